This is an optimization exercise on Yosys and OpenROAD, whose aim is small area, a short achievable clock period and few clock cycles, not a production implementation. Only simulation tests tie the RTL to the original design; equivalence was not proved. Runs are listed by start time; runs that overlapped did not see each other's results, and the first one shown may already differ from the original design. Some runs may be left out. An edit can pass the tests and still lose a function that they never use.

$ cat flow/config.mk
export PLATFORM = sky130hd
export DESIGN_NAME = CHIP
export DESIGN_NICKNAME = CHIP
export VERILOG_FILES = /design/flow/design.v
export SDC_FILE = /design/flow/constraint.sdc
export NUM_CORES = 4
export LEC_CHECK = 0
export CAP_MARGIN = 20
export CORE_MARGIN = 2
export CORE_UTILIZATION = 40
export SLEW_MARGIN = 20
$ cat flow/constraint.sdc
create_clock -name core_clock -period 20.0 [get_ports {clk}]
set_input_delay 4.0000 -clock core_clock [delete_from_list [all_inputs] [get_ports {clk}]]
set_output_delay 4.0000 -clock core_clock [all_outputs]
set_load 0.01 [all_outputs]
$ cat flow/design.v
module ALU (
    input      signed [31:0] data1_i  ,
    input      signed [31:0] data2_i  ,
    input             [ 3:0] ALUCtrl_i,
    output reg signed [31:0] data_o   ,
    output                   Zero_o
);
    wire signed [31:0] Adder_o     ;
    wire        [32:0] data1_extend;
    wire        [32:0] data2_extend;
    wire               overflow    ;
    wire               neg         ;
    assign neg = ALUCtrl_i[3] || ALUCtrl_i[2];
    assign data1_extend = {data1_i[31], data1_i};
    assign data2_extend = {data2_i[31], data2_i} ^ {33{neg}};
    assign {overflow, Adder_o} = data1_extend + data2_extend + neg;
    assign Zero_o = (data_o == 0);
    always @(*) begin
        case(ALUCtrl_i)
            4'b0000 : data_o = data1_i & data2_i;
            4'b0001  : data_o = data1_i | data2_i;
            4'b0011 : data_o = data1_i ^ data2_i;
            4'b1000 : data_o = overflow;
            4'b1001 : data_o = data1_i << data2_i[4:0];
            4'b1010 : data_o = data1_i >> data2_i[4:0];
            4'b1011 : data_o = data1_i >>> data2_i[4:0];
            default : data_o = Adder_o;
        endcase
    end
endmodule
module ALU_Control (
    input      [2:0] funct3_i ,
    input            funct7_i ,
    input      [1:0] ALUOp_i  ,
    output reg [3:0] ALUCtrl_o
);
    always @(*)
        begin
            if ({funct7_i, funct3_i, ALUOp_i} == 6'b000001)
                ALUCtrl_o = 4'b0010;  
            else if ({funct7_i, funct3_i, ALUOp_i} == 6'b100001)
                ALUCtrl_o = 4'b0110;  
            else if ({funct3_i, ALUOp_i} == 5'b00010)
                ALUCtrl_o = 4'b0010;  
            else if ({funct7_i, funct3_i, ALUOp_i} == 6'b011101)
                ALUCtrl_o = 4'b0000;  
            else if ({funct3_i, ALUOp_i} == 5'b11110)
                ALUCtrl_o = 4'b0000;  
            else if ({funct7_i, funct3_i, ALUOp_i} == 6'b011001)
                ALUCtrl_o = 4'b0001;  
            else if ({funct3_i, ALUOp_i} == 5'b11010)
                ALUCtrl_o = 4'b0001;  
            else if ({funct7_i, funct3_i, ALUOp_i} == 6'b010001)
                ALUCtrl_o = 4'b0011;  
            else if ({funct3_i, ALUOp_i} == 5'b10010)
                ALUCtrl_o = 4'b0011;  
            else if ({funct7_i, funct3_i, ALUOp_i} == 6'b000110)
                ALUCtrl_o = 4'b1001;  
            else if ({funct7_i, funct3_i, ALUOp_i} == 6'b110110)
                ALUCtrl_o = 4'b1011;  
            else if ({funct7_i, funct3_i, ALUOp_i} == 6'b010110)
                ALUCtrl_o = 4'b1010;  
            else if ({funct7_i, funct3_i, ALUOp_i} == 6'b001001)
                ALUCtrl_o = 4'b1000;  
            else if ({funct3_i, ALUOp_i} == 5'b01010)
                ALUCtrl_o = 4'b1000;  
            else if ({funct3_i, ALUOp_i} == 5'b00000)
                ALUCtrl_o = 4'b0110;  
            else
                ALUCtrl_o = 4'b0010;  
        end
endmodule
module Adder (
    input  [31:0] data1_in,
    input  [31:0] data2_in,
    output [31:0] data_o
);
    assign data_o = data1_in + data2_in;
endmodule
module PC (
    input             clk      ,
    input             rst_n    ,
    input             stall_i  ,
    input             PCWrite_i,
    input      [31:0] pc_i     ,
    output reg [31:0] pc_o
);
    always@(posedge clk) begin
        if(~rst_n)
            pc_o <= 32'b0;
        else if (PCWrite_i && ~stall_i)  
            pc_o <= pc_i;
        else
            pc_o <= pc_o;
    end
endmodule
module IF_ID(
        clk,
        rst_n,
        instr_i,
        instr_o,
        pc_plus_i,
        pc_plus_o,
        pc_imm_i,
        pc_imm_o,
        pc_i,
        pc_o,
        BP_hit_i,
        BP_hit_o,
        Stall_i
    );
    input clk, rst_n, Stall_i;
    input [31: 0] instr_i;
    output reg [31: 0] instr_o;
    input [31: 0] pc_plus_i;
    output reg [31: 0] pc_plus_o;
    input [31: 0] pc_i;
    output reg [31: 0] pc_o;
    input [31: 0] pc_imm_i;
    output reg [31: 0] pc_imm_o;
    input BP_hit_i;
    output reg BP_hit_o;
    always @(posedge clk) begin
        if (~rst_n) begin
            instr_o <= 32'b0;
            pc_plus_o <= 32'b0;
            pc_o <= 32'b0;
            pc_imm_o <= 32'b0;
            BP_hit_o <= 0;
        end
        else if (~Stall_i) begin
            instr_o <= instr_i;
            pc_plus_o <= pc_plus_i;
            pc_o <= pc_i;
            pc_imm_o <= pc_imm_i;
            BP_hit_o <= BP_hit_i;
        end
        else begin
            instr_o <= instr_o;
            pc_plus_o <= pc_plus_o;
            pc_o <= pc_o;
            pc_imm_o <= pc_imm_o;
            BP_hit_o <= BP_hit_o;
        end
    end
endmodule
module Registers (
    input                clk       ,
    input                rst_n     ,
    input         [ 4:0] RS1addr_i ,
    input         [ 4:0] RS2addr_i ,
    input         [ 4:0] RDaddr_i  ,
    input  signed [31:0] RDdata_i  ,
    input                RegWrite_i,
    output signed [31:0] RS1data_o ,
    output signed [31:0] RS2data_o
);
    reg signed [31:0] register[0:31];
    integer i;
    assign RS1data_o = (RS1addr_i == RDaddr_i && RegWrite_i && RS1addr_i != 0)? RDdata_i : register[RS1addr_i];
    assign RS2data_o = (RS2addr_i == RDaddr_i && RegWrite_i && RS2addr_i != 0)? RDdata_i : register[RS2addr_i];
    always @(posedge clk) begin
        if (~rst_n)
            for (i = 0; i < 32; i = i + 1)
                register[i] <= 32'b0;
        else if (RegWrite_i && RDaddr_i)
            register[RDaddr_i] <= RDdata_i;
    end
endmodule
module Imm_Gen (
    input      [31:0] instruction_i,
    output reg signed [31:0] imm_o
);
    always @(*) begin
        case (instruction_i[6:0])
            7'b0000011, 7'b1100111: imm_o = {{20{instruction_i[31]}}, instruction_i[31:20]};  
            7'b0100011 : imm_o = {{20{instruction_i[31]}}, instruction_i[31:25], instruction_i[11:7]};
            7'b1100011 : imm_o = {{20{instruction_i[31]}}, instruction_i[7], instruction_i[30:25], instruction_i[11:8], 1'b0};
            7'b1101111 : imm_o = {{12{instruction_i[31]}}, instruction_i[19:12], instruction_i[20], instruction_i[30:21], 1'b0};
            default    : imm_o = {{20{instruction_i[31]}}, instruction_i[31:20]};
        endcase
    end
endmodule
module Jump_Imm_Gen (
    input      [31:0] instruction_i,
    output  reg signed [31:0] imm_o
);
    always @(*) begin
        case (instruction_i[6:0])
            7'b1100011 : imm_o = {{20{instruction_i[31]}}, instruction_i[7], instruction_i[30:25], instruction_i[11:8], 1'b0};
            default    : imm_o = {{12{instruction_i[31]}}, instruction_i[19:12], instruction_i[20], instruction_i[30:21], 1'b0};
        endcase
    end
endmodule
module Control (
    input      [6:0] Op_i      ,
    input            NoOp_i    ,
    output reg       jalr_o    ,
    output reg       jal_o     ,
    output reg       branch_o  ,
    output reg       MemRead_o ,
    output reg       MemtoReg_o,
    output reg [1:0] ALUOp_o   ,
    output reg       MemWrite_o,
    output reg       ALUSrc_o  ,  
    output reg       RegWrite_o
);
    always @(*)
        begin
            ALUOp_o = (Op_i == 7'b0110011) ? 2'b01 : Op_i[4:3];
            if (NoOp_i)
                begin
                    jalr_o     = 0;
                    jal_o      = 0;
                    ALUOp_o    = 2'b0;
                    ALUSrc_o   = 0;
                    RegWrite_o = 0;
                    MemRead_o  = 0;
                    MemWrite_o = 0;
                    MemtoReg_o = 0;
                    branch_o   = 0;
                end
            else
                begin
                    case (Op_i)
                        7'b0110011 :
                            begin
                                jalr_o     = 0;
                                jal_o      = 0;
                                branch_o   = 0;
                                MemRead_o  = 0;
                                MemtoReg_o = 0;
                                MemWrite_o = 0;
                                ALUSrc_o   = 0;
                                RegWrite_o = 1;
                            end
                        7'b0010011 :
                            begin
                                jalr_o     = 0;
                                jal_o      = 0;
                                branch_o   = 0;
                                MemRead_o  = 0;
                                MemtoReg_o = 0;
                                MemWrite_o = 0;
                                ALUSrc_o   = 1;
                                RegWrite_o = 1;
                            end
                        7'b0100011 :
                            begin
                                jalr_o     = 0;
                                jal_o      = 0;
                                branch_o   = 0;
                                MemRead_o  = 0;
                                MemtoReg_o = 0;
                                MemWrite_o = 1;
                                ALUSrc_o   = 1;
                                RegWrite_o = 0;
                            end
                        7'b0000011 :
                            begin
                                jalr_o     = 0;
                                jal_o      = 0;
                                branch_o   = 0;
                                MemRead_o  = 1;
                                MemtoReg_o = 1;
                                MemWrite_o = 0;
                                ALUSrc_o   = 1;
                                RegWrite_o = 1;
                            end
                        7'b1100011 :
                            begin
                                jalr_o     = 0;
                                jal_o      = 0;
                                branch_o   = 1;
                                MemRead_o  = 0;
                                MemtoReg_o = 0;
                                MemWrite_o = 0;
                                ALUSrc_o   = 0;
                                RegWrite_o = 0;
                            end
                        7'b1101111 :
                            begin
                                jalr_o     = 0;
                                jal_o      = 1;
                                branch_o   = 0;
                                MemRead_o  = 0;
                                MemtoReg_o = 0;
                                MemWrite_o = 0;
                                ALUSrc_o   = 0;
                                RegWrite_o = 1;
                            end
                        7'b1100111 :
                            begin
                                jalr_o     = 1;
                                jal_o      = 0;
                                branch_o   = 0;
                                MemRead_o  = 0;
                                MemtoReg_o = 0;
                                MemWrite_o = 0;
                                ALUSrc_o   = 0;
                                RegWrite_o = 1;
                            end
                        default :
                            begin
                                jalr_o     = 0;
                                jal_o      = 0;
                                branch_o   = 0;
                                MemRead_o  = 0;
                                MemtoReg_o = 0;
                                MemWrite_o = 0;
                                ALUSrc_o   = 0;
                                RegWrite_o = 0;
                            end
                    endcase
                end
        end
endmodule
module Hazard_Detection (
    input  [4:0] ID_RS1_i    ,
    input  [4:0] ID_RS2_i    ,
    input  [4:0] EX_RDaddr_i ,
    input        EX_MEMRead_i,
    output       NoOP_o      ,
    output       PCWrite_o   ,
    output       Stall_o
);
    assign NoOP_o    = EX_MEMRead_i & (EX_RDaddr_i == ID_RS1_i | EX_RDaddr_i == ID_RS2_i);
    assign Stall_o   = NoOP_o;
    assign PCWrite_o = ~Stall_o;
endmodule
module ID_EX(
        clk,
        rst_n,
        ctrl_i,
        ctrl_o,
        RS1data_i,
        RS1data_o,
        RS2data_i,
        RS2data_o,
        jump_i,
        jump_o,
        jalr_i,
        jalr_o,
        branch_i,
        branch_o,
        func3_0_i,
        func3_0_o,
        BP_hit_i,
        BP_hit_o,
        pc_imm_i,
        pc_imm_o,
        pc_plus_i,
        pc_plus_o,
        imm_i,
        imm_o,
        funct_i,
        funct_o,
        RS1addr_i,
        RS1addr_o,
        RS2addr_i,
        RS2addr_o,
        RDaddr_i,
        RDaddr_o,
        Stall_i,
        flush_i
    );
    input clk, rst_n, Stall_i, flush_i;
    input [6: 0] ctrl_i;
    output reg [6: 0] ctrl_o;
    input [31: 0] RS1data_i;
    output reg [31: 0] RS1data_o;
    input [31: 0] RS2data_i;
    output reg [31: 0] RS2data_o;
    input jump_i;
    output reg jump_o;
    input jalr_i;
    output reg jalr_o;
    input branch_i;
    output reg branch_o;
    input func3_0_i;
    output reg func3_0_o;
    input BP_hit_i;
    output reg BP_hit_o;
    input [31: 0] pc_imm_i;
    output reg [31: 0] pc_imm_o;
    input [31: 0] pc_plus_i;
    output reg [31: 0] pc_plus_o;
    input [31: 0] imm_i;
    output reg [31: 0] imm_o;
    input [9: 0] funct_i;
    output reg [9: 0] funct_o;
    input [4: 0] RS1addr_i;
    output reg [4: 0] RS1addr_o;
    input [4: 0] RS2addr_i;
    output reg [4: 0] RS2addr_o;
    input [4: 0] RDaddr_i;
    output reg [4: 0] RDaddr_o;
    always @(posedge clk) begin
        if (~rst_n) begin
            ctrl_o <= 7'b0;
            RS1data_o <= 32'b0;
            RS2data_o <= 32'b0;
            jump_o <= 1'b0;
            jalr_o <= 1'b0;
            branch_o <= 1'b0;
            func3_0_o <= 3'b0;
            BP_hit_o <= 1'b0;
            pc_imm_o <= 32'b0;
            pc_plus_o <= 32'b0;
            imm_o <= 32'b0;
            funct_o <= 10'b0;
            RS1addr_o <= 5'b0;
            RS2addr_o <= 5'b0;
            RDaddr_o <= 5'b0;
        end else if (Stall_i) begin
            ctrl_o <= ctrl_o;
            RS1data_o <= RS1data_o;
            RS2data_o <= RS2data_o;
            jump_o <= jump_o;
            jalr_o <= jalr_o;
            branch_o <= branch_o;
            func3_0_o <= func3_0_o;
            BP_hit_o <= BP_hit_o;
            pc_imm_o <= pc_imm_o;
            pc_plus_o <= pc_plus_o;
            imm_o <= imm_o;
            funct_o <= funct_o;
            RS1addr_o <= RS1addr_o;
            RS2addr_o <= RS2addr_o;
            RDaddr_o <= RDaddr_o;
        end
        else if (flush_i) begin
            ctrl_o <= 7'b0;
            RS1data_o <= 32'b0;
            RS2data_o <= 32'b0;
            jump_o <= 1'b0;
            jalr_o <= 1'b0;
            branch_o <= 1'b0;
            func3_0_o <= 3'b0;
            BP_hit_o <= 1'b0;
            pc_imm_o <= 32'b0;
            pc_plus_o <= 32'b0;
            imm_o <= 32'b0;
            funct_o <= 10'b0;
            RS1addr_o <= 5'b0;
            RS2addr_o <= 5'b0;
            RDaddr_o <= 5'b0;
        end
        else begin
            ctrl_o <= ctrl_i;
            RS1data_o <= RS1data_i;
            RS2data_o <= RS2data_i;
            jump_o <= jump_i;
            jalr_o <= jalr_i;
            branch_o <= branch_i;
            func3_0_o <= func3_0_i;
            BP_hit_o <= BP_hit_i;
            pc_imm_o <= pc_imm_i;
            pc_plus_o <= pc_plus_i;
            imm_o <= imm_i;
            funct_o <= funct_i;
            RS1addr_o <= RS1addr_i;
            RS2addr_o <= RS2addr_i;
            RDaddr_o <= RDaddr_i;
        end
    end
endmodule
module Forwarding_Unit (
    input      [4:0] RS1_i         ,
    input      [4:0] RS2_i         ,
    input      [4:0] MEM_RD_i      ,
    input      [4:0] WB_RD_i       ,
    input            MEM_RegWrite_i,
    input            WB_RegWrite_i ,
    output reg [1:0] FowardA_o     ,
    output reg [1:0] FowardB_o
);
    always @(*) begin
        if (MEM_RegWrite_i && MEM_RD_i != 0 && MEM_RD_i == RS1_i)
            FowardA_o = 2'b10;
        else if (WB_RegWrite_i && WB_RD_i != 0 && WB_RD_i == RS1_i)
            FowardA_o = 2'b01;
        else
            FowardA_o = 2'b00;
        if (MEM_RegWrite_i && MEM_RD_i != 0 && MEM_RD_i == RS2_i)
            FowardB_o = 2'b10;
        else if (WB_RegWrite_i && WB_RD_i != 0 && WB_RD_i == RS2_i)
            FowardB_o = 2'b01;
        else
            FowardB_o = 2'b00;
    end
endmodule
module MUX4 (
    input      [31:0] data00_i,
    input      [31:0] data01_i,
    input      [31:0] data10_i,
    input      [31:0] data11_i,
    input      [ 1:0] select_i,
    output reg [31:0] data_o
);
    always @(*) begin
        case (select_i)
            2'b00   : data_o = data00_i;
            2'b01   : data_o = data01_i;
            2'b10   : data_o = data10_i;
            default : data_o = data11_i;
        endcase
    end
endmodule
module EX_MEM(
        clk,
        rst_n,
        ctrl_i,
        ctrl_o,
        ALUResult_i,
        ALUResult_o,
        RS2data_i,
        RS2data_o,
        RDaddr_i,
        RDaddr_o,
        Stall_i,
        flush_i
    );
    input clk, rst_n, Stall_i, flush_i;
    input [3: 0] ctrl_i;
    output reg [3: 0] ctrl_o;
    input signed [31: 0] ALUResult_i;
    output reg signed [31: 0] ALUResult_o;
    input signed [31: 0] RS2data_i;
    output reg signed [31: 0] RS2data_o;
    input [4: 0] RDaddr_i;
    output reg [4: 0] RDaddr_o;
    always @(posedge clk) begin
        if (~rst_n) begin
            ctrl_o <= 4'b0;
            ALUResult_o <= 32'b0;
            RS2data_o <= 32'b0;
            RDaddr_o <= 5'b0;
        end
        else if (~Stall_i) begin
            ctrl_o <= ctrl_i;
            ALUResult_o <= ALUResult_i;
            RS2data_o <= RS2data_i;
            RDaddr_o <= RDaddr_i;
        end
        else if (flush_i) begin
            ctrl_o <= 4'b0;
            ALUResult_o <= 32'b0;
            RS2data_o <= 32'b0;
            RDaddr_o <= 5'b0;
        end
        else begin
            ctrl_o <= ctrl_o;
            ALUResult_o <= ALUResult_o;
            RS2data_o <= RS2data_o;
            RDaddr_o <= RDaddr_o;
        end
    end
endmodule
module MEM_WB(
        clk,
        rst_n,
        ctrl_i,
        ctrl_o,
        ALUResult_i,
        ALUResult_o,
        MemData_i,
        MemData_o,
        RDaddr_i,
        RDaddr_o,
        Stall_i
    );
    input clk, rst_n, Stall_i;
    input [1: 0] ctrl_i;
    output reg [1: 0] ctrl_o;
    input signed [31: 0] ALUResult_i;
    output reg signed [31: 0] ALUResult_o;
    input signed [31: 0] MemData_i;
    output reg signed [31: 0] MemData_o;
    input [4: 0] RDaddr_i;
    output reg [4: 0] RDaddr_o;
    always @(posedge clk) begin
        if (~rst_n) begin
            ctrl_o <= 4'b0;
            ALUResult_o <= 32'b0;
            MemData_o <= 32'b0;
            RDaddr_o <= 5'b0;
        end
        else if (~Stall_i) begin
            ctrl_o <= ctrl_i;
            ALUResult_o <= ALUResult_i;
            MemData_o <= MemData_i;
            RDaddr_o <= RDaddr_i;
        end
        else begin
            ctrl_o <= ctrl_o;
            ALUResult_o <= ALUResult_o;
            MemData_o <= MemData_o;
            RDaddr_o <= RDaddr_o;
        end
    end
endmodule
module PC_Control (
    input  [31:0] imm_ext         ,
    input  [31:0] PC_i            ,
    input  [31:0] PC_branch       ,
    input  [31:0] PC_branch_target,
    input  [31:0] PC_jalr         ,
    input  [31:0] PC_jal          ,
    input         jal_i           ,
    input         jalr_i          ,
    input         IF_jalr_i       ,
    input         IF_jal_i        ,
    input         branch_pred     ,
    input         compressed      ,
    input         miss            ,
    output [31:0] PC_o            ,
    output [31:0] PC_plus2_o      ,
    output [31:0] PC_plus4_o      ,
    output [31:0] PC_plus_o       ,
    output [31:0] PC_imm_o
);
    wire IF_jump;
    assign IF_jump = IF_jalr_i | IF_jal_i;
    assign PC_plus2_o = {PC_i[31:1]+1'b1, PC_i[0]};
    assign PC_plus4_o = {PC_i[31:2]+1'b1, PC_i[1:0]};
    assign PC_plus_o  = compressed ? PC_plus2_o : PC_plus4_o;
    assign PC_o = miss ? PC_branch :
        (branch_pred ? PC_branch_target :
            (jalr_i ? PC_jalr :
                (jal_i ? PC_jal :
                    (IF_jump ? PC_i : PC_plus_o))));
endmodule
module Compare (
    input  equal_i       ,
    input  func3_0_i     ,
    input  branch_i      ,
    output branch_taken_o
);
    assign branch_taken_o = branch_i & (equal_i ^ func3_0_i);
endmodule
module Decompressor (
    input             PC_2    ,  
    input      [31:0] inst_raw,
    output reg [31:0] inst    ,
    output reg        compr
);
    reg [15:0] half_inst;
    always @ (*) begin
        half_inst = inst_raw[15:0];
        inst      = inst_raw;
        if (inst_raw[1:0] == 2'b11) begin  
            compr = 0;  
            inst  = inst_raw;
        end else begin
            compr = 1;  
            case ({half_inst[15:13], half_inst[1:0]})
                5'b01000 : inst = {5'b00000, half_inst[5], half_inst[12:10], half_inst[6], 2'b00, 2'b01, half_inst[9:7], 3'b010, 2'b01, half_inst[4:2], 7'b0000011};
                5'b11000 : inst = {5'b00000, half_inst[5], half_inst[12], 2'b01, half_inst[4:2], 2'b01, half_inst[9:7], 3'b010, half_inst[11:10], half_inst[6], 2'b00, 7'b0100011};
                5'b00001 : begin
                    if (half_inst[12:2] == 11'b0)
                        inst = {25'b0, 7'b0010011};
                    else inst = {{7{half_inst[12]}}, half_inst[6:2], half_inst[11:7], 3'b000, half_inst[11:7], 7'b0010011};
                end
                5'b00101 : inst = {half_inst[12], half_inst[8], half_inst[10:9], half_inst[6], half_inst[7], half_inst[2], half_inst[11], half_inst[5:3], half_inst[12], {8{half_inst[12]}}, 5'd1, 7'b1101111};
                5'b10001 : begin
                    if (half_inst[11:10] == 2'b10)
                        inst = {{7{half_inst[12]}}, half_inst[6:2], 2'b01, half_inst[9:7], 3'b111, 2'b01, half_inst[9:7], 7'b0010011};
                    else if (half_inst[12] == 1'b0 && half_inst[6:2] == 5'b0)
                        inst = 32'b0;
                    else if (half_inst[11:10] == 2'b00)
                        inst = {7'b0000000, half_inst[6:2], 2'b01, half_inst[9:7], 3'b101, 2'b01, half_inst[9:7], 7'b0010011};
                    else
                        inst = {7'b0100000, half_inst[6:2], 2'b01, half_inst[9:7], 3'b101, 2'b01, half_inst[9:7], 7'b0010011};
                end
                5'b10101 : inst = {half_inst[12], half_inst[8], half_inst[10:9], half_inst[6], half_inst[7], half_inst[2], half_inst[11], half_inst[5:3], half_inst[12], {8{half_inst[12]}}, 5'd0, 7'b1101111};
                5'b11001 : inst = {{4{half_inst[12]}}, half_inst[6], half_inst[5], half_inst[2], 5'd0, 2'b01, half_inst[9:7], 3'b000, half_inst[11], half_inst[10], half_inst[4], half_inst[3], half_inst[12], 7'b1100011};
                5'b11101 : inst = {{4{half_inst[12]}}, half_inst[6], half_inst[5], half_inst[2], 5'd0, 2'b01, half_inst[9:7], 3'b001, half_inst[11], half_inst[10], half_inst[4], half_inst[3], half_inst[12], 7'b1100011};
                5'b00010 : inst = {7'b0000000, half_inst[6:2], half_inst[11:7], 3'b001, half_inst[11:7], 7'b0010011};
                5'b10010 : begin
                    if (half_inst[6:2] == 5'd0) begin
                        if (half_inst[12] && half_inst[11:7] != 5'b0)
                            inst = {12'b0, half_inst[11:7], 3'b000, 5'd1, 7'b1100111};
                        else inst = {12'b0, half_inst[11:7], 3'b000, 5'd0, 7'b1100111};
                    end
                    else if (half_inst[11:7] != 5'b0) begin
                        if (half_inst[12] == 1'b0)
                            inst = {7'b0000000, half_inst[6:2], 5'd0, 3'b000, half_inst[11:7], 7'b0110011};
                        else inst = {7'b0000000, half_inst[6:2], half_inst[11:7], 3'b000, half_inst[11:7], 7'b0110011};
                    end
                end
                default : inst = 32'b0;
            endcase
        end
    end
endmodule
module RISCV_Pipeline (
    input         clk         ,
    input         rst_n       ,
    output        ICACHE_ren  ,
    output        ICACHE_wen  ,
    output [30:0] ICACHE_addr ,
    output [31:0] ICACHE_wdata,
    input         ICACHE_stall,
    input  [31:0] ICACHE_rdata,
    output        DCACHE_ren  ,
    output        DCACHE_wen  ,
    output [29:0] DCACHE_addr ,
    output [31:0] DCACHE_wdata,
    input         DCACHE_stall,
    input  [31:0] DCACHE_rdata,
    output [31:0] PC
);
    wire        [31:0] IF_pc_i, IF_pc_o, IF_instruction, IF_instruction_raw, IF_pc_plus, IF_pc_plus2, IF_pc_plus4, IF_BTB_addr4, IF_BTB_addr2, IF_BTB_addr;
    wire signed [31:0] IF_pc_imm, IF_imm;
    wire               IF_jal, IF_jalr, IF_BPHit, IF_compressed, IF_branch, IF_BPHit2, IF_BPHit4;
    wire        [31:0] ID_instr, ID_pc_plus, ID_pc_imm, ID_pc, ID_jal_addr;
    wire signed [31:0] ID_RS1data, ID_RS2data, ID_imm_ext, ID_pc_o;
    wire        [ 6:0] ID_ctrl   ;
    wire        [ 4:0] ID_RS1addr, ID_RS2addr;
    wire        [ 1:0] ID_Foward1, ID_Foward2;
    wire               NoOP, PCWrite, Stall, Flush, Branch, ID_jalr, ID_jal, Branch_taken, ID_BPHit;
    assign ID_RS1addr = ID_instr[19: 15];
    assign ID_RS2addr = ID_instr[24: 20];
    wire        [31:0] EX_pc_plus, EX_pc_imm, EX_imm_addr, EX_RS1data_jalr, EX_jalr_addr;
    wire signed [31:0] EX_RS1data, EX_RS2data, EX_imm_ext, EX_ALUdata1, EX_ALU_data2, EX_ALURS2, EX_ALUResult, EX_ALUResult_final;
    wire        [ 9:0] EX_funct  ;
    wire        [ 6:0] EX_ctrl   ;
    wire        [ 4:0] EX_RDaddr, EX_RS1addr, EX_RS2addr;
    wire        [ 3:0] EX_ALUCtrl;
    wire        [ 1:0] EX_ALUOp, EX_FowardA, EX_FowardB;
    wire               EX_zero, EX_jump, EX_Branch, EX_func3_0, EX_jalr, EX_miss, EX_BPHit, EX_BPHit2, EX_BPHit4;
    wire signed [31:0] MEM_ALUResult, MEM_RS2data, MEM_MemData;
    wire        [ 4:0] MEM_RDaddr   ;
    wire        [ 3:0] MEM_ctrl     ;
    wire               MEM_Stall    ;
    wire signed [31:0] WB_ALUResult, WB_MemData, WB_RDdata;
    wire        [ 4:0] WB_RDaddr   ;
    wire        [ 1:0] WB_ctrl     ;
    assign ICACHE_ren         = 1'b1;
    assign ICACHE_wen         = 1'b0;
    assign ICACHE_addr        = IF_pc_o[31:1]; 
    assign ICACHE_wdata       = 32'd0;
    assign MEM_Stall          = ICACHE_stall | DCACHE_stall;
    assign IF_instruction_raw = {ICACHE_rdata[7:0], ICACHE_rdata[15:8], ICACHE_rdata[23:16], ICACHE_rdata[31:24]};
    assign DCACHE_ren   = MEM_ctrl[2];
    assign DCACHE_wen   = MEM_ctrl[3];
    assign DCACHE_addr  = MEM_ALUResult[31:2];
    assign DCACHE_wdata = {MEM_RS2data[7:0], MEM_RS2data[15:8], MEM_RS2data[23:16], MEM_RS2data[31:24]};
    assign MEM_MemData = {DCACHE_rdata[7:0], DCACHE_rdata[15:8], DCACHE_rdata[23:16], DCACHE_rdata[31:24]};
    assign PC = IF_pc_o;
    assign IF_jal    = (IF_instruction[4:3] == 2'b01);
    assign IF_jalr   = (IF_instruction[4:2] == 3'b001);
    assign IF_branch = IF_compressed ? ({IF_instruction_raw[15:14], IF_instruction_raw[1:0]} == 4'b1101) : (IF_instruction_raw[6:2] == 5'b11000);
    PC_Control PC_Control (
        .imm_ext         (IF_imm       ),
        .PC_i            (IF_pc_o      ),
        .PC_branch       (EX_imm_addr  ),
        .PC_branch_target(IF_BTB_addr  ),
        .PC_jalr         (EX_jalr_addr ),
        .PC_jal          (ID_jal_addr  ),
        .jal_i           (ID_jal       ),
        .jalr_i          (EX_jalr      ),
        .IF_jalr_i       (ID_jalr      ),
        .IF_jal_i        (1'b0         ),
        .branch_pred     (IF_BPHit     ),
        .compressed      (IF_compressed),
        .miss            (EX_miss      ),
        .PC_o            (IF_pc_i      ),
        .PC_plus2_o      (IF_pc_plus2  ),
        .PC_plus4_o      (IF_pc_plus4  ),
        .PC_plus_o       (IF_pc_plus   )
    );
    PC PC_module (
        .clk      (clk      ),
        .rst_n    (rst_n    ),
        .PCWrite_i(PCWrite  ),
        .pc_i     (IF_pc_i  ),
        .pc_o     (IF_pc_o  ),
        .stall_i  (MEM_Stall)
    );
    Decompressor Decompressor (
        .PC_2    (IF_pc_o[1]        ),
        .inst_raw(IF_instruction_raw),
        .inst    (IF_instruction    )
    );
    assign IF_compressed = (IF_instruction_raw[1:0] != 2'b11);
    assign IF_BPHit    = 1'b0;
    assign IF_BTB_addr = 32'd0;
    Jump_Imm_Gen Jump_Imm_Gen (
        .instruction_i(IF_instruction),
        .imm_o        (IF_imm        )
    );
    IF_ID IF_ID (
        .clk      (clk                                                            ),
        .rst_n    (rst_n                                                          ),
        .instr_i  ((ID_jal | EX_jalr | ID_jalr | EX_miss) ? 32'b0 : IF_instruction),
        .instr_o  (ID_instr                                                       ),
        .pc_plus_i(IF_pc_plus                                                     ),
        .pc_plus_o(ID_pc_plus                                                     ),
        .pc_i     (IF_pc_o                                                        ),
        .pc_o     (ID_pc                                                          ),
        .BP_hit_i (IF_BPHit                                                       ),
        .BP_hit_o (ID_BPHit                                                       ),
        .Stall_i  (Stall | MEM_Stall                                              )
    );
    Registers Registers (
        .clk       (clk       ),
        .rst_n     (rst_n     ),
        .RS1addr_i (ID_RS1addr),
        .RS2addr_i (ID_RS2addr),
        .RDaddr_i  (WB_RDaddr ),
        .RDdata_i  (WB_RDdata ),
        .RegWrite_i(WB_ctrl[0]),
        .RS1data_o (ID_RS1data),
        .RS2data_o (ID_RS2data)
    );
    Imm_Gen Imm_Gen (
        .instruction_i(ID_instr  ),
        .imm_o        (ID_imm_ext)
    );
    Adder Add_jal_addr (
        .data1_in(ID_imm_ext ),
        .data2_in(ID_pc      ),
        .data_o  (ID_jal_addr)
    );
    Control Control (
        .Op_i      (ID_instr[6: 0]),
        .NoOp_i    (NoOP          ),
        .jalr_o    (ID_jalr       ),
        .jal_o     (ID_jal        ),
        .RegWrite_o(ID_ctrl[0]    ),
        .MemtoReg_o(ID_ctrl[1]    ),
        .MemRead_o (ID_ctrl[2]    ),
        .MemWrite_o(ID_ctrl[3]    ),
        .ALUOp_o   (ID_ctrl[5: 4] ),
        .ALUSrc_o  (ID_ctrl[6]    ),
        .branch_o  (Branch        )
    );
    Hazard_Detection Hazard_Detection (
        .ID_RS1_i    (ID_instr[19: 15]),
        .ID_RS2_i    (ID_instr[24: 20]),
        .EX_RDaddr_i (EX_RDaddr       ),
        .EX_MEMRead_i(EX_ctrl[2]      ),
        .NoOP_o      (NoOP            ),
        .PCWrite_o   (PCWrite         ),
        .Stall_o     (Stall           )
    );
    ID_EX ID_EX (
        .clk      (clk                                 ),
        .rst_n    (rst_n                               ),
        .ctrl_i   (ID_ctrl                             ),
        .ctrl_o   (EX_ctrl                             ),
        .RS1data_i(ID_RS1data                          ),
        .RS1data_o(EX_RS1data                          ),
        .RS2data_i(ID_RS2data                          ),
        .RS2data_o(EX_RS2data                          ),
        .jump_i   (ID_jalr | ID_jal                    ),
        .jump_o   (EX_jump                             ),
        .jalr_i   (ID_jalr                             ),
        .jalr_o   (EX_jalr                             ),
        .branch_i (Branch                              ),
        .branch_o (EX_Branch                           ),
        .func3_0_i(ID_instr[12]                        ),
        .func3_0_o(EX_func3_0                          ),
        .pc_imm_i (ID_jal_addr                         ),
        .pc_imm_o (EX_pc_imm                           ),
        .pc_plus_i(ID_pc_plus                          ),
        .pc_plus_o(EX_pc_plus                          ),
        .BP_hit_i (ID_BPHit                            ),
        .BP_hit_o (EX_BPHit                            ),
        .imm_i    (ID_imm_ext                          ),
        .imm_o    (EX_imm_ext                          ),
        .funct_i  ({ID_instr[31: 25], ID_instr[14: 12]}),
        .funct_o  (EX_funct                            ),
        .RS1addr_i(ID_instr[19: 15]                    ),
        .RS1addr_o(EX_RS1addr                          ),
        .RS2addr_i(ID_instr[24: 20]                    ),
        .RS2addr_o(EX_RS2addr                          ),
        .RDaddr_i (ID_instr[11: 7]                     ),
        .RDaddr_o (EX_RDaddr                           ),
        .Stall_i  (MEM_Stall                           ),
        .flush_i  (EX_miss                             )
    );
    assign EX_imm_addr = Branch_taken ? EX_pc_imm : EX_pc_plus;
    Forwarding_Unit Forwarding_Unit_EX (
        .RS1_i         (EX_RS1addr ),
        .RS2_i         (EX_RS2addr ),
        .MEM_RD_i      (MEM_RDaddr ),
        .WB_RD_i       (WB_RDaddr  ),
        .MEM_RegWrite_i(MEM_ctrl[0]),
        .WB_RegWrite_i (WB_ctrl[0] ),
        .FowardA_o     (EX_FowardA ),
        .FowardB_o     (EX_FowardB )
    );
    assign EX_ALU_data2 = EX_ctrl[6] ? EX_imm_ext : EX_ALURS2;
    MUX4 MUXA (
        .data00_i(EX_RS1data   ),
        .data01_i(WB_RDdata    ),
        .data10_i(MEM_ALUResult),
        .data11_i(32'b0        ),
        .select_i(EX_FowardA   ),
        .data_o  (EX_ALUdata1  )
    );
    MUX4 MUXB (
        .data00_i(EX_RS2data   ),
        .data01_i(WB_RDdata    ),
        .data10_i(MEM_ALUResult),
        .data11_i(32'b0        ),
        .select_i(EX_FowardB   ),
        .data_o  (EX_ALURS2    )
    );
    Adder Add_jalr_addr (
        .data1_in(EX_imm_ext  ),
        .data2_in(EX_ALUdata1 ),
        .data_o  (EX_jalr_addr)
    );
    Compare Compare (
        .equal_i       (EX_ALUdata1 == EX_ALU_data2),
        .func3_0_i     (EX_func3_0                 ),
        .branch_i      (EX_Branch                  ),
        .branch_taken_o(Branch_taken               )
    );
    assign EX_miss = EX_Branch & (EX_BPHit ^ Branch_taken);
    ALU ALU (
        .data1_i  (EX_ALUdata1 ),
        .data2_i  (EX_ALU_data2),
        .ALUCtrl_i(EX_ALUCtrl  ),
        .data_o   (EX_ALUResult),
        .Zero_o   (EX_zero     )
    );
    assign EX_ALUOp = EX_ctrl[5: 4];
    ALU_Control ALU_Control (
        .funct3_i (EX_funct[2:0]),
        .funct7_i (EX_funct[8]  ),
        .ALUOp_i  (EX_ctrl[5:4] ),
        .ALUCtrl_o(EX_ALUCtrl   )
    );
    assign EX_ALUResult_final = EX_jump ? EX_pc_plus : EX_ALUResult;
    EX_MEM EX_MEM (
        .clk        (clk               ),
        .rst_n      (rst_n             ),
        .ctrl_i     (EX_ctrl[3: 0]     ),
        .ctrl_o     (MEM_ctrl          ),
        .ALUResult_i(EX_ALUResult_final),
        .ALUResult_o(MEM_ALUResult     ),
        .RS2data_i  (EX_ALURS2         ),
        .RS2data_o  (MEM_RS2data       ),
        .RDaddr_i   (EX_RDaddr         ),
        .RDaddr_o   (MEM_RDaddr        ),
        .Stall_i    (MEM_Stall         ),
        .flush_i    (1'b0                 )
    );
    MEM_WB MEM_WB (
        .clk        (clk           ),
        .rst_n      (rst_n         ),
        .ctrl_i     (MEM_ctrl[1: 0]),
        .ctrl_o     (WB_ctrl       ),
        .ALUResult_i(MEM_ALUResult ),
        .ALUResult_o(WB_ALUResult  ),
        .MemData_i  (MEM_MemData   ),
        .MemData_o  (WB_MemData    ),
        .RDaddr_i   (MEM_RDaddr    ),
        .RDaddr_o   (WB_RDaddr     ),
        .Stall_i    (MEM_Stall     )
    );
    assign WB_RDdata = WB_ctrl[1] ? WB_MemData : WB_ALUResult;
endmodule
module cache_sram_2way (
    input          clk    ,
    input          rst    ,
    input  [ 29:0] addr_i ,
    input  [155:0] wdata_i,
    input          write_i,
    output [155:0] rdata_o,
    output         hit_o
);
    integer i, j;
    wire [25:0] tag_i;
    wire [ 1:0] index;
    reg [155:0] sram[0:3][0:1];
    reg  lru    [0:3];  
    wire way         ;
    wire lru_nxt     ;
    wire hit[0:1];
    assign tag_i = addr_i[29:4];
    assign index = addr_i[3:2];
    assign rdata_o = sram[index][way];
    assign hit_o   = hit[0] || hit[1];
    assign lru_nxt = ~way;
    assign way = hit[0] ? 0 : (hit[1] ? 1 : lru[index]);
    assign hit[0] = sram[index][0][155] & (sram[index][0][153:128] == tag_i);
    assign hit[1] = sram[index][1][155] & (sram[index][1][153:128] == tag_i);
    always @(posedge clk) begin
        if (rst) begin
            for (i = 0; i < 4; i = i + 1) begin
                for (j = 0; j < 2; j = j + 1) begin
                    sram[i][j] <= 0;
                end
                lru[i] <= 0;
            end
        end
        else if (write_i) begin
            sram[index][way] <= wdata_i;
            lru[index]       <= lru_nxt;
        end
    end
endmodule
module I_cache (
    input              clk         ,
    input              proc_reset_i,
    input              proc_read_i ,
    input              proc_write_i,
    input      [ 30:0] proc_addr_i ,
    output reg [ 31:0] proc_rdata_o,
    input      [ 31:0] proc_wdata_i,
    output             proc_stall_o,
    output reg         mem_read_o  ,
    output reg         mem_write_o ,
    output reg [ 27:0] mem_addr_o  ,
    input      [127:0] mem_rdata_i ,
    output     [127:0] mem_wdata_o ,
    input              mem_ready_i
);
    localparam STATE_IDLE     = 3'd0;
    localparam STATE_NEXTLINE = 3'd1;
    localparam STATE_ALLOCATE = 3'd2;
    localparam STATE_READY    = 3'd3;
    wire proc_access;
    wire [155:0] sram_rdata     ;
    reg  [155:0] sram_wdata     ;
    wire [ 25:0] sram_tag       ;
    wire [ 25:0] proc_addr_tag  ;
    wire [  1:0] proc_addr_index;
    wire [127:0] sram_data ;
    wire         sram_hit  ;
    wire         sram_dirty;
    reg          sram_write;
    wire [2:0] proc_addr_offset;
    reg [2:0] state    ;
    reg [2:0] state_nxt;
    wire        last_word          ;
    wire        compressed         ;
    reg         fetch_next, fetch_next_nxt, fetch_next_stall, fetch_next_stall_nxt;
    reg  [29:0] sram_addr          ;
    reg  [31:0] sram_data_word     ;
    reg  [15:0] prev_last_half_word;
    assign last_word  = (proc_addr_offset == 3'b111);
    assign compressed = ~(sram_data_word[25:24] == 2'b11);
    always @(*) begin
        if (fetch_next) begin
            proc_rdata_o = {prev_last_half_word, sram_data[31:16]};
            sram_addr    = (proc_addr_i >> 1) + 1'b1;
        end
        else begin
            proc_rdata_o = sram_data_word;
            sram_addr    = (proc_addr_i >> 1);
        end
    end
    integer i;
    cache_sram_2way cache_sram_2way_U (
        .clk    (clk         ),
        .rst    (proc_reset_i),
        .addr_i (sram_addr   ),
        .wdata_i(sram_wdata  ),
        .write_i(sram_write  ),
        .rdata_o(sram_rdata  ),
        .hit_o  (sram_hit    )
    );
    always @* begin
        state_nxt            = state;
        fetch_next_nxt       = fetch_next;
        fetch_next_stall_nxt = fetch_next_stall;
        case (state)
            STATE_IDLE : begin
                if (proc_access && !sram_hit) begin
                    state_nxt = STATE_ALLOCATE;
                end
                else if (last_word & ~compressed & ~fetch_next) begin
                    state_nxt      = STATE_NEXTLINE;
                    fetch_next_nxt = 1;
                end else begin
                    fetch_next_nxt = 0;
                end
                fetch_next_stall_nxt = 1;
            end
            STATE_NEXTLINE : begin
                if (!sram_hit) begin
                    state_nxt = STATE_ALLOCATE;
                end else begin
                    state_nxt      = STATE_IDLE;
                    fetch_next_nxt = 0;
                end
            end
            STATE_ALLOCATE : begin
                if (mem_ready_i) begin
                    state_nxt = STATE_READY;
                end
            end
            STATE_READY : begin
                state_nxt = STATE_IDLE;
                if (last_word & ~compressed & ~fetch_next) begin
                        state_nxt      = STATE_NEXTLINE;
                        fetch_next_nxt = 1;
                    end 
            end
        endcase
    end
    always @(posedge clk) begin
        if (proc_reset_i) begin
            state               <= STATE_IDLE;
            fetch_next          <= 0;
            fetch_next_stall    <= 1;
            prev_last_half_word <= 0;
        end
        else begin
            state            <= state_nxt;
            fetch_next       <= fetch_next_nxt;
            fetch_next_stall <= fetch_next_stall_nxt;
            if (~fetch_next)
                prev_last_half_word <= (state == STATE_READY) ? mem_rdata_i[111:96] : sram_data_word[31:16];
        end
    end
    always @* begin
        mem_read_o  = 0;
        mem_write_o = 0;
        mem_addr_o  = proc_addr_i[30:3];
        sram_write  = 0;
        case (state)
            STATE_IDLE : begin
                sram_write = proc_write_i && sram_hit;
            end
            STATE_NEXTLINE : begin
            end
            STATE_ALLOCATE : begin
                mem_read_o = 1;
                mem_addr_o = sram_addr[29:2];
            end
            STATE_READY : begin
                sram_write = 1;
            end
        endcase
    end
    assign proc_access  = proc_read_i || proc_write_i;
    assign proc_stall_o = proc_access && (!sram_hit || (last_word & ~compressed & ~fetch_next));
    assign mem_wdata_o = sram_data;
    always @* begin
        case(proc_addr_offset)
            3'b000 : sram_data_word = sram_data[ 31:  0];
            3'b001 : sram_data_word = {sram_data[ 15: 0], sram_data[ 63: 48]};
            3'b010 : sram_data_word = sram_data[ 63: 32];
            3'b011 : sram_data_word = {sram_data[ 47: 32], sram_data[ 95: 80]};
            3'b100 : sram_data_word = sram_data[ 95: 64];
            3'b101 : sram_data_word = {sram_data[ 79: 64], sram_data[ 127: 112]};
            3'b110 : sram_data_word = sram_data[127: 96];
            3'b111 : sram_data_word = {sram_data[111: 96], 16'b0};
        endcase
    end
    assign sram_dirty = sram_rdata[154];
    assign sram_tag   = sram_rdata[153:128];
    assign sram_data  = sram_rdata[127:0];
    assign proc_addr_tag    = sram_addr[29:4];
    assign proc_addr_index  = proc_addr_i[4:3];
    assign proc_addr_offset = proc_addr_i[2:0];
    always @* begin
        sram_wdata = { 2'b10, proc_addr_tag, mem_rdata_i };
    end
endmodule
module D_cache (
    input              clk         ,
    input              proc_reset_i,
    input              proc_read_i ,
    input              proc_write_i,
    input      [ 29:0] proc_addr_i ,
    output reg [ 31:0] proc_rdata_o,
    input      [ 31:0] proc_wdata_i,
    output             proc_stall_o,
    output reg         mem_read_o  ,
    output reg         mem_write_o ,
    output reg [ 27:0] mem_addr_o  ,
    input      [127:0] mem_rdata_i ,
    output     [127:0] mem_wdata_o ,
    input              mem_ready_i
);
    localparam STATE_IDLE      = 3'd0;
    localparam STATE_WRITEBACK = 3'd1;
    localparam STATE_ALLOCATE  = 3'd2;
    localparam STATE_READY     = 3'd3;
    wire proc_access;
    wire [155:0] sram_rdata     ;
    reg  [155:0] sram_wdata     ;
    wire [ 25:0] sram_tag       ;
    wire [ 25:0] proc_addr_tag  ;
    wire [  1:0] proc_addr_index;
    wire [127:0] sram_data ;
    wire         sram_hit  ;
    wire         sram_dirty;
    reg          sram_write;
    wire [1:0] proc_addr_offset;
    reg [2:0] state    ;
    reg [2:0] state_nxt;
    integer i;
    cache_sram_2way cache_sram_2way_U (
        .clk    (clk         ),
        .rst    (proc_reset_i),
        .addr_i (proc_addr_i ),
        .wdata_i(sram_wdata  ),
        .write_i(sram_write  ),
        .rdata_o(sram_rdata  ),
        .hit_o  (sram_hit    )
    );
    always @* begin
        state_nxt = state;
        case (state)
            STATE_IDLE : begin
                if (proc_access && !sram_hit) begin
                    if (sram_dirty) begin
                        state_nxt = STATE_WRITEBACK;
                    end
                    else begin
                        state_nxt = STATE_ALLOCATE;
                    end
                end
            end
            STATE_WRITEBACK : begin
                if (mem_ready_i) begin
                    state_nxt = STATE_ALLOCATE;
                end
            end
            STATE_ALLOCATE : begin
                if (mem_ready_i) begin
                    state_nxt = STATE_READY;
                end
            end
            STATE_READY : begin
                state_nxt = STATE_IDLE;
            end
        endcase
    end
    always @(posedge clk) begin
        if (proc_reset_i) begin
            state <= STATE_IDLE;
        end
        else begin
            state <= state_nxt;
        end
    end
    always @* begin
        mem_read_o  = 0;
        mem_write_o = 0;
        mem_addr_o  = proc_addr_i[29:2];
        sram_write  = 0;
        case (state)
            STATE_IDLE : begin
                sram_write = proc_write_i && sram_hit;
            end
            STATE_WRITEBACK : begin
                mem_write_o = 1;
                mem_addr_o  = { sram_tag, proc_addr_index };
            end
            STATE_ALLOCATE : begin
                mem_read_o = 1;
                mem_addr_o = proc_addr_i[29:2];
            end
            STATE_READY : begin
                sram_write = 1;
            end
        endcase
    end
    assign proc_access  = proc_read_i || proc_write_i;
    assign proc_stall_o = proc_access && !sram_hit;
    assign mem_wdata_o = sram_data;
    always @* begin
        for (i = 0; i < 32; i = i + 1) begin
            proc_rdata_o[i] = sram_data[(proc_addr_offset<<5) + i];
        end
    end
    assign sram_dirty = sram_rdata[154];
    assign sram_tag   = sram_rdata[153:128];
    assign sram_data  = sram_rdata[127:0];
    assign proc_addr_tag    = proc_addr_i[29:4];
    assign proc_addr_index  = proc_addr_i[3:2];
    assign proc_addr_offset = proc_addr_i[1:0];
    always @* begin
        sram_wdata = { 2'b11, proc_addr_tag, sram_data };
        if (state == STATE_READY) begin
            sram_wdata[154]   = 0;  
            sram_wdata[127:0] = mem_rdata_i;
        end
        else begin
            sram_wdata[154] = 1;  
            for (i = 0; i < 32; i = i + 1) begin
                sram_wdata[(proc_addr_offset<<5)+i] = proc_wdata_i[i];
            end
        end
    end
endmodule
module CHIP ( clk,
              rst_n,
              mem_read_D,
              mem_write_D,
              mem_addr_D,
              mem_wdata_D,
              mem_rdata_D,
              mem_ready_D,
              mem_read_I,
              mem_write_I,
              mem_addr_I,
              mem_wdata_I,
              mem_rdata_I,
              mem_ready_I,
              DCACHE_addr,
              DCACHE_wdata,
              DCACHE_wen,
              PC
            );
input			clk, rst_n;
output			mem_read_D;
output			mem_write_D;
output	[31:4]	mem_addr_D;
output	[127:0]	mem_wdata_D;
input	[127:0]	mem_rdata_D;
input			mem_ready_D;
output			mem_read_I;
output			mem_write_I;
output	[31:4]	mem_addr_I;
output	[127:0]	mem_wdata_I;
input	[127:0]	mem_rdata_I;
input			mem_ready_I;
output	[29:0]	DCACHE_addr;
output	[31:0]	DCACHE_wdata;
output			DCACHE_wen;
output	[31:0]	PC;
wire        ICACHE_ren;
wire        ICACHE_wen;
wire [30:0] ICACHE_addr;
wire [31:0] ICACHE_wdata;
wire        ICACHE_stall;
wire [31:0] ICACHE_rdata;
wire        DCACHE_ren;
wire        DCACHE_wen;
wire [29:0] DCACHE_addr;
wire [31:0] DCACHE_wdata;
wire        DCACHE_stall;
wire [31:0] DCACHE_rdata;
wire [31:0] PC;
wire           L1i_read ;
wire           L1i_write;
wire   [ 27:0] L1i_addr ;
wire   [127:0] L1i_wdata;
wire   [127:0] L1i_rdata;
wire           L1i_ready;
wire           L1d_read ;
wire           L1d_write;
wire   [ 27:0] L1d_addr ;
wire   [127:0] L1d_wdata;
wire   [127:0] L1d_rdata;
wire           L1d_ready;
RISCV_Pipeline i_RISCV(
                   .clk            (clk)           ,
                   .rst_n          (rst_n)         ,
                   .ICACHE_ren     (ICACHE_ren)    ,
                   .ICACHE_wen     (ICACHE_wen)    ,
                   .ICACHE_addr    (ICACHE_addr)   ,
                   .ICACHE_wdata   (ICACHE_wdata)  ,
                   .ICACHE_stall   (ICACHE_stall)  ,
                   .ICACHE_rdata   (ICACHE_rdata)  ,
                   .DCACHE_ren     (DCACHE_ren)    ,
                   .DCACHE_wen     (DCACHE_wen)    ,
                   .DCACHE_addr    (DCACHE_addr)   ,
                   .DCACHE_wdata   (DCACHE_wdata)  ,
                   .DCACHE_stall   (DCACHE_stall)  ,
                   .DCACHE_rdata   (DCACHE_rdata)	,
                   .PC(PC)
               );
D_cache D_cache(
            .clk          (clk)         ,
            .proc_reset_i (~rst_n)      ,
            .proc_read_i  (DCACHE_ren)  ,
            .proc_write_i (DCACHE_wen)  ,
            .proc_addr_i  (DCACHE_addr) ,
            .proc_rdata_o (DCACHE_rdata),
            .proc_wdata_i (DCACHE_wdata),
            .proc_stall_o (DCACHE_stall),
            .mem_read_o   (mem_read_D)  ,
            .mem_write_o  (mem_write_D) ,
            .mem_addr_o   (mem_addr_D)  ,
            .mem_wdata_o  (mem_wdata_D) ,
            .mem_rdata_i  (mem_rdata_D) ,
            .mem_ready_i  (mem_ready_D)
        );
I_cache I_cache(
            .clk          (clk)         ,
            .proc_reset_i (~rst_n)      ,
            .proc_read_i  (ICACHE_ren)  ,
            .proc_write_i (ICACHE_wen)  ,
            .proc_addr_i  (ICACHE_addr) ,
            .proc_rdata_o (ICACHE_rdata),
            .proc_wdata_i (ICACHE_wdata),
            .proc_stall_o (ICACHE_stall),
            .mem_read_o   (mem_read_I)  ,
            .mem_write_o  (mem_write_I) ,
            .mem_addr_o   (mem_addr_I)  ,
            .mem_wdata_o  (L1i_wdata)   ,
            .mem_rdata_i  (mem_rdata_I) ,
            .mem_ready_i  (mem_ready_I)
        );
assign mem_wdata_I = 128'd0;
endmodule
$ cat flow/run.sh
#!/bin/bash
# synth_recipe.tcl (not shown) runs the flow's synth.tcl, then flattens the netlist and writes it again
# the make line also repeats each setting of config.mk as NAME=value (left out here)
make -C /OpenROAD-flow-scripts/flow DESIGN_CONFIG=/design/flow/config.mk WORK_HOME=/design/flow/orfs CLKGATE_MAP_FILE= SYNTH_SCRIPT=/design/flow/synth_recipe.tcl finish
==> results of run 1 <==
## routing by layer
layer / part of all wire (%) / vias up
met1: 38 / 73700
li1: - / 60300
met5: 0.067 / -
met2: 45 / 9105
met3: 12 / 1707
met4: 5.4 / 80
## synthesized netlist by cell type, types with 132 or more instances
library cell,n,area (sq um)
and3_1,664,4150
nor3_1,142,711
buf_4,179,1340
nand3_1,277,1390
dfxtp_1,493,9870
mux4_2,1268,28600
a21oi_1,753,3770
o21ai_0,474,2370
mux2i_1,476,4760
nor2_1,2739,10300
edfxtp_1,3506,105000
and2_1,640,4000
xnor2_1,168,1470
clkbuf_1,1188,4460
buf_1,174,653
xor2_1,133,1160
inv_1,254,953
o211ai_1,132,991
ha_1,181,2260
nand2_1,1225,4600
## final timing paths
kind	startpoint	slack, ns	cells after the start	endpoint
max	i_RISCV.EX_MEM.ALUResult_o[4]$_SDFFE_PN0N_	6.74	15	mem_wdata_D[65]
min	i_RISCV.ID_EX.pc_imm_o[16]$_SDFFE_PN0N_	0.45	2	i_RISCV.ID_EX.pc_imm_o[16]$_SDFFE_PN0N_
max reg2reg	I_cache.fetch_next$_SDFFE_PN0P_	9.05	22	i_RISCV.IF_ID.instr_o[17]$_SDFFE_PN0N_
min reg2reg	i_RISCV.ID_EX.pc_imm_o[16]$_SDFFE_PN0N_	0.45	2	i_RISCV.ID_EX.pc_imm_o[16]$_SDFFE_PN0N_
## worst max-delay path, cell delays in order, from the launching register on
cell	delay, ns
dfxtp_4	0.64
buf_4	0.75
mux4_2	0.62
xnor2_1	0.25
nand4_1	0.13
nor4_1	0.58
nand4_1	0.28
nor2b_1	0.24
a21oi_4	0.10
buf_4	0.80
buf_12	0.65
buf_4	0.87
mux4_2	0.41
mux2i_1	0.71
inv_1	0.25
clkdlybuf4s50_1	0.58
## per-stage QoR
stage,util (%),std cells,area (sq um)
after floorplan,-,16400,204000
after global placement,42.7,22600,216000
after detailed placement,42.7,22600,216000
after CTS,45.4,23400,229000
after global routing,45.4,23400,229000
final,45.4,23400,230000
## area by class of cell
type | instances | area share (%)
clock inverters | 196 | 0.867
multi-input cells | 10600 | 35.6
repair buffers | 1030 | 4.09
well taps | 6706 | 3.65
diodes | 45 | 0.0491
flip-flops and latches | 3999 | 50.2
clock buffers | 594 | 5.09
inverters | 262 | 0.432
## cell families after synthesis
logic type	after synthesis
AOI/OAI and AO/OA	2091
other	1
buffers and inverters	1866
adders and majority gates	184
xor gates and xnor gates	321
and+or+nand+nor	5999
DFF	3999
muxes	1822
==> results.toml, run 1 <==
[logic_synthesis]
synth_cell_types = 112
synth_top_family_by_area = "multiplexers"
syn-cell-area_sq_um = 203000
synthSimpleGateAreaFrac_pct = 13.5
synth-seq-cells = 3999
ys_seq_area_share_pct = 56.7
synth_compound_area_share_pct = 6.48
ys_warn_count = 17
ys.flop_type = "edfxtp_1"
async_flop_share_pct = 0
synthXorXnorAreaFrac_pct = 1.52
synthCells = 16300
yosys.area_share.adder_pct = 1.14
synth_mux_area_share_pct = 16.8
synth_enable_flop_cells = 3506
synth.avg_cell_area_sq_um = 12.5

[setup_path]
critPathKind = "reg2out"
crit_arrival_ns = 9.26
worst_ep_required_time_ns = 16.00
critPathLaunchType = "register"
crit_path_max_fanout = 141
cp-end-kind = "primary output"

[drt]
wl_mm = 755
viasPerCell = 6.19
num_vias = 145000
drtIter0Drc = 19800
routedWlPerCell_um = 32.3
drcViolationCount = 0
ant_nets = 0
drt_first_pass_iters = 8

[finish]
final_cell_mix = "edfxtp_1, nor2_1, mux4_2"
regMostFlops = "D_cache.cache_sram_2way_U.sram"
syn2layout_area_growth_pct = 13.0
largest_reg_flops = 1248
fin_nets = 16700
layout_commonest_cell = "edfxtp_1"
drive_gt1_share_pct = 16.1
largestRegisters = "D_cache.cache_sram_2way_U.sram: 1248 flops, I_cache.cache_sram_2way_U.sram: 1240 flops, i_RISCV.Registers.register: 1024 flops"
nFillCells = 45300
register_area_sq_um = 115000
multi_input_area_sq_um = 81800

[global_route]
grt_start_max_net_pins = 254
grt_busiest_layer = "met2"
use_met2_pct = 43.4
met1_usage_pct = 38.2
grt-ovfl-total = 0
grt_antenna_before_repair = 107
grtUsageTotal_pct = 28.6
grt_first_pass_wirelength_mm = 1060
met3_usage_pct = 8.06
grt_pass1_vias = 138000

[floorplanning]
core_area_sq_um = 506000
start_util_pct = 40.2
die_area_sq_um = 513000
die_w_um = 717
die_h_um = 717
ios = 671
rows = 261

[clock_network]
cts_buffer_depth = 4
cts_root_buf = "clkbuf_16"
postCtsSetupBuffers = 0
cts_resized = 0
cts_buffers = 429
clock_latency_ns = 1.10
cts_num_sinks = 3999
clk_pin_slew_ns = 0.06
cts_max_level = 5
cts.hold.buffers_added = 0
cts_tree = "built"

[timing]
finalCriticalPeriod_ns = 13.26
slew_viol_final = 0
whs_ns = 0.447
report.final.setup_viol = 0
skew_ns = 0.141
tns_ns = 0
hold_violations = 0
finalWorstSetupSlack_ns = 6.74
rsz0062_at_grt = "no"
timing.final.crit_share_pct = 66.3
tightest_slew_ns = 1.34
max_slew_margin_pct = 9.58
fmax_ghz = 0.0754

[run_status]
status = "no timing/DRC/antenna violations"

[placed_design]
pre_cts_ws_ns = 7.90
io_buffer_count = 541
gp_congestion = 0.982
dpl.hpwl_mm = 466

[hold_path]
min_path_type = "reg2reg"

[flow_run]
maxCapViolations = 0
Testbench counts, summed over its fixed seeds: cycles 1,578,980.
Power of run 1 is not shown: the default activity estimate is doubtful for this run.
==> run 2: changes to the inputs <==
==> flow/design.v (replaced) <==
module ALU (
    input      signed [31:0] data1_i  ,
    input      signed [31:0] data2_i  ,
    input             [ 3:0] ALUCtrl_i,
    output reg signed [31:0] data_o   ,
    output                   Zero_o
);
    wire signed [31:0] Adder_o     ;
    wire        [32:0] data1_extend;
    wire        [32:0] data2_extend;
    wire               overflow    ;
    wire               neg         ;
    assign neg = ALUCtrl_i[3] || ALUCtrl_i[2];
    assign data1_extend = {data1_i[31], data1_i};
    assign data2_extend = {data2_i[31], data2_i} ^ {33{neg}};
    assign {overflow, Adder_o} = data1_extend + data2_extend + neg;
    assign Zero_o = (data_o == 0);
    always @(*) begin
        case(ALUCtrl_i)
            4'b0000 : data_o = data1_i & data2_i;
            4'b0001  : data_o = data1_i | data2_i;
            4'b0011 : data_o = data1_i ^ data2_i;
            4'b1000 : data_o = overflow;
            4'b1001 : data_o = data1_i << data2_i[4:0];
            4'b1010 : data_o = data1_i >> data2_i[4:0];
            4'b1011 : data_o = data1_i >>> data2_i[4:0];
            default : data_o = Adder_o;
        endcase
    end
endmodule
module ALU_Control (
    input      [2:0] funct3_i ,
    input            funct7_i ,
    input      [1:0] ALUOp_i  ,
    output reg [3:0] ALUCtrl_o
);
    always @(*)
        begin
            if ({funct7_i, funct3_i, ALUOp_i} == 6'b000001)
                ALUCtrl_o = 4'b0010;  
            else if ({funct7_i, funct3_i, ALUOp_i} == 6'b100001)
                ALUCtrl_o = 4'b0110;  
            else if ({funct3_i, ALUOp_i} == 5'b00010)
                ALUCtrl_o = 4'b0010;  
            else if ({funct7_i, funct3_i, ALUOp_i} == 6'b011101)
                ALUCtrl_o = 4'b0000;  
            else if ({funct3_i, ALUOp_i} == 5'b11110)
                ALUCtrl_o = 4'b0000;  
            else if ({funct7_i, funct3_i, ALUOp_i} == 6'b011001)
                ALUCtrl_o = 4'b0001;  
            else if ({funct3_i, ALUOp_i} == 5'b11010)
                ALUCtrl_o = 4'b0001;  
            else if ({funct7_i, funct3_i, ALUOp_i} == 6'b010001)
                ALUCtrl_o = 4'b0011;  
            else if ({funct3_i, ALUOp_i} == 5'b10010)
                ALUCtrl_o = 4'b0011;  
            else if ({funct7_i, funct3_i, ALUOp_i} == 6'b000110)
                ALUCtrl_o = 4'b1001;  
            else if ({funct7_i, funct3_i, ALUOp_i} == 6'b110110)
                ALUCtrl_o = 4'b1011;  
            else if ({funct7_i, funct3_i, ALUOp_i} == 6'b010110)
                ALUCtrl_o = 4'b1010;  
            else if ({funct7_i, funct3_i, ALUOp_i} == 6'b001001)
                ALUCtrl_o = 4'b1000;  
            else if ({funct3_i, ALUOp_i} == 5'b01010)
                ALUCtrl_o = 4'b1000;  
            else if ({funct3_i, ALUOp_i} == 5'b00000)
                ALUCtrl_o = 4'b0110;  
            else
                ALUCtrl_o = 4'b0010;  
        end
endmodule
module Imm_Gen (
    input      [31:0] instruction_i,
    output reg signed [31:0] imm_o
);
    always @(*) begin
        case (instruction_i[6:0])
            7'b0000011, 7'b1100111: imm_o = {{20{instruction_i[31]}}, instruction_i[31:20]};  
            7'b0100011 : imm_o = {{20{instruction_i[31]}}, instruction_i[31:25], instruction_i[11:7]};
            7'b1100011 : imm_o = {{20{instruction_i[31]}}, instruction_i[7], instruction_i[30:25], instruction_i[11:8], 1'b0};
            7'b1101111 : imm_o = {{12{instruction_i[31]}}, instruction_i[19:12], instruction_i[20], instruction_i[30:21], 1'b0};
            default    : imm_o = {{20{instruction_i[31]}}, instruction_i[31:20]};
        endcase
    end
endmodule
module Control (
    input      [6:0] Op_i      ,
    input            NoOp_i    ,
    output reg       jalr_o    ,
    output reg       jal_o     ,
    output reg       branch_o  ,
    output reg       MemRead_o ,
    output reg       MemtoReg_o,
    output reg [1:0] ALUOp_o   ,
    output reg       MemWrite_o,
    output reg       ALUSrc_o  ,  
    output reg       RegWrite_o
);
    always @(*)
        begin
            ALUOp_o = (Op_i == 7'b0110011) ? 2'b01 : Op_i[4:3];
            if (NoOp_i)
                begin
                    jalr_o     = 0;
                    jal_o      = 0;
                    ALUOp_o    = 2'b0;
                    ALUSrc_o   = 0;
                    RegWrite_o = 0;
                    MemRead_o  = 0;
                    MemWrite_o = 0;
                    MemtoReg_o = 0;
                    branch_o   = 0;
                end
            else
                begin
                    case (Op_i)
                        7'b0110011 :
                            begin
                                jalr_o     = 0;
                                jal_o      = 0;
                                branch_o   = 0;
                                MemRead_o  = 0;
                                MemtoReg_o = 0;
                                MemWrite_o = 0;
                                ALUSrc_o   = 0;
                                RegWrite_o = 1;
                            end
                        7'b0010011 :
                            begin
                                jalr_o     = 0;
                                jal_o      = 0;
                                branch_o   = 0;
                                MemRead_o  = 0;
                                MemtoReg_o = 0;
                                MemWrite_o = 0;
                                ALUSrc_o   = 1;
                                RegWrite_o = 1;
                            end
                        7'b0100011 :
                            begin
                                jalr_o     = 0;
                                jal_o      = 0;
                                branch_o   = 0;
                                MemRead_o  = 0;
                                MemtoReg_o = 0;
                                MemWrite_o = 1;
                                ALUSrc_o   = 1;
                                RegWrite_o = 0;
                            end
                        7'b0000011 :
                            begin
                                jalr_o     = 0;
                                jal_o      = 0;
                                branch_o   = 0;
                                MemRead_o  = 1;
                                MemtoReg_o = 1;
                                MemWrite_o = 0;
                                ALUSrc_o   = 1;
                                RegWrite_o = 1;
                            end
                        7'b1100011 :
                            begin
                                jalr_o     = 0;
                                jal_o      = 0;
                                branch_o   = 1;
                                MemRead_o  = 0;
                                MemtoReg_o = 0;
                                MemWrite_o = 0;
                                ALUSrc_o   = 0;
                                RegWrite_o = 0;
                            end
                        7'b1101111 :
                            begin
                                jalr_o     = 0;
                                jal_o      = 1;
                                branch_o   = 0;
                                MemRead_o  = 0;
                                MemtoReg_o = 0;
                                MemWrite_o = 0;
                                ALUSrc_o   = 0;
                                RegWrite_o = 1;
                            end
                        7'b1100111 :
                            begin
                                jalr_o     = 1;
                                jal_o      = 0;
                                branch_o   = 0;
                                MemRead_o  = 0;
                                MemtoReg_o = 0;
                                MemWrite_o = 0;
                                ALUSrc_o   = 0;
                                RegWrite_o = 1;
                            end
                        default :
                            begin
                                jalr_o     = 0;
                                jal_o      = 0;
                                branch_o   = 0;
                                MemRead_o  = 0;
                                MemtoReg_o = 0;
                                MemWrite_o = 0;
                                ALUSrc_o   = 0;
                                RegWrite_o = 0;
                            end
                    endcase
                end
        end
endmodule
module Decompressor (
    input             PC_2    ,  
    input      [31:0] inst_raw,
    output reg [31:0] inst    ,
    output reg        compr
);
    reg [15:0] half_inst;
    always @ (*) begin
        half_inst = inst_raw[15:0];
        inst      = inst_raw;
        if (inst_raw[1:0] == 2'b11) begin  
            compr = 0;  
            inst  = inst_raw;
        end else begin
            compr = 1;  
            case ({half_inst[15:13], half_inst[1:0]})
                5'b01000 : inst = {5'b00000, half_inst[5], half_inst[12:10], half_inst[6], 2'b00, 2'b01, half_inst[9:7], 3'b010, 2'b01, half_inst[4:2], 7'b0000011};
                5'b11000 : inst = {5'b00000, half_inst[5], half_inst[12], 2'b01, half_inst[4:2], 2'b01, half_inst[9:7], 3'b010, half_inst[11:10], half_inst[6], 2'b00, 7'b0100011};
                5'b00001 : begin
                    if (half_inst[12:2] == 11'b0)
                        inst = {25'b0, 7'b0010011};
                    else inst = {{7{half_inst[12]}}, half_inst[6:2], half_inst[11:7], 3'b000, half_inst[11:7], 7'b0010011};
                end
                5'b00101 : inst = {half_inst[12], half_inst[8], half_inst[10:9], half_inst[6], half_inst[7], half_inst[2], half_inst[11], half_inst[5:3], half_inst[12], {8{half_inst[12]}}, 5'd1, 7'b1101111};
                5'b10001 : begin
                    if (half_inst[11:10] == 2'b10)
                        inst = {{7{half_inst[12]}}, half_inst[6:2], 2'b01, half_inst[9:7], 3'b111, 2'b01, half_inst[9:7], 7'b0010011};
                    else if (half_inst[12] == 1'b0 && half_inst[6:2] == 5'b0)
                        inst = 32'b0;
                    else if (half_inst[11:10] == 2'b00)
                        inst = {7'b0000000, half_inst[6:2], 2'b01, half_inst[9:7], 3'b101, 2'b01, half_inst[9:7], 7'b0010011};
                    else
                        inst = {7'b0100000, half_inst[6:2], 2'b01, half_inst[9:7], 3'b101, 2'b01, half_inst[9:7], 7'b0010011};
                end
                5'b10101 : inst = {half_inst[12], half_inst[8], half_inst[10:9], half_inst[6], half_inst[7], half_inst[2], half_inst[11], half_inst[5:3], half_inst[12], {8{half_inst[12]}}, 5'd0, 7'b1101111};
                5'b11001 : inst = {{4{half_inst[12]}}, half_inst[6], half_inst[5], half_inst[2], 5'd0, 2'b01, half_inst[9:7], 3'b000, half_inst[11], half_inst[10], half_inst[4], half_inst[3], half_inst[12], 7'b1100011};
                5'b11101 : inst = {{4{half_inst[12]}}, half_inst[6], half_inst[5], half_inst[2], 5'd0, 2'b01, half_inst[9:7], 3'b001, half_inst[11], half_inst[10], half_inst[4], half_inst[3], half_inst[12], 7'b1100011};
                5'b00010 : inst = {7'b0000000, half_inst[6:2], half_inst[11:7], 3'b001, half_inst[11:7], 7'b0010011};
                5'b10010 : begin
                    if (half_inst[6:2] == 5'd0) begin
                        if (half_inst[12] && half_inst[11:7] != 5'b0)
                            inst = {12'b0, half_inst[11:7], 3'b000, 5'd1, 7'b1100111};
                        else inst = {12'b0, half_inst[11:7], 3'b000, 5'd0, 7'b1100111};
                    end
                    else if (half_inst[11:7] != 5'b0) begin
                        if (half_inst[12] == 1'b0)
                            inst = {7'b0000000, half_inst[6:2], 5'd0, 3'b000, half_inst[11:7], 7'b0110011};
                        else inst = {7'b0000000, half_inst[6:2], half_inst[11:7], 3'b000, half_inst[11:7], 7'b0110011};
                    end
                end
                default : inst = 32'b0;
            endcase
        end
    end
endmodule
module CHIP ( clk,
              rst_n,
              mem_read_D,
              mem_write_D,
              mem_addr_D,
              mem_wdata_D,
              mem_rdata_D,
              mem_ready_D,
              mem_read_I,
              mem_write_I,
              mem_addr_I,
              mem_wdata_I,
              mem_rdata_I,
              mem_ready_I,
              DCACHE_addr,
              DCACHE_wdata,
              DCACHE_wen,
              PC
            );
input           clk, rst_n;
output          mem_read_D;
output          mem_write_D;
output  [31:4]  mem_addr_D;
output  [127:0] mem_wdata_D;
input   [127:0] mem_rdata_D;
input           mem_ready_D;
output          mem_read_I;
output          mem_write_I;
output  [31:4]  mem_addr_I;
output  [127:0] mem_wdata_I;
input   [127:0] mem_rdata_I;
input           mem_ready_I;
output  [29:0]  DCACHE_addr;
output  [31:0]  DCACHE_wdata;
output          DCACHE_wen;
output  [31:0]  PC;
    wire rst = ~rst_n;
    genvar gi, gj;
    reg  [31:0] pc;
    reg         ifid_v;
    reg  [31:0] ifid_win;       
    reg  [31:0] ifid_pc;
    reg         ex_regwrite, ex_memtoreg, ex_memread, ex_memwrite;
    reg         ex_branch, ex_jump, ex_jalr, ex_alusrc;
    reg  [1:0]  ex_aluop;
    reg  [2:0]  ex_funct3;
    reg         ex_funct7;
    reg  [31:0] ex_rs1v, ex_rs2v, ex_imm, ex_aux;
    reg  [4:0]  ex_rd;
    reg         ex_fa_mem, ex_fa_wb, ex_fb_mem, ex_fb_wb;
    reg         m_regwrite, m_memtoreg, m_memread, m_memwrite;
    reg  [31:0] m_res, m_rs2v;
    reg  [4:0]  m_rd;
    reg         w_regwrite;
    reg  [4:0]  w_rd;
    reg  [31:0] w_data;
    wire        dstall;
    wire [127:0] ic_data [0:7];
    wire [6:0]   ic_tag  [0:7];
    reg  [7:0]   ic_valid;
    reg          ic_busy;
    reg  [9:0]   ic_line;           
    reg          ic_rd_q;
    wire [127:0] ic_fill;
    generate
        for (gi = 0; gi < 16; gi = gi + 1) begin : g_icfill
            assign ic_fill[8*gi+7:8*gi] = mem_rdata_I[32*(gi/4) + 24 - 8*(gi%4) +: 8];
        end
    endgenerate
    wire [2:0]   f_idx  = pc[6:4];
    wire [2:0]   f_off  = pc[3:1];
    wire [6:0]   f_tag  = pc[13:7];
    wire [2:0]   f_idx1 = f_idx + 3'd1;
    wire [6:0]   f_tag1 = (f_idx == 3'd7) ? (f_tag + 7'd1) : f_tag;
    wire [127:0] f_line = ic_data[f_idx];
    wire [15:0]  f_nhw  = ic_data[f_idx1][15:0];
    wire [143:0] f_ext  = {f_nhw, f_line};
    wire [31:0]  f_win  = f_ext[f_off*16 +: 32];
    wire         f_c    = (f_win[1:0] != 2'b11);
    wire         f_hit1 = ic_valid[f_idx]  & (ic_tag[f_idx]  == f_tag);
    wire         f_hit2 = ic_valid[f_idx1] & (ic_tag[f_idx1] == f_tag1);
    wire         f_strad = (f_off == 3'd7) & ~f_c;
    wire         f_hit  = f_hit1 & (~f_strad | f_hit2);
    wire [9:0]   f_mline = f_hit1 ? (pc[13:4] + 10'd1) : pc[13:4];
    wire         f_live;           
    always @(posedge clk) begin
        if (rst) begin
            ic_busy  <= 1'b0;
            ic_rd_q  <= 1'b0;
            ic_valid <= 8'd0;
        end else if (!ic_busy) begin
            if (f_live && !f_hit) begin
                ic_busy <= 1'b1;
                ic_rd_q <= 1'b1;
                ic_valid[f_mline[2:0]] <= 1'b0;
            end
        end else if (mem_ready_I) begin
            ic_busy <= 1'b0;
            ic_rd_q <= 1'b0;
            ic_valid[ic_line[2:0]] <= 1'b1;
        end
    end
    always @(posedge clk) begin
        if (!ic_busy && f_live && !f_hit)
            ic_line <= f_mline;
    end
    generate
        for (gi = 0; gi < 8; gi = gi + 1) begin : g_icline
            reg [127:0] d;
            reg [6:0]   t;
            always @(posedge clk) begin
                if (!ic_busy && f_live && !f_hit && f_mline[2:0] == gi)
                    t <= f_mline[9:3];
                if (ic_busy && ic_line[2:0] == gi)
                    d <= ic_fill;
            end
            assign ic_data[gi] = d;
            assign ic_tag[gi]  = t;
        end
    endgenerate
    assign mem_read_I  = ic_rd_q;
    assign mem_write_I = 1'b0;
    assign mem_addr_I  = {18'd0, ic_line};
    assign mem_wdata_I = 128'd0;
    wire [31:0] id_inst;
    Decompressor Decompressor (
        .PC_2    (1'b0    ),
        .inst_raw(ifid_win),
        .inst    (id_inst ),
        .compr   (        )
    );
    wire        id_c = (ifid_win[1:0] != 2'b11);
    wire        c_jalr, c_jal, c_branch, c_memread, c_memtoreg, c_memwrite, c_alusrc, c_regwrite;
    wire [1:0]  c_aluop;
    Control Control (
        .Op_i      (id_inst[6:0]),
        .NoOp_i    (1'b0        ),
        .jalr_o    (c_jalr      ),
        .jal_o     (c_jal       ),
        .RegWrite_o(c_regwrite  ),
        .MemtoReg_o(c_memtoreg  ),
        .MemRead_o (c_memread   ),
        .MemWrite_o(c_memwrite  ),
        .ALUOp_o   (c_aluop     ),
        .ALUSrc_o  (c_alusrc    ),
        .branch_o  (c_branch    )
    );
    wire [31:0] id_imm;
    Imm_Gen Imm_Gen (
        .instruction_i(id_inst),
        .imm_o        (id_imm )
    );
    wire [4:0]  id_rs1 = id_inst[19:15];
    wire [4:0]  id_rs2 = id_inst[24:20];
    wire [4:0]  id_rd  = id_inst[11:7];
    wire [31:0] id_target = ifid_pc + id_imm;
    wire [31:0] id_link   = ifid_pc + (id_c ? 32'd2 : 32'd4);
    wire [31:0] rf [0:31];
    wire [31:0] rf_wd = rst ? 32'd0 : w_data;
    assign rf[0] = 32'd0;
    generate
        for (gi = 1; gi < 32; gi = gi + 1) begin : g_rf
            reg [31:0] r;
            always @(posedge clk)
                if (rst || (w_regwrite && w_rd == gi))
                    r <= rf_wd;
            assign rf[gi] = r;
        end
    endgenerate
    wire [31:0] rf_r1 = rf[id_rs1];
    wire [31:0] rf_r2 = rf[id_rs2];
    wire [31:0] id_rs1v = (w_regwrite && w_rd == id_rs1 && id_rs1 != 5'd0) ? w_data : rf_r1;
    wire [31:0] id_rs2v = (w_regwrite && w_rd == id_rs2 && id_rs2 != 5'd0) ? w_data : rf_r2;
    wire        ld_stall  = ifid_v & ex_memread & (ex_rd == id_rs1 | ex_rd == id_rs2);
    wire        id_jal    = ifid_v & c_jal & ~ld_stall;
    wire        id_jalr   = ifid_v & c_jalr;
    wire [31:0] ex_alu;
    wire        ex_taken;
    wire        ex_redirect = ex_taken | ex_jalr;
    wire [31:0] ex_target   = ex_jalr ? ex_alu : ex_aux;
    assign f_live = ~ex_redirect & ~id_jal & ~id_jalr;
    wire id_fa_mem = ex_regwrite & (ex_rd != 5'd0) & (ex_rd == id_rs1);
    wire id_fb_mem = ex_regwrite & (ex_rd != 5'd0) & (ex_rd == id_rs2);
    wire id_fa_wb  = m_regwrite  & (m_rd  != 5'd0) & (m_rd  == id_rs1);
    wire id_fb_wb  = m_regwrite  & (m_rd  != 5'd0) & (m_rd  == id_rs2);
    always @(posedge clk) begin
        if (rst) begin
            pc     <= 32'd0;
            ifid_v <= 1'b0;
        end else if (!dstall) begin
            if (ex_redirect) begin
                pc     <= ex_target;
                ifid_v <= 1'b0;
            end else if (ld_stall) begin
            end else if (id_jal) begin
                pc     <= id_target;
                ifid_v <= 1'b0;
            end else if (id_jalr) begin
                ifid_v <= 1'b0;
            end else begin
                ifid_v <= f_hit;
                if (f_hit)
                    pc <= pc + (f_c ? 32'd2 : 32'd4);
            end
        end
    end
    always @(posedge clk) begin
        if (!dstall && !ex_redirect && !ld_stall) begin
            ifid_win <= f_win;
            ifid_pc  <= pc;
        end
    end
    wire id_go = ifid_v & ~ld_stall & ~ex_redirect;
    always @(posedge clk) begin
        if (rst) begin
            ex_regwrite <= 1'b0; ex_memtoreg <= 1'b0; ex_memread <= 1'b0; ex_memwrite <= 1'b0;
            ex_branch   <= 1'b0; ex_jump     <= 1'b0; ex_jalr    <= 1'b0;
        end else if (!dstall) begin
            ex_regwrite <= id_go & c_regwrite;
            ex_memtoreg <= id_go & c_memtoreg;
            ex_memread  <= id_go & c_memread;
            ex_memwrite <= id_go & c_memwrite;
            ex_branch   <= id_go & c_branch;
            ex_jump     <= id_go & (c_jal | c_jalr);
            ex_jalr     <= id_go & c_jalr;
        end
    end
    always @(posedge clk) begin
        if (!dstall) begin
            ex_alusrc <= c_alusrc | c_jalr;
            ex_aluop  <= c_aluop;
            ex_funct3 <= id_inst[14:12];
            ex_funct7 <= id_inst[30];
            ex_rs1v   <= id_rs1v;
            ex_rs2v   <= id_rs2v;
            ex_imm    <= id_imm;
            ex_aux    <= c_branch ? id_target : id_link;
            ex_rd     <= id_rd;
            ex_fa_mem <= id_fa_mem;
            ex_fa_wb  <= id_fa_wb & ~id_fa_mem;
            ex_fb_mem <= id_fb_mem;
            ex_fb_wb  <= id_fb_wb & ~id_fb_mem;
        end
    end
    wire [31:0] ex_a  = ex_fa_mem ? m_res : (ex_fa_wb ? w_data : ex_rs1v);
    wire [31:0] ex_bf = ex_fb_mem ? m_res : (ex_fb_wb ? w_data : ex_rs2v);
    wire [31:0] ex_b  = ex_alusrc ? ex_imm : ex_bf;
    wire [3:0]  ex_aluctl_d;
    ALU_Control ALU_Control (
        .funct3_i (ex_funct3  ),
        .funct7_i (ex_funct7  ),
        .ALUOp_i  (ex_aluop   ),
        .ALUCtrl_o(ex_aluctl_d)
    );
    wire [3:0]  ex_aluctl = ex_jalr ? 4'b0010 : ex_aluctl_d;
    ALU ALU (
        .data1_i  (ex_a     ),
        .data2_i  (ex_b     ),
        .ALUCtrl_i(ex_aluctl),
        .data_o   (ex_alu   ),
        .Zero_o   (         )
    );
    assign ex_taken = ex_branch & ((ex_a == ex_bf) ^ ex_funct3[0]);
    always @(posedge clk) begin
        if (rst) begin
            m_regwrite <= 1'b0; m_memtoreg <= 1'b0; m_memread <= 1'b0; m_memwrite <= 1'b0;
        end else if (!dstall) begin
            m_regwrite <= ex_regwrite;
            m_memtoreg <= ex_memtoreg;
            m_memread  <= ex_memread;
            m_memwrite <= ex_memwrite;
        end
    end
    always @(posedge clk) begin
        if (!dstall) begin
            m_res  <= ex_jump ? ex_aux : ex_alu;
            m_rs2v <= ex_bf;
            m_rd   <= ex_rd;
        end
    end
    localparam DS_IDLE = 2'd0, DS_WB = 2'd1, DS_RD = 2'd2;
    wire [127:0] dc_data [0:7];      
    wire [7:0]   dc_tag  [0:7];
    reg  [7:0]   dc_valid, dc_dirty;
    reg  [3:0]   dc_lru;             
    reg  [1:0]   dc_state;
    reg          dc_vw;
    reg          dc_rd_q, dc_wr_q;
    reg  [9:0]   dc_maddr;
    reg  [127:0] dc_wdata_q;
    wire [1:0]   d_set  = m_res[5:4];
    wire [7:0]   d_tag  = m_res[13:6];
    wire [1:0]   d_word = m_res[3:2];
    wire         d_h0   = dc_valid[{d_set,1'b0}] & (dc_tag[{d_set,1'b0}] == d_tag);
    wire         d_h1   = dc_valid[{d_set,1'b1}] & (dc_tag[{d_set,1'b1}] == d_tag);
    wire         d_hit  = d_h0 | d_h1;
    wire         d_acc  = m_memread | m_memwrite;
    assign       dstall = d_acc & ~d_hit;
    wire         d_lw   = dc_lru[d_set];
    wire [2:0]   d_vi   = {d_set, d_lw};           
    wire [2:0]   d_fi   = {d_set, dc_vw};          
    wire [127:0] d_line = dc_data[{d_set, d_h1}];
    wire [31:0]  d_word_m = d_line[32*d_word +: 32];
    wire [31:0]  d_load = {d_word_m[7:0], d_word_m[15:8], d_word_m[23:16], d_word_m[31:24]};
    wire [31:0]  d_swdata = {m_rs2v[7:0], m_rs2v[15:8], m_rs2v[23:16], m_rs2v[31:24]};
    always @(posedge clk) begin
        if (rst) begin
            dc_state <= DS_IDLE;
            dc_rd_q  <= 1'b0;
            dc_wr_q  <= 1'b0;
            dc_valid <= 8'd0;
            dc_dirty <= 8'd0;
            dc_lru   <= 4'd0;
        end else begin
            case (dc_state)
                DS_IDLE: begin
                    if (dstall) begin
                        if (dc_valid[d_vi] && dc_dirty[d_vi]) begin
                            dc_state <= DS_WB;
                            dc_wr_q  <= 1'b1;
                        end else begin
                            dc_state <= DS_RD;
                            dc_rd_q  <= 1'b1;
                            dc_valid[d_vi] <= 1'b0;
                        end
                    end else if (d_acc) begin
                        dc_lru[d_set] <= ~d_h1;
                        if (m_memwrite)
                            dc_dirty[{d_set, d_h1}] <= 1'b1;
                    end
                end
                DS_WB: begin
                    if (mem_ready_D) begin
                        dc_state <= DS_RD;
                        dc_wr_q  <= 1'b0;
                        dc_rd_q  <= 1'b1;
                        dc_valid[d_fi] <= 1'b0;
                    end
                end
                default: begin
                    if (mem_ready_D) begin
                        dc_state <= DS_IDLE;
                        dc_rd_q  <= 1'b0;
                        dc_valid[d_fi] <= 1'b1;
                        dc_dirty[d_fi] <= 1'b0;
                    end
                end
            endcase
        end
    end
    always @(posedge clk) begin
        if (dc_state == DS_IDLE) begin
            dc_vw    <= d_lw;
            dc_maddr <= (dc_valid[d_vi] && dc_dirty[d_vi]) ? {dc_tag[d_vi], d_set} : m_res[13:4];
        end else if (dc_state == DS_WB && mem_ready_D) begin
            dc_maddr <= m_res[13:4];
        end
        dc_wdata_q <= dc_data[d_vi];
    end
    generate
        for (gi = 0; gi < 8; gi = gi + 1) begin : g_dcline
            reg [7:0] t;
            always @(posedge clk) begin
                if (dc_state == DS_RD && d_fi == gi)
                    t <= d_tag;
            end
            assign dc_tag[gi] = t;
            for (gj = 0; gj < 4; gj = gj + 1) begin : g_word
                reg [31:0] d;
                always @(posedge clk) begin
                    if (dc_state == DS_RD && d_fi == gi)
                        d <= mem_rdata_D[32*gj +: 32];
                    else if (dc_state == DS_IDLE && m_memwrite && d_hit && {d_set, d_h1} == gi && d_word == gj)
                        d <= d_swdata;
                end
                assign dc_data[gi][32*gj +: 32] = d;
            end
        end
    endgenerate
    assign mem_read_D  = dc_rd_q;
    assign mem_write_D = dc_wr_q;
    assign mem_addr_D  = {18'd0, dc_maddr};
    assign mem_wdata_D = dc_wdata_q;
    assign DCACHE_wen   = m_memwrite;
    assign DCACHE_addr  = m_res[31:2];
    assign DCACHE_wdata = d_swdata;
    always @(posedge clk) begin
        if (rst) begin
            w_regwrite <= 1'b0;
        end else if (!dstall) begin
            w_regwrite <= m_regwrite;
        end
    end
    always @(posedge clk) begin
        if (!dstall) begin
            w_rd   <= m_rd;
            w_data <= m_memtoreg ? d_load : m_res;
        end
    end
    assign PC = pc;
endmodule
--- a/flow/config.mk
+++ b/flow/config.mk
@@ -5,7 +5,8 @@
 export SDC_FILE = /design/flow/constraint.sdc
 export NUM_CORES = 4
 export LEC_CHECK = 0
+export ABC_CLOCK_PERIOD_IN_PS = 5000
 export CAP_MARGIN = 20
 export CORE_MARGIN = 2
-export CORE_UTILIZATION = 40
+export CORE_UTILIZATION = 50
 export SLEW_MARGIN = 20
==> results.toml, run 2 <==
[run_status]
status = "no timing/DRC/antenna violations"

[setup_path]
path_common_cell = "buf_4"
cp_cell_sequence = "buf_4, inv_1, ha_1, buf_4, or4_1, o211ai_1, xnor2_1, o2111ai_1, nor4_2, buf_4, ha_4, buf_4, nor2b_4, nand2_1, o21ai_4, buf_4"
cp-end-kind = "register"
path_delay_family = "buffers and inverters"
critPathLaunchType = "register"
cpMaxStageDelayCell = "o21ai_4"
path_buf_inv = 6
worst_ep_required_time_ns = 20.64
max_stage_delay_ns = 0.92
crit_path_max_fanout = 61
crit_arrival_ns = 8.95
critPathKind = "reg2reg"

[timing]
whs_ns = 0.457
timing.final.crit_share_pct = 41.5
rsz0062_at_grt = "no"
slew_viol_final = 0
tns_ns = 0
max_slew_margin_pct = 11.1
report.final.setup_viol = 0
hold_violations = 0
finalCriticalPeriod_ns = 8.30
fmax_ghz = 0.120
tightest_slew_ns = 1.32
skew_ns = 0.112

[floorplanning]
die_w_um = 600
start_util_pct = 50.3
ios = 671
die_h_um = 600
core_area_sq_um = 353000
rows = 218
die_area_sq_um = 360000

[finish]
fin_area_sq_um = 201000
fin_cells = 20200
syn2layout_area_growth_pct = 13.0
fin_nets = 15500
final_cell_mix = "edfxtp_1, nand2_1, a22oi_1"
layout_commonest_cell = "edfxtp_1"
drive_gt1_share_pct = 12.0
nFillCells = 29100
largestRegisters = "g_dcline.g_word.d: 1024 flops, g_icline.d: 1024 flops, g_rf.r: 992 flops"

[global_route]
grt_pass1_vias = 138000
grt-ovfl-total = 0
grt_first_pass_wirelength_mm = 1120
grt_start_max_net_pins = 127
grtUsageTotal_pct = 44.6
grt_antenna_before_repair = 92

[drt]
routedWlPerCell_um = 40.9
wl_mm = 827
viasPerCell = 7.27
num_vias = 147000
drcViolationCount = 0
drtIter0Drc = 29600
ant_nets = 0
drt_first_pass_iters = 15

[logic_synthesis]
syn-cell-area_sq_um = 178000
synth_top_area_cell = "edfxtp_1"
ys_top_cells_by_area = "edfxtp_1, nand2_1, a22oi_1, mux2_2, a222oi_1"
synth.avg_cell_area_sq_um = 11.8
synth_top_area_share_pct = 58.9
ys_warn_count = 6
synthCells = 15000
synth_cell_types = 101
async_flop_share_pct = 0
synth-seq-cells = 3688
synth_enable_flop_cells = 3483
synth.most_common_cell = "edfxtp_1"
ys_seq_area_share_pct = 61.2
ys.flop_type = "edfxtp_1"
ys_top_cells_by_count = "edfxtp_1, nand2_1, clkbuf_1"

[placed_design]
placedCellCount = 19400
gp_congestion = 1.01
placed_cell_area_sq_um = 188000
dpl.hpwl_mm = 510
io_buffer_count = 505

[clock_network]
cts.hold.buffers_added = 0
clock_latency_ns = 1.08
cts_buffer_depth = 4
cts_root_buf = "clkbuf_16"
cts_buffers = 389
cts_max_level = 5
cts_num_sinks = 3688
clk_pin_slew_ns = 0.07
cts_tree = "built"
postCtsSetupBuffers = 0
cts_resized = 0

[hold_path]
min_path_type = "reg2reg"

[flow_run]
maxCapViolations = 0
-- run 2: changes by cell type in the layout (fill, tap and decap cells not counted), sizes merged, moves of 157 or more --
cell	before	now
a31oi	37	194
a222oi	8	510
dfxtp	493	205
and2	642	67
nor2	2741	730
a21oi	754	570
nand2	1226	3309
a22o	17	206
and3	664	67
a221oi	38	311
mux4	1268	68
mux2	78	505
a22oi	40	768
mux2i	476	264
-- run 2: per-stage QoR --
step                worst slack (ns)  util [%]
detailed placement             12.15      53.2
floorplan                       7.90         -
finish                         11.70      56.8
CTS                            12.10      56.8
global placement               12.15      53.2
global route                   11.69      56.8
-- run 2: layer usage --
layer  up-vias  GRT usage [%]  wire, um
li1      57700              -         -
met1     71800           54.9    281000
met2     13800           65.7    352000
met3      3735           15.2    118000
met4        48           32.3     74000
met5         -         0.0535       348
-- run 2: worst min-delay path, stage by stage, from the launching register on --
cell and delay, ns:
dfxtp_1 0.31, nand2_1 0.05, a21oi_1 0.05
-- run 2: cell families after synthesis --
logic type                 synth area share [%]
adders and majority gates                  1.27
muxes                                      5.56
and+or+nand+nor                            11.3
xor gates and xnor gates                   1.08
DFF                                        61.2
buffers and inverters                      4.10
other                                   0.00211
AOI/OAI and AO/OA                          15.5
-- run 2: worst paths after layout --
kind	from	end	slack, ns	cells after the start
max	m_res[4]$_DFFE_PN_	g_dcline[3].g_word[3].d[20]$_DFFE_PP_	11.70	16
min	dc_dirty[1]$_SDFFE_PN0P_	dc_dirty[1]$_SDFFE_PN0P_	0.46	2
max reg2reg	m_res[4]$_DFFE_PN_	g_dcline[3].g_word[3].d[20]$_DFFE_PP_	11.70	16
min reg2reg	dc_dirty[1]$_SDFFE_PN0P_	dc_dirty[1]$_SDFFE_PN0P_	0.46	2
-- run 2: layout make-up --
| type | count | area (sq um) | share of cell area, % |
|---|---|---|---|
| Antenna cell | 75 | 188 | 0.0935 |
| Clock buffer | 501 | 10300 | 5.13 |
| Clock inverter | 208 | 2390 | 1.19 |
| Inverter | 180 | 732 | 0.365 |
| Multi-Input combinational cell | 9916 | 64000 | 31.9 |
| Sequential cell | 3688 | 109000 | 54.2 |
| Tap cell | 4730 | 5920 | 2.95 |
| Timing Repair Buffer | 924 | 8420 | 4.20 |
Testbench counts for the RTL of run 2, summed over its fixed seeds: cycles 1,432,779.
Power of run 2 is not shown: the default activity estimate is doubtful for this run.
==> run 3: changes to the inputs <==
--- a/flow/design.v
+++ b/flow/design.v
@@ -309,7 +309,8 @@
     reg  [1:0]  ex_aluop;
     reg  [2:0]  ex_funct3;
     reg         ex_funct7;
-    reg  [31:0] ex_rs1v, ex_rs2v, ex_imm, ex_aux;
+    reg  [31:0] ex_rs1v, ex_rs2v, ex_imm, ex_pc;
+    reg         ex_c;
     reg  [4:0]  ex_rd;
     reg         ex_fa_mem, ex_fa_wb, ex_fb_mem, ex_fb_wb;
     reg         m_regwrite, m_memtoreg, m_memread, m_memwrite;
@@ -334,29 +335,47 @@
     wire [2:0]   f_idx  = pc[6:4];
     wire [2:0]   f_off  = pc[3:1];
     wire [6:0]   f_tag  = pc[13:7];
-    wire [2:0]   f_idx1 = f_idx + 3'd1;
-    wire [6:0]   f_tag1 = (f_idx == 3'd7) ? (f_tag + 7'd1) : f_tag;
+    wire [6:0]   f_tagp = f_tag + 7'd1;
+    wire [9:0]   f_linep = pc[13:4] + 10'd1;
+    wire [7:0]   l_ok;             
+    wire [7:0]   l_nok;            
+    wire [15:0]  l_nhw [0:7];      
+    generate
+        for (gi = 0; gi < 8; gi = gi + 1) begin : g_iclk
+            wire vj = ic_valid[(gi+1)%8] & ~(ic_busy & (ic_line[2:0] == (gi+1)%8));
+            assign l_ok[gi]  = ic_valid[gi] & ~(ic_busy & (ic_line[2:0] == gi)) & (ic_tag[gi] == f_tag);
+            assign l_nok[gi] = vj & (ic_tag[(gi+1)%8] == ((gi == 7) ? f_tagp : f_tag));
+            assign l_nhw[gi] = ic_data[(gi+1)%8][15:0];
+        end
+    endgenerate
     wire [127:0] f_line = ic_data[f_idx];
-    wire [15:0]  f_nhw  = ic_data[f_idx1][15:0];
+    wire [15:0]  f_nhw  = l_nhw[f_idx];
     wire [143:0] f_ext  = {f_nhw, f_line};
     wire [31:0]  f_win  = f_ext[f_off*16 +: 32];
     wire         f_c    = (f_win[1:0] != 2'b11);
-    wire         f_hit1 = ic_valid[f_idx]  & (ic_tag[f_idx]  == f_tag);
-    wire         f_hit2 = ic_valid[f_idx1] & (ic_tag[f_idx1] == f_tag1);
+    wire         f_hit1 = l_ok[f_idx];
+    wire         f_hit2 = l_nok[f_idx];
     wire         f_strad = (f_off == 3'd7) & ~f_c;
     wire         f_hit  = f_hit1 & (~f_strad | f_hit2);
-    wire [9:0]   f_mline = f_hit1 ? (pc[13:4] + 10'd1) : pc[13:4];
+    wire [9:0]   f_mline = f_hit1 ? f_linep : pc[13:4];
+    wire [31:0]  pc_p2 = pc + 32'd2;
+    wire [31:0]  pc_p4 = pc + 32'd4;
+    wire         f_isjal = f_c ? (f_win[1:0] == 2'b01 && f_win[14:13] == 2'b01)
+                               : (f_win[6:0] == 7'b1101111);
+    wire [31:0]  f_jimm  = f_c ? {{21{f_win[12]}}, f_win[8], f_win[10:9], f_win[6], f_win[7], f_win[2], f_win[11], f_win[5:3], 1'b0}
+                               : {{12{f_win[31]}}, f_win[19:12], f_win[20], f_win[30:21], 1'b0};
+    wire [31:0]  pc_jt   = pc + f_jimm;
     wire         f_live;           
+    wire         f_req  = f_live & (~f_hit | (f_hit1 & ~f_hit2 & ~f_isjal & (f_off >= 3'd2)));
     always @(posedge clk) begin
         if (rst) begin
             ic_busy  <= 1'b0;
             ic_rd_q  <= 1'b0;
             ic_valid <= 8'd0;
         end else if (!ic_busy) begin
-            if (f_live && !f_hit) begin
+            if (f_req) begin
                 ic_busy <= 1'b1;
                 ic_rd_q <= 1'b1;
-                ic_valid[f_mline[2:0]] <= 1'b0;
             end
         end else if (mem_ready_I) begin
             ic_busy <= 1'b0;
@@ -365,7 +384,7 @@
         end
     end
     always @(posedge clk) begin
-        if (!ic_busy && f_live && !f_hit)
+        if (!ic_busy && f_req)
             ic_line <= f_mline;
     end
     generate
@@ -373,8 +392,8 @@
             reg [127:0] d;
             reg [6:0]   t;
             always @(posedge clk) begin
-                if (!ic_busy && f_live && !f_hit && f_mline[2:0] == gi)
-                    t <= f_mline[9:3];
+                if (ic_busy && mem_ready_I && ic_line[2:0] == gi)
+                    t <= ic_line[9:3];
                 if (ic_busy && ic_line[2:0] == gi)
                     d <= ic_fill;
             end
@@ -417,8 +436,6 @@
     wire [4:0]  id_rs1 = id_inst[19:15];
     wire [4:0]  id_rs2 = id_inst[24:20];
     wire [4:0]  id_rd  = id_inst[11:7];
-    wire [31:0] id_target = ifid_pc + id_imm;
-    wire [31:0] id_link   = ifid_pc + (id_c ? 32'd2 : 32'd4);
     wire [31:0] rf [0:31];
     wire [31:0] rf_wd = rst ? 32'd0 : w_data;
     assign rf[0] = 32'd0;
@@ -436,13 +453,15 @@
     wire [31:0] id_rs1v = (w_regwrite && w_rd == id_rs1 && id_rs1 != 5'd0) ? w_data : rf_r1;
     wire [31:0] id_rs2v = (w_regwrite && w_rd == id_rs2 && id_rs2 != 5'd0) ? w_data : rf_r2;
     wire        ld_stall  = ifid_v & ex_memread & (ex_rd == id_rs1 | ex_rd == id_rs2);
-    wire        id_jal    = ifid_v & c_jal & ~ld_stall;
     wire        id_jalr   = ifid_v & c_jalr;
     wire [31:0] ex_alu;
     wire        ex_taken;
     wire        ex_redirect = ex_taken | ex_jalr;
-    wire [31:0] ex_target   = ex_jalr ? ex_alu : ex_aux;
-    assign f_live = ~ex_redirect & ~id_jal & ~id_jalr;
+    wire [31:0] ex_jt       = ex_a + ex_imm;
+    wire [31:0] ex_bt       = ex_pc + ex_imm;
+    wire [31:0] ex_link     = ex_pc + (ex_c ? 32'd2 : 32'd4);
+    wire [31:0] ex_target   = ex_jalr ? ex_jt : ex_bt;
+    assign f_live = ~id_jalr;
     wire id_fa_mem = ex_regwrite & (ex_rd != 5'd0) & (ex_rd == id_rs1);
     wire id_fb_mem = ex_regwrite & (ex_rd != 5'd0) & (ex_rd == id_rs2);
     wire id_fa_wb  = m_regwrite  & (m_rd  != 5'd0) & (m_rd  == id_rs1);
@@ -456,23 +475,24 @@
                 pc     <= ex_target;
                 ifid_v <= 1'b0;
             end else if (ld_stall) begin
-            end else if (id_jal) begin
-                pc     <= id_target;
-                ifid_v <= 1'b0;
             end else if (id_jalr) begin
                 ifid_v <= 1'b0;
             end else begin
                 ifid_v <= f_hit;
                 if (f_hit)
-                    pc <= pc + (f_c ? 32'd2 : 32'd4);
+                    pc <= f_isjal ? pc_jt : (f_c ? pc_p2 : pc_p4);
             end
         end
     end
     always @(posedge clk) begin
-        if (!dstall && !ex_redirect && !ld_stall) begin
+        if (!dstall && !ex_redirect && !ld_stall)
             ifid_win <= f_win;
-            ifid_pc  <= pc;
-        end
+    end
+    always @(posedge clk) begin
+        if (rst)
+            ifid_pc <= 32'd0;
+        else if (!dstall && !ex_redirect && !ld_stall)
+            ifid_pc <= pc;
     end
     wire id_go = ifid_v & ~ld_stall & ~ex_redirect;
     always @(posedge clk) begin
@@ -491,14 +511,15 @@
     end
     always @(posedge clk) begin
         if (!dstall) begin
-            ex_alusrc <= c_alusrc | c_jalr;
+            ex_alusrc <= c_alusrc;
             ex_aluop  <= c_aluop;
             ex_funct3 <= id_inst[14:12];
             ex_funct7 <= id_inst[30];
             ex_rs1v   <= id_rs1v;
             ex_rs2v   <= id_rs2v;
             ex_imm    <= id_imm;
-            ex_aux    <= c_branch ? id_target : id_link;
+            ex_pc     <= ifid_pc;
+            ex_c      <= id_c;
             ex_rd     <= id_rd;
             ex_fa_mem <= id_fa_mem;
             ex_fa_wb  <= id_fa_wb & ~id_fa_mem;
@@ -516,7 +537,7 @@
         .ALUOp_i  (ex_aluop   ),
         .ALUCtrl_o(ex_aluctl_d)
     );
-    wire [3:0]  ex_aluctl = ex_jalr ? 4'b0010 : ex_aluctl_d;
+    wire [3:0]  ex_aluctl = ex_aluctl_d;
     ALU ALU (
         .data1_i  (ex_a     ),
         .data2_i  (ex_b     ),
@@ -537,104 +558,98 @@
     end
     always @(posedge clk) begin
         if (!dstall) begin
-            m_res  <= ex_jump ? ex_aux : ex_alu;
+            m_res  <= ex_jump ? ex_link : ex_alu;
             m_rs2v <= ex_bf;
             m_rd   <= ex_rd;
         end
     end
-    localparam DS_IDLE = 2'd0, DS_WB = 2'd1, DS_RD = 2'd2;
-    wire [127:0] dc_data [0:7];      
-    wire [7:0]   dc_tag  [0:7];
-    reg  [7:0]   dc_valid, dc_dirty;
-    reg  [3:0]   dc_lru;             
-    reg  [1:0]   dc_state;
-    reg          dc_vw;
-    reg          dc_rd_q, dc_wr_q;
-    reg  [9:0]   dc_maddr;
+    reg  [3:0]   dc_valid, dc_dirty;
+    reg  [1:0]   dc_lru;             
+    reg          dc_vw;              
+    reg          dc_rd_q, dc_wr_q;   
+    reg          dc_wbp;             
+    reg  [9:0]   dc_maddr, dc_wbaddr;
     reg  [127:0] dc_wdata_q;
-    wire [1:0]   d_set  = m_res[5:4];
-    wire [7:0]   d_tag  = m_res[13:6];
+    wire [127:0] dc_data [0:3];      
+    wire [8:0]   dc_tag  [0:3];
+    wire         d_set  = m_res[4];
+    wire [8:0]   d_tag  = m_res[13:5];
     wire [1:0]   d_word = m_res[3:2];
     wire         d_h0   = dc_valid[{d_set,1'b0}] & (dc_tag[{d_set,1'b0}] == d_tag);
     wire         d_h1   = dc_valid[{d_set,1'b1}] & (dc_tag[{d_set,1'b1}] == d_tag);
     wire         d_hit  = d_h0 | d_h1;
     wire         d_acc  = m_memread | m_memwrite;
     assign       dstall = d_acc & ~d_hit;
-    wire         d_lw   = dc_lru[d_set];
-    wire [2:0]   d_vi   = {d_set, d_lw};           
-    wire [2:0]   d_fi   = {d_set, dc_vw};          
-    wire [127:0] d_line = dc_data[{d_set, d_h1}];
-    wire [31:0]  d_word_m = d_line[32*d_word +: 32];
+    wire         d_lw    = dc_lru[d_set];
+    wire [1:0]   d_vi    = {d_set, d_lw};           
+    wire [1:0]   d_fi    = {d_set, dc_vw};          
+    wire         d_vdirty = dc_valid[d_vi] & dc_dirty[d_vi];
+    wire         d_start = dstall & ~dc_rd_q & ~dc_wbp;
+    wire         d_rdone = dc_rd_q & mem_ready_D;
+    wire [127:0] d_line0 = dc_data[{d_set, 1'b0}];
+    wire [127:0] d_line1 = dc_data[{d_set, 1'b1}];
+    wire [31:0]  d_w0 = d_line0[32*d_word +: 32];
+    wire [31:0]  d_w1 = d_line1[32*d_word +: 32];
+    wire [31:0]  d_word_m = d_h1 ? d_w1 : d_w0;
     wire [31:0]  d_load = {d_word_m[7:0], d_word_m[15:8], d_word_m[23:16], d_word_m[31:24]};
     wire [31:0]  d_swdata = {m_rs2v[7:0], m_rs2v[15:8], m_rs2v[23:16], m_rs2v[31:24]};
     always @(posedge clk) begin
         if (rst) begin
-            dc_state <= DS_IDLE;
             dc_rd_q  <= 1'b0;
             dc_wr_q  <= 1'b0;
-            dc_valid <= 8'd0;
-            dc_dirty <= 8'd0;
-            dc_lru   <= 4'd0;
+            dc_wbp   <= 1'b0;
+            dc_valid <= 4'd0;
+            dc_dirty <= 4'd0;
+            dc_lru   <= 2'd0;
         end else begin
-            case (dc_state)
-                DS_IDLE: begin
-                    if (dstall) begin
-                        if (dc_valid[d_vi] && dc_dirty[d_vi]) begin
-                            dc_state <= DS_WB;
-                            dc_wr_q  <= 1'b1;
-                        end else begin
-                            dc_state <= DS_RD;
-                            dc_rd_q  <= 1'b1;
-                            dc_valid[d_vi] <= 1'b0;
-                        end
-                    end else if (d_acc) begin
-                        dc_lru[d_set] <= ~d_h1;
-                        if (m_memwrite)
-                            dc_dirty[{d_set, d_h1}] <= 1'b1;
-                    end
-                end
-                DS_WB: begin
-                    if (mem_ready_D) begin
-                        dc_state <= DS_RD;
-                        dc_wr_q  <= 1'b0;
-                        dc_rd_q  <= 1'b1;
-                        dc_valid[d_fi] <= 1'b0;
-                    end
-                end
-                default: begin
-                    if (mem_ready_D) begin
-                        dc_state <= DS_IDLE;
-                        dc_rd_q  <= 1'b0;
-                        dc_valid[d_fi] <= 1'b1;
-                        dc_dirty[d_fi] <= 1'b0;
-                    end
-                end
-            endcase
+            if (d_start) begin
+                dc_rd_q <= 1'b1;
+                dc_valid[d_vi] <= 1'b0;
+                if (d_vdirty)
+                    dc_wbp <= 1'b1;
+            end
+            if (d_rdone) begin
+                dc_rd_q <= 1'b0;
+                dc_valid[d_fi] <= 1'b1;
+                dc_dirty[d_fi] <= 1'b0;
+                if (dc_wbp)
+                    dc_wr_q <= 1'b1;
+            end
+            if (dc_wr_q && mem_ready_D) begin
+                dc_wr_q <= 1'b0;
+                dc_wbp  <= 1'b0;
+            end
+            if (d_acc && d_hit) begin
+                dc_lru[d_set] <= ~d_h1;
+                if (m_memwrite)
+                    dc_dirty[{d_set, d_h1}] <= 1'b1;
+            end
         end
     end
     always @(posedge clk) begin
-        if (dc_state == DS_IDLE) begin
-            dc_vw    <= d_lw;
-            dc_maddr <= (dc_valid[d_vi] && dc_dirty[d_vi]) ? {dc_tag[d_vi], d_set} : m_res[13:4];
-        end else if (dc_state == DS_WB && mem_ready_D) begin
-            dc_maddr <= m_res[13:4];
+        if (d_start) begin
+            dc_vw      <= d_lw;
+            dc_maddr   <= m_res[13:4];
+            dc_wbaddr  <= {dc_tag[d_vi], d_set};
+            dc_wdata_q <= dc_data[d_vi];
+        end else if (d_rdone) begin
+            dc_maddr   <= dc_wbaddr;
         end
-        dc_wdata_q <= dc_data[d_vi];
     end
     generate
-        for (gi = 0; gi < 8; gi = gi + 1) begin : g_dcline
-            reg [7:0] t;
+        for (gi = 0; gi < 4; gi = gi + 1) begin : g_dcline
+            reg [8:0] t;
             always @(posedge clk) begin
-                if (dc_state == DS_RD && d_fi == gi)
+                if (dc_rd_q && d_fi == gi)
                     t <= d_tag;
             end
             assign dc_tag[gi] = t;
             for (gj = 0; gj < 4; gj = gj + 1) begin : g_word
                 reg [31:0] d;
                 always @(posedge clk) begin
-                    if (dc_state == DS_RD && d_fi == gi)
+                    if (dc_rd_q && d_fi == gi)
                         d <= mem_rdata_D[32*gj +: 32];
-                    else if (dc_state == DS_IDLE && m_memwrite && d_hit && {d_set, d_h1} == gi && d_word == gj)
+                    else if (m_memwrite && !dc_rd_q && d_set == gi/2 && ((gi%2) ? d_h1 : d_h0) && d_word == gj)
                         d <= d_swdata;
                 end
                 assign dc_data[gi][32*gj +: 32] = d;
@@ -661,5 +676,5 @@
             w_data <= m_memtoreg ? d_load : m_res;
         end
     end
-    assign PC = pc;
+    assign PC = ifid_pc;
 endmodule
--- a/flow/config.mk
+++ b/flow/config.mk
@@ -8,5 +8,5 @@
 export ABC_CLOCK_PERIOD_IN_PS = 5000
 export CAP_MARGIN = 20
 export CORE_MARGIN = 2
-export CORE_UTILIZATION = 50
+export CORE_UTILIZATION = 55
 export SLEW_MARGIN = 20
==> results.toml, run 3 <==
[drt]
drtIter0Drc = 20600
drt_first_pass_iters = 15
viasPerCell = 7.25
wl_mm = 588
ant_nets = 0
routedWlPerCell_um = 37.3
num_vias = 114000
drcViolationCount = 0

[finish]
syn2layout_area_growth_pct = 13.5
layout_commonest_cell = "edfxtp_1"
multi_input_area_sq_um = 53100
largestRegisters = "g_icline.d: 1024 flops, g_rf.r: 992 flops, g_dcline.g_word.d: 512 flops"
final_cell_mix = "edfxtp_1, nand2_1, a22oi_1"
fin_nets = 12300
drive_gt1_share_pct = 11.9
register_area_sq_um = 93600
regMostFlops = "g_icline.d"
largest_reg_flops = 1024
nFillCells = 20400

[setup_path]
regToRegEndpoint = "pc[29]$_SDFFE_PN0P_"
critPathKind = "reg2reg"
critPathLaunch = "pc[4]$_SDFFE_PN0P_"
crit_path_max_fanout = 71
endpoint = "pc[29]$_SDFFE_PN0P_"
rr_worst_depth = 26
critPathLaunchType = "register"
reg2reg_slack_ns = 11.17
crit_arrival_ns = 9.69
reg2reg_from = "pc[4]$_SDFFE_PN0P_"
worst_ep_required_time_ns = 20.86
cp-end-kind = "register"

[logic_synthesis]
synth.avg_cell_area_sq_um = 13.0
synth_cell_types = 107
syn-cell-area_sq_um = 150000
ys_top_cells_by_count = "edfxtp_1, nand2_1, a22oi_1"
synthCells = 11600
ys_warn_count = 6
synth-seq-cells = 3148
synth.most_common_cell = "edfxtp_1"
ys_top_cells_by_area = "edfxtp_1, nand2_1, mux4_2, a22oi_1, mux2i_1"
async_flop_share_pct = 0
synth_top_area_cell = "edfxtp_1"
synth_top_area_share_pct = 61.0
ys_seq_area_share_pct = 62.3
ys.flop_type = "edfxtp_1"
synth_enable_flop_cells = 3050

[timing]
slew_viol_final = 0
finalWorstSetupSlack_ns = 11.17
fmax_ghz = 0.113
report.final.setup_viol = 0
tightest_slew_ns = 1.30
hold_violations = 0
rsz0062_at_grt = "no"
tns_ns = 0
finalCriticalPeriod_ns = 8.83
skew_ns = 0.0700
timing.final.crit_share_pct = 44.1
max_slew_margin_pct = 12.3

[hold_path]
min_path_type = "reg2reg"

[global_route]
grt_pass1_vias = 109000
grt_antenna_before_repair = 38
grt_start_max_net_pins = 145
grtUsageTotal_pct = 41.2
grt_first_pass_wirelength_mm = 817
grt-ovfl-total = 0

[floorplanning]
rows = 191
die_area_sq_um = 277000
die_w_um = 527
die_h_um = 527
ios = 671
start_util_pct = 55.4
core_area_sq_um = 271000

[placed_design]
io_buffer_count = 505
dpl.hpwl_mm = 354
gp_congestion = 1.00
pre_cts_ws_ns = 11.27

[clock_network]
cts_root_buf = "clkbuf_16"
cts_resized = 0
cts_num_sinks = 3148
cts_max_level = 5
cts_buffer_depth = 4
cts_tree = "built"
postCtsSetupBuffers = 0
cts_buffers = 334
clock_latency_ns = 0.98
cts.hold.buffers_added = 0
clk_pin_slew_ns = 0.07

[flow_run]
maxCapViolations = 0

[run_status]
status = "no timing/DRC/antenna violations"
## run 3: changes by cell type in the layout (fill, tap and decap cells not counted), moves of 126 or more
cell      before   now
a211oi_1      48   195
edfxtp_1    3483  3050
a22oi_1      768   531
a21o_1        51   201
nor2b_1       34   168
a31oi_1      193    67
mux2_2       505   222
a222oi_1     510   201
nor2_1       691   328
nand2_1     3304  1438
mux2i_1      258   388
## run 3: critical path, cell delays in order, from the launching register on
cell and delay (ns):
dfxtp_1 0.82, ha_1 0.46, ha_4 0.53, buf_4 0.62, nor4_4 0.13, nand2_4 0.61, buf_4 0.74, o22ai_1 0.20
o311a_1 0.39, and4_1 0.24, inv_1 0.15, nand3_1 0.09, buf_4 0.24, mux2_2 0.27, ha_1 0.20, inv_1 0.08
fa_1 0.40, nand2b_1 0.19, a21o_1 0.20, a211oi_1 0.41, o211ai_1 0.22, a31o_2 0.27, a311oi_1 0.34, o21ai_0 0.22
o31ai_1 0.27, o211ai_1 0.12, a211oi_1 0.25
## run 3: cell type report
class	count	area share [%]
Tap cell	3570	2.62
Inverter	171	0.390
Timing Repair Buffer	841	4.50
Sequential cell	3148	54.8
Multi-Input combinational cell	7394	31.1
Clock inverter	193	1.23
Clock buffer	421	5.24
Antenna cell	38	0.0557
## run 3: worst min path at each step
stage / from / cells past startpoint / endpoint / slack (ns)
after floorplan: ic_valid[5]$_SDFFE_PN0P_ / 2 / ic_valid[5]$_SDFFE_PN0P_ / 0.43
after global placement: dc_dirty[2]$_SDFF_PN0_ / 2 / dc_dirty[2]$_SDFF_PN0_ / 0.45
after detailed placement: dc_dirty[2]$_SDFF_PN0_ / 2 / dc_dirty[2]$_SDFF_PN0_ / 0.45
after CTS: dc_dirty[2]$_SDFF_PN0_ / 2 / dc_dirty[2]$_SDFF_PN0_ / 0.46
after global routing: ifid_pc[0]$_SDFFE_PN0P_ / 0 / ex_pc[0]$_DFFE_PN_ / 0.48
final: dc_dirty[2]$_SDFF_PN0_ / 2 / dc_dirty[2]$_SDFF_PN0_ / 0.46
## run 3: through the flow
step / hold slack [ns] / area (sq um) / util, % / cells
5_1_grt: 0.480 / 171000 / 62.9 / 15800
6_report: 0.462 / 171000 / 62.9 / 15800
2_1_floorplan: 0.429 / 151000 / - / 11700
3_5_place_dp: 0.452 / 159000 / 58.8 / 15100
4_1_cts: 0.460 / 170000 / 62.8 / 15700
3_3_place_gp: 0.445 / 159000 / 58.8 / 15100
## run 3: cells by family after synthesis
group | Yosys count | share of synthesized area (%)
buffers and inverters | 1172 | 3.59
flip-flops | 3148 | 62.3
XOR/XNOR | 287 | 1.67
AO/OA/AOI/OAI | 3075 | 15.0
adder cells (fa/ha/maj) | 181 | 1.53
multiplexers | 794 | 6.99
other | 1 | 0.00250
AND/OR/NAND/NOR | 2892 | 8.96
## run 3: routing by layer
metal | global-route usage [%] | share of wire, % | vias up
met4 | 23.0 | 6.8 | 20
met2 | 60.1 | 43 | 9652
met5 | 0.294 | 0.035 | -
met3 | 12.1 | 14 | 2117
li1 | - | - | 46000
met1 | 55.4 | 36 | 56600
Testbench counts for the RTL of run 3, summed over its fixed seeds: cycles 1,295,347.
Power of run 3 is not shown: the default activity estimate is doubtful for this run.
==> run 4: changes to the inputs <==
==> flow/flow/run.sh (new file) <==
#!/bin/bash
# The standard layout (standard.sh: standard synthesis, floorplan, placement,
# CTS, routing, finish) with two changes:
#  - timing repair aims for a setup margin of 14.2 ns on the 20 ns constraint
#    instead of 0, so that the repair steps after CTS and global routing size
#    and buffer the slowest paths;
#  - the buffers that global placement puts on every input and output port are
#    sky130_fd_sc_hd__buf_4 cells.
# The make output of the whole run goes to standard_finish.log; ORFS keeps
# each step's log under orfs/logs/.
set -euo pipefail
bash standard.sh SETUP_SLACK_MARGIN=14.2 "BUFFER_PORTS_ARGS=-buffer_cell sky130_fd_sc_hd__buf_4" finish > standard_finish.log 2>&1
==> flow/standard.sh (new file) <==
#!/bin/bash
# synth_recipe.tcl (not shown) runs the flow's synth.tcl, then flattens the netlist and writes it again
# the make line also repeats each setting of config.mk as NAME=value (left out here)
make -C /OpenROAD-flow-scripts/flow DESIGN_CONFIG=/design/flow/config.mk WORK_HOME=/design/flow/orfs CLKGATE_MAP_FILE= SYNTH_SCRIPT=/design/flow/synth_recipe.tcl "${@:-finish}"
removed: flow/run.sh
==> results.toml, run 4 <==
[timing]
rsz0062_at_grt = "yes"
slew_viol_final = 0
tightest_slew_ns = 1.29
max_slew_margin_pct = 13.8
hold_violations = 0
timing.final.crit_share_pct = 30.4
fmax_ghz = 0.164
report.final.setup_viol = 0
skew_ns = 0.0846
tns_ns = 0
finalCriticalPeriod_ns = 6.08

[floorplanning]
die_w_um = 527
core_area_sq_um = 271000
die_area_sq_um = 277000
start_util_pct = 55.4
ios = 671
rows = 191
die_h_um = 527

[global_route]
grt_pass1_vias = 110000
grt-ovfl-total = 0
grt_first_pass_wirelength_mm = 839
grtUsageTotal_pct = 42.6
grt_start_max_net_pins = 146
grt_antenna_before_repair = 55

[logic_synthesis]
ys.flop_type = "edfxtp_1"
syn-cell-area_sq_um = 150000
ys_top_cells_by_area = "edfxtp_1, nand2_1, mux4_2, a22oi_1, mux2i_1"
synth_enable_flop_cells = 3050
synthCells = 11600
synth_top_area_share_pct = 61.0
ys_seq_area_share_pct = 62.3
async_flop_share_pct = 0
ys_warn_count = 6
synth.avg_cell_area_sq_um = 13.0
synth_cell_types = 107
synth-seq-cells = 3148
ys_top_cells_by_count = "edfxtp_1, nand2_1, a22oi_1"
synth_top_area_cell = "edfxtp_1"
synth.most_common_cell = "edfxtp_1"

[placed_design]
dpl.hpwl_mm = 367
io_buffer_count = 505
gp_congestion = 1.01

[drt]
drtIter0Drc = 21300
drt_first_pass_iters = 13
drcViolationCount = 0
viasPerCell = 7.29
wl_mm = 610
ant_nets = 0
num_vias = 116000
routedWlPerCell_um = 38.3

[finish]
layout_commonest_cell = "edfxtp_1"
drive_gt1_share_pct = 18.7
nFillCells = 20300
regMostFlops = "g_icline.d"
fin_nets = 12500
largestRegisters = "g_icline.d: 1024 flops, g_rf.r: 992 flops, g_dcline.g_word.d: 512 flops"
final_cell_mix = "edfxtp_1, nand2_1, buf_4"
largest_reg_flops = 1024
syn2layout_area_growth_pct = 14.8

[flow_run]
maxCapViolations = 0

[setup_path]
critPathKind = "reg2reg"
endpoint = "pc[27]$_SDFFE_PN0P_"
cpMaxStageDelayCell = "or4_4"
path_delay_family = "compound AO/OA/AOI/OAI gates"
max_stage_delay_ns = 0.62
reg2reg_slack_ns = 13.92
path_buf_inv = 7
crit_path_max_fanout = 5
critPathLaunch = "pc[5]$_SDFFE_PN0P_"
critPathLaunchType = "register"
crit_arrival_ns = 6.88
reg2reg_from = "pc[5]$_SDFFE_PN0P_"
worst_ep_required_time_ns = 20.80
cp-end-kind = "register"
rr_worst_depth = 29
regToRegEndpoint = "pc[27]$_SDFFE_PN0P_"
cp_num_cells = 29

[clock_network]
cts_num_sinks = 3148
cts_max_level = 5
cts_buffer_depth = 4
cts_buffers = 332
cts_root_buf = "clkbuf_16"
cts_tree = "built"
clk_pin_slew_ns = 0.07
clock_latency_ns = 0.98

[hold_path]
min_path_type = "reg2reg"

[run_status]
status = "no timing/DRC/antenna violations"
## run 4: cell count changes in the layout (fill, tap and decap cells not counted), sizes merged
cell	delta
bufinv	-4
bufbuf	+14
clkinv	-7
and2	+2
clkdlybuf4s50	-504
buf	+665
clkbuf	+1
diode	+12
inv	-3
## run 4: cell families after synthesis
family / share of synthesized area, %
mux: 6.99
compound gates: 15.0
simple gates: 8.96
fa+ha+maj: 1.53
other cells: 0.00250
xor+xnor: 1.67
flops: 62.3
buf+inv: 3.59
## run 4: layout make-up
cell class	count	area, sq um	share of cell area [%]
Multi-Input combinational cell	7396	54000	31.3
Clock buffer	416	8790	5.09
Sequential cell	3148	93600	54.2
Tap cell	3570	4470	2.59
Timing Repair Buffer	1022	9030	5.23
Timing Repair inverter	1	5.00	0.00290
Antenna cell	50	125	0.0725
Inverter	171	717	0.415
Clock inverter	178	1850	1.07
## run 4: what timing repair did
action / in CTS / in global routing
buffers inserted: 96 / 36
gates cloned: 21 / 6
hold buffers: 0 / 0
pin swaps: 40 / 63
gates resized for setup: 207 / 128
endpoints found under the hold margin: 0 / 0
endpoints found under the setup margin: 1476 / 1085
## run 4: metal layers
layer | vias up | wire (um) | track usage, %
li1 | 46400 | - | -
met1 | 57300 | 216000 | 56.1
met2 | 10100 | 262000 | 62.4
met3 | 2334 | 88000 | 13.1
met4 | 38 | 43800 | 24.6
met5 | - | 309 | 0.225
## run 4: worst min path at each step
stage | startpoint | cells past startpoint | slack, ns | to
global route | dc_dirty[2]$_SDFF_PN0_ | 2 | 0.48 | dc_dirty[2]$_SDFF_PN0_
detailed placement | dc_dirty[2]$_SDFF_PN0_ | 2 | 0.45 | dc_dirty[2]$_SDFF_PN0_
floorplan | ic_valid[5]$_SDFFE_PN0P_ | 2 | 0.43 | ic_valid[5]$_SDFFE_PN0P_
finish | dc_dirty[2]$_SDFF_PN0_ | 2 | 0.46 | dc_dirty[2]$_SDFF_PN0_
global placement | dc_dirty[2]$_SDFF_PN0_ | 2 | 0.44 | dc_dirty[2]$_SDFF_PN0_
CTS | dc_dirty[2]$_SDFF_PN0_ | 2 | 0.46 | dc_dirty[2]$_SDFF_PN0_
## run 4: worst register-to-register path: cells and delay by family (launching register included)
kind / cells / cell delay [ns]
and+or+nand+nor: 5 / 1.30
xor gates and xnor gates: 1 / 0.12
muxes: 1 / 0.21
DFF: 1 / 0.41
AOI/OAI and AO/OA: 11 / 2.23
buffers and inverters: 7 / 0.87
adders and majority gates: 4 / 0.84
## run 4: metrics by stage
step / hold WS [ns] / setup WS, ns / cell area, sq um / util, % / instances
after CTS: 0.455 / 14.04 / 171000 / 63.2 / 15900
final: 0.457 / 13.92 / 173000 / 63.6 / 16000
after global routing: 0.477 / 13.74 / 173000 / 63.6 / 15900
after detailed placement: 0.449 / 12.01 / 158000 / 58.4 / 15100
after floorplan: 0.429 / 13.31 / 151000 / - / 11700
after global placement: 0.441 / 11.99 / 158000 / 58.4 / 15100
Power of run 4 is not shown: the default activity estimate is doubtful for this run.
==> run 5: changes to the inputs <==
--- a/flow/design.v
+++ b/flow/design.v
@@ -302,6 +302,7 @@
     genvar gi, gj;
     reg  [31:0] pc;
     reg         ifid_v;
+    reg         ifid_pred;      
     reg  [31:0] ifid_win;       
     reg  [31:0] ifid_pc;
     reg         ex_regwrite, ex_memtoreg, ex_memread, ex_memwrite;
@@ -315,6 +316,7 @@
     reg         ex_fa_mem, ex_fa_wb, ex_fb_mem, ex_fb_wb;
     reg         m_regwrite, m_memtoreg, m_memread, m_memwrite;
     reg  [31:0] m_res, m_rs2v;
+    reg  [13:2] m_addr;         
     reg  [4:0]  m_rd;
     reg         w_regwrite;
     reg  [4:0]  w_rd;
@@ -325,6 +327,7 @@
     reg  [7:0]   ic_valid;
     reg          ic_busy;
     reg  [9:0]   ic_line;           
+    reg  [7:0]   ic_fsel;           
     reg          ic_rd_q;
     wire [127:0] ic_fill;
     generate
@@ -342,8 +345,8 @@
     wire [15:0]  l_nhw [0:7];      
     generate
         for (gi = 0; gi < 8; gi = gi + 1) begin : g_iclk
-            wire vj = ic_valid[(gi+1)%8] & ~(ic_busy & (ic_line[2:0] == (gi+1)%8));
-            assign l_ok[gi]  = ic_valid[gi] & ~(ic_busy & (ic_line[2:0] == gi)) & (ic_tag[gi] == f_tag);
+            wire vj = ic_valid[(gi+1)%8] & ~ic_fsel[(gi+1)%8];
+            assign l_ok[gi]  = ic_valid[gi] & ~ic_fsel[gi] & (ic_tag[gi] == f_tag);
             assign l_nok[gi] = vj & (ic_tag[(gi+1)%8] == ((gi == 7) ? f_tagp : f_tag));
             assign l_nhw[gi] = ic_data[(gi+1)%8][15:0];
         end
@@ -360,13 +363,14 @@
     wire [9:0]   f_mline = f_hit1 ? f_linep : pc[13:4];
     wire [31:0]  pc_p2 = pc + 32'd2;
     wire [31:0]  pc_p4 = pc + 32'd4;
-    wire         f_isjal = f_c ? (f_win[1:0] == 2'b01 && f_win[14:13] == 2'b01)
-                               : (f_win[6:0] == 7'b1101111);
-    wire [31:0]  f_jimm  = f_c ? {{21{f_win[12]}}, f_win[8], f_win[10:9], f_win[6], f_win[7], f_win[2], f_win[11], f_win[5:3], 1'b0}
-                               : {{12{f_win[31]}}, f_win[19:12], f_win[20], f_win[30:21], 1'b0};
-    wire [31:0]  pc_jt   = pc + f_jimm;
+    reg  [1:0]   btb_v;
+    reg  [12:0]  btb_tag [0:1];    
+    reg  [13:0]  btb_tgt [0:1];    
+    wire         f_bi   = pc[2];
+    wire         f_btb  = btb_v[f_bi] & (btb_tag[f_bi] == pc[13:1]);
+    wire [31:0]  f_btgt = {18'd0, btb_tgt[f_bi]};
     wire         f_live;           
-    wire         f_req  = f_live & (~f_hit | (f_hit1 & ~f_hit2 & ~f_isjal & (f_off >= 3'd2)));
+    wire         f_req  = f_live & (~f_hit | (f_hit1 & ~f_hit2 & ~f_btb & (f_off >= 3'd2)));
     always @(posedge clk) begin
         if (rst) begin
             ic_busy  <= 1'b0;
@@ -380,21 +384,29 @@
         end else if (mem_ready_I) begin
             ic_busy <= 1'b0;
             ic_rd_q <= 1'b0;
-            ic_valid[ic_line[2:0]] <= 1'b1;
+            ic_valid <= ic_valid | ic_fsel;
         end
     end
     always @(posedge clk) begin
         if (!ic_busy && f_req)
             ic_line <= f_mline;
     end
+    always @(posedge clk) begin
+        if (rst)
+            ic_fsel <= 8'd0;
+        else if (!ic_busy && f_req)
+            ic_fsel <= 8'd1 << f_mline[2:0];
+        else if (ic_busy && mem_ready_I)
+            ic_fsel <= 8'd0;
+    end
     generate
         for (gi = 0; gi < 8; gi = gi + 1) begin : g_icline
             reg [127:0] d;
             reg [6:0]   t;
             always @(posedge clk) begin
-                if (ic_busy && mem_ready_I && ic_line[2:0] == gi)
+                if (ic_fsel[gi] && mem_ready_I)
                     t <= ic_line[9:3];
-                if (ic_busy && ic_line[2:0] == gi)
+                if (ic_fsel[gi])
                     d <= ic_fill;
             end
             assign ic_data[gi] = d;
@@ -454,6 +466,12 @@
     wire [31:0] id_rs2v = (w_regwrite && w_rd == id_rs2 && id_rs2 != 5'd0) ? w_data : rf_r2;
     wire        ld_stall  = ifid_v & ex_memread & (ex_rd == id_rs1 | ex_rd == id_rs2);
     wire        id_jalr   = ifid_v & c_jalr;
+    wire        id_jal    = ifid_v & c_jal & ~ifid_pred & ~ld_stall;
+    wire [31:0] id_cjimm  = {{21{ifid_win[12]}}, ifid_win[8], ifid_win[10:9], ifid_win[6], ifid_win[7], ifid_win[2], ifid_win[11], ifid_win[5:3], 1'b0};
+    wire [31:0] id_jjimm  = {{12{ifid_win[31]}}, ifid_win[19:12], ifid_win[20], ifid_win[30:21], 1'b0};
+    wire [31:0] id_cjt    = ifid_pc + id_cjimm;
+    wire [31:0] id_jjt    = ifid_pc + id_jjimm;
+    wire [31:0] id_jt     = id_c ? id_cjt : id_jjt;
     wire [31:0] ex_alu;
     wire        ex_taken;
     wire        ex_redirect = ex_taken | ex_jalr;
@@ -461,7 +479,7 @@
     wire [31:0] ex_bt       = ex_pc + ex_imm;
     wire [31:0] ex_link     = ex_pc + (ex_c ? 32'd2 : 32'd4);
     wire [31:0] ex_target   = ex_jalr ? ex_jt : ex_bt;
-    assign f_live = ~id_jalr;
+    assign f_live = ~id_jal & ~id_jalr;
     wire id_fa_mem = ex_regwrite & (ex_rd != 5'd0) & (ex_rd == id_rs1);
     wire id_fb_mem = ex_regwrite & (ex_rd != 5'd0) & (ex_rd == id_rs2);
     wire id_fa_wb  = m_regwrite  & (m_rd  != 5'd0) & (m_rd  == id_rs1);
@@ -475,18 +493,35 @@
                 pc     <= ex_target;
                 ifid_v <= 1'b0;
             end else if (ld_stall) begin
+            end else if (id_jal) begin
+                pc     <= id_jt;
+                ifid_v <= 1'b0;
             end else if (id_jalr) begin
                 ifid_v <= 1'b0;
             end else begin
                 ifid_v <= f_hit;
                 if (f_hit)
-                    pc <= f_isjal ? pc_jt : (f_c ? pc_p2 : pc_p4);
+                    pc <= f_btb ? f_btgt : (f_c ? pc_p2 : pc_p4);
             end
         end
     end
     always @(posedge clk) begin
-        if (!dstall && !ex_redirect && !ld_stall)
-            ifid_win <= f_win;
+        if (!dstall && !ex_redirect && !ld_stall) begin
+            ifid_win  <= f_win;
+            ifid_pred <= f_btb;
+        end
+    end
+    always @(posedge clk) begin
+        if (rst)
+            btb_v <= 2'd0;
+        else if (!dstall && !ex_redirect && id_jal)
+            btb_v[ifid_pc[2]] <= 1'b1;
+    end
+    always @(posedge clk) begin
+        if (!dstall && !ex_redirect && id_jal) begin
+            btb_tag[ifid_pc[2]] <= ifid_pc[13:1];
+            btb_tgt[ifid_pc[2]] <= id_jt[13:0];
+        end
     end
     always @(posedge clk) begin
         if (rst)
@@ -559,6 +594,7 @@
     always @(posedge clk) begin
         if (!dstall) begin
             m_res  <= ex_jump ? ex_link : ex_alu;
+            m_addr <= ex_alu[13:2];
             m_rs2v <= ex_bf;
             m_rd   <= ex_rd;
         end
@@ -572,9 +608,9 @@
     reg  [127:0] dc_wdata_q;
     wire [127:0] dc_data [0:3];      
     wire [8:0]   dc_tag  [0:3];
-    wire         d_set  = m_res[4];
-    wire [8:0]   d_tag  = m_res[13:5];
-    wire [1:0]   d_word = m_res[3:2];
+    wire         d_set  = m_addr[4];
+    wire [8:0]   d_tag  = m_addr[13:5];
+    wire [1:0]   d_word = m_addr[3:2];
     wire         d_h0   = dc_valid[{d_set,1'b0}] & (dc_tag[{d_set,1'b0}] == d_tag);
     wire         d_h1   = dc_valid[{d_set,1'b1}] & (dc_tag[{d_set,1'b1}] == d_tag);
     wire         d_hit  = d_h0 | d_h1;
@@ -629,7 +665,7 @@
     always @(posedge clk) begin
         if (d_start) begin
             dc_vw      <= d_lw;
-            dc_maddr   <= m_res[13:4];
+            dc_maddr   <= m_addr[13:4];
             dc_wbaddr  <= {dc_tag[d_vi], d_set};
             dc_wdata_q <= dc_data[d_vi];
         end else if (d_rdone) begin
==> results.toml, run 5 <==
[finish]
largest_reg_flops = 1024
regMostFlops = "g_icline.d"
nFillCells = 20700
layout_commonest_cell = "edfxtp_1"
drive_gt1_share_pct = 16.3
fin_nets = 12400
fin_area_sq_um = 171000
largestRegisters = "g_icline.d: 1024 flops, g_rf.r: 992 flops, g_dcline.g_word.d: 512 flops"
final_cell_mix = "edfxtp_1, nand2_1, buf_4"
syn2layout_area_growth_pct = 13.2

[placed_design]
dpl.hpwl_mm = 392
pre_cts_ws_ns = 13.18
io_buffer_count = 505
placed_cell_area_sq_um = 160000
gp_congestion = 1.04

[timing]
timing.final.crit_share_pct = 29.5
finalWorstSetupSlack_ns = 14.09
finalCriticalPeriod_ns = 5.91
tightest_slew_ns = 1.31
tns_ns = 0
slew_viol_final = 0
report.final.setup_viol = 0
skew_ns = 0.0812
hold_violations = 0
max_slew_margin_pct = 12.3
fmax_ghz = 0.169
rsz0062_at_grt = "no"

[setup_path]
critPathLaunchType = "register"
reg2reg_from = "ifid_win[7]$_DFFE_PP_"
reg2reg_slack_ns = 14.09
rr_worst_depth = 11
regToRegEndpoint = "ex_rs1v[16]$_DFFE_PN_"
crit_path_max_fanout = 22
crit_arrival_ns = 6.63
worst_ep_required_time_ns = 20.72
critPathKind = "reg2reg"
cp-end-kind = "register"

[hold_path]
hold_path_end = "dc_dirty[0]$_SDFF_PN0_"
worstHoldStart = "dc_dirty[0]$_SDFF_PN0_"
min_path_type = "reg2reg"
holdPathStages = 2

[logic_synthesis]
synth_cell_types = 96
ys_top_cells_by_area = "edfxtp_1, nand2_1, mux4_2, a22oi_1, mux2i_1"
ys_top_cells_by_count = "edfxtp_1, nand2_1, clkbuf_1"
synthSimpleGateAreaFrac_pct = 8.54
async_flop_share_pct = 0
synth_compound_area_share_pct = 15.2
synth_top_family_by_area = "compound AO/OA/AOI/OAI gates"
ys_warn_count = 6
synth-seq-cells = 3226
syn-cell-area_sq_um = 151000
synthXorXnorAreaFrac_pct = 1.78
synth.most_common_cell = "edfxtp_1"
ys_seq_area_share_pct = 63.3
yosys.area_share.adder_pct = 1.46
ys.flop_type = "edfxtp_1"
synth_top_area_share_pct = 61.9
synth_enable_flop_cells = 3117
synth_mux_area_share_pct = 6.27
synthCells = 11600
synth.avg_cell_area_sq_um = 13.1
synth_top_area_cell = "edfxtp_1"

[global_route]
grt_pass1_vias = 109000
grt_antenna_before_repair = 97
grt-ovfl-total = 0
grt_start_max_net_pins = 128
grtUsageTotal_pct = 44.3
grt_first_pass_wirelength_mm = 865

[floorplanning]
die_area_sq_um = 279000
die_h_um = 529
rows = 192
ios = 671
start_util_pct = 55.3
core_area_sq_um = 274000
die_w_um = 529

[drt]
drtIter0Drc = 23700
drcViolationCount = 0
wl_mm = 638
routedWlPerCell_um = 40.1
num_vias = 118000
viasPerCell = 7.43
drt_first_pass_iters = 13
ant_nets = 0

[clock_network]
clk_pin_slew_ns = 0.06
clock_latency_ns = 0.98
cts_buffers = 338
cts_max_level = 5
cts_num_sinks = 3226
cts_buffer_depth = 4
cts_tree = "built"
cts_root_buf = "clkbuf_16"

[run_status]
status = "no timing/DRC/antenna violations"

[flow_run]
maxCapViolations = 0
## run 5: changes by cell type after synthesis, sizes merged, moves of 33 or more
cell / change
nand3: -44
a222oi: +90
nand2: +42
mux2: -61
nor2: +166
mux2i: -33
nor2b: -71
edfxtp: +67
buf: -90
o2111ai: +45
a211oi: -110
clkbuf: +84
and2: -44
o21a: +33
## run 5: metrics by stage
stage	hold WS (ns)	utilization, %	cells
floorplan	0.429	-	11700
global placement	0.438	58.3	15200
detailed placement	0.446	58.3	15200
CTS	0.459	62.3	15800
global route	0.489	62.5	15900
finish	0.460	62.6	15900
## run 5: worst max path at each step
stage | start | end | slack, ns | cells past startpoint
4_1_cts | ifid_win[15]$_DFFE_PP_ | ex_rs1v[17]$_DFFE_PN_ | 14.17 | 13
2_1_floorplan | m_addr[4]$_DFFE_PN_ | dc_vw$_DFFE_PP_ | 13.03 | 13
5_1_grt | ifid_win[14]$_DFFE_PP_ | ex_rs2v[10]$_DFFE_PN_ | 14.21 | 13
3_5_place_dp | rst_n | g_rf[17].r[28]$_DFFE_PP_ | 13.18 | 3
6_report | ifid_win[7]$_DFFE_PP_ | ex_rs1v[16]$_DFFE_PN_ | 14.09 | 11
3_3_place_gp | rst_n | g_rf[17].r[19]$_DFFE_PP_ | 13.28 | 4
## run 5: logic make-up after synthesis
kind of cell	count (synthesis)
simple gates	2885
xor+xnor	307
buf+inv	1161
mux	700
compound gates	3108
flops	3226
fa+ha+maj	174
other cells	1
## run 5: area by class of cell
| class | instances | area [sq um] | area share, % |
|---|---|---|---|
| clock inverters | 183 | 1500 | 0.878 |
| multi-input cells | 7341 | 52500 | 30.6 |
| repair buffers | 894 | 7020 | 4.10 |
| inverters | 166 | 662 | 0.387 |
| well taps | 3589 | 4490 | 2.62 |
| flip-flops and latches | 3226 | 95800 | 56.0 |
| clock buffers | 422 | 9040 | 5.28 |
| diodes | 78 | 195 | 0.114 |
## run 5: layer usage
metal	global-route usage (%)	wire, um	up-vias
met3	17.9	104000	2742
met2	62.5	264000	11100
met5	1.07	1260	-
met4	26.7	49300	105
met1	57.1	218000	57800
li1	-	-	46400
## run 5: what timing repair did
item | CTS | global route
hold buffers | 0 | 0
gates cloned | 1 | 3
setup buffers | 28 | 19
setup endpoints to repair | 281 | 243
pin swaps | 2 | 7
gates resized for setup | 37 | 46
## run 5: critical path, stage by stage, from the launching register on
cell and delay, ns:
edfxtp_1 0.58, nor4_1 0.69, nand2_1 0.35, a211oi_1 0.55, o21a_1 0.20, buf_4 0.46
nand2_1 0.46, nor3_4 0.82, buf_6 0.58, a221oi_1 0.20, nand4_1 0.38, a22o_1 0.37
Testbench counts for the RTL of run 5, summed over its fixed seeds: cycles 1,310,546.
Power of run 5 is not shown: the default activity estimate is doubtful for this run.
==> run 6: changes to the inputs <==
--- a/flow/config.mk
+++ b/flow/config.mk
@@ -8,5 +8,5 @@
 export ABC_CLOCK_PERIOD_IN_PS = 5000
 export CAP_MARGIN = 20
 export CORE_MARGIN = 2
-export CORE_UTILIZATION = 55
+export CORE_UTILIZATION = 62
 export SLEW_MARGIN = 20
==> results.toml, run 6 <==
[run_status]
status = "no timing/DRC/antenna violations"

[timing]
fmax_ghz = 0.167
skew_ns = 0.133
tightest_slew_ns = 1.29
finalCriticalPeriod_ns = 5.98
timing.final.crit_share_pct = 29.9
tns_ns = 0
report.final.setup_viol = 0
slew_viol_final = 0
hold_violations = 0
max_slew_margin_pct = 13.8
rsz0062_at_grt = "yes"

[logic_synthesis]
ys_top_cells_by_area = "edfxtp_1, nand2_1, mux4_2, a22oi_1, mux2i_1"
synthCells = 11600
syn-cell-area_sq_um = 151000
synth_enable_flop_cells = 3117
ys_warn_count = 6
synth.most_common_cell = "edfxtp_1"
async_flop_share_pct = 0
synth_top_area_share_pct = 61.9
synth-seq-cells = 3226
ys.flop_type = "edfxtp_1"
synth.avg_cell_area_sq_um = 13.1
synth_cell_types = 96
ys_seq_area_share_pct = 63.3
ys_top_cells_by_count = "edfxtp_1, nand2_1, clkbuf_1"
synth_top_area_cell = "edfxtp_1"

[placed_design]
dpl.hpwl_mm = 383
gp_congestion = 1.03
io_buffer_count = 505

[drt]
drt_first_pass_iters = 17
ant_nets = 0
num_vias = 120000
routedWlPerCell_um = 39.9
drcViolationCount = 0
drtIter0Drc = 25900
viasPerCell = 7.73
wl_mm = 620

[setup_path]
cp_cell_sequence = "or3b_1, a211oi_4, a32oi_1, o21ai_2, buf_4, nand2_2, buf_4, nor3_4, buf_4, a22o_1, a221oi_1, and3_1, nand4_1, a22o_1"
cp-end-kind = "register"
critPathKind = "reg2reg"
crit_arrival_ns = 6.78
path_common_cell = "buf_4"
cpMaxStageDelayCell = "nor3_4"
critPathLaunch = "ifid_win[14]$_DFFE_PP_"
regToRegEndpoint = "ex_rs1v[11]$_DFFE_PN_"
crit_path_max_fanout = 18
reg2reg_from = "ifid_win[14]$_DFFE_PP_"
max_stage_delay_ns = 0.86
endpoint = "ex_rs1v[11]$_DFFE_PN_"
reg2reg_slack_ns = 14.02
rr_worst_depth = 14
critPathLaunchType = "register"
worst_ep_required_time_ns = 20.80

[hold_path]
worstHoldStart = "dc_dirty[0]$_SDFF_PN0_"
min_path_type = "reg2reg"

[finish]
drive_gt1_share_pct = 16.7
fin_nets = 12400
final_cell_mix = "edfxtp_1, nand2_1, buf_4"
largestRegisters = "g_icline.d: 1024 flops, g_rf.r: 992 flops, g_dcline.g_word.d: 512 flops"
syn2layout_area_growth_pct = 13.1
regMostFlops = "g_icline.d"
largest_reg_flops = 1024
layout_commonest_cell = "edfxtp_1"

[floorplanning]
ios = 671
start_util_pct = 62.3
core_area_sq_um = 243000
die_h_um = 498
die_area_sq_um = 248000
die_w_um = 498
rows = 181

[clock_network]
clock_latency_ns = 1.03
cts_num_sinks = 3226
cts.hold.buffers_added = 0
cts_buffers = 340
cts_buffer_depth = 4
cts_tree = "built"
cts_root_buf = "clkbuf_16"
cts_max_level = 5
clk_pin_slew_ns = 0.07

[global_route]
grt-ovfl-total = 0
grt_start_max_net_pins = 109
grt_antenna_before_repair = 87
grtUsageTotal_pct = 48.7
grt_first_pass_wirelength_mm = 853
grt_pass1_vias = 111000

[flow_run]
maxCapViolations = 0
## run 6: cell count changes in the layout (fill, tap and decap cells not counted), moves of 6 or more
cell,delta
dfxtp_2,+8
clkbuf_8,-7
buf_12,+8
buf_4,+23
bufinv_16,+18
nor3_2,+12
and2_1,-6
mux2i_2,+7
nor3_4,-7
clkinv_2,-15
clkinvlp_4,+9
dfxtp_1,-9
mux2i_1,-7
## run 6: per-layer routing
metal	track usage [%]	vias to the layer above	wire, um
met5	1.56	-	1260
met4	31.0	96	51600
met3	22.1	3162	111000
met2	67.8	12700	254000
met1	61.5	57600	202000
li1	-	46500	-
## run 6: how the worst min path moves through the flow
stage / to / slack [ns] / cells past startpoint
after global routing: dc_dirty[0]$_SDFF_PN0_ / 0.48 / 2
after global placement: dc_dirty[0]$_SDFF_PN0_ / 0.44 / 2
after floorplan: ic_valid[1]$_SDFFE_PN0P_ / 0.43 / 2
after detailed placement: ic_valid[2]$_SDFFE_PN0P_ / 0.45 / 2
after CTS: dc_dirty[0]$_SDFF_PN0_ / 0.46 / 2
final: dc_dirty[0]$_SDFF_PN0_ / 0.45 / 2
## run 6: metrics by stage
stage          utilization, %  instances  area (sq um)  hold WS, ns  setup slack, ns
6_report                 70.5      15500        171000        0.454            14.02
5_1_grt                  70.4      15500        171000        0.483            14.17
4_1_cts                  70.2      15400        171000        0.456            14.20
3_5_place_dp             65.5      14800        159000        0.448            13.27
3_3_place_gp             65.4      14800        159000        0.438            13.41
2_1_floorplan               -      11700        152000        0.429            13.03
## run 6: timing repair
action / in CTS / in global routing
endpoints found under the setup margin: 333 / 302
setup buffers: 55 / 19
gates cloned: 1 / 0
pin swaps: 5 / 1
resized for setup: 56 / 49
## run 6: area by class of cell
type | instances | area [sq um]
diodes | 80 | 200
repair buffers | 916 | 7180
inverters | 166 | 657
fillers | 16200 | 71800
multi-input cells | 7340 | 52500
clock buffers | 410 | 8910
clock inverters | 195 | 1920
flip-flops and latches | 3226 | 95900
well taps | 3202 | 4010
## run 6: kinds of logic (layout without fill, tap and decap cells)
group	count (synthesis)	count (layout)	share of synthesized area [%]
compound gates	3108	3108	15.2
xor+xnor	307	307	1.78
fa+ha+maj	174	174	1.46
buf+inv	1161	1687	3.45
flops	3226	3226	63.3
mux	700	700	6.27
other cells	1	245	0.00248
simple gates	2885	2886	8.54
## run 6: worst max-delay path, delay by kind of cell (launching register included)
kind,cells,cell delay [ns]
simple gates,5,2.32
buf+inv,3,1.43
flops,1,0.62
compound gates,6,1.40
Power of run 6 is not shown: the default activity estimate is doubtful for this run.
==> run 7: changes to the inputs <==
--- a/flow/design.v
+++ b/flow/design.v
@@ -300,17 +300,21 @@
 output  [31:0]  PC;
     wire rst = ~rst_n;
     genvar gi, gj;
-    reg  [31:0] pc;
+    reg  [13:0] pc;             
     reg         ifid_v;
     reg         ifid_pred;      
+    reg  [6:0]  ifid_op;        
+    reg  [4:0]  ifid_rs1;       
+    reg  [4:0]  ifid_rs2;
     reg  [31:0] ifid_win;       
-    reg  [31:0] ifid_pc;
+    reg  [13:0] ifid_pc;
     reg         ex_regwrite, ex_memtoreg, ex_memread, ex_memwrite;
     reg         ex_branch, ex_jump, ex_jalr, ex_alusrc;
     reg  [1:0]  ex_aluop;
     reg  [2:0]  ex_funct3;
     reg         ex_funct7;
-    reg  [31:0] ex_rs1v, ex_rs2v, ex_imm, ex_pc;
+    reg  [31:0] ex_rs1v, ex_rs2v, ex_imm;
+    reg  [13:0] ex_pc;
     reg         ex_c;
     reg  [4:0]  ex_rd;
     reg         ex_fa_mem, ex_fa_wb, ex_fb_mem, ex_fb_wb;
@@ -361,14 +365,21 @@
     wire         f_strad = (f_off == 3'd7) & ~f_c;
     wire         f_hit  = f_hit1 & (~f_strad | f_hit2);
     wire [9:0]   f_mline = f_hit1 ? f_linep : pc[13:4];
-    wire [31:0]  pc_p2 = pc + 32'd2;
-    wire [31:0]  pc_p4 = pc + 32'd4;
+    wire [13:0]  pc_p2 = pc + 14'd2;
+    wire [13:0]  pc_p4 = pc + 14'd4;
     reg  [1:0]   btb_v;
     reg  [12:0]  btb_tag [0:1];    
     reg  [13:0]  btb_tgt [0:1];    
     wire         f_bi   = pc[2];
     wire         f_btb  = btb_v[f_bi] & (btb_tag[f_bi] == pc[13:1]);
-    wire [31:0]  f_btgt = {18'd0, btb_tgt[f_bi]};
+    wire [13:0]  f_btgt = btb_tgt[f_bi];
+    wire [31:0]  f_inst;
+    Decompressor Decompressor_IF (
+        .PC_2    (1'b0  ),
+        .inst_raw(f_win ),
+        .inst    (f_inst),
+        .compr   (      )
+    );
     wire         f_live;           
     wire         f_req  = f_live & (~f_hit | (f_hit1 & ~f_hit2 & ~f_btb & (f_off >= 3'd2)));
     always @(posedge clk) begin
@@ -428,7 +439,7 @@
     wire        c_jalr, c_jal, c_branch, c_memread, c_memtoreg, c_memwrite, c_alusrc, c_regwrite;
     wire [1:0]  c_aluop;
     Control Control (
-        .Op_i      (id_inst[6:0]),
+        .Op_i      (ifid_op     ),
         .NoOp_i    (1'b0        ),
         .jalr_o    (c_jalr      ),
         .jal_o     (c_jal       ),
@@ -445,8 +456,8 @@
         .instruction_i(id_inst),
         .imm_o        (id_imm )
     );
-    wire [4:0]  id_rs1 = id_inst[19:15];
-    wire [4:0]  id_rs2 = id_inst[24:20];
+    wire [4:0]  id_rs1 = ifid_rs1;
+    wire [4:0]  id_rs2 = ifid_rs2;
     wire [4:0]  id_rd  = id_inst[11:7];
     wire [31:0] rf [0:31];
     wire [31:0] rf_wd = rst ? 32'd0 : w_data;
@@ -469,16 +480,16 @@
     wire        id_jal    = ifid_v & c_jal & ~ifid_pred & ~ld_stall;
     wire [31:0] id_cjimm  = {{21{ifid_win[12]}}, ifid_win[8], ifid_win[10:9], ifid_win[6], ifid_win[7], ifid_win[2], ifid_win[11], ifid_win[5:3], 1'b0};
     wire [31:0] id_jjimm  = {{12{ifid_win[31]}}, ifid_win[19:12], ifid_win[20], ifid_win[30:21], 1'b0};
-    wire [31:0] id_cjt    = ifid_pc + id_cjimm;
-    wire [31:0] id_jjt    = ifid_pc + id_jjimm;
-    wire [31:0] id_jt     = id_c ? id_cjt : id_jjt;
+    wire [13:0] id_cjt    = ifid_pc + id_cjimm[13:0];
+    wire [13:0] id_jjt    = ifid_pc + id_jjimm[13:0];
+    wire [13:0] id_jt     = id_c ? id_cjt : id_jjt;
     wire [31:0] ex_alu;
     wire        ex_taken;
     wire        ex_redirect = ex_taken | ex_jalr;
-    wire [31:0] ex_jt       = ex_a + ex_imm;
-    wire [31:0] ex_bt       = ex_pc + ex_imm;
-    wire [31:0] ex_link     = ex_pc + (ex_c ? 32'd2 : 32'd4);
-    wire [31:0] ex_target   = ex_jalr ? ex_jt : ex_bt;
+    wire [13:0] ex_jt       = ex_a[13:0] + ex_imm[13:0];
+    wire [13:0] ex_bt       = ex_pc + ex_imm[13:0];
+    wire [13:0] ex_link     = ex_pc + (ex_c ? 14'd2 : 14'd4);
+    wire [13:0] ex_target   = ex_jalr ? ex_jt : ex_bt;
     assign f_live = ~id_jal & ~id_jalr;
     wire id_fa_mem = ex_regwrite & (ex_rd != 5'd0) & (ex_rd == id_rs1);
     wire id_fb_mem = ex_regwrite & (ex_rd != 5'd0) & (ex_rd == id_rs2);
@@ -486,7 +497,7 @@
     wire id_fb_wb  = m_regwrite  & (m_rd  != 5'd0) & (m_rd  == id_rs2);
     always @(posedge clk) begin
         if (rst) begin
-            pc     <= 32'd0;
+            pc     <= 14'd0;
             ifid_v <= 1'b0;
         end else if (!dstall) begin
             if (ex_redirect) begin
@@ -509,6 +520,9 @@
         if (!dstall && !ex_redirect && !ld_stall) begin
             ifid_win  <= f_win;
             ifid_pred <= f_btb;
+            ifid_op   <= f_inst[6:0];
+            ifid_rs1  <= f_inst[19:15];
+            ifid_rs2  <= f_inst[24:20];
         end
     end
     always @(posedge clk) begin
@@ -520,12 +534,12 @@
     always @(posedge clk) begin
         if (!dstall && !ex_redirect && id_jal) begin
             btb_tag[ifid_pc[2]] <= ifid_pc[13:1];
-            btb_tgt[ifid_pc[2]] <= id_jt[13:0];
+            btb_tgt[ifid_pc[2]] <= id_jt;
         end
     end
     always @(posedge clk) begin
         if (rst)
-            ifid_pc <= 32'd0;
+            ifid_pc <= 14'd0;
         else if (!dstall && !ex_redirect && !ld_stall)
             ifid_pc <= pc;
     end
@@ -593,7 +607,7 @@
     end
     always @(posedge clk) begin
         if (!dstall) begin
-            m_res  <= ex_jump ? ex_link : ex_alu;
+            m_res  <= ex_jump ? {18'd0, ex_link} : ex_alu;
             m_addr <= ex_alu[13:2];
             m_rs2v <= ex_bf;
             m_rd   <= ex_rd;
@@ -712,5 +726,5 @@
             w_data <= m_memtoreg ? d_load : m_res;
         end
     end
-    assign PC = ifid_pc;
+    assign PC = {18'd0, ifid_pc};
 endmodule
--- a/flow/config.mk
+++ b/flow/config.mk
@@ -8,5 +8,7 @@
 export ABC_CLOCK_PERIOD_IN_PS = 5000
 export CAP_MARGIN = 20
 export CORE_MARGIN = 2
-export CORE_UTILIZATION = 62
+export CORE_UTILIZATION = 60
+export CTS_CLUSTER_DIAMETER = 80
+export CTS_CLUSTER_SIZE = 24
 export SLEW_MARGIN = 20
==> results.toml, run 7 <==
[logic_synthesis]
synth_enable_flop_cells = 3116
ys.flop_type = "edfxtp_1"
synth-seq-cells = 3189
synth_top_area_share_pct = 62.6
ys_warn_count = 6
async_flop_share_pct = 0
ys_top_cells_by_area = "edfxtp_1, nand2_1, mux4_2, a22oi_1, mux2i_1"
synth_cell_types = 109
ys_top_cells_by_count = "edfxtp_1, nand2_1, clkbuf_1"
synthCells = 11300
synth_top_area_cell = "edfxtp_1"
synth.avg_cell_area_sq_um = 13.3
ys_seq_area_share_pct = 63.6
synth.most_common_cell = "edfxtp_1"
syn-cell-area_sq_um = 149000

[setup_path]
crit_path_max_fanout = 36
cp-end-kind = "register"
regToRegEndpoint = "btb_tgt[1][11]$_DFFE_PP_"
reg2reg_from = "ex_fa_wb$_DFFE_PN_"
crit_arrival_ns = 6.38
critPathKind = "in2reg"
rr_worst_depth = 12
reg2reg_slack_ns = 14.26
critPathLaunchType = "input port"
worst_ep_required_time_ns = 20.58

[finish]
drive_gt1_share_pct = 14.2
layout_commonest_cell = "edfxtp_1"
fin_area_sq_um = 162000
largest_reg_flops = 1024
regMostFlops = "g_icline.d"
nFillCells = 18300
final_cell_mix = "edfxtp_1, nand2_1, buf_4"
syn2layout_area_growth_pct = 8.70
fin_nets = 11800
largestRegisters = "g_icline.d: 1024 flops, g_rf.r: 992 flops, g_dcline.g_word.d: 512 flops"

[drt]
routedWlPerCell_um = 38.8
drcViolationCount = 0
ant_nets = 0
num_vias = 112000
drtIter0Drc = 22400
wl_mm = 576
viasPerCell = 7.54
drt_first_pass_iters = 14

[clock_network]
cts_buffer_depth = 3
cts_num_sinks = 3189
clock_latency_ns = 0.91
cts_root_buf = "clkbuf_16"
cts_tree = "built"
cts_max_level = 4
cts_buffers = 170
clk_pin_slew_ns = 0.09

[global_route]
grt_start_max_net_pins = 131
grt-ovfl-total = 0
grt_pass1_vias = 106000
grtUsageTotal_pct = 44.4
grt_antenna_before_repair = 59
grt_first_pass_wirelength_mm = 794

[placed_design]
placed_cell_area_sq_um = 157000
gp_congestion = 1.00
io_buffer_count = 487
dpl.hpwl_mm = 351

[timing]
report.final.setup_viol = 0
whs_ns = 0.476
tightest_slew_ns = 1.42
timing.final.crit_share_pct = 29.0
hold_violations = 0
rsz0062_at_grt = "no"
tns_ns = 0
slew_viol_final = 0
finalCriticalPeriod_ns = 5.80
fmax_ghz = 0.172
max_slew_margin_pct = 4.66
skew_ns = 0.0756

[hold_path]
holdPathStages = 2
worstHoldStart = "ic_valid[5]$_SDFFE_PN0P_"
hold_path_end = "ic_valid[5]$_SDFFE_PN0P_"
min_path_type = "reg2reg"

[floorplanning]
start_util_pct = 60.2
die_area_sq_um = 253000
core_area_sq_um = 248000
ios = 671
die_h_um = 503
rows = 183
die_w_um = 503

[run_status]
status = "no timing/DRC/antenna violations"

[flow_run]
maxCapViolations = 0
[run 7: worst max-delay path by stage]
stage,start,endpoint,slack (ns),cells after the start
6_report,rst_n,g_rf[11].r[4]$_DFFE_PP_,14.20,5
5_1_grt,pc[5]$_SDFFE_PN0P_,ifid_rs2[2]$_DFFE_PP_,14.20,16
4_1_cts,m_res[2]$_DFFE_PN_,DCACHE_addr[0],14.20,1
3_5_place_dp,rst_n,g_rf[22].r[13]$_DFFE_PP_,12.81,4
3_3_place_gp,rst_n,g_rf[22].r[13]$_DFFE_PP_,12.88,4
2_1_floorplan,rst_n,g_rf[16].r[0]$_DFFE_PP_,13.87,3
[run 7: area by class of cell]
| cell class | count | area (sq um) | share of cell area, % |
|---|---|---|---|
| Antenna cell | 44 | 110 | 0.0678 |
| Clock buffer | 197 | 4420 | 2.72 |
| Timing Repair Buffer | 817 | 6330 | 3.90 |
| Inverter | 166 | 666 | 0.410 |
| Multi-Input combinational cell | 7064 | 50800 | 31.3 |
| Clock inverter | 62 | 843 | 0.519 |
| Tap cell | 3330 | 4170 | 2.57 |
| Sequential cell | 3189 | 95100 | 58.5 |
[run 7: kinds of logic after synthesis]
family	count (synthesis)	synth area share, %
other	1	0.00251
multiplexers	667	6.09
AND/OR/NAND/NOR	2713	8.39
XOR/XNOR	245	1.44
flip-flops	3189	63.6
AO/OA/AOI/OAI	3114	15.5
adder cells (fa/ha/maj)	139	1.18
buffers and inverters	1188	3.78
[run 7: worst max-delay path, cell delays in order]
cell,delay [ns]
buf_4,0.34
buf_6,0.44
buf_8,0.53
o21ai_4,0.42
buf_4,0.46
[run 7: per-stage QoR]
stage	utilization, %	setup slack (ns)	cells
final	65.4	14.20	14900
after global routing	65.4	14.20	14800
after CTS	65.3	14.20	14800
after detailed placement	63.1	12.81	14500
after global placement	63.1	12.88	14500
after floorplan	-	13.87	11400
[run 7: layer usage]
metal / part of all wire (%) / vias up / wire length (um) / global-route usage, %
li1: - / 44400 / - / -
met1: 34 / 54800 / 196000 / 58.0
met2: 43 / 10300 / 249000 / 65.0
met3: 15 / 2425 / 88900 / 15.3
met4: 7.4 / 63 / 42700 / 25.2
met5: 0.11 / - / 657 / 0.114
[run 7: timing repair]
item	in CTS	in global routing
pin swaps	0	5
setup endpoints to repair	1035	401
hold buffers	0	0
setup buffers	9	12
gates cloned	1	2
endpoints found under the hold margin	0	0
resized for setup	28	29
Testbench counts for the RTL of run 7, summed over its fixed seeds: cycles 1,310,546.
Power of run 7 is not shown: the default activity estimate is doubtful for this run.
==> run 8: changes to the inputs <==
--- a/flow/design.v
+++ b/flow/design.v
@@ -313,7 +313,9 @@
     reg  [1:0]  ex_aluop;
     reg  [2:0]  ex_funct3;
     reg         ex_funct7;
-    reg  [31:0] ex_rs1v, ex_rs2v, ex_imm;
+    reg  [31:0] ex_rs1v, ex_rs2v;
+    reg  [12:0] ex_imm13;       
+    wire [31:0] ex_imm = {{19{ex_imm13[12]}}, ex_imm13};
     reg  [13:0] ex_pc;
     reg         ex_c;
     reg  [4:0]  ex_rd;
@@ -566,7 +568,7 @@
             ex_funct7 <= id_inst[30];
             ex_rs1v   <= id_rs1v;
             ex_rs2v   <= id_rs2v;
-            ex_imm    <= id_imm;
+            ex_imm13  <= id_imm[12:0];
             ex_pc     <= ifid_pc;
             ex_c      <= id_c;
             ex_rd     <= id_rd;
@@ -613,31 +615,27 @@
             m_rd   <= ex_rd;
         end
     end
-    reg  [3:0]   dc_valid, dc_dirty;
-    reg  [1:0]   dc_lru;             
+    reg  [1:0]   dc_valid, dc_dirty;
+    reg          dc_lru;             
     reg          dc_vw;              
     reg          dc_rd_q, dc_wr_q;   
     reg          dc_wbp;             
     reg  [9:0]   dc_maddr, dc_wbaddr;
     reg  [127:0] dc_wdata_q;
-    wire [127:0] dc_data [0:3];      
-    wire [8:0]   dc_tag  [0:3];
-    wire         d_set  = m_addr[4];
-    wire [8:0]   d_tag  = m_addr[13:5];
+    wire [127:0] dc_data [0:1];
+    wire [9:0]   dc_tag  [0:1];      
+    wire [9:0]   d_tag  = m_addr[13:4];
     wire [1:0]   d_word = m_addr[3:2];
-    wire         d_h0   = dc_valid[{d_set,1'b0}] & (dc_tag[{d_set,1'b0}] == d_tag);
-    wire         d_h1   = dc_valid[{d_set,1'b1}] & (dc_tag[{d_set,1'b1}] == d_tag);
+    wire         d_h0   = dc_valid[0] & (dc_tag[0] == d_tag);
+    wire         d_h1   = dc_valid[1] & (dc_tag[1] == d_tag);
     wire         d_hit  = d_h0 | d_h1;
     wire         d_acc  = m_memread | m_memwrite;
     assign       dstall = d_acc & ~d_hit;
-    wire         d_lw    = dc_lru[d_set];
-    wire [1:0]   d_vi    = {d_set, d_lw};           
-    wire [1:0]   d_fi    = {d_set, dc_vw};          
-    wire         d_vdirty = dc_valid[d_vi] & dc_dirty[d_vi];
+    wire         d_vdirty = dc_valid[dc_lru] & dc_dirty[dc_lru];
     wire         d_start = dstall & ~dc_rd_q & ~dc_wbp;
     wire         d_rdone = dc_rd_q & mem_ready_D;
-    wire [127:0] d_line0 = dc_data[{d_set, 1'b0}];
-    wire [127:0] d_line1 = dc_data[{d_set, 1'b1}];
+    wire [127:0] d_line0 = dc_data[0];
+    wire [127:0] d_line1 = dc_data[1];
     wire [31:0]  d_w0 = d_line0[32*d_word +: 32];
     wire [31:0]  d_w1 = d_line1[32*d_word +: 32];
     wire [31:0]  d_word_m = d_h1 ? d_w1 : d_w0;
@@ -648,20 +646,20 @@
             dc_rd_q  <= 1'b0;
             dc_wr_q  <= 1'b0;
             dc_wbp   <= 1'b0;
-            dc_valid <= 4'd0;
-            dc_dirty <= 4'd0;
-            dc_lru   <= 2'd0;
+            dc_valid <= 2'd0;
+            dc_dirty <= 2'd0;
+            dc_lru   <= 1'b0;
         end else begin
             if (d_start) begin
                 dc_rd_q <= 1'b1;
-                dc_valid[d_vi] <= 1'b0;
+                dc_valid[dc_lru] <= 1'b0;
                 if (d_vdirty)
                     dc_wbp <= 1'b1;
             end
             if (d_rdone) begin
                 dc_rd_q <= 1'b0;
-                dc_valid[d_fi] <= 1'b1;
-                dc_dirty[d_fi] <= 1'b0;
+                dc_valid[dc_vw] <= 1'b1;
+                dc_dirty[dc_vw] <= 1'b0;
                 if (dc_wbp)
                     dc_wr_q <= 1'b1;
             end
@@ -670,36 +668,36 @@
                 dc_wbp  <= 1'b0;
             end
             if (d_acc && d_hit) begin
-                dc_lru[d_set] <= ~d_h1;
+                dc_lru <= ~d_h1;
                 if (m_memwrite)
-                    dc_dirty[{d_set, d_h1}] <= 1'b1;
+                    dc_dirty[d_h1] <= 1'b1;
             end
         end
     end
     always @(posedge clk) begin
         if (d_start) begin
-            dc_vw      <= d_lw;
+            dc_vw      <= dc_lru;
             dc_maddr   <= m_addr[13:4];
-            dc_wbaddr  <= {dc_tag[d_vi], d_set};
-            dc_wdata_q <= dc_data[d_vi];
+            dc_wbaddr  <= dc_tag[dc_lru];
+            dc_wdata_q <= dc_data[dc_lru];
         end else if (d_rdone) begin
             dc_maddr   <= dc_wbaddr;
         end
     end
     generate
-        for (gi = 0; gi < 4; gi = gi + 1) begin : g_dcline
-            reg [8:0] t;
+        for (gi = 0; gi < 2; gi = gi + 1) begin : g_dcline
+            reg [9:0] t;
             always @(posedge clk) begin
-                if (dc_rd_q && d_fi == gi)
+                if (dc_rd_q && dc_vw == gi)
                     t <= d_tag;
             end
             assign dc_tag[gi] = t;
             for (gj = 0; gj < 4; gj = gj + 1) begin : g_word
                 reg [31:0] d;
                 always @(posedge clk) begin
-                    if (dc_rd_q && d_fi == gi)
+                    if (dc_rd_q && dc_vw == gi)
                         d <= mem_rdata_D[32*gj +: 32];
-                    else if (m_memwrite && !dc_rd_q && d_set == gi/2 && ((gi%2) ? d_h1 : d_h0) && d_word == gj)
+                    else if (m_memwrite && !dc_rd_q && ((gi == 1) ? d_h1 : d_h0) && d_word == gj)
                         d <= d_swdata;
                 end
                 assign dc_data[gi][32*gj +: 32] = d;
==> flow/flow/run.sh (replaced) <==
#!/bin/bash
# The standard layout (standard.sh: standard synthesis, floorplan, placement,
# CTS, routing, finish) with two changes:
#  - timing repair aims for a setup margin of 14.2 ns on the 20 ns constraint
#    instead of 0, so that the repair steps after CTS and global routing size
#    and buffer the slowest paths;
#  - the buffers that global placement puts on every input and output port are
#    sky130_fd_sc_hd__buf_2 cells.
# The make output of the whole run goes to standard_finish.log; ORFS keeps
# each step's log under orfs/logs/.
set -euo pipefail
bash standard.sh SETUP_SLACK_MARGIN=14.2 "BUFFER_PORTS_ARGS=-buffer_cell sky130_fd_sc_hd__buf_2" finish > standard_finish.log 2>&1
--- a/flow/config.mk
+++ b/flow/config.mk
@@ -8,7 +8,7 @@
 export ABC_CLOCK_PERIOD_IN_PS = 5000
 export CAP_MARGIN = 20
 export CORE_MARGIN = 2
-export CORE_UTILIZATION = 60
+export CORE_UTILIZATION = 55
 export CTS_CLUSTER_DIAMETER = 80
 export CTS_CLUSTER_SIZE = 24
 export SLEW_MARGIN = 20
==> results.toml, run 8 <==
[setup_path]
regToRegEndpoint = "m_res[11]$_DFFE_PN_"
crit_path_max_fanout = 40
worst_ep_required_time_ns = 20.57
reg2reg_from = "ex_fb_wb$_DFFE_PN_"
cpMaxStageDelayCell = "buf_6"
path_common_cell = "buf_4"
critPathLaunchType = "input port"
path_delay_family = "buffers and inverters"
cp_cell_sequence = "buf_4, buf_6, o21ai_4, buf_4"
reg2reg_slack_ns = 14.31
path_buf_inv = 3
critPathKind = "in2reg"
max_stage_delay_ns = 0.71
cp_num_cells = 4
cp-end-kind = "register"
crit_arrival_ns = 6.44
rr_worst_depth = 15

[flow_run]
maxCapViolations = 0

[logic_synthesis]
ys_seq_area_share_pct = 64.8
synthCells = 9901
synth_top_area_cell = "edfxtp_1"
synth-seq-cells = 2900
synth.avg_cell_area_sq_um = 13.5
ys_warn_count = 6
async_flop_share_pct = 0
ys_top_cells_by_area = "edfxtp_1, nand2_1, a22oi_1, mux2_2, mux2i_1"
syn-cell-area_sq_um = 133000
synth_cell_types = 108
synth_enable_flop_cells = 2832
ys_top_cells_by_count = "edfxtp_1, nand2_1, a22oi_1"
synth_top_area_share_pct = 63.8
ys.flop_type = "edfxtp_1"
synth.most_common_cell = "edfxtp_1"

[finish]
fin_nets = 10600
nFillCells = 18700
multi_input_area_sq_um = 43700
syn2layout_area_growth_pct = 8.64
final_cell_mix = "edfxtp_1, nand2_1, a22oi_1"
regMostFlops = "g_icline.d"
fin_area_sq_um = 145000
drive_gt1_share_pct = 16.0
largest_reg_flops = 1024
register_area_sq_um = 86500
layout_commonest_cell = "edfxtp_1"
largestRegisters = "g_icline.d: 1024 flops, g_rf.r: 992 flops, g_dcline.g_word.d: 256 flops"

[drt]
drtIter0Drc = 17000
drcViolationCount = 0
num_vias = 98100
wirelength_met1_mm = 183
top_layer_used = "met5"
wl_met3_mm = 69.7
wl_mm = 523
dr_wl_met2_mm = 228
viasPerCell = 7.29
drt_first_pass_iters = 13
routedWlPerCell_um = 38.8
ant_nets = 0

[timing]
report.final.setup_viol = 0
finalWorstSetupSlack_ns = 14.13
fmax_ghz = 0.170
skew_ns = 0.0678
slew_viol_final = 0
whs_ns = 0.475
rsz0062_at_grt = "yes"
max_slew_margin_pct = 9.99
tightest_slew_ns = 1.34
timing.final.crit_share_pct = 29.3
finalCriticalPeriod_ns = 5.87
tns_ns = 0
hold_violations = 0

[global_route]
grt_antenna_before_repair = 72
grt_first_pass_wirelength_mm = 718
grt_start_max_net_pins = 112
grtUsageTotal_pct = 41.4
grt_pass1_vias = 92500
grt-ovfl-total = 0

[clock_network]
cts_root_buf = "clkbuf_16"
cts_buffer_depth = 3
cts_max_level = 4
cts_tree = "built"
clock_latency_ns = 0.91
cts_num_sinks = 2900
cts_buffers = 151
cts.hold.buffers_added = 0
clk_pin_slew_ns = 0.09

[placed_design]
dpl.hpwl_mm = 317
io_buffer_count = 487
pre_cts_ws_ns = 13.09
placed_cell_area_sq_um = 139000
gp_congestion = 1.01

[floorplanning]
die_w_um = 496
ios = 671
die_h_um = 496
start_util_pct = 55.3
die_area_sq_um = 246000
rows = 180
core_area_sq_um = 241000

[hold_path]
worstHoldStart = "pc[0]$_SDFFE_PN0P_"
min_path_type = "reg2reg"
holdPathStages = 2
hold_path_end = "ifid_pc[0]$_SDFFE_PN0P_"

[run_status]
status = "no timing/DRC/antenna violations"
==> run 8: changes by cell type in the layout (fill, tap and decap cells not counted), sizes merged, moves of 54 or more <==
cell,previous run,this run
nand2,1367,1124
edfxtp,3116,2832
mux2i,357,303
nor2,330,402
mux2,129,310
nor2b,207,28
mux4,181,82
a21oi,373,291
a211oi,204,65
a21o,164,40
==> run 8: logic make-up after synthesis <==
group	Yosys count	synth area share, %
XOR/XNOR	260	1.71
adder cells (fa/ha/maj)	139	1.33
flip-flops	2900	64.8
AO/OA/AOI/OAI	2560	14.3
other	1	0.00281
multiplexers	695	6.28
AND/OR/NAND/NOR	2275	7.65
buffers and inverters	1071	3.85
==> run 8: layout make-up <==
type / count / share of cell area [%]
Antenna cell: 46 / 0.0795
Clock buffer: 175 / 2.69
Clock inverter: 57 / 0.615
Inverter: 184 / 0.492
Multi-Input combinational cell: 6115 / 30.2
Sequential cell: 2900 / 59.7
Tap cell: 3185 / 2.75
Timing Repair Buffer: 800 / 3.48
==> run 8: worst reg2reg max path: stages, from the launching register on <==
cell      delay, ns
edfxtp_1       0.33
buf_4          0.38
mux2_1         0.40
mux2i_1        0.42
o21a_2         0.19
buf_4          0.30
inv_2          0.25
buf_4          0.37
nor2_1         0.95
nand2_1        0.12
o21ai_0        0.16
a211oi_1       0.12
a32o_1         0.30
a311oi_1       0.44
o221ai_1       0.37
mux2_2         0.37
==> run 8: through the flow <==
step	std cells	utilization (%)
after CTS	13400	60.0
after global routing	13400	60.1
final	13500	60.1
after global placement	13200	57.9
after floorplan	10100	-
after detailed placement	13200	57.9
==> run 8: worst max path at each step <==
| stage | end | from |
|---|---|---|
| 2_1_floorplan | g_rf[12].r[0]$_DFFE_PP_ | rst_n |
| 3_3_place_gp | ifid_rs2[1]$_DFFE_PP_ | pc[4]$_SDFFE_PN0P_ |
| 3_5_place_dp | ifid_rs2[1]$_DFFE_PP_ | pc[4]$_SDFFE_PN0P_ |
| 4_1_cts | m_res[30]$_SDFFCE_PP0N_ | ex_funct3[1]$_DFFE_PN_ |
| 5_1_grt | m_res[30]$_SDFFCE_PP0N_ | ex_fb_wb$_DFFE_PN_ |
| 6_report | g_rf[11].r[11]$_DFFE_PP_ | rst_n |
==> run 8: what timing repair did <==
item	4_1_cts	5_1_grt
pin swaps	5	1
gates cloned	3	1
buffers inserted	14	4
gates resized for setup	28	17
endpoints found under the setup margin	402	33
==> run 8: per-layer routing <==
metal / global-route usage [%] / vias up
li1: - / 39200
met1: 53.1 / 48500
met2: 62.1 / 8241
met3: 12.8 / 2151
met4: 24.8 / 69
met5: 0.405 / -
Testbench counts for the RTL of run 8, summed over its fixed seeds: cycles 1,368,894.
Power of run 8 is not shown: the default activity estimate is doubtful for this run.
==> run 9: changes to the inputs <==
==> flow/flow/run.sh (replaced) <==
#!/bin/bash
# The standard layout (standard.sh: standard synthesis, floorplan, placement,
# CTS, routing, finish) with two changes:
#  - timing repair aims for a setup margin of 14.4 ns on the 20 ns constraint
#    instead of 0, so that the repair steps after CTS and global routing size
#    and buffer the slowest paths;
#  - the buffers that global placement puts on every input and output port are
#    sky130_fd_sc_hd__buf_2 cells.
# The make output of the whole run goes to standard_finish.log; ORFS keeps
# each step's log under orfs/logs/.
set -euo pipefail
bash standard.sh SETUP_SLACK_MARGIN=14.4 "BUFFER_PORTS_ARGS=-buffer_cell sky130_fd_sc_hd__buf_2" finish > standard_finish.log 2>&1
--- a/flow/config.mk
+++ b/flow/config.mk
@@ -8,7 +8,7 @@
 export ABC_CLOCK_PERIOD_IN_PS = 5000
 export CAP_MARGIN = 20
 export CORE_MARGIN = 2
-export CORE_UTILIZATION = 55
+export CORE_UTILIZATION = 60
 export CTS_CLUSTER_DIAMETER = 80
 export CTS_CLUSTER_SIZE = 24
 export SLEW_MARGIN = 20
==> results.toml, run 9 <==
[logic_synthesis]
ys_top_cells_by_area = "edfxtp_1, nand2_1, a22oi_1, mux2_2, mux2i_1"
synthCells = 9901
syn-cell-area_sq_um = 133000
synth_top_area_share_pct = 63.8
ys_top_cells_by_count = "edfxtp_1, nand2_1, a22oi_1"
ys_seq_area_share_pct = 64.8
synth.avg_cell_area_sq_um = 13.5
synth_top_area_cell = "edfxtp_1"
ys.flop_type = "edfxtp_1"
async_flop_share_pct = 0
synth_cell_types = 108
synth_enable_flop_cells = 2832
synth.most_common_cell = "edfxtp_1"
synth-seq-cells = 2900
ys_warn_count = 6

[setup_path]
cpMaxStageDelayCell = "edfxtp_1"
critPathLaunchType = "register"
worst_ep_required_time_ns = 16.00
reg2reg_from = "pc[5]$_SDFFE_PN0P_"
max_stage_delay_ns = 0.55
regToRegEndpoint = "ifid_rs1[1]$_DFFE_PP_"
rr_worst_depth = 14
critPathLaunch = "m_rs2v[19]$_DFFE_PN_"
path_buf_inv = 1
crit_path_max_fanout = 3
cp-end-kind = "primary output"
endpoint = "DCACHE_wdata[11]"
cp_cell_sequence = "buf_2"
cp_num_cells = 1
crit_arrival_ns = 1.61
critPathKind = "reg2out"
reg2reg_slack_ns = 14.53
path_delay_family = "flip-flops"

[floorplanning]
die_h_um = 475
rows = 172
core_area_sq_um = 220000
ios = 671
start_util_pct = 60.5
die_area_sq_um = 226000
die_w_um = 475

[finish]
regMostFlops = "g_icline.d"
layout_commonest_cell = "edfxtp_1"
nFillCells = 16100
final_cell_mix = "edfxtp_1, nand2_1, a22oi_1"
syn2layout_area_growth_pct = 8.42
largestRegisters = "g_icline.d: 1024 flops, g_rf.r: 992 flops, g_dcline.g_word.d: 256 flops"
drive_gt1_share_pct = 16.4
fin_util_pct = 65.6
largest_reg_flops = 1024
fin_nets = 10600

[timing]
finalCriticalPeriod_ns = 5.61
slew_viol_final = 0
fmax_ghz = 0.178
finalWorstSetupSlack_ns = 14.39
tightest_slew_ns = 1.30
timing.final.crit_share_pct = 28.1
skew_ns = 0.0507
max_slew_margin_pct = 12.7
tns_ns = 0
report.final.setup_viol = 0
hold_violations = 0
rsz0062_at_grt = "yes"

[clock_network]
cts_num_sinks = 2900
cts_max_level = 4
clk_pin_slew_ns = 0.09
cts_buffers = 150
cts_tree = "built"
cts.hold.buffers_added = 0
clock_latency_ns = 0.88
cts_buffer_depth = 3
cts_root_buf = "clkbuf_16"

[placed_design]
pre_cts_ws_ns = 13.01
dpl.hpwl_mm = 310
gp_congestion = 1.01
io_buffer_count = 487

[drt]
num_vias = 98300
drt_first_pass_iters = 9
drcViolationCount = 0
wl_mm = 504
viasPerCell = 7.41
routedWlPerCell_um = 38.0
ant_nets = 0
drtIter0Drc = 18500

[global_route]
grt_antenna_before_repair = 92
grt-ovfl-total = 0
grtUsageTotal_pct = 43.7
grt_pass1_vias = 92400
grt_start_max_net_pins = 163
grt_first_pass_wirelength_mm = 697

[run_status]
status = "no timing/DRC/antenna violations"

[hold_path]
min_path_type = "reg2reg"

[flow_run]
maxCapViolations = 0
run 9: kinds of logic (layout without fill, tap and decap cells):
logic type,count (synthesis),in the layout,share of synthesized area (%)
flops,2900,2900,64.8
compound gates,2560,2560,14.3
fa+ha+maj,139,139,1.33
other cells,1,236,0.00281
mux,695,695,6.28
xor+xnor,260,260,1.71
buf+inv,1071,1238,3.85
simple gates,2275,2277,7.65
run 9: final cells by class:
type,instances,area (sq um),area share [%]
inverter,184,712,0.493
timing repair buffer,835,5290,3.66
antenna,53,133,0.0918
tap,2958,3700,2.56
multi-input combinational,6114,43600,30.2
sequential,2900,86500,59.9
clock buffer,166,3890,2.69
clock inverter,53,696,0.482
run 9: what timing repair did:
action | CTS | global route
cloned | 2 | 1
endpoints found under the setup margin | 987 | 512
pin swaps | 2 | 6
buffers inserted | 37 | 18
endpoints found under the hold margin | 0 | 0
resized for setup | 44 | 35
run 9: layer usage:
layer	GRT usage (%)	routed length (um)	vias to the layer above
met1	55.7	170000	47900
li1	-	-	39300
met3	14.6	72900	2233
met2	64.0	218000	8838
met4	28.7	42500	74
met5	1.11	824	-
run 9: worst min-delay path by stage:
stage / from / endpoint / slack, ns / cells after the start
4_1_cts: pc[0]$_SDFFE_PN0P_ / ifid_pc[0]$_SDFFE_PN0P_ / 0.47 / 2
2_1_floorplan: dc_lru$_SDFFE_PN0P_ / dc_vw$_DFFE_PP_ / 0.41 / 0
3_5_place_dp: pc[0]$_SDFFE_PN0P_ / ifid_pc[0]$_SDFFE_PN0P_ / 0.46 / 2
5_1_grt: pc[0]$_SDFFE_PN0P_ / pc[0]$_SDFFE_PN0P_ / 0.49 / 2
6_report: pc[0]$_SDFFE_PN0P_ / ifid_pc[0]$_SDFFE_PN0P_ / 0.47 / 2
3_3_place_gp: pc[0]$_SDFFE_PN0P_ / ifid_pc[0]$_SDFFE_PN0P_ / 0.44 / 2
run 9: metrics by stage:
stage               std cells  cell area [sq um]  hold slack, ns
floorplan               10100             134000           0.406
global placement        12900             139000           0.439
detailed placement      12900             139000           0.456
CTS                     13200             144000           0.469
global route            13200             144000           0.488
finish                  13300             144000           0.471
Power of run 9 is not shown: the default activity estimate is doubtful for this run.
==> run 10: changes to the inputs <==
--- a/flow/design.v
+++ b/flow/design.v
@@ -383,7 +383,7 @@
         .compr   (      )
     );
     wire         f_live;           
-    wire         f_req  = f_live & (~f_hit | (f_hit1 & ~f_hit2 & ~f_btb & (f_off >= 3'd2)));
+    wire         f_req  = f_live & (~f_hit | (f_hit1 & ~f_hit2 & ~f_btb & (f_off >= 3'd1)));
     always @(posedge clk) begin
         if (rst) begin
             ic_busy  <= 1'b0;
==> flow/flow/run.sh (replaced) <==
#!/bin/bash
# The standard layout (standard.sh: standard synthesis, floorplan, placement,
# CTS, routing, finish) with two changes:
#  - timing repair aims for a setup margin of 14.6 ns on the 20 ns constraint
#    instead of 0, so that the repair steps after CTS and global routing size
#    and buffer the slowest paths;
#  - the buffers that global placement puts on every input and output port are
#    sky130_fd_sc_hd__buf_2 cells.
# The make output of the whole run goes to standard_finish.log; ORFS keeps
# each step's log under orfs/logs/.
set -euo pipefail
bash standard.sh SETUP_SLACK_MARGIN=14.6 "BUFFER_PORTS_ARGS=-buffer_cell sky130_fd_sc_hd__buf_2" finish > standard_finish.log 2>&1
==> results.toml, run 10 <==
[finish]
multi_input_area_sq_um = 43600
syn2layout_area_growth_pct = 9.49
nFillCells = 15900
fin_nets = 10500
drive_gt1_share_pct = 17.4
largest_reg_flops = 1024
regMostFlops = "g_icline.d"
largestRegisters = "g_icline.d: 1024 flops, g_rf.r: 992 flops, g_dcline.g_word.d: 256 flops"
register_area_sq_um = 86500
fin_area_sq_um = 145000
layout_commonest_cell = "edfxtp_1"
final_cell_mix = "edfxtp_1, nand2_1, a22oi_1"

[setup_path]
reg2reg_slack_ns = 14.61
critPathLaunchType = "register"
max_stage_delay_ns = 0.57
reg2reg_from = "pc[5]$_SDFFE_PN0P_"
crit_arrival_ns = 1.65
cp-end-kind = "primary output"
worst_ep_required_time_ns = 16.00
crit_path_max_fanout = 2
critPathLaunch = "m_rs2v[11]$_DFFE_PN_"
rr_worst_depth = 16
path_delay_family = "flip-flops"
cp_num_cells = 1
path_buf_inv = 1
cp_cell_sequence = "buf_2"
cpMaxStageDelayCell = "edfxtp_1"
critPathKind = "reg2out"

[run_status]
status = "no timing/DRC/antenna violations"

[drt]
drt_first_pass_iters = 13
drtIter0Drc = 19000
wl_mm = 512
num_vias = 98700
drcViolationCount = 0
ant_nets = 0
viasPerCell = 7.48
routedWlPerCell_um = 38.8

[placed_design]
dpl.hpwl_mm = 310
placed_cell_area_sq_um = 139000
io_buffer_count = 487
gp_congestion = 1.00

[global_route]
grt_start_max_net_pins = 96
grt-ovfl-total = 0
grt_antenna_before_repair = 70
grtUsageTotal_pct = 44.4
grt_first_pass_wirelength_mm = 705
grt_pass1_vias = 93600

[timing]
tns_ns = 0
timing.final.crit_share_pct = 28.2
skew_ns = 0.0709
max_slew_margin_pct = 15.2
slew_viol_final = 0
tightest_slew_ns = 1.26
finalCriticalPeriod_ns = 5.65
hold_violations = 0
rsz0062_at_grt = "yes"
fmax_ghz = 0.177
report.final.setup_viol = 0

[logic_synthesis]
synth_enable_flop_cells = 2832
synth.most_common_cell = "edfxtp_1"
ys_seq_area_share_pct = 65.0
ys_top_cells_by_area = "edfxtp_1, nand2_1, a221oi_1, mux2_2, a22oi_1"
synth.avg_cell_area_sq_um = 13.6
synthCells = 9788
synth_top_area_share_pct = 64.0
syn-cell-area_sq_um = 133000
synth-seq-cells = 2900
async_flop_share_pct = 0
ys.flop_type = "edfxtp_1"
synth_top_area_cell = "edfxtp_1"
synth_cell_types = 98
ys_warn_count = 6
ys_top_cells_by_count = "edfxtp_1, nand2_1, clkbuf_1"

[floorplanning]
die_w_um = 475
die_area_sq_um = 225000
die_h_um = 475
ios = 671
start_util_pct = 60.4
rows = 172
core_area_sq_um = 220000

[clock_network]
cts_num_sinks = 2900
cts_buffers = 150
cts_root_buf = "clkbuf_16"
cts_tree = "built"
clk_pin_slew_ns = 0.10
cts_max_level = 4
cts_buffer_depth = 3
clock_latency_ns = 0.89
cts.hold.buffers_added = 0

[hold_path]
worstHoldStart = "dc_dirty[0]$_SDFF_PN0_"
min_path_type = "reg2reg"
holdPathStages = 2

[flow_run]
maxCapViolations = 0
[run 10: changes by cell type after synthesis, moves of 28 or more]
cell,before,now
mux2i_1,303,230
clkbuf_1,460,488
a221oi_1,279,380
nand2_1,1124,1075
a22oi_1,497,431
nor2_1,401,300
a21oi_1,291,223
or3_1,16,56
o211ai_1,68,113
a22o_1,305,361
nor3_1,123,166
[run 10: layer usage]
| layer | track usage [%] | up-vias | routed length (um) |
|---|---|---|---|
| met2 | 64.9 | 8843 | 220000 |
| met1 | 56.0 | 48300 | 172000 |
| li1 | - | 39200 | - |
| met5 | 0.173 | - | 566 |
| met4 | 29.4 | 62 | 43700 |
| met3 | 15.8 | 2270 | 75700 |
[run 10: logic make-up (layout without fill, tap and decap cells)]
family                   after synthesis  count (layout)  synth area share [%]
flip-flops                          2900            2900                  65.0
AO/OA/AOI/OAI                       2601            2602                  14.8
AND/OR/NAND/NOR                     2234            2239                  7.73
buffers and inverters               1057            1268                  3.75
multiplexers                         609             609                  5.68
XOR/XNOR                             247             247                  1.63
adder cells (fa/ha/maj)              139             139                  1.33
other                                  1             232               0.00282
[run 10: layout make-up]
cell class                 count  area share (%)
tap                         2958            2.54
inverter                     164           0.443
sequential                  2900            59.5
antenna                       49          0.0843
multi-input combinational   6019            30.0
timing repair buffer         887            4.30
clock inverter                45           0.442
clock buffer                 172            2.74
[run 10: final timing paths]
kind / end
worst max-delay path: DCACHE_wdata[19]
worst min register to register: dc_dirty[0]$_SDFF_PN0_
worst max register to register: pc[4]$_SDFFE_PN0P_
worst min-delay path: dc_dirty[0]$_SDFF_PN0_
[run 10: stage by stage]
stage | std cells | setup slack, ns | hold slack [ns] | utilization (%)
after CTS | 13100 | 14.32 | 0.474 | 65.8
after detailed placement | 12800 | 12.56 | 0.459 | 63.0
after global routing | 13200 | 14.28 | 0.504 | 66.1
after floorplan | 9970 | 14.18 | 0.406 | -
final | 13200 | 14.35 | 0.471 | 66.1
after global placement | 12800 | 12.85 | 0.442 | 63.0
[run 10: repair_timing]
action                      CTS  global route
gates cloned                  8             0
setup buffers                96            16
pin swaps                    12             2
gates resized for setup     198            88
setup endpoints to repair  1465          1272
Testbench counts for the RTL of run 10, summed over its fixed seeds: cycles 1,364,503.
Power of run 10 is not shown: the default activity estimate is doubtful for this run.
==> run 11: changes to the inputs <==
==> flow/flow/run.sh (replaced) <==
#!/bin/bash
# The standard layout (standard.sh: standard synthesis, floorplan, placement,
# CTS, routing, finish) with two changes:
#  - timing repair aims for a setup margin of 14.8 ns on the 20 ns constraint
#    instead of 0, so that the repair steps after CTS and global routing size
#    and buffer the slowest paths;
#  - the buffers that global placement puts on every input and output port are
#    sky130_fd_sc_hd__buf_2 cells.
# The make output of the whole run goes to standard_finish.log; ORFS keeps
# each step's log under orfs/logs/.
set -euo pipefail
bash standard.sh SETUP_SLACK_MARGIN=14.8 "BUFFER_PORTS_ARGS=-buffer_cell sky130_fd_sc_hd__buf_2" finish > standard_finish.log 2>&1
==> results.toml, run 11 <==
[drt]
ant_nets = 0
wl_mm = 506
num_vias = 99400
drcViolationCount = 0
drtIter0Drc = 18700
viasPerCell = 7.51
routedWlPerCell_um = 38.3
drt_first_pass_iters = 14

[clock_network]
cts.hold.buffers_added = 0
clk_pin_slew_ns = 0.10
cts_root_buf = "clkbuf_16"
cts_tree = "built"
cts_buffers = 156
cts_max_level = 4
clock_latency_ns = 0.89
cts_buffer_depth = 3
cts_num_sinks = 2900

[global_route]
grtUsageTotal_pct = 43.9
grt-ovfl-total = 0
grt_busiest_layer = "met2"
grt_start_max_net_pins = 121
met1_usage_pct = 56.0
met3_usage_pct = 14.8
grt_pass1_vias = 93600
grt_first_pass_wirelength_mm = 699
grt_antenna_before_repair = 61
use_met2_pct = 64.4

[logic_synthesis]
syn-cell-area_sq_um = 133000
ys_seq_area_share_pct = 65.0
synth_enable_flop_cells = 2832
synthSimpleGateAreaFrac_pct = 7.73
synth.most_common_cell = "edfxtp_1"
ys_warn_count = 6
synth_cell_types = 98
ys_top_cells_by_count = "edfxtp_1, nand2_1, clkbuf_1"
synth_compound_area_share_pct = 14.8
synth_mux_area_share_pct = 5.68
synthXorXnorAreaFrac_pct = 1.63
async_flop_share_pct = 0
yosys.area_share.adder_pct = 1.33
synth-seq-cells = 2900
synth_top_area_cell = "edfxtp_1"
synth_top_family_by_area = "compound AO/OA/AOI/OAI gates"
ys_top_cells_by_area = "edfxtp_1, nand2_1, a221oi_1, mux2_2, a22oi_1"
synth.avg_cell_area_sq_um = 13.6
synthCells = 9788
synth_top_area_share_pct = 64.0
ys.flop_type = "edfxtp_1"

[setup_path]
cp-end-kind = "primary output"
max_stage_delay_ns = 0.57
worst_ep_required_time_ns = 16.00
path_buf_inv = 1
critPathLaunchType = "register"
crit_arrival_ns = 1.67
critPathKind = "reg2out"
cpMaxStageDelayCell = "edfxtp_1"
rr_worst_depth = 17
regToRegEndpoint = "m_res[15]$_SDFFCE_PP0N_"
reg2reg_slack_ns = 14.86
reg2reg_from = "ex_fb_wb$_DFFE_PN_"
path_delay_family = "flip-flops"
crit_path_max_fanout = 2
cp_cell_sequence = "buf_2"

[finish]
register_area_sq_um = 86500
largestRegisters = "g_icline.d: 1024 flops, g_rf.r: 992 flops, g_dcline.g_word.d: 256 flops"
final_cell_mix = "edfxtp_1, nand2_1, a22oi_1"
layout_commonest_cell = "edfxtp_1"
largest_reg_flops = 1024
fin_nets = 10600
nFillCells = 15800
multi_input_area_sq_um = 43500
regMostFlops = "g_icline.d"
drive_gt1_share_pct = 17.8
syn2layout_area_growth_pct = 9.75

[timing]
hold_violations = 0
slew_viol_final = 0
skew_ns = 0.0818
tightest_slew_ns = 1.44
fmax_ghz = 0.176
finalCriticalPeriod_ns = 5.67
max_slew_margin_pct = 3.50
finalWorstSetupSlack_ns = 14.33
timing.final.crit_share_pct = 28.4
rsz0062_at_grt = "yes"
tns_ns = 0
report.final.setup_viol = 0

[floorplanning]
die_h_um = 475
die_area_sq_um = 225000
ios = 671
core_area_sq_um = 220000
die_w_um = 475
start_util_pct = 60.4
rows = 172

[hold_path]
min_path_type = "reg2reg"
worstHoldStart = "ic_valid[4]$_SDFFE_PN0P_"
hold_path_end = "ic_valid[4]$_SDFFE_PN0P_"
holdPathStages = 2

[placed_design]
gp_congestion = 1.01
io_buffer_count = 487
dpl.hpwl_mm = 302
pre_cts_ws_ns = 12.79

[run_status]
status = "no timing/DRC/antenna violations"

[flow_run]
maxCapViolations = 0
## run 11: cell counts after synthesis
No cell type changed its count.
## run 11: layout make-up
type                            count  share of cell area [%]
Sequential cell                  2900                    59.3
Antenna cell                       56                  0.0961
Clock buffer                      168                    2.72
Tap cell                         2958                    2.54
Inverter                          164                   0.447
Multi-Input combinational cell   6016                    29.9
Clock inverter                     61                   0.543
Timing Repair Buffer              916                    4.46
## run 11: per-layer routing
| metal | routed length [um] | vias to the layer above |
|---|---|---|
| met5 | 478 | - |
| met1 | 171000 | 48500 |
| li1 | - | 39300 |
| met4 | 42400 | 53 |
| met3 | 73700 | 2316 |
| met2 | 219000 | 9154 |
## run 11: cells by family after synthesis
group           after synthesis
compound gates             2601
xor+xnor                    247
fa+ha+maj                   139
buf+inv                    1057
flops                      2900
mux                         609
other cells                   1
simple gates               2234
## run 11: worst register-to-register path, stage by stage, from the launching register on
cell and delay (ns):
edfxtp_1 0.34, clkbuf_8 0.29, mux2_2 0.44, mux2i_1 0.38, buf_4 0.29, nor2_1 0.08
a21oi_2 0.30, xnor2_1 0.21, ha_1 0.36, a2111oi_1 0.51, nand2_1 0.10, o211ai_1 0.10
a31o_2 0.25, nor2b_1 0.34, o21ai_0 0.17, xor2_1 0.18, a221oi_1 0.41, a21oi_1 0.12
## run 11: stage by stage
step / instances / cell area [sq um] / utilization (%) / hold slack [ns]
CTS: 13100 / 145000 / 65.9 / 0.470
finish: 13200 / 146000 / 66.3 / 0.474
floorplan: 9970 / 134000 / - / 0.406
global placement: 12800 / 139000 / 63.0 / 0.439
global route: 13200 / 146000 / 66.2 / 0.503
detailed placement: 12800 / 139000 / 63.0 / 0.451
## run 11: what timing repair did
| action | CTS | global route |
|---|---|---|
| setup buffers | 109 | 35 |
| cloned | 2 | 1 |
| setup endpoints to repair | 1779 | 294 |
| gates resized for setup | 221 | 63 |
| pin swaps | 11 | 5 |
## run 11: worst max-delay path by stage
stage                                 start  depth (start not counted)  slack [ns]                       to
floorplan                             rst_n                          3       14.81  g_rf[31].r[0]$_DFFE_PP_
global placement         pc[4]$_SDFFE_PN0P_                         15       12.85    ifid_rs1[2]$_DFFE_PP_
detailed placement       pc[4]$_SDFFE_PN0P_                         15       12.79    ifid_rs1[0]$_DFFE_PP_
CTS                 m_res[17]$_SDFFCE_PP0N_                          1       14.32          DCACHE_addr[15]
global route        m_res[17]$_SDFFCE_PP0N_                          1       14.33          DCACHE_addr[15]
finish              m_res[17]$_SDFFCE_PP0N_                          1       14.33          DCACHE_addr[15]
Power of run 11 is not shown: the default activity estimate is doubtful for this run.

static timing again, ports no longer ideal:
In the flow no input, the clock included, has a driving cell. The finished layouts below were timed again as built, in two steps. Step 1: set_driving_cell puts a clkbuf_16 on clk and a buf_2 on each other input, an assumption about the parent block. Step 2, shift: input delay + t, output delay - t, t = (earliest + latest rising clock arrival at the registers) / 2. This alone moves slack from input paths to output paths. a / b / c = ideal ports / drivers / drivers and shift; a / b = the first two.
| run | shift t [ns] | setup WS [ns] | hold slack, ns | worst setup path at the end | worst slew at a driven data input, ns |
|---|---|---|---|---|---|
| run 1 | 1.160 | 6.739 / 6.603 / 7.763 | 0.447 / 0.447 / 0.447 | register to output | 0.26 |
| run 2 | 1.130 | 11.695 / 11.695 / 11.695 | 0.457 / 0.457 / 0.457 | register to register | 0.20 |
| run 3 | 1.028 | 11.170 / 11.170 / 11.170 | 0.462 / 0.462 / 0.462 | register to register | 0.22 |
| run 4 | 1.035 | 13.918 / 13.918 / 13.247 | 0.457 / 0.457 / 0.457 | input to register | 0.20 |
| run 5 | 1.044 | 14.091 / 14.061 / 13.117 | 0.460 / 0.460 / 0.460 | input to register | 0.23 |
| run 6 | 1.068 | 14.016 / 14.016 / 13.084 | 0.454 / 0.454 / 0.454 | input to register | 0.27 |
| run 7 | 0.986 | 14.198 / 14.090 / 13.290 | 0.476 / 0.476 / 0.476 | input to register | 0.25 |
| run 8 | 0.970 | 14.130 / 14.113 / 13.186 | 0.475 / 0.475 / 0.475 | input to register | 0.23 |
| run 9 | 0.944 | 14.389 / 14.289 / 13.505 | 0.471 / 0.471 / 0.471 | input to register | 0.23 |
| run 10 | 0.962 | 14.351 / 14.248 / 13.729 | 0.471 / 0.471 / 0.471 | input to register | 0.22 |
| run 11 | 0.952 | 14.328 / 14.234 / 13.798 | 0.474 / 0.474 / 0.474 | input to register | 0.21 |
After both steps setup and hold are still met in every run listed. The setup slack of run 5, which loses most, moves by -0.030 ns with the drivers and by -0.974 ns with both steps.
